Background: an optimization exercise with open tools, aiming at small area. Do not read the settings as production practice.
At most, simulation tests tie the RTL to the original design; equivalence was not proved.
Runs are listed by start time; runs that overlapped did not see each other's results, and the first one shown may already differ from the original design.
The series may have gaps, and a smaller design here may also do less where the tests do not look.
No functional check of the RTL was part of runs 8 and 13.
The flow treats the clock pin as an ideal source, which a real chip does not have.
Power is estimated from default activity; no workload was simulated.

[flow/run.sh]
#!/bin/bash
# synth_recipe.tcl (not shown) runs the flow's synth.tcl, then flattens the netlist and writes it again
# the make line also repeats each setting of config.mk as NAME=value (left out here)
make -C /OpenROAD-flow-scripts/flow DESIGN_CONFIG=/design/flow/config.mk WORK_HOME=/design/flow/orfs CLKGATE_MAP_FILE= SYNTH_SCRIPT=/design/flow/synth_recipe.tcl finish
[flow/config.mk]
export PLATFORM = sky130hd
export DESIGN_NAME = Digital_Clock
export DESIGN_NICKNAME = Digital_Clock
export VERILOG_FILES = /design/flow/design.v
export SDC_FILE = /design/flow/constraint.sdc
export NUM_CORES = 4
export LEC_CHECK = 0
export CAP_MARGIN = 20
export CORE_MARGIN = 2
export CORE_UTILIZATION = 40
export SLEW_MARGIN = 20
[flow/constraint.sdc]
create_clock -name core_clock -period 10.0 [get_ports {clk}]
set_input_delay 2.0000 -clock core_clock [delete_from_list [all_inputs] [get_ports {clk}]]
set_output_delay 2.0000 -clock core_clock [all_outputs]
set_load 0.01 [all_outputs]
[flow/design.v]
`timescale 1ns / 1ps
module sevseg (
    input clk,
    input reset,
    input [3:0] digit,             
    output [1:0] digit_sel,        
    output [3:0] IO_SSEG_SEL,      
    output reg [6:0] IO_SSEG       
    );
    localparam [3:0] BLANK = 4'd12;    
    localparam [3:0] ALL_ON = 4'd15;   
    reg [2:0] phase;    
    reg [3:0] hold;     
    reg [3:0] st0, st2;
    reg [2:0] st1;
    reg [1:0] st3;
    reg [3:0] code;     
    wire [1:0] cur = phase[2:1];
    wire half = phase[0];
    assign digit_sel = cur + half;
    wire [1:0] prev = half ? cur : cur - 2'd1;
    wire blank = (code == BLANK);
    assign IO_SSEG_SEL = blank ? 4'b1111 : ~(4'b0001 << prev);
    reg [3:0] stored;
    always @(*) begin
        case (cur)
            2'd0: stored = st0;
            2'd1: stored = (st1 == 3'b111) ? ALL_ON : {1'b0, st1};
            2'd2: stored = st2;
            default: stored = (st3 == 2'b11) ? ALL_ON : {2'b00, st3};
        endcase
    end
    always @(posedge clk) begin
        if (reset) begin
            phase <= 0;
            hold <= 0;
            st0 <= 4'd8;
            st1 <= 3'b111;
            st2 <= 4'd8;
            st3 <= 2'b11;
            code <= BLANK;
        end else begin
            phase <= phase + 3'd1;
            if (half) begin
                code <= hold;
                hold <= digit;
            end else begin
                code <= stored;
                case (cur)
                    2'd0: st0 <= digit;
                    2'd1: st1 <= digit[2:0];
                    2'd2: st2 <= digit;
                    default: st3 <= digit[1:0];
                endcase
            end
        end
    end
    always @(*) begin
        case (code)
            4'd0 : IO_SSEG = 7'b1000000;
            4'd1 : IO_SSEG = 7'b1111001;
            4'd2 : IO_SSEG = 7'b0100100;
            4'd3 : IO_SSEG = 7'b0110000;
            4'd4 : IO_SSEG = 7'b0011001;
            4'd5 : IO_SSEG = 7'b0010010;
            4'd6 : IO_SSEG = 7'b0000010;
            4'd7 : IO_SSEG = 7'b1111000;
            4'd8 : IO_SSEG = 7'b0000000;
            4'd9 : IO_SSEG = 7'b0011000;
            4'd15: IO_SSEG = 7'b0000000;
            default: IO_SSEG = 7'b1111111;
        endcase
    end
endmodule
`timescale 1ns / 1ps
module Digital_Clock(
    input clk,
    input reset,
    input IO_BTN_C,IO_BTN_U, IO_BTN_L, IO_BTN_R, IO_BTN_D,
    input [0:0] IO_SWITCH,
    output [6:0] IO_SSEG, output [3:0] IO_SSEG_SEL,
    output [0:0] IO_LED,
    output change_time,
    output alarm,
    output reg speaker,
    output led_reset
    );
    assign led_reset = 1;
    reg [3:0] counter;           
    reg [5:0] Seconds;           
    reg [2:0] m_t;  reg [3:0] m_o;    
    reg [1:0] h_t;  reg [3:0] h_o;    
    reg [2:0] am_t; reg [3:0] am_o;   
    reg [1:0] ah_t; reg [3:0] ah_o;   
    reg current_bit;
    reg set_ct, set_al;          
    reg mode_ct, mode_al;
    reg AMPM, AM_PM;
    assign IO_LED[0] = AM_PM;
    assign change_time = mode_ct;
    assign alarm = mode_al;
    wire clock_mode = ~set_ct & ~set_al;
    wire sec60  = Seconds[5] & Seconds[4] & Seconds[3] & Seconds[2];
    wire cnt11  = counter[3] & counter[1] & counter[0];
    wire cnt_ge2 = counter[3] | counter[2] | counter[1];
    wire wrap   = clock_mode ? cnt11 : cnt_ge2;
    wire step   = ~clock_mode & cnt_ge2;
    function [12:0] hm_next;    
        input [2:0] mt; input [3:0] mo; input [1:0] ht; input [3:0] ho;
        input carry_in;     
        input st;           
        input bit_h;        
        input up, down;
        reg m60, h24, m0, h0, h1;
        reg [2:0] mt_inc, mt_dec; reg [3:0] mo_inc, mo_dec;
        reg [1:0] ht_inc, ht_dec; reg [3:0] ho_inc, ho_dec;
        reg [2:0] nmt; reg [3:0] nmo; reg [1:0] nht; reg [3:0] nho;
        begin
            m60 = mt[2] & mt[1];
            h24 = ht[1] & ho[2];
            m0  = (mt == 0) & (mo == 0);
            h0  = (ht == 0) & (ho == 0);
            h1  = (ht == 0) & (ho == 1);
            if (mo == 9) begin mo_inc = 0; mt_inc = mt + 1; end
            else begin mo_inc = mo + 1; mt_inc = mt; end
            if (mo == 0) begin mo_dec = 9; mt_dec = mt - 1; end
            else begin mo_dec = mo - 1; mt_dec = mt; end
            if (ho == 9) begin ho_inc = 0; ht_inc = ht + 1; end
            else begin ho_inc = ho + 1; ht_inc = ht; end
            if (h1) begin ho_dec = 2; ht_dec = 1; end
            else if (ho == 0) begin ho_dec = 9; ht_dec = ht - 1; end
            else begin ho_dec = ho - 1; ht_dec = ht; end
            nmt = mt; nmo = mo; nht = ht; nho = ho;
            if (st) begin
                if (!bit_h) begin
                    if (down & ~m0) begin nmt = mt_dec; nmo = mo_dec; end
                    else if (down & ~h0) begin
                        nmt = 5; nmo = 9; nht = ht_dec; nho = ho_dec;
                    end else if (up) begin nmt = mt_inc; nmo = mo_inc; end
                end else begin
                    if (down & ~h0) begin nht = ht_dec; nho = ho_dec; end
                    else if (up) begin nht = ht_inc; nho = ho_inc; end
                end
            end
            if (carry_in) begin nmt = mt_inc; nmo = mo_inc; end
            if (m60) begin nmt = 0; nmo = 0; nht = ht_inc; nho = ho_inc; end
            if (h24) begin nht = 0; nho = 0; end
            hm_next = {nmt, nmo, nht, nho};
        end
    endfunction
    wire [12:0] t_next = hm_next(m_t, m_o, h_t, h_o, sec60, step & set_ct,
                                 current_bit, IO_BTN_U, IO_BTN_D);
    wire [12:0] a_next = hm_next(am_t, am_o, ah_t, ah_o, 1'b0, step & set_al,
                                 current_bit, IO_BTN_U, IO_BTN_D);
    wire [1:0] digit_sel;
    wire [2:0] s_mt = set_al ? am_t : m_t;
    wire [3:0] s_mo = set_al ? am_o : m_o;
    wire [1:0] s_ht = set_al ? ah_t : h_t;
    wire [3:0] s_ho = set_al ? ah_o : h_o;
    reg [3:0] h12_o; reg h12_t; reg pm;
    always @(*) begin
        pm = s_ht[1] | (s_ht[0] & (s_ho >= 2));
        case (s_ht)
            2'd0: if (s_ho == 0) begin h12_t = 1; h12_o = 2; end
                  else begin h12_t = 0; h12_o = s_ho; end
            2'd1: if (s_ho <= 2) begin h12_t = 1; h12_o = s_ho; end
                  else begin h12_t = 0; h12_o = s_ho - 2; end
            default: if (s_ho <= 1) begin h12_t = 0; h12_o = s_ho + 8; end
                  else begin h12_t = 1; h12_o = s_ho - 2; end
        endcase
    end
    reg [3:0] digit;
    always @(*) begin
        case (digit_sel)
            2'd0: digit = s_mo;
            2'd1: digit = {1'b0, s_mt};
            2'd2: digit = AMPM ? s_ho : h12_o;
            default: digit = AMPM ? {2'b00, s_ht} : {3'b000, h12_t};
        endcase
    end
    sevseg display(.clk(clk), .reset(reset), .digit(digit),
        .digit_sel(digit_sel), .IO_SSEG_SEL(IO_SSEG_SEL), .IO_SSEG(IO_SSEG));
    always @(posedge clk) begin
        if (reset) begin
            counter <= 0;
            Seconds <= 0;
            {m_t, m_o, h_t, h_o} <= 0;
            {am_t, am_o, ah_t, ah_o} <= {3'd0, 4'd1, 2'd0, 4'd0};
            current_bit <= 0;
            set_ct <= 1;
            set_al <= 0;
            mode_ct <= 0;
            mode_al <= 0;
            AMPM <= 0;
            AM_PM <= 0;
            speaker <= 0;
        end else begin
            counter <= wrap ? 4'd0 : counter + 4'd1;
            if (sec60)
                Seconds <= 0;
            else if (clock_mode & cnt11)
                Seconds <= Seconds + 1;
            else if (clock_mode & IO_BTN_C)
                Seconds <= 0;
            {m_t, m_o, h_t, h_o} <= t_next;
            {am_t, am_o, ah_t, ah_o} <= a_next;
            if (clock_mode & IO_BTN_C)
                current_bit <= 0;
            else if (step & (IO_BTN_L | IO_BTN_R))
                current_bit <= ~current_bit;
            if (IO_BTN_C) begin
                set_ct <= clock_mode;
                set_al <= set_ct;
            end
            mode_ct <= set_ct;
            mode_al <= set_al;
            if (clock_mode)
                speaker <= ({m_t, m_o, h_t, h_o} == {am_t, am_o, ah_t, ah_o});
            AMPM <= IO_SWITCH[0];
            AM_PM <= ~AMPM & pm;
        end
    end
endmodule
==> impl_metrics.json, run 1 <==
{
  "syn_area_um2": 5120,
  "setup_tns_ns": 0,
  "post-route-cell-area_um2": 5700,
  "synth_edf_count": 0,
  "die_w_um": 117,
  "min_period_ns": 4.51,
  "syn_nets": 687,
  "postCtsResizedCells": 0,
  "synthArstFlopShare": 0,
  "grt_pass1_wl_mm": 21.0,
  "place_area_um2": 5390,
  "cts_buffers": 9,
  "min_from": "display.st2[1]",
  "reg2reg_depth": 8,
  "cts_tree": "yes",
  "core-area_um2": 12600,
  "r2r_end": "IO_SSEG[0]",
  "finalHoldViolCount": 0,
  "rrSetupSlack_ns": 7.36,
  "cp-start-kind": "flop",
  "seq_area_frac_synth": 0.293,
  "maxSlewViolCount": 0,
  "synth_top_cell_by_area": "dfxtp_1",
  "wl_mm": 12.7,
  "die_h_um": 117,
  "hold_buffers": 0,
  "viasPerCell": 5.85,
  "hold_class": "flop to flop",
  "irDropWorstVdd_mv": 0.0630,
  "grt_overflow": 0,
  "post_drt_wl_per_cell_um": 15.5,
  "crit_arrival_ns": 2.51,
  "fin_skew_ns": 0.00535,
  "leakage_nw": 2.03,
  "initial_core_util": 0.407,
  "fin_ws_ns": 5.49,
  "ant_nets": 0,
  "drv_cap": 0,
  "max_freq_ghz": 0.222,
  "htreeDepth": 3,
  "antenna_found_initial": 0,
  "synth_ff_type": "dfxtp_1",
  "yosys_warnings": 2,
  "setup-violations-final": 0,
  "dr.first_iter.drc_count": 255,
  "postSynthAreaPerCell_um2": 7.84,
  "clock-sinks": 75,
  "grt_usage": 0.193,
  "grt_pass1_vias": 4309,
  "path_class": "flop to output pin",
  "dp_slack_ns": 5.28,
  "crit_path_end_kind": "output pin",
  "cp_cell_sequence": "ha_1 > nor2b_1 > nand2_1 > clkdlybuf4s50_1",
  "nets": 680,
  "slowest_stage": "dfxtp_1",
  "diodes": 0,
  "num_vias": 4806,
  "drive_gt1_frac": 0.0738,
  "dieArea_um2": 13700,
  "cpPeakStageDelay_ns": 0.83,
  "drtPass1Iterations": 5,
  "remaining_drc_errors": 0,
  "syn_inst": 653,
  "grt_max_degree": 33,
  "clk_pin_slew_ns": 0.06,
  "io_buffers": 22,
  "ys_types": 77,
  "synth_top_cell_area_share": 0.293,
  "clk_latency_ns": 0.34,
  "r2r-start": "display.phase[2]",
  "max-clock-path-buffers": 2,
  "post_cts_buffers": 0,
  "status": "finished clean",
  "fin_total_pwr_uw": 926,
  "root_buffer": "clkbuf_16",
  "final_core_util": 0.453,
  "crit_fanout": 24,
  "place.gp.congestion": 0.910,
  "fin_crit_sh": 0.451,
  "slew-limit-headroom": 0.477,
  "rsz0062_at_grt": "no",
  "synth.area.top_cells": "dfxtp_1 29%, ha_1 6.4%, a21oi_1 5.0%",
  "rows": 41,
  "hold-path-endpoint": "display.st2[1]",
  "p_per_area_nw_per_um2": 162,
  "yosys_register_bits": 75,
  "hpwl_mm": 9.06,
  "worst_slew_pin_slew_ns": 0.783,
  "timing.critical_path.required_ns": 8.00,
  "fill_cells": 1274,
  "io_pins": 24,
  "holdPathStages": 2,
  "area_growth_pct": 11.3
}
cell type report:
type                    count  area, um^2  share of cell area
repair buffers             24         235              0.0413
multi-input cells         503        3320               0.583
flip-flops and latches     75        1500               0.263
inverters                  33         124              0.0217
well taps                 172         215              0.0378
clock inverters             3        46.3             0.00812
clock buffers              12         256              0.0450
power by group:
part	internal, mW	switching (mW)
logic	0.103	0.134
registers	0.324	0.0326
clock network	0.206	0.127
cells in the final DEF (no fill, tap or decap), types with 18 or more instances in the layout:
cell,count
nand2_1,52
a21oi_1,51
inv_1,33
nor2_1,51
nor2b_1,18
a211oi_1,20
nand3_1,25
ha_1,26
dfxtp_1,75
o21ai_0,43
clkdlybuf4s50_1,22
flip-flops by register name, indices dropped and copies added, names as in the netlist, 2 cells and up:
name and flops:
display.hold 4, display.st0 4, Seconds 6, counter 4
ah_t 2, display.st3 2, display.phase 3, am_o 4
h_t 2, am_t 3, display.st2 4, m_o 4
display.code 4, m_t 3, display.st1 3, IO_SSEG 7
ah_o 4, h_o 4
metal layers:
metal	share of wire	vias to the layer above	global-route usage	wire (um)
li1	-	2385	-	-
met1	0.47	2264	0.259	6010
met2	0.46	133	0.303	5890
met3	0.042	24	0.0350	532
met4	0.024	0	0.0871	303
met5	0	-	0	0
worst max-delay path by stage:
| stage | from | slack, ns | endpoint |
|---|---|---|---|
| CTS | display.phase[0] | 5.48 | IO_SSEG_SEL[0] |
| floorplan | IO_BTN_D | 6.55 | ah_o[2] |
| finish | display.phase[0] | 5.49 | IO_SSEG_SEL[2] |
| global route | display.phase[0] | 5.28 | IO_SSEG_SEL[2] |
| global placement | reset | 5.37 | IO_SSEG[0] |
| detailed placement | reset | 5.28 | IO_SSEG[1] |
worst max-delay path: cells and delay by family (launching register included):
family | cells | cell delay (ns)
simple gates | 2 | 0.30
flops | 1 | 0.83
buf+inv | 1 | 0.53
fa+ha+maj | 1 | 0.52
stage by stage:
stage,hold slack [ns],std cells
final,0.459,822
after global routing,0.486,822
after CTS,0.459,822
after detailed placement,0.453,807
after global placement,0.441,807
after floorplan,0.425,653
cells by family after synthesis:
kind of cell | after synthesis | share of synthesized area
simple gates | 233 | 0.243
compound gates | 203 | 0.263
mux | 19 | 0.0416
fa+ha+maj | 26 | 0.0636
xor+xnor | 21 | 0.0359
other cells | 1 | 0.000733
buf+inv | 75 | 0.0594
flops | 75 | 0.293
synth_stat cells, drive strengths merged, types with 13 or more instances:
library cell	count
a211oi	20
a21oi	51
a31oi	15
buf	16
clkbuf	26
dfxtp	75
ha	26
inv	33
nand2	52
nand2b	13
nand3	25
nand4	13
nor2	52
nor2b	18
nor3	15
o21ai	52
xnor2	14
==> run 2, diff against run 1 <==
--- a/flow/design.v
+++ b/flow/design.v
@@ -5,7 +5,7 @@
     input [3:0] digit,             
     output [1:0] digit_sel,        
     output [3:0] IO_SSEG_SEL,      
-    output reg [6:0] IO_SSEG       
+    output [6:0] IO_SSEG       
     );
     localparam [3:0] BLANK = 4'd12;    
     localparam [3:0] ALL_ON = 4'd15;   
@@ -55,22 +55,13 @@
             end
         end
     end
-    always @(*) begin
-        case (code)
-            4'd0 : IO_SSEG = 7'b1000000;
-            4'd1 : IO_SSEG = 7'b1111001;
-            4'd2 : IO_SSEG = 7'b0100100;
-            4'd3 : IO_SSEG = 7'b0110000;
-            4'd4 : IO_SSEG = 7'b0011001;
-            4'd5 : IO_SSEG = 7'b0010010;
-            4'd6 : IO_SSEG = 7'b0000010;
-            4'd7 : IO_SSEG = 7'b1111000;
-            4'd8 : IO_SSEG = 7'b0000000;
-            4'd9 : IO_SSEG = 7'b0011000;
-            4'd15: IO_SSEG = 7'b0000000;
-            default: IO_SSEG = 7'b1111111;
-        endcase
-    end
+    assign IO_SSEG[0] = (code == 4'd1) | (code == 4'd4) | (code == 4'd12);
+    assign IO_SSEG[1] = (code == 4'd5) | (code == 4'd6) | (code == 4'd12);
+    assign IO_SSEG[2] = (code == 4'd2) | (code == 4'd12);
+    assign IO_SSEG[3] = (code == 4'd1) | (code == 4'd4) | (code == 4'd7) | (code == 4'd9) | (code == 4'd12);
+    assign IO_SSEG[4] = (code == 4'd1) | (code == 4'd3) | (code == 4'd4) | (code == 4'd5) | (code == 4'd7) | (code == 4'd9) | (code == 4'd12);
+    assign IO_SSEG[5] = (code == 4'd1) | (code == 4'd2) | (code == 4'd3) | (code == 4'd7) | (code == 4'd12);
+    assign IO_SSEG[6] = (code == 4'd0) | (code == 4'd1) | (code == 4'd7) | (code == 4'd12);
 endmodule
 `timescale 1ns / 1ps
 module Digital_Clock(
@@ -105,53 +96,11 @@
     wire cnt_ge2 = counter[3] | counter[2] | counter[1];
     wire wrap   = clock_mode ? cnt11 : cnt_ge2;
     wire step   = ~clock_mode & cnt_ge2;
-    function [12:0] hm_next;    
-        input [2:0] mt; input [3:0] mo; input [1:0] ht; input [3:0] ho;
-        input carry_in;     
-        input st;           
-        input bit_h;        
-        input up, down;
-        reg m60, h24, m0, h0, h1;
-        reg [2:0] mt_inc, mt_dec; reg [3:0] mo_inc, mo_dec;
-        reg [1:0] ht_inc, ht_dec; reg [3:0] ho_inc, ho_dec;
-        reg [2:0] nmt; reg [3:0] nmo; reg [1:0] nht; reg [3:0] nho;
-        begin
-            m60 = mt[2] & mt[1];
-            h24 = ht[1] & ho[2];
-            m0  = (mt == 0) & (mo == 0);
-            h0  = (ht == 0) & (ho == 0);
-            h1  = (ht == 0) & (ho == 1);
-            if (mo == 9) begin mo_inc = 0; mt_inc = mt + 1; end
-            else begin mo_inc = mo + 1; mt_inc = mt; end
-            if (mo == 0) begin mo_dec = 9; mt_dec = mt - 1; end
-            else begin mo_dec = mo - 1; mt_dec = mt; end
-            if (ho == 9) begin ho_inc = 0; ht_inc = ht + 1; end
-            else begin ho_inc = ho + 1; ht_inc = ht; end
-            if (h1) begin ho_dec = 2; ht_dec = 1; end
-            else if (ho == 0) begin ho_dec = 9; ht_dec = ht - 1; end
-            else begin ho_dec = ho - 1; ht_dec = ht; end
-            nmt = mt; nmo = mo; nht = ht; nho = ho;
-            if (st) begin
-                if (!bit_h) begin
-                    if (down & ~m0) begin nmt = mt_dec; nmo = mo_dec; end
-                    else if (down & ~h0) begin
-                        nmt = 5; nmo = 9; nht = ht_dec; nho = ho_dec;
-                    end else if (up) begin nmt = mt_inc; nmo = mo_inc; end
-                end else begin
-                    if (down & ~h0) begin nht = ht_dec; nho = ho_dec; end
-                    else if (up) begin nht = ht_inc; nho = ho_inc; end
-                end
-            end
-            if (carry_in) begin nmt = mt_inc; nmo = mo_inc; end
-            if (m60) begin nmt = 0; nmo = 0; nht = ht_inc; nho = ho_inc; end
-            if (h24) begin nht = 0; nho = 0; end
-            hm_next = {nmt, nmo, nht, nho};
-        end
-    endfunction
-    wire [12:0] t_next = hm_next(m_t, m_o, h_t, h_o, sec60, step & set_ct,
-                                 current_bit, IO_BTN_U, IO_BTN_D);
-    wire [12:0] a_next = hm_next(am_t, am_o, ah_t, ah_o, 1'b0, step & set_al,
-                                 current_bit, IO_BTN_U, IO_BTN_D);
+    wire [12:0] t_next, a_next;
+    hm_unit time_u(.mt(m_t), .mo(m_o), .ht(h_t), .ho(h_o), .carry_in(sec60),
+        .st(step & set_ct), .bit_h(current_bit), .up(IO_BTN_U), .down(IO_BTN_D), .o(t_next));
+    hm_unit alarm_u(.mt(am_t), .mo(am_o), .ht(ah_t), .ho(ah_o), .carry_in(1'b0),
+        .st(step & set_al), .bit_h(current_bit), .up(IO_BTN_U), .down(IO_BTN_D), .o(a_next));
     wire [1:0] digit_sel;
     wire [2:0] s_mt = set_al ? am_t : m_t;
     wire [3:0] s_mo = set_al ? am_o : m_o;
@@ -221,3 +170,42 @@
         end
     end
 endmodule
+module hm_unit(input [2:0] mt, input [3:0] mo, input [1:0] ht, input [3:0] ho, input carry_in, st, bit_h, up, down, output [12:0] o);
+    wire m60 = mt[2] & mt[1];
+    wire h24 = ht[1] & ho[2];
+    wire m0  = ~(|mt | |mo);
+    wire h0  = ~(|ht | |ho);
+    wire h1  = ~(|ht | ho[3] | ho[2] | ho[1]) & ho[0];
+    wire stm = st & ~bit_h;
+    wire sth = st & bit_h;
+    wire dn_any = down & ~(m0 & h0);
+    wire dec_m = stm & dn_any;
+    wire inc_m = carry_in | (stm & up & ~dn_any);
+    wire dn_h = down & ~h0;
+    wire dec_h = dn_h & (sth | (stm & m0));
+    wire inc_h = m60 | (sth & up & ~dn_h);
+    wire [3:0] nmo;
+    wire mi = inc_m, mj = dec_m;
+    assign nmo[0] = mo[0] ^ (mi | mj);
+    assign nmo[1] = mi ? ((mo[1] ^ mo[0]) & ~mo[3]) : mj ? (~(mo[1] ^ mo[0]) & (mo[0] | mo[2] | mo[3])) : mo[1];
+    assign nmo[2] = mi ? (mo[2] ^ (mo[1] & mo[0])) : mj ? (mo[2] ^ (~mo[1] & ~mo[0] & (mo[2] | mo[3]))) : mo[2];
+    assign nmo[3] = mi ? (mo[3] ? ~mo[0] : (mo[2] & mo[1] & mo[0])) : mj ? (mo[3] ? mo[0] : ~(mo[2] | mo[1] | mo[0])) : mo[3];
+    wire ti = mi & mo[3] & mo[0];
+    wire tj = mj & ~(|mo);
+    wire [2:0] nmt;
+    assign nmt[0] = ~m60 & (mt[0] ^ (ti | tj));
+    assign nmt[1] = ~m60 & (ti ? (mt[1] ^ mt[0]) : tj ? ((mt[1] & mt[0]) | (mt[2] & ~mt[1] & ~mt[0])) : mt[1]);
+    assign nmt[2] = ~m60 & (ti ? (mt[2] ^ (mt[1] & mt[0])) : tj ? ((~mt[2] & ~mt[1] & ~mt[0]) | (mt[2] & mt[0])) : mt[2]);
+    wire hi = inc_h, hj = dec_h;
+    wire [3:0] nho;
+    assign nho[0] = ~h24 & (ho[0] ^ (hi | hj));
+    assign nho[1] = ~h24 & (hi ? ((ho[1] ^ ho[0]) & ~ho[3]) : hj ? ((~(ho[1] ^ ho[0]) & (ho[0] | ho[2] | ho[3])) | h1) : ho[1]);
+    assign nho[2] = ~h24 & (hi ? (ho[2] ^ (ho[1] & ho[0])) : hj ? (ho[2] ^ (~ho[1] & ~ho[0] & (ho[2] | ho[3]))) : ho[2]);
+    assign nho[3] = ~h24 & (hi ? (ho[3] ? ~ho[0] : (ho[2] & ho[1] & ho[0])) : hj ? (ho[3] ? ho[0] : ~(ho[2] | ho[1] | ho[0])) : ho[3]);
+    wire hti = hi & ho[3] & ho[0];
+    wire htj = hj & ~(|ho);
+    wire [1:0] nht;
+    assign nht[0] = ~h24 & (hti ? ~ht[0] : htj ? ht[1] : (hj & h1) ? 1'b1 : ht[0]);
+    assign nht[1] = ~h24 & (hti ? ht[0] : htj ? 1'b0 : ht[1]);
+    assign o = {nmt, nmo, nht, nho};
+endmodule
--- a/flow/config.mk
+++ b/flow/config.mk
@@ -5,6 +5,7 @@
 export SDC_FILE = /design/flow/constraint.sdc
 export NUM_CORES = 4
 export LEC_CHECK = 0
+export ABC_AREA = 1
 export CAP_MARGIN = 20
 export CORE_MARGIN = 2
 export CORE_UTILIZATION = 40
==> run 2 against run 1 <==
  * Count of clock-buffer cells in the layout shrank 1
  * Routed wire length is 9.6% lower
  * Critical path depth increased by 2
  * Sequential share of layout area shrank 0.50 points
  * Clock power increased by 3%
  * Still clean
  * Worst setup slack gained 0.36 ns
  * Die area down 9.2%
  * Critical endpoint is now IO_SSEG_SEL[1]
==> impl_metrics.json, run 2 <==
{
  "fin_crit_sh": 0.415,
  "max-clock-path-buffers": 2,
  "dp_slack_ns": 6.19,
  "p_per_area_nw_per_um2": 174,
  "num_vias": 4374,
  "most-common-layout-cells": "173 x nand2_1, 87 x inv_1, 77 x nor2_1",
  "clock-sinks": 68,
  "grt_usage": 0.193,
  "grt_overflow": 0,
  "r2r-start": "set_al",
  "critPathLaunch": "display.phase[2]",
  "path_class": "flop to output pin",
  "largest_reg_flops": 6,
  "status": "finished clean",
  "syn_inst": 699,
  "yosysMostFrequentCell": "nand2_1",
  "die_w_um": 112,
  "synth.area.top_cells": "dfxtp_1 29%, nand2_1 14%, inv_1 7.1%",
  "nets": 749,
  "hold-path-endpoint": "display.hold[0]",
  "yosys_register_bits": 68,
  "core-area_um2": 11400,
  "io_buffers": 22,
  "diodes": 0,
  "dieArea_um2": 12500,
  "min_period_ns": 4.15,
  "crit_fanout": 6,
  "synth_ff_type": "dfxtp_1",
  "place.gp.congestion": 0.908,
  "finalHoldViolCount": 0,
  "maxSlewViolCount": 0,
  "antenna_found_initial": 0,
  "reg2reg_depth": 10,
  "hpwl_mm": 8.86,
  "drive_gt1_frac": 0.119,
  "grt_pass1_vias": 4093,
  "drtPass1Iterations": 8,
  "dp.cells": 852,
  "final_core_util": 0.463,
  "crit_path_end_kind": "output pin",
  "ant_nets": 0,
  "seq_area_frac_synth": 0.294,
  "rrSetupSlack_ns": 7.85,
  "grt_max_degree": 28,
  "fin_skew_ns": 0.00881,
  "min_from": "display.hold[0]",
  "max_freq_ghz": 0.241,
  "die_h_um": 112,
  "grt_pass1_wl_mm": 19.5,
  "slew-limit-headroom": 0.550,
  "timing.critical_path.required_ns": 8.00,
  "postCtsResizedCells": 0,
  "irDropWorstVdd_mv": 0.0945,
  "root_buffer": "clkbuf_16",
  "rows": 39,
  "r2r_end": "display.hold[3]",
  "htreeDepth": 3,
  "cts_buffers": 9,
  "holdPathStages": 2,
  "cp-start-kind": "flop",
  "clk_pin_slew_ns": 0.05,
  "yosys_warnings": 2,
  "final_common_cell": "nand2_1",
  "synth_edf_count": 0,
  "fin_total_pwr_uw": 916,
  "place_area_um2": 4950,
  "finalNonFillerCells": 867,
  "synth_top_cell_area_share": 0.294,
  "ys_types": 41,
  "fin_ws_ns": 5.85,
  "io_pins": 24,
  "crit_arrival_ns": 2.15,
  "dr.first_iter.drc_count": 304,
  "worst_slew_pin_slew_ns": 0.675,
  "fill_cells": 1147,
  "clk_latency_ns": 0.34,
  "viasPerCell": 5.04,
  "syn_area_um2": 4630,
  "setup_tns_ns": 0,
  "setup-violations-final": 0,
  "synthArstFlopShare": 0,
  "wl_mm": 11.5,
  "leakage_nw": 2.46,
  "area_growth_pct": 13.7,
  "rsz0062_at_grt": "no",
  "cts_tree": "yes",
  "hold_class": "flop to flop",
  "hold_buffers": 0,
  "post_drt_wl_per_cell_um": 13.3,
  "post_cts_buffers": 0,
  "remaining_drc_errors": 0,
  "synth_top_cell_by_area": "dfxtp_1",
  "synth_common_cells": "173 x nand2_1, 87 x inv_1, 77 x nor2_1",
  "drv_cap": 0,
  "whs_ns": 0.454,
  "syn_nets": 728,
  "post-route-cell-area_um2": 5270,
  "initial_core_util": 0.407,
  "postSynthAreaPerCell_um2": 6.63
}
## run 2: how the worst max path moves through the flow
stage                     end  depth (start not counted)
2_1_floorplan  IO_SSEG_SEL[0]                          5
3_5_place_dp   IO_SSEG_SEL[1]                          6
6_report       IO_SSEG_SEL[1]                          6
3_3_place_gp   IO_SSEG_SEL[0]                          6
5_1_grt        IO_SSEG_SEL[1]                          6
4_1_cts        IO_SSEG_SEL[1]                          6
## run 2: routing by layer
layer  global-route usage  up-vias  wire length [um]
met1                0.248     1931              5490
met3               0.0397       23               595
li1                     -     2306                 -
met4               0.0930        0               278
met5                    0        -                 0
met2                0.309      114              5150
## run 2: worst max-delay path: stages (launching register included)
cell and delay [ns]:
dfxtp_1 0.46, inv_1 0.10, ha_1 0.27, o21ai_0 0.27, inv_1 0.10, nand3_1 0.08
clkdlybuf4s50_1 0.54
## run 2: logic make-up (layout without fill, tap and decap cells)
group           count (synthesis)  count (layout)  share of synthesized area
compound gates                126             126                      0.159
buf+inv                       109             134                     0.0978
fa+ha+maj                      21              21                     0.0567
flops                          68              68                      0.294
xor+xnor                       14              14                     0.0281
other cells                     1               1                   0.000810
simple gates                  360             360                      0.363
## run 2: where the power goes
group | leakage [nW] | switching [mW] | internal (mW)
registers | 0.554 | 0.0291 | 0.295
logic | 1.75 | 0.155 | 0.0950
clock network | 0.156 | 0.119 | 0.224
total | 2.46 | 0.303 | 0.613
## run 2: layout make-up
class                   instances  area, um^2  share of cell area
clock buffers                  11         243              0.0461
clock inverters                 4        73.8              0.0140
inverters                      96         365              0.0694
multi-input cells             522        2820               0.535
flip-flops and latches         68        1360               0.258
well taps                     143         179              0.0340
repair buffers                 23         228              0.0432
==> run 3, diff against run 2 <==
==> flow/flow/run.sh (new file) <==
#!/bin/bash
# Layout flow: the standard flow (standard.sh / ORFS) with
#  - synthesis: the standard flow's synthesis script with an area-oriented ABC mapping
#    script (flow/abc_map.script) and no adder-cell mapping;
#  - port buffers of the smallest buffer cell;
#  - clock tree of small clock buffers, without dummy loads.
# Each tool's output goes to its own log in this folder.
set -euo pipefail
HERE=$(pwd)
export FLOW_ABC_SCRIPT=$HERE/flow/abc_map.script
MK=(make -C "$FLOW_HOME" DESIGN_CONFIG="$FLOW_CONFIG" WORK_HOME="$HERE/orfs" CLKGATE_MAP_FILE=
    SYNTH_SCRIPT="$HERE/flow/synth.tcl" ADDER_MAP_FILE=
    "BUFFER_PORTS_ARGS=-buffer_cell sky130_fd_sc_hd__buf_1"
    "CTS_ARGS=-sink_clustering_enable -repair_clock_nets -dont_use_dummy_load -buf_list sky130_fd_sc_hd__clkbuf_8 -sink_clustering_size 20")
"${MK[@]}" synth > "$HERE/log_synth.log" 2>&1
"${MK[@]}" finish > "$HERE/log_finish.log" 2>&1
R=$HERE/orfs/results/$FLOW_PLATFORM/Digital_Clock/base
: # left out here: write the final layout as DEF
==> flow/flow/abc_map.script (new file) <==
strash; dc2; balance; rewrite; refactor; balance; rewrite; rewrite -z; balance; refactor -z; rewrite -z; balance; dch -f; amap; topo; dnsize
==> flow/flow/synth.tcl (new file) <==
# The standard synthesis (synth_recipe.tcl), with one change: the final
# technology mapping uses the ABC script in abc_map.script (area oriented).
proc synth {args} { yosys synth -nofsm -noshare {*}$args }
proc abc {args} {
  set i [lsearch -exact $args -script]
  if { $i >= 0 && ![string match *retime* [lindex $args [expr {$i + 1}]]] } {
    lset args [expr {$i + 1}] $::env(FLOW_ABC_SCRIPT)
  }
  yosys abc {*}$args
}
source $::env(SCRIPTS_DIR)/synth.tcl
# left out here: clear keep_hierarchy, flatten, clean up, hide names made inside functions, write 1_2_yosys.v
==> flow/standard.sh (new file) <==
#!/bin/bash
# synth_recipe.tcl (not shown) runs the flow's synth.tcl, then flattens the netlist and writes it again
# the make line also repeats each setting of config.mk as NAME=value (left out here)
make -C /OpenROAD-flow-scripts/flow DESIGN_CONFIG=/design/flow/config.mk WORK_HOME=/design/flow/orfs CLKGATE_MAP_FILE= SYNTH_SCRIPT=/design/flow/synth_recipe.tcl "${@:-finish}"
--- a/flow/config.mk
+++ b/flow/config.mk
@@ -8,5 +8,5 @@
 export ABC_AREA = 1
 export CAP_MARGIN = 20
 export CORE_MARGIN = 2
-export CORE_UTILIZATION = 40
+export CORE_UTILIZATION = 65
 export SLEW_MARGIN = 20
removed: flow/run.sh
==> run 3 against run 2 <==
  * Global-route usage up 12 points
  * Clock power fell by 51%
  * Non-clock buffer count is the same
  * Count of clock-buffer cells in the layout decreased by 2
  * Synthesized area fell by 22%
  * Worst setup slack better by 0.034 ns
  * Sequential share of layout area is 9.0 points higher
  * Routed wire length down 20%
  * Core utilization grew 25 points
  * Die area shrank 51%
  * Critical endpoint is now IO_SSEG_SEL[3]
  * Largest cell class unchanged
  * Largest power group is now registers
==> impl_metrics.json, run 3 <==
{
  "status": "finished clean",
  "grt.busiest_layer": "met2",
  "diodes": 0,
  "finalNonFillerCells": 623,
  "crit_fanout": 6,
  "reg2reg_depth": 10,
  "p_per_area_nw_per_um2": 148,
  "synth.area.top_cells": "dfxtp_1 38%, nor2_1 11%, clkinv_1 8.5%",
  "place_area_um2": 3780,
  "grt_use_met3": 0.0621,
  "htreeDepth": 3,
  "hpwl_mm": 6.97,
  "cp_cell_sequence": "clkinv_1 > nor2_1 > clkinv_1 > o21ai_0 > nand2_1 > buf_1",
  "grt_usage": 0.312,
  "dieArea_um2": 6160,
  "postCtsResizedCells": 0,
  "rows": 27,
  "clock-sinks": 68,
  "synth_top_cell_area_share": 0.378,
  "initial_core_util": 0.663,
  "timing.critical_path.required_ns": 8.00,
  "rsz0062_at_grt": "no",
  "root_buffer": "clkbuf_8",
  "dp_slack_ns": 6.18,
  "synth_ff_type": "dfxtp_1",
  "synthArstFlopShare": 0,
  "yosysMostFrequentCell": "nor2_1",
  "cts_tree": "yes",
  "switching_power_uw": 176,
  "die_w_um": 78.5,
  "wl_mm": 9.23,
  "postSynthAreaPerCell_um2": 6.93,
  "ant_nets": 0,
  "largest_reg_flops": 6,
  "leakage_nw": 1.34,
  "viasPerCell": 6.16,
  "drtPass1Iterations": 5,
  "num_vias": 3838,
  "netSwitchingFraction": 0.305,
  "crit_top_cell": "clkinv_1",
  "clock_power_share": 0.293,
  "critPathLaunch": "display.phase[0]",
  "hold-path-endpoint": "counter[0]",
  "io_buffers": 22,
  "core-area_um2": 5440,
  "dp.cells": 614,
  "fin_crit_sh": 0.411,
  "slew-limit-headroom": 0.465,
  "internal_power_uw": 402,
  "irDropWorstVdd_mv": 0.111,
  "syn_nets": 528,
  "max_freq_ghz": 0.243,
  "remaining_drc_errors": 0,
  "holdPathStages": 1,
  "synth_common_cells": "107 x nor2_1, 82 x clkinv_1, 68 x dfxtp_1",
  "crit_family": "compound AO/OA/AOI/OAI gates",
  "io_pins": 24,
  "post_cts_buffers": 0,
  "most-common-layout-cells": "107 x nor2_1, 82 x clkinv_1, 68 x dfxtp_1",
  "post_drt_wl_per_cell_um": 14.8,
  "grt_pass1_wl_mm": 15.3,
  "place.gp.congestion": 0.975,
  "drv_cap": 0,
  "drive_gt1_frac": 0.0181,
  "grt_max_degree": 22,
  "maxSlewViolCount": 0,
  "grt_pass1_vias": 3364,
  "crit_path_end_kind": "output pin",
  "antenna_found_initial": 0,
  "worst_slew_pin_slew_ns": 0.801,
  "fin_ws_ns": 5.89,
  "final_core_util": 0.718,
  "finalHoldViolCount": 0,
  "cp-start-kind": "flop",
  "post-route-cell-area_um2": 3900,
  "fin_skew_ns": 0.0350,
  "r2r_end": "display.st1[0]",
  "slowest_stage": "o21ai_0",
  "grtUsageMet2": 0.486,
  "grt_overflow": 0,
  "dr.first_iter.drc_count": 421,
  "setup_tns_ns": 0,
  "die_h_um": 78.5,
  "critPathBufInv": 3,
  "setup-violations-final": 0,
  "cpPeakStageDelay_ns": 0.59,
  "rrSetupSlack_ns": 6.80,
  "min_from": "counter[0]",
  "path_class": "flop to output pin",
  "hold_buffers": 0,
  "whs_ns": 0.446,
  "max-clock-path-buffers": 2,
  "yosys_register_bits": 68,
  "hold_class": "flop to flop",
  "power_frac_comb": 0.189,
  "syn_area_um2": 3610,
  "seq_area_frac_synth": 0.378,
  "nets": 561,
  "area_growth_pct": 8.22,
  "syn_inst": 520,
  "clk_latency_ns": 0.35,
  "clk_pin_slew_ns": 0.07,
  "fin_total_pwr_uw": 578,
  "p_seq_frac": 0.518,
  "min_period_ns": 4.11,
  "crit_arrival_ns": 2.11,
  "synth_edf_count": 0,
  "met1_usage": 0.432,
  "final_common_cell": "nor2_1",
  "yosys_warnings": 2,
  "cts_buffers": 9,
  "ys_types": 37,
  "r2r-start": "set_al",
  "synth_top_cell_by_area": "dfxtp_1"
}
## run 3: cell type report
| class | instances | area, um^2 |
|---|---|---|
| multi-input cells | 369 | 1930 |
| fillers | 472 | 1540 |
| flip-flops and latches | 68 | 1360 |
| inverters | 82 | 308 |
| clock buffers | 9 | 124 |
| repair buffers | 23 | 90.1 |
| well taps | 72 | 90.1 |
## run 3: worst max-delay path by stage
stage / end / slack [ns] / depth (start not counted)
floorplan: IO_SSEG_SEL[3] / 6.65 / 6
global placement: IO_SSEG_SEL[3] / 6.31 / 7
detailed placement: ah_o[2] / 6.18 / 8
CTS: IO_SSEG_SEL[3] / 5.91 / 6
global route: IO_SSEG_SEL[3] / 5.71 / 7
finish: IO_SSEG_SEL[3] / 5.89 / 6
## run 3: power by group through the flow
stage               Sequential (mW)  Combinational [mW]  Clock (mW)
global route                  0.301               0.122       0.181
finish                        0.299               0.109       0.169
CTS                           0.299               0.107       0.170
floorplan                     0.302              0.0788           0
global placement              0.305               0.104           0
detailed placement            0.305               0.107           0
## run 3: kinds of logic after synthesis
kind of cell,share of synthesized area
other,0.00104
AND/OR/NAND/NOR,0.253
AO/OA/AOI/OAI,0.281
flip-flops,0.378
buffers and inverters,0.0874
## run 3: metal layers
metal  up-vias  wire, um
met5         -         0
met4         0       189
li1       1916         -
met1      1722      4230
met2       175      3950
met3        25       848
## run 3: worst register-to-register path: cells and delay by family, from the launching register on
kind / cells / cell delay, ns
AND/OR/NAND/NOR: 2 / 0.16
AO/OA/AOI/OAI: 5 / 1.56
buffers and inverters: 3 / 0.71
flip-flops: 1 / 0.61
==> run 4, diff against run 3 <==
--- a/flow/flow/run.sh
+++ b/flow/flow/run.sh
@@ -11,7 +11,7 @@
 MK=(make -C "$FLOW_HOME" DESIGN_CONFIG="$FLOW_CONFIG" WORK_HOME="$HERE/orfs" CLKGATE_MAP_FILE=
     SYNTH_SCRIPT="$HERE/flow/synth.tcl" ADDER_MAP_FILE=
     "BUFFER_PORTS_ARGS=-buffer_cell sky130_fd_sc_hd__buf_1"
-    "CTS_ARGS=-sink_clustering_enable -repair_clock_nets -dont_use_dummy_load -buf_list sky130_fd_sc_hd__clkbuf_8 -sink_clustering_size 20")
+    "CTS_ARGS=-sink_clustering_enable -repair_clock_nets -dont_use_dummy_load -buf_list sky130_fd_sc_hd__clkbuf_4 -sink_clustering_size 8")
 "${MK[@]}" synth > "$HERE/log_synth.log" 2>&1
 "${MK[@]}" finish > "$HERE/log_finish.log" 2>&1
 R=$HERE/orfs/results/$FLOW_PLATFORM/Digital_Clock/base
==> run 4 against run 3 <==
  * Fmax down 1.9%
  * First-iteration DRC count down 9.3%
  * Synthesized cell count unchanged
  * Combinational power about the same
  * Sequential power about the same
  * Final area down 1.4%
  * Synthesized area unchanged
  * Non-clock buffer count unchanged
  * Power down 7.7%
  * Worst setup slack worse by 0.078 ns
  * Final cell count unchanged
==> impl_metrics.json, run 4 <==
{
  "status": "finished clean",
  "grt_pass1_wl_mm": 15.2,
  "dr.first_iter.drc_count": 382,
  "hold_buffers": 0,
  "viasPerCell": 6.18,
  "syn_inst": 520,
  "io_pins": 24,
  "initial_core_util": 0.663,
  "irDropWorstVdd_mv": 0.100,
  "reg2reg_depth": 10,
  "synth.area.top_cells": "dfxtp_1 38%, nor2_1 11%, clkinv_1 8.5%",
  "path_class": "flop to output pin",
  "synth_ff_type": "dfxtp_1",
  "r2r_end": "display.st1[0]",
  "maxSlewViolCount": 0,
  "grt_overflow": 0,
  "crit_fanout": 7,
  "place.gp.congestion": 0.975,
  "synth_top_cell_by_area": "dfxtp_1",
  "final_common_cell": "nor2_1",
  "worst_slew_pin_slew_ns": 0.807,
  "max_freq_ghz": 0.239,
  "fin_crit_sh": 0.419,
  "root_buffer": "clkbuf_4",
  "cts_buffers": 9,
  "grt_pass1_vias": 3379,
  "ant_nets": 0,
  "most-common-layout-cells": "107 x nor2_1, 82 x clkinv_1, 68 x dfxtp_1",
  "syn_area_um2": 3610,
  "num_vias": 3849,
  "area_growth_pct": 6.66,
  "min_from": "counter[0]",
  "rsz0062_at_grt": "no",
  "timing.critical_path.required_ns": 8.00,
  "diodes": 0,
  "leakage_nw": 1.31,
  "drtPass1Iterations": 5,
  "post_cts_buffers": 0,
  "rrSetupSlack_ns": 6.78,
  "yosys_register_bits": 68,
  "htreeDepth": 3,
  "finalHoldViolCount": 0,
  "antenna_found_initial": 0,
  "drv_cap": 0,
  "crit_path_end_kind": "output pin",
  "postCtsResizedCells": 0,
  "grt_max_degree": 22,
  "clk_latency_ns": 0.41,
  "synth_top_cell_area_share": 0.378,
  "remaining_drc_errors": 0,
  "yosysMostFrequentCell": "nor2_1",
  "r2r-start": "set_al",
  "hold_class": "flop to flop",
  "cts_tree": "yes",
  "fin_skew_ns": 0.0514,
  "hpwl_mm": 6.97,
  "drive_gt1_frac": 0.0181,
  "clk_pin_slew_ns": 0.11,
  "grt_usage": 0.310,
  "setup_tns_ns": 0,
  "io_buffers": 22,
  "ys_types": 37,
  "hold-path-endpoint": "counter[0]",
  "post_drt_wl_per_cell_um": 14.7,
  "slew-limit-headroom": 0.460,
  "setup-violations-final": 0,
  "die_w_um": 78.5,
  "clock-sinks": 68,
  "holdPathStages": 1,
  "largest_reg_flops": 6,
  "max-clock-path-buffers": 2,
  "synth_common_cells": "107 x nor2_1, 82 x clkinv_1, 68 x dfxtp_1",
  "cp-start-kind": "flop",
  "dp.cells": 614,
  "wl_mm": 9.17,
  "crit_arrival_ns": 2.19,
  "synthArstFlopShare": 0,
  "yosys_warnings": 2,
  "min_period_ns": 4.19,
  "syn_nets": 528,
  "core-area_um2": 5440,
  "synth_edf_count": 0,
  "p_per_area_nw_per_um2": 139,
  "rows": 27,
  "postSynthAreaPerCell_um2": 6.93,
  "dieArea_um2": 6160,
  "finalNonFillerCells": 623,
  "die_h_um": 78.5,
  "seq_area_frac_synth": 0.378,
  "nets": 561
}
==> run 4: cell counts after synthesis <==
No cell type changed its count.
==> run 4: kinds of logic after synthesis <==
group | count (synthesis) | synth area share
AND/OR/NAND/NOR | 215 | 0.253
buffers and inverters | 83 | 0.0874
AO/OA/AOI/OAI | 153 | 0.281
flip-flops | 68 | 0.378
other | 1 | 0.00104
==> run 4: final cells by class <==
class	count	area, um^2
well taps	72	90.1
clock buffers	9	67.6
inverters	82	308
repair buffers	23	90.1
flip-flops and latches	68	1360
fillers	480	1590
multi-input cells	369	1930
==> run 4: per-stage QoR <==
stage | instance area (um^2) | utilization | power (mW) | worst slack, ns | hold WS, ns
6_report | 3850 | 0.707 | 0.534 | 5.81 | 0.452
3_5_place_dp | 3780 | 0.695 | 0.412 | 6.18 | 0.439
4_1_cts | 3850 | 0.707 | 0.532 | 5.84 | 0.455
3_3_place_gp | 3780 | 0.695 | 0.409 | 6.31 | 0.430
2_1_floorplan | 3610 | - | 0.381 | 6.65 | 0.413
5_1_grt | 3850 | 0.707 | 0.560 | 5.64 | 0.461
==> run 4: metal layers <==
layer,routed length [um],GRT usage
met1,4200,0.433
met3,830,0.0460
met5,0,0
met2,3910,0.484
met4,219,0.121
==> run 4: report_power, final <==
group,internal (mW),switching [mW]
sequential,0.285,0.0137
clock,0.0418,0.0836
combinational,0.0362,0.0730
==> run 4: critical path, stage by stage (launching register included) <==
cell and delay, ns:
dfxtp_1 0.45, clkinv_1 0.13, nor2_1 0.24, clkinv_1 0.12, o21ai_0 0.61, nand2_1 0.10
buf_1 0.15
==> run 4: worst max path at each step <==
stage                endpoint              from
3_3_place_gp   IO_SSEG_SEL[3]  display.phase[0]
4_1_cts        IO_SSEG_SEL[3]  display.phase[0]
2_1_floorplan  IO_SSEG_SEL[3]  display.phase[0]
6_report       IO_SSEG_SEL[3]  display.phase[1]
3_5_place_dp          ah_o[2]          IO_BTN_D
5_1_grt        IO_SSEG_SEL[3]  display.phase[0]
==> run 5, diff against run 4 <==
==> flow/design.v (replaced) <==
`timescale 1ns / 1ps
module sevseg (
    input clk,
    input reset,
    input [3:0] digit,             
    output [1:0] digit_sel,        
    output [3:0] IO_SSEG_SEL,      
    output [6:0] IO_SSEG       
    );
    localparam [3:0] BLANK = 4'd12;    
    localparam [3:0] ALL_ON = 4'd15;   
    reg [2:0] phase;    
    reg [3:0] hold;     
    reg [3:0] st0, st2;
    reg [2:0] st1;
    reg [1:0] st3;
    reg [3:0] code;     
    wire [1:0] cur = phase[2:1];
    wire half = phase[0];
    assign digit_sel = cur + half;
    wire [1:0] prev = half ? cur : cur - 2'd1;
    wire blank = (code == BLANK);
    assign IO_SSEG_SEL = blank ? 4'b1111 : ~(4'b0001 << prev);
    reg [3:0] stored;
    always @(*) begin
        case (cur)
            2'd0: stored = st0;
            2'd1: stored = (st1 == 3'b111) ? ALL_ON : {1'b0, st1};
            2'd2: stored = st2;
            default: stored = (st3 == 2'b11) ? ALL_ON : {2'b00, st3};
        endcase
    end
    always @(posedge clk) begin
        if (reset) begin
            phase <= 0;
            hold <= 0;
            st0 <= 4'd8;
            st1 <= 3'b111;
            st2 <= 4'd8;
            st3 <= 2'b11;
            code <= BLANK;
        end else begin
            phase <= phase + 3'd1;
            if (half) begin
                code <= hold;
                hold <= digit;
            end else begin
                code <= stored;
                case (cur)
                    2'd0: st0 <= digit;
                    2'd1: st1 <= digit[2:0];
                    2'd2: st2 <= digit;
                    default: st3 <= digit[1:0];
                endcase
            end
        end
    end
    assign IO_SSEG[0] = (code == 4'd1) | (code == 4'd4) | (code == 4'd12);
    assign IO_SSEG[1] = (code == 4'd5) | (code == 4'd6) | (code == 4'd12);
    assign IO_SSEG[2] = (code == 4'd2) | (code == 4'd12);
    assign IO_SSEG[3] = (code == 4'd1) | (code == 4'd4) | (code == 4'd7) | (code == 4'd9) | (code == 4'd12);
    assign IO_SSEG[4] = (code == 4'd1) | (code == 4'd3) | (code == 4'd4) | (code == 4'd5) | (code == 4'd7) | (code == 4'd9) | (code == 4'd12);
    assign IO_SSEG[5] = (code == 4'd1) | (code == 4'd2) | (code == 4'd3) | (code == 4'd7) | (code == 4'd12);
    assign IO_SSEG[6] = (code == 4'd0) | (code == 4'd1) | (code == 4'd7) | (code == 4'd12);
endmodule
`timescale 1ns / 1ps
module Digital_Clock(
    input clk,  
    input reset,
    input IO_BTN_C,IO_BTN_U, IO_BTN_L, IO_BTN_R, IO_BTN_D,  
    input [0:0] IO_SWITCH, 
    output [6:0] IO_SSEG, output [3:0] IO_SSEG_SEL,  
    output [0:0] IO_LED,  
    output change_time,
    output alarm,
    output reg speaker,
    output led_reset
    );
    assign led_reset = 1;
    reg [3:0] counter;           
    reg [5:0] Seconds;           
    reg [5:0] Minutes;           
    reg [4:0] Hours;             
    reg [5:0] Minutes_alarm;
    reg [4:0] Hours_alarm;
    reg current_bit;
    reg set_ct, set_al;          
    reg c_prev;                  
    reg AMPM, AM_PM;
    assign IO_LED[0] = AM_PM;
    wire clock_mode = ~set_ct & ~set_al;
    assign change_time = c_prev ? set_al : set_ct;
    assign alarm = c_prev ? clock_mode : set_al;
    wire sec60   = Seconds[5] & Seconds[4] & Seconds[3] & Seconds[2];
    wire cnt11   = counter[3] & counter[1] & counter[0];
    wire cnt_ge2 = counter[3] | counter[2] | counter[1];
    wire wrap    = clock_mode ? cnt11 : cnt_ge2;
    wire step    = ~clock_mode & cnt_ge2;
    wire [10:0] t_next, a_next;
    hm_unit time_u(.m(Minutes), .h(Hours), .carry_in(sec60),
        .st(step & set_ct), .bit_h(current_bit), .up(IO_BTN_U), .down(IO_BTN_D), .o(t_next));
    hm_unit alarm_u(.m(Minutes_alarm), .h(Hours_alarm), .carry_in(1'b0),
        .st(step & set_al), .bit_h(current_bit), .up(IO_BTN_U), .down(IO_BTN_D), .o(a_next));
    wire [1:0] digit_sel;
    wire [5:0] s_m = set_al ? Minutes_alarm : Minutes;
    wire [4:0] s_h = set_al ? Hours_alarm : Hours;
    wire pm = (s_h >= 5'd12);
    reg [4:0] h_disp;
    always @(*) begin
        if (AMPM)                 h_disp = s_h;            
        else if (s_h == 5'd0)     h_disp = 5'd12;          
        else if (s_h > 5'd12)     h_disp = s_h - 5'd12;
        else                      h_disp = s_h;
    end
    wire [5:0] value = digit_sel[1] ? {1'b0, h_disp} : s_m;
    wire [2:0] tens = value / 10;
    wire [3:0] ones = value % 10;
    wire [3:0] digit = digit_sel[0] ? {1'b0, tens} : ones;
    sevseg display(.clk(clk), .reset(reset), .digit(digit),
        .digit_sel(digit_sel), .IO_SSEG_SEL(IO_SSEG_SEL), .IO_SSEG(IO_SSEG));
    always @(posedge clk) begin
        if (reset) begin
            counter <= 0;
            Seconds <= 0;
            Minutes <= 0;
            Hours <= 0;
            Minutes_alarm <= 1;
            Hours_alarm <= 0;
            current_bit <= 0;
            set_ct <= 1;
            set_al <= 0;
            c_prev <= 1;
            AMPM <= 0;
            AM_PM <= 0;
            speaker <= 0;
        end else begin
            counter <= wrap ? 4'd0 : counter + 4'd1;
            if (sec60)
                Seconds <= 0;
            else if (clock_mode & cnt11)
                Seconds <= Seconds + 1;
            else if (clock_mode & IO_BTN_C)
                Seconds <= 0;
            {Minutes, Hours} <= t_next;
            {Minutes_alarm, Hours_alarm} <= a_next;
            if (clock_mode & IO_BTN_C)
                current_bit <= 0;
            else if (step & (IO_BTN_L | IO_BTN_R))
                current_bit <= ~current_bit;
            if (IO_BTN_C) begin
                set_ct <= clock_mode;
                set_al <= set_ct;
            end
            c_prev <= IO_BTN_C;
            if (clock_mode)
                speaker <= ({Hours, Minutes} == {Hours_alarm, Minutes_alarm});
            AMPM <= IO_SWITCH[0];
            AM_PM <= ~AMPM & pm;
        end
    end
endmodule
module hm_unit(input [5:0] m, input [4:0] h, input carry_in, st, bit_h, up, down,
               output [10:0] o);
    wire m60 = m[5] & m[4] & m[3] & m[2];
    wire h24 = h[4] & h[3];
    wire m0  = ~|m;
    wire h0  = ~|h;
    wire h1  = (h == 5'd1);
    wire stm = st & ~bit_h;
    wire sth = st & bit_h;
    wire dn_any = down & ~(m0 & h0);
    wire dec_m = stm & dn_any;
    wire inc_m = carry_in | (stm & up & ~dn_any);
    wire dn_h  = down & ~h0;
    wire dec_h = dn_h & (sth | (stm & m0));
    wire inc_h = m60 | (sth & up & ~dn_h);
    reg [5:0] nm; reg [4:0] nh;
    always @(*) begin
        nm = m; nh = h;
        if (inc_m) nm = m + 6'd1;
        if (dec_m) nm = m0 ? 6'd59 : m - 6'd1;
        if (m60)   nm = 0;
        if (inc_h) nh = h + 5'd1;
        if (dec_h) nh = h1 ? 5'd12 : h - 5'd1;
        if (h24)   nh = 0;
    end
    assign o = {nm, nh};
endmodule
--- a/flow/flow/run.sh
+++ b/flow/flow/run.sh
@@ -11,7 +11,7 @@
 MK=(make -C "$FLOW_HOME" DESIGN_CONFIG="$FLOW_CONFIG" WORK_HOME="$HERE/orfs" CLKGATE_MAP_FILE=
     SYNTH_SCRIPT="$HERE/flow/synth.tcl" ADDER_MAP_FILE=
     "BUFFER_PORTS_ARGS=-buffer_cell sky130_fd_sc_hd__buf_1"
-    "CTS_ARGS=-sink_clustering_enable -repair_clock_nets -dont_use_dummy_load -buf_list sky130_fd_sc_hd__clkbuf_4 -sink_clustering_size 8")
+    "CTS_ARGS=-sink_clustering_enable -repair_clock_nets -dont_use_dummy_load -buf_list sky130_fd_sc_hd__clkbuf_16 -sink_clustering_size 70 -sink_clustering_max_diameter 500")
 "${MK[@]}" synth > "$HERE/log_synth.log" 2>&1
 "${MK[@]}" finish > "$HERE/log_finish.log" 2>&1
 R=$HERE/orfs/results/$FLOW_PLATFORM/Digital_Clock/base
==> flow/flow/abc_map.script (replaced) <==
strash; &get -n; &deepsyn -T 20; &put; dc2; dch -f; amap; topo; dnsize
==> run 5 against run 4 <==
  * Still clean on timing, DRC and antenna
  * Power increased by 26%
  * Global-route usage grew 1.1 points
  * Synthesized area fell by 10%
  * Fmax decreased by 12%
  * Clock skew decreased by 0.038 ns
  * Sequential share of layout area is 0.62 points lower
  * Combinational power up 28%
  * Flip-flop and latch count shrank 5
  * Count of clock-buffer cells in the layout unchanged
  * Sequential power shrank 5%
  * Via count fell by 9.7%
==> impl_metrics.json, run 5 <==
{
  "status": "finished clean",
  "initial_core_util": 0.681,
  "grt_overflow": 0,
  "min_period_ns": 4.78,
  "syn_inst": 459,
  "met1_usage": 0.437,
  "dr.first_iter.drc_count": 528,
  "clock_power_share": 0.373,
  "rrSetupSlack_ns": 5.22,
  "core-area_um2": 4750,
  "syn_nets": 467,
  "most-common-layout-cells": "94 x nor2_1, 67 x clkinv_1, 63 x dfxtp_1",
  "dp_slack_ns": 5.39,
  "post_cts_buffers": 0,
  "synth.area.top_cells": "dfxtp_1 39%, nor2_1 11%, clkinv_1 7.8%",
  "hold_class": "flop to flop",
  "die_w_um": 74.6,
  "rsz0062_at_grt": "no",
  "drive_gt1_frac": 0.0204,
  "root_buffer": "clkbuf_16",
  "p_per_area_nw_per_um2": 186,
  "path_class": "flop to flop",
  "grt_usage": 0.320,
  "post_drt_wl_per_cell_um": 15.2,
  "grt_max_degree": 15,
  "place_area_um2": 3400,
  "finalNonFillerCells": 557,
  "netSwitchingFraction": 0.302,
  "worst_slew_pin_slew_ns": 0.683,
  "fin_skew_ns": 0.0135,
  "post-route-cell-area_um2": 3630,
  "io_buffers": 22,
  "ant_nets": 0,
  "clk_pin_slew_ns": 0.05,
  "final_common_cell": "nor2_1",
  "maxSlewViolCount": 0,
  "max-clock-path-buffers": 2,
  "final_core_util": 0.763,
  "seq_area_frac_synth": 0.390,
  "clk_latency_ns": 0.33,
  "slew-limit-headroom": 0.540,
  "fin_crit_sh": 0.478,
  "die_h_um": 74.6,
  "diodes": 0,
  "ys_types": 39,
  "whs_ns": 0.438,
  "area_growth_pct": 12.1,
  "p_seq_frac": 0.420,
  "num_vias": 3477,
  "hpwl_mm": 6.23,
  "r2r-start": "set_al",
  "crit_arrival_ns": 4.96,
  "cts_tree": "yes",
  "leakage_nw": 1.23,
  "synth_ff_type": "dfxtp_1",
  "drtPass1Iterations": 7,
  "antenna_found_initial": 0,
  "syn_area_um2": 3240,
  "grt.busiest_layer": "met2",
  "internal_power_uw": 471,
  "yosysMostFrequentCell": "nor2_1",
  "viasPerCell": 6.24,
  "cts_buffers": 9,
  "synth_edf_count": 0,
  "remaining_drc_errors": 0,
  "reg2reg_depth": 18,
  "hold_buffers": 0,
  "synth_top_cell_area_share": 0.390,
  "dieArea_um2": 5560,
  "htreeDepth": 3,
  "synth_common_cells": "94 x nor2_1, 67 x clkinv_1, 63 x dfxtp_1",
  "fin_ws_ns": 5.22,
  "place.gp.congestion": 0.944,
  "r2r_end": "display.hold[2]",
  "crit_path_end_kind": "flop",
  "fin_total_pwr_uw": 674,
  "postCtsResizedCells": 0,
  "clock-sinks": 63,
  "yosys_register_bits": 63,
  "switching_power_uw": 204,
  "grt_pass1_vias": 3036,
  "synthArstFlopShare": 0,
  "drv_cap": 0,
  "crit_fanout": 14,
  "io_pins": 24,
  "grtUsageMet2": 0.494,
  "nets": 500,
  "critPathLaunch": "set_al",
  "endpoint": "display.hold[2]",
  "max_freq_ghz": 0.209,
  "yosys_warnings": 3,
  "min_from": "counter[0]",
  "finalHoldViolCount": 0,
  "dp.cells": 548,
  "postSynthAreaPerCell_um2": 7.05,
  "irDropWorstVdd_mv": 0.141,
  "synth_top_cell_by_area": "dfxtp_1",
  "setup-violations-final": 0,
  "timing.critical_path.required_ns": 10.18,
  "rows": 25,
  "wl_mm": 8.49,
  "cp-start-kind": "flop",
  "grt_pass1_wl_mm": 13.5,
  "setup_tns_ns": 0,
  "power_frac_comb": 0.207,
  "grt_use_met3": 0.0718
}
-- run 5: cell types whose count changed in the layout (fill, tap and decap cells not counted), sizes merged, moves of 5 or more --
cell    previous run  this run
nor3              28        20
nand3             13         8
nor2             107        94
a311oi             5         0
o221ai             8         2
nand2             46        34
nor4               3         8
clkinv            82        67
dfxtp             68        63
-- run 5: worst min path at each step --
stage,endpoint,slack [ns],cells after the start
global route,counter[0],0.47,1
finish,counter[0],0.44,1
floorplan,counter[0],0.41,1
global placement,counter[0],0.43,1
detailed placement,counter[0],0.43,1
CTS,counter[0],0.44,1
-- run 5: layer usage --
layer / vias up / share of wire
met5: - / 0
met4: 0 / 0.026
met3: 24 / 0.10
met2: 204 / 0.43
met1: 1544 / 0.45
li1: 1705 / -
-- run 5: power by group through the flow --
stage                     sequential [mW]  clock (mW)  combinational [mW]
after global routing                0.285       0.259               0.157
after detailed placement            0.287           0               0.135
after global placement              0.287           0               0.133
final                               0.283       0.252               0.140
after floorplan                     0.284           0               0.102
after CTS                           0.282       0.251               0.136
-- run 5: cells by family (layout without fill, tap and decap cells) --
| logic type | after synthesis | after routing | synth area share |
|---|---|---|---|
| AOI/OAI and AO/OA | 144 | 144 | 0.283 |
| and+or+nand+nor | 182 | 182 | 0.243 |
| xor gates and xnor gates | 1 | 1 | 0.00271 |
| other | 1 | 1 | 0.00116 |
| DFF | 63 | 63 | 0.390 |
| buffers and inverters | 68 | 99 | 0.0800 |
-- run 5: critical path, stage by stage, from the launching register on --
cell	delay, ns
dfxtp_1	0.59
clkinv_1	0.43
o22ai_1	0.40
nor2b_1	0.23
o21ai_0	0.10
o21ai_0	0.10
nand2_1	0.08
a21oi_1	0.13
a31oi_1	0.08
nand2_1	0.21
clkinv_1	0.16
nor4_1	0.42
nor3_1	0.13
or3_1	0.34
o21ai_0	0.52
o21ai_0	0.24
nor2_1	0.14
o32a_1	0.23
o21ai_0	0.12
-- run 5: layout make-up --
class,instances,area [um^2]
sequential,63,1260
clock buffer,9,225
multi-input combinational,328,1720
fill,373,1130
timing repair buffer,23,90.1
tap,67,83.8
inverter,67,251
==> run 6, diff against run 5 <==
--- a/flow/flow/run.sh
+++ b/flow/flow/run.sh
@@ -11,7 +11,7 @@
 MK=(make -C "$FLOW_HOME" DESIGN_CONFIG="$FLOW_CONFIG" WORK_HOME="$HERE/orfs" CLKGATE_MAP_FILE=
     SYNTH_SCRIPT="$HERE/flow/synth.tcl" ADDER_MAP_FILE=
     "BUFFER_PORTS_ARGS=-buffer_cell sky130_fd_sc_hd__buf_1"
-    "CTS_ARGS=-sink_clustering_enable -repair_clock_nets -dont_use_dummy_load -buf_list sky130_fd_sc_hd__clkbuf_16 -sink_clustering_size 70 -sink_clustering_max_diameter 500")
+    "CTS_ARGS=-sink_clustering_enable -repair_clock_nets -dont_use_dummy_load -buf_list sky130_fd_sc_hd__clkbuf_8 -sink_clustering_size 17")
 "${MK[@]}" synth > "$HERE/log_synth.log" 2>&1
 "${MK[@]}" finish > "$HERE/log_finish.log" 2>&1
 R=$HERE/orfs/results/$FLOW_PLATFORM/Digital_Clock/base
==> run 6 against run 5 <==
  * Still clean on timing, DRC and antenna
  * Count of clock-buffer cells in the layout unchanged
  * Register-to-register slack is essentially flat
  * Die area unchanged
  * First-iteration DRC count fell by 5.5%
  * Clock power decreased by 35%
  * Core utilization fell by 2.1 points
  * Routed wire length fell by 3.4%
  * Combinational power barely moved
  * Sequential share of layout area increased by 1.0 points
  * Final area decreased by 2.8%
  * Largest power group unchanged
  * Highest routed layer unchanged
==> impl_metrics.json, run 6 <==
{
  "setup-violations-final": 0,
  "ys_types": 39,
  "cp_cell_sequence": "nor2_1 > a21oi_1 > clkinv_1 > nand2_1 > clkinv_1 > nor2_1 > clkinv_1 > a31oi_1 > nand2_1 > o22ai_1 > nand2_1 > clkinv_1 > a21oi_1 > a21oi_1 > nor3_1 > or3_1 > o21ai_0 > o21ai_0 > nor3_1 > nor3_1 > o32ai_1",
  "clk_latency_ns": 0.34,
  "max_freq_ghz": 0.210,
  "setup_tns_ns": 0,
  "syn_inst": 459,
  "syn_area_um2": 3240,
  "final_core_util": 0.742,
  "synth_edf_count": 0,
  "leakage_nw": 1.18,
  "cts_tree": "yes",
  "cpPeakStageDelay_ns": 0.53,
  "num_vias": 3491,
  "slew-limit-headroom": 0.535,
  "hpwl_mm": 6.23,
  "cp-start-kind": "flop",
  "path_class": "flop to flop",
  "fin_crit_sh": 0.477,
  "grt_max_degree": 15,
  "post-route-cell-area_um2": 3530,
  "seq_area_frac_synth": 0.390,
  "diodes": 0,
  "grt_pass1_vias": 2979,
  "dieArea_um2": 5560,
  "clock_power_share": 0.279,
  "die_h_um": 74.6,
  "slowest_stage": "o21ai_0",
  "most-common-layout-cells": "94 x nor2_1, 67 x clkinv_1, 63 x dfxtp_1",
  "grt_pass1_wl_mm": 13.2,
  "worst_slew_pin_slew_ns": 0.693,
  "core-area_um2": 4750,
  "drtPass1Iterations": 5,
  "initial_core_util": 0.681,
  "rows": 25,
  "synth_ff_type": "dfxtp_1",
  "postCtsResizedCells": 0,
  "ant_nets": 0,
  "synth_top_cell_area_share": 0.390,
  "maxSlewViolCount": 0,
  "hold_class": "flop to flop",
  "synthArstFlopShare": 0,
  "internal_power_uw": 393,
  "power_frac_comb": 0.238,
  "io_buffers": 22,
  "switching_power_uw": 191,
  "post_drt_wl_per_cell_um": 14.7,
  "place.gp.congestion": 0.944,
  "critPathBufInv": 4,
  "crit_family": "compound AO/OA/AOI/OAI gates",
  "max-clock-path-buffers": 2,
  "synth.area.top_cells": "dfxtp_1 39%, nor2_1 11%, clkinv_1 7.8%",
  "htreeDepth": 3,
  "crit_arrival_ns": 5.01,
  "io_pins": 24,
  "crit_top_cell": "clkinv_1",
  "post_cts_buffers": 0,
  "yosys_warnings": 3,
  "hold_buffers": 0,
  "die_w_um": 74.6,
  "fin_skew_ns": 0.0165,
  "place_area_um2": 3400,
  "min_period_ns": 4.77,
  "p_per_area_nw_per_um2": 166,
  "antenna_found_initial": 0,
  "yosysMostFrequentCell": "nor2_1",
  "syn_nets": 467,
  "drive_gt1_frac": 0.0204,
  "synth_top_cell_by_area": "dfxtp_1",
  "crit_path_end_kind": "flop",
  "crit_fanout": 7,
  "grt_usage": 0.313,
  "viasPerCell": 6.27,
  "whs_ns": 0.442,
  "cts_buffers": 9,
  "p_seq_frac": 0.483,
  "clock-sinks": 63,
  "status": "finished clean",
  "dp_slack_ns": 5.39,
  "clk_pin_slew_ns": 0.07,
  "irDropWorstVdd_mv": 0.123,
  "rsz0062_at_grt": "no",
  "postSynthAreaPerCell_um2": 7.05,
  "yosys_register_bits": 63,
  "root_buffer": "clkbuf_8",
  "grt_overflow": 0,
  "final_common_cell": "nor2_1",
  "dr.first_iter.drc_count": 499,
  "netSwitchingFraction": 0.327,
  "synth_common_cells": "94 x nor2_1, 67 x clkinv_1, 63 x dfxtp_1",
  "timing.critical_path.required_ns": 10.24,
  "drv_cap": 0,
  "fin_ws_ns": 5.23,
  "area_growth_pct": 8.97,
  "nets": 500,
  "finalHoldViolCount": 0,
  "remaining_drc_errors": 0,
  "wl_mm": 8.19
}
-- run 6: through the flow --
step	instances	power [mW]
2_1_floorplan	459	0.386
3_3_place_gp	548	0.420
3_5_place_dp	548	0.422
4_1_cts	557	0.580
5_1_grt	557	0.612
6_report	557	0.585
-- run 6: worst paths after layout --
path	from	endpoint	slack, ns	cells past startpoint
max	display.phase[0]	display.hold[3]	5.23	21
min	counter[0]	counter[0]	0.44	1
max reg2reg	display.phase[0]	display.hold[3]	5.23	21
min reg2reg	counter[0]	counter[0]	0.44	1
-- run 6: power by group through the flow --
stage	Combinational [mW]	Sequential [mW]	Clock (mW)
global placement	0.133	0.287	0
floorplan	0.102	0.284	0
CTS	0.136	0.282	0.163
detailed placement	0.135	0.287	0
finish	0.139	0.282	0.163
global route	0.156	0.284	0.172
-- run 6: layout make-up --
cell class	count	area, um^2
clock buffers	9	124
fillers	382	1230
inverters	67	251
multi-input cells	328	1720
flip-flops and latches	63	1260
well taps	67	83.8
repair buffers	23	90.1
-- run 6: metal layers --
metal / track usage / routed length [um] / share of wire / vias up
li1: - / - / - / 1698
met1: 0.435 / 3700 / 0.45 / 1570
met2: 0.475 / 3500 / 0.43 / 204
met3: 0.0705 / 821 / 0.10 / 19
met4: 0.123 / 169 / 0.021 / 0
met5: 0 / 0 / 0 / -
-- run 6: logic make-up after synthesis --
group / share of synthesized area
buffers and inverters: 0.0800
XOR/XNOR: 0.00271
AO/OA/AOI/OAI: 0.283
AND/OR/NAND/NOR: 0.243
other: 0.00116
flip-flops: 0.390
-- run 6: worst register-to-register path: cells and delay by family (launching register included) --
kind,cells,cell delay (ns)
AOI/OAI and AO/OA,8,1.99
buffers and inverters,4,0.69
DFF,1,0.40
and+or+nand+nor,9,1.59
==> run 7, diff against run 6 <==
--- a/flow/flow/run.sh
+++ b/flow/flow/run.sh
@@ -11,7 +11,9 @@
 MK=(make -C "$FLOW_HOME" DESIGN_CONFIG="$FLOW_CONFIG" WORK_HOME="$HERE/orfs" CLKGATE_MAP_FILE=
     SYNTH_SCRIPT="$HERE/flow/synth.tcl" ADDER_MAP_FILE=
     "BUFFER_PORTS_ARGS=-buffer_cell sky130_fd_sc_hd__buf_1"
-    "CTS_ARGS=-sink_clustering_enable -repair_clock_nets -dont_use_dummy_load -buf_list sky130_fd_sc_hd__clkbuf_8 -sink_clustering_size 17")
+    "CTS_ARGS=-sink_clustering_enable -repair_clock_nets -dont_use_dummy_load -buf_list sky130_fd_sc_hd__clkbuf_8"
+    PRE_CTS_TCL="$HERE/flow/pre_cts.tcl")
+export FLOW_CLOCK_BUFFER=sky130_fd_sc_hd__clkbuf_16
 "${MK[@]}" synth > "$HERE/log_synth.log" 2>&1
 "${MK[@]}" finish > "$HERE/log_finish.log" 2>&1
 R=$HERE/orfs/results/$FLOW_PLATFORM/Digital_Clock/base
==> flow/flow/pre_cts.tcl (new file) <==
# Clock buffering for this small design: one clock buffer, placed at the
# centre of the flip-flops, drives every flip-flop's clock pin (the clock
# port drives only that buffer). TritonCTS then finds no flip-flop left on
# the port's net to build a tree for.
set block [ord::get_db_block]
set db [ord::get_db]
set master [$db findMaster $::env(FLOW_CLOCK_BUFFER)]
set clknet [$block findNet clk]
set newnet [odb::dbNet_create $block clknet_root]
$newnet setSigType CLOCK
set inst [odb::dbInst_create $block $master clkbuf_root]
set sx 0; set sy 0; set n 0
foreach iterm [$clknet getITerms] {
  set sink [$iterm getInst]
  set loc [$sink getLocation]
  set sx [expr {$sx + [lindex $loc 0]}]
  set sy [expr {$sy + [lindex $loc 1]}]
  incr n
  $iterm disconnect
  $iterm connect $newnet
}
puts "clock buffer $::env(FLOW_CLOCK_BUFFER) drives $n clock pins"
[$inst findITerm A] connect $clknet
[$inst findITerm X] connect $newnet
$inst setLocation [expr {$sx / $n}] [expr {$sy / $n}]
$inst setPlacementStatus PLACED
global_connect
detailed_placement
==> run 7 against run 6 <==
  * Still clean
  * Worst hold slack worse by 0.0015 ns
  * Worst setup slack lost 0.0099 ns
  * Synthesized area unchanged
  * Clock skew up 0.0057 ns
  * Final area grew 0.71%
  * Core utilization rose by 0.53 points
  * Sequential power about the same
  * Sequential share of layout area decreased by 0.25 points
  * Via count fell by 0.23%
  * Combinational power is essentially flat
  * Final cell count up 0.18%
  * Power up 2.9%
  * Largest power group unchanged
==> impl_metrics.json, run 7 <==
{
  "synth_top_cell_by_area": "dfxtp_1",
  "initial_core_util": 0.681,
  "die_h_um": 74.6,
  "grt_overflow": 0,
  "timing.critical_path.required_ns": 10.31,
  "grt.busiest_layer": "met2",
  "cts_buffers": 9,
  "fin_crit_sh": 0.478,
  "drtPass1Iterations": 6,
  "cp_cell_sequence": "nor2_1 > a21oi_1 > clkinv_1 > nand2_1 > clkinv_1 > nor2_1 > clkinv_1 > a31oi_1 > nand2_1 > o22ai_1 > nand2_1 > clkinv_1 > a21oi_1 > a21oi_1 > nor3_1 > or3_1 > o21ai_0 > o21ai_0 > nor2_1 > o32a_1 > o21ai_0",
  "hpwl_mm": 6.23,
  "yosysMostFrequentCell": "nor2_1",
  "final_core_util": 0.747,
  "synth_ff_type": "dfxtp_1",
  "synthArstFlopShare": 0,
  "ant_nets": 0,
  "p_per_area_nw_per_um2": 169,
  "crit_top_cell": "clkinv_1",
  "seq_area_frac_synth": 0.390,
  "fin_skew_ns": 0.0222,
  "max_freq_ghz": 0.209,
  "seq_area_um2": 1260,
  "postCtsResizedCells": 0,
  "grt_use_met3": 0.0745,
  "post_drt_wl_per_cell_um": 14.7,
  "final_common_cell": "nor2_1",
  "cp-start-kind": "flop",
  "grtUsageMet2": 0.481,
  "finalHoldViolCount": 0,
  "fill_cells": 381,
  "remaining_drc_errors": 0,
  "core-area_um2": 4750,
  "syn_area_um2": 3240,
  "io_buffers": 22,
  "path_class": "flop to flop",
  "die_w_um": 74.6,
  "grt_max_degree": 15,
  "netSwitchingFraction": 0.318,
  "yosys_register_bits": 63,
  "synth_common_cells": "94 x nor2_1, 67 x clkinv_1, 63 x dfxtp_1",
  "clock-sinks": 63,
  "ys_types": 39,
  "grt_pass1_vias": 3000,
  "syn_inst": 459,
  "hold_class": "flop to flop",
  "drive_gt1_frac": 0.0224,
  "status": "finished clean",
  "leakage_nw": 1.19,
  "min_period_ns": 4.78,
  "io_pins": 24,
  "cts_tree": "yes",
  "postSynthAreaPerCell_um2": 7.05,
  "antenna_found_initial": 0,
  "slew-limit-headroom": 0.544,
  "critPathBufInv": 4,
  "maxSlewViolCount": 0,
  "post_cts_buffers": 0,
  "clk_latency_ns": 0.45,
  "switching_power_uw": 191,
  "synth_edf_count": 0,
  "worst_slew_pin_slew_ns": 0.679,
  "synth.area.top_cells": "dfxtp_1 39%, nor2_1 11%, clkinv_1 7.8%",
  "wl_mm": 8.21,
  "met1_usage": 0.438,
  "crit_path_end_kind": "flop",
  "power_frac_comb": 0.230,
  "internal_power_uw": 410,
  "irDropWorstVdd_mv": 0.122,
  "hold_buffers": 0,
  "grt_usage": 0.312,
  "crit_arrival_ns": 5.08,
  "p_seq_frac": 0.470,
  "dp.cells": 548,
  "num_vias": 3483,
  "most-common-layout-cells": "94 x nor2_1, 67 x clkinv_1, 63 x dfxtp_1",
  "multiInputGateArea_um2": 1720,
  "syn_nets": 467,
  "synth_top_cell_area_share": 0.390,
  "grt_pass1_wl_mm": 13.3,
  "place.gp.congestion": 0.944,
  "slowest_stage": "o21ai_0",
  "rows": 25,
  "finalNonFillerCells": 558,
  "nets": 501,
  "viasPerCell": 6.24,
  "area_growth_pct": 9.74,
  "dr.first_iter.drc_count": 547,
  "clock_power_share": 0.300,
  "setup_tns_ns": 0,
  "drv_cap": 0,
  "crit_fanout": 7,
  "setup-violations-final": 0,
  "crit_family": "compound AO/OA/AOI/OAI gates",
  "dieArea_um2": 5560,
  "yosys_warnings": 3,
  "rsz0062_at_grt": "no",
  "diodes": 0,
  "cpPeakStageDelay_ns": 0.54,
  "clk_pin_slew_ns": 0.07
}
==> run 7: cell counts after synthesis <==
Identical to the previous run, type by type.
==> run 7: cells by family (layout without fill, tap and decap cells) <==
logic type,count (synthesis),after routing,share of synthesized area
flip-flops,63,63,0.390
AO/OA/AOI/OAI,144,144,0.283
AND/OR/NAND/NOR,182,182,0.243
XOR/XNOR,1,1,0.00271
other,1,1,0.00116
buffers and inverters,68,100,0.0800
==> run 7: through the flow <==
step | hold WS, ns | instance area, um^2 | worst slack (ns) | power, mW
floorplan | 0.413 | 3240 | 6.13 | 0.386
global placement | 0.428 | 3400 | 5.57 | 0.420
detailed placement | 0.434 | 3400 | 5.39 | 0.422
CTS | 0.443 | 3550 | 5.35 | 0.599
global route | 0.474 | 3550 | 4.65 | 0.632
finish | 0.441 | 3550 | 5.22 | 0.602
==> run 7: power groups by stage <==
| stage | logic [mW] | registers (mW) | clock network [mW] |
|---|---|---|---|
| floorplan | 0.102 | 0.284 | 0 |
| global placement | 0.133 | 0.287 | 0 |
| detailed placement | 0.135 | 0.287 | 0 |
| CTS | 0.136 | 0.282 | 0.182 |
| global route | 0.156 | 0.284 | 0.192 |
| finish | 0.139 | 0.282 | 0.180 |
==> run 7: layout make-up, clock buffers not listed <==
cell class | count | area share
multi-input combinational | 328 | 0.483
sequential | 63 | 0.355
inverter | 67 | 0.0708
timing repair buffer | 23 | 0.0254
tap | 67 | 0.0236
buffer | 1 | 0.00705
==> run 7: path summary, 6_finish.rpt <==
check	startpoint	end	slack [ns]	cells after the start
worst max register to register	display.phase[0]	display.hold[2]	5.22	21
worst min-delay path	counter[0]	counter[0]	0.44	1
worst max-delay path	display.phase[0]	display.hold[2]	5.22	21
worst min register to register	counter[0]	counter[0]	0.44	1
==> run 7: per-layer routing <==
metal  share of wire  wire length, um
met1            0.43             3540
met2            0.43             3510
met3            0.12              972
met4           0.021              176
met5               0                0
==> run 7: worst register-to-register path: stages, from the launching register on <==
cell and delay, ns:
dfxtp_1 0.39, nor2_1 0.07, a21oi_1 0.32, clkinv_1 0.25
nand2_1 0.15, clkinv_1 0.08, nor2_1 0.37, clkinv_1 0.23
a31oi_1 0.23, nand2_1 0.08, o22ai_1 0.24, nand2_1 0.22
clkinv_1 0.13, a21oi_1 0.07, a21oi_1 0.12, nor3_1 0.08
or3_1 0.34, o21ai_0 0.54, o21ai_0 0.25, nor2_1 0.14
o32a_1 0.23, o21ai_0 0.12
==> run 8, diff against run 7 <==
--- a/flow/design.v
+++ b/flow/design.v
@@ -81,8 +81,8 @@
     reg [5:0] Seconds;           
     reg [5:0] Minutes;           
     reg [4:0] Hours;             
-    reg [5:0] Minutes_alarm;
-    reg [4:0] Hours_alarm;
+    reg [5:0] Minutes_other;     
+    reg [4:0] Hours_other;
     reg current_bit;
     reg set_ct, set_al;          
     reg c_prev;                  
@@ -96,14 +96,17 @@
     wire cnt_ge2 = counter[3] | counter[2] | counter[1];
     wire wrap    = clock_mode ? cnt11 : cnt_ge2;
     wire step    = ~clock_mode & cnt_ge2;
-    wire [10:0] t_next, a_next;
-    hm_unit time_u(.m(Minutes), .h(Hours), .carry_in(sec60),
-        .st(step & set_ct), .bit_h(current_bit), .up(IO_BTN_U), .down(IO_BTN_D), .o(t_next));
-    hm_unit alarm_u(.m(Minutes_alarm), .h(Hours_alarm), .carry_in(1'b0),
-        .st(step & set_al), .bit_h(current_bit), .up(IO_BTN_U), .down(IO_BTN_D), .o(a_next));
+    wire [10:0] s_next;
+    hm_unit shown_u(.m(Minutes), .h(Hours), .carry_in(sec60),
+        .st(step), .bit_h(current_bit), .up(IO_BTN_U), .down(IO_BTN_D), .o(s_next));
+    wire o_m60 = Minutes_other[5] & Minutes_other[4] & Minutes_other[3] & Minutes_other[2];
+    wire o_h24 = Hours_other[4] & Hours_other[3];
+    wire [5:0] o_m_next = o_m60 ? 6'd0 : Minutes_other;
+    wire [4:0] o_h_next = o_h24 ? 5'd0 : o_m60 ? Hours_other + 5'd1 : Hours_other;
+    wire swap = IO_BTN_C & ~clock_mode;    
     wire [1:0] digit_sel;
-    wire [5:0] s_m = set_al ? Minutes_alarm : Minutes;
-    wire [4:0] s_h = set_al ? Hours_alarm : Hours;
+    wire [5:0] s_m = Minutes;
+    wire [4:0] s_h = Hours;
     wire pm = (s_h >= 5'd12);
     reg [4:0] h_disp;
     always @(*) begin
@@ -124,8 +127,8 @@
             Seconds <= 0;
             Minutes <= 0;
             Hours <= 0;
-            Minutes_alarm <= 1;
-            Hours_alarm <= 0;
+            Minutes_other <= 1;
+            Hours_other <= 0;
             current_bit <= 0;
             set_ct <= 1;
             set_al <= 0;
@@ -141,8 +144,13 @@
                 Seconds <= Seconds + 1;
             else if (clock_mode & IO_BTN_C)
                 Seconds <= 0;
-            {Minutes, Hours} <= t_next;
-            {Minutes_alarm, Hours_alarm} <= a_next;
+            if (swap) begin
+                {Minutes, Hours} <= {o_m_next, o_h_next};
+                {Minutes_other, Hours_other} <= s_next;
+            end else begin
+                {Minutes, Hours} <= s_next;
+                {Minutes_other, Hours_other} <= {o_m_next, o_h_next};
+            end
             if (clock_mode & IO_BTN_C)
                 current_bit <= 0;
             else if (step & (IO_BTN_L | IO_BTN_R))
@@ -153,7 +161,7 @@
             end
             c_prev <= IO_BTN_C;
             if (clock_mode)
-                speaker <= ({Hours, Minutes} == {Hours_alarm, Minutes_alarm});
+                speaker <= ({Hours, Minutes} == {Hours_other, Minutes_other});
             AMPM <= IO_SWITCH[0];
             AM_PM <= ~AMPM & pm;
         end
--- a/flow/flow/run.sh
+++ b/flow/flow/run.sh
@@ -11,9 +11,9 @@
 MK=(make -C "$FLOW_HOME" DESIGN_CONFIG="$FLOW_CONFIG" WORK_HOME="$HERE/orfs" CLKGATE_MAP_FILE=
     SYNTH_SCRIPT="$HERE/flow/synth.tcl" ADDER_MAP_FILE=
     "BUFFER_PORTS_ARGS=-buffer_cell sky130_fd_sc_hd__buf_1"
-    "CTS_ARGS=-sink_clustering_enable -repair_clock_nets -dont_use_dummy_load -buf_list sky130_fd_sc_hd__clkbuf_8"
+    "CTS_ARGS=-clk_nets clk -sink_clustering_enable -dont_use_dummy_load -buf_list sky130_fd_sc_hd__clkbuf_8"
     PRE_CTS_TCL="$HERE/flow/pre_cts.tcl")
-export FLOW_CLOCK_BUFFER=sky130_fd_sc_hd__clkbuf_16
+export FLOW_CLOCK_BUFFER=sky130_fd_sc_hd__clkbuf_8
 "${MK[@]}" synth > "$HERE/log_synth.log" 2>&1
 "${MK[@]}" finish > "$HERE/log_finish.log" 2>&1
 R=$HERE/orfs/results/$FLOW_PLATFORM/Digital_Clock/base
==> flow/flow/pre_cts.tcl (replaced) <==
# Clock buffering for this small design: the flip-flops are split into four
# groups by position (halves by x, then each half by y); one clock buffer,
# placed at the centre of its group, drives each group's clock pins. The
# clock port drives only these four buffers. TritonCTS is then run on the
# port's net only (CTS_ARGS -clk_nets clk), where it finds nothing to do.
set block [ord::get_db_block]
set db [ord::get_db]
set master [$db findMaster $::env(FLOW_CLOCK_BUFFER)]
set clknet [$block findNet clk]
set sinks {}
foreach iterm [$clknet getITerms] {
  set loc [[$iterm getInst] getLocation]
  lappend sinks [list $iterm [lindex $loc 0] [lindex $loc 1]]
}
proc halves { items idx } {
  set s [lsort -integer -index $idx $items]
  set h [expr {[llength $s] / 2}]
  return [list [lrange $s 0 [expr {$h - 1}]] [lrange $s $h end]]
}
set groups {}
foreach half [halves $sinks 1] {
  foreach q [halves $half 2] { lappend groups $q }
}
set g 0
foreach grp $groups {
  set net [odb::dbNet_create $block clknet_g$g]
  $net setSigType CLOCK
  set inst [odb::dbInst_create $block $master clkbuf_g$g]
  set sx 0; set sy 0
  foreach s $grp {
    set iterm [lindex $s 0]
    $iterm disconnect
    $iterm connect $net
    set sx [expr {$sx + [lindex $s 1]}]
    set sy [expr {$sy + [lindex $s 2]}]
  }
  set n [llength $grp]
  [$inst findITerm A] connect $clknet
  [$inst findITerm X] connect $net
  $inst setLocation [expr {$sx / $n}] [expr {$sy / $n}]
  $inst setPlacementStatus PLACED
  puts "clock buffer clkbuf_g$g ($::env(FLOW_CLOCK_BUFFER)) drives $n clock pins"
  incr g
}
global_connect
detailed_placement
==> run 8 against run 7 <==
  * Register-to-register slack improved by 0.85 ns
  * First-iteration DRC count decreased by 52%
  * Fmax increased by 1.6%
  * Combinational power decreased by 3%
  * Global-route usage decreased by 2.6 points
  * Power decreased by 7.0%
  * Clock power decreased by 21%
  * Critical endpoint is now IO_SSEG_SEL[3]
  * Largest power group unchanged
==> impl_metrics.json, run 8 <==
{
  "irDropWorstVdd_mv": 0.127,
  "drv_cap": 0,
  "clk_pin_slew_ns": 0.10,
  "setup_tns_ns": 0,
  "hold_class": "flop to flop",
  "status": "finished clean",
  "grt_pass1_vias": 2689,
  "grt_pass1_wl_mm": 12.1,
  "finalNonFillerCells": 510,
  "min_period_ns": 4.70,
  "nets": 466,
  "timing.critical_path.required_ns": 8.00,
  "drive_gt1_frac": 0.0154,
  "synth_ff_type": "dfxtp_1",
  "remaining_drc_errors": 0,
  "cts_buffers": 3,
  "grtUsageMet2": 0.459,
  "clk_latency_ns": 0.42,
  "syn_nets": 436,
  "rows": 25,
  "grt_max_degree": 17,
  "max_freq_ghz": 0.213,
  "reg2reg_depth": 16,
  "syn_inst": 428,
  "synth.area.top_cells": "dfxtp_1 41%, o22ai_1 9.7%, nor2_1 9.1%",
  "cp-start-kind": "flop",
  "dp.cells": 503,
  "diodes": 0,
  "holdPathStages": 1,
  "setup-violations-final": 0,
  "path_class": "flop to output pin",
  "maxSlewViolCount": 0,
  "crit_path_end_kind": "output pin",
  "fin_crit_sh": 0.470,
  "final_common_cell": "nor2_1",
  "ant_nets": 0,
  "p_per_area_nw_per_um2": 168,
  "met1_usage": 0.404,
  "postCtsResizedCells": 0,
  "cts_tree": "yes",
  "worst_slew_pin_slew_ns": 0.693,
  "synth_top_cell_area_share": 0.409,
  "hpwl_mm": 5.56,
  "most-common-layout-cells": "75 x nor2_1, 71 x clkinv_1, 63 x dfxtp_1",
  "synth_common_cells": "75 x nor2_1, 71 x clkinv_1, 63 x dfxtp_1",
  "r2r_end": "display.st0[2]",
  "crit_fanout": 8,
  "fin_skew_ns": 0.0160,
  "synth_edf_count": 0,
  "dr.first_iter.drc_count": 263,
  "grt_overflow": 0,
  "initial_core_util": 0.662,
  "grt_usage": 0.286,
  "seq_area_frac_synth": 0.409,
  "place.gp.congestion": 0.930,
  "hold-path-endpoint": "counter[0]",
  "synth_top_cell_by_area": "dfxtp_1",
  "postSynthAreaPerCell_um2": 7.21,
  "antenna_found_initial": 0,
  "drtPass1Iterations": 5,
  "yosys_warnings": 3,
  "syn_area_um2": 3090,
  "finalHoldViolCount": 0,
  "viasPerCell": 6.22,
  "fill_cells": 397,
  "post_drt_wl_per_cell_um": 14.5,
  "rrSetupSlack_ns": 6.07,
  "die_h_um": 72.9,
  "dieArea_um2": 5310,
  "min_from": "counter[0]",
  "wl_mm": 7.39,
  "crit_arrival_ns": 2.70,
  "core-area_um2": 4660,
  "die_w_um": 72.9,
  "yosysMostFrequentCell": "nor2_1",
  "grt.busiest_layer": "met2",
  "io_buffers": 22,
  "post_cts_buffers": 0,
  "rsz0062_at_grt": "no",
  "leakage_nw": 1.13,
  "io_pins": 24,
  "hold_buffers": 0,
  "yosys_register_bits": 63,
  "area_growth_pct": 7.75,
  "num_vias": 3174,
  "r2r-start": "display.phase[2]",
  "slew-limit-headroom": 0.533,
  "synthArstFlopShare": 0,
  "grt_use_met3": 0.0331,
  "ys_types": 36
}
-- run 8: cell count changes after synthesis, moves of 4 or more --
cell      change
o22ai_1      +21
nor2_1       -19
a211oi_1     -11
nor3_1       -10
a21oi_1       -9
o21ai_0       -7
a221oi_1      -4
clkinv_1      +4
-- run 8: critical path, cell delays in order (launching register included) --
cell,delay [ns]
dfxtp_1,0.48
clkinv_1,0.18
nor2_1,0.16
clkinv_1,0.17
o22ai_1,0.50
clkinv_1,0.30
or3_1,0.36
buf_1,0.13
-- run 8: logic make-up (layout without fill, tap and decap cells) --
logic type	after synthesis	after routing	synth area share
compound gates	138	138	0.287
flops	63	63	0.409
other cells	1	1	0.00122
simple gates	154	154	0.215
buf+inv	72	100	0.0888
-- run 8: layer usage --
| layer | vias up | part of all wire |
|---|---|---|
| li1 | 1579 | - |
| met1 | 1435 | 0.45 |
| met2 | 145 | 0.45 |
| met3 | 15 | 0.075 |
| met4 | 0 | 0.018 |
| met5 | - | 0 |
-- run 8: through the flow --
stage / cell area, um^2 / setup WS (ns) / power, mW / utilization / hold WS [ns]
detailed placement: 3230 / 5.44 / 0.419 / 0.693 / 0.436
floorplan: 3090 / 5.93 / 0.384 / - / 0.413
global route: 3320 / 4.93 / 0.591 / 0.713 / 0.482
global placement: 3230 / 5.60 / 0.417 / 0.693 / 0.432
finish: 3320 / 5.30 / 0.560 / 0.713 / 0.449
CTS: 3320 / 5.32 / 0.559 / 0.713 / 0.450
-- run 8: how the worst max path moves through the flow --
stage / startpoint / end / slack [ns] / cells after the start
2_1_floorplan: IO_BTN_D / Minutes_other[5] / 5.93 / 14
3_3_place_gp: IO_BTN_D / Minutes_other[5] / 5.60 / 15
3_5_place_dp: IO_BTN_D / Minutes_other[5] / 5.44 / 15
4_1_cts: display.phase[2] / IO_SSEG_SEL[3] / 5.32 / 7
5_1_grt: display.phase[2] / IO_SSEG_SEL[3] / 4.93 / 7
6_report: display.phase[2] / IO_SSEG_SEL[3] / 5.30 / 7
-- run 8: power by group --
part           switching (mW)  internal, mW  total (mW)
Combinational          0.0894        0.0453       0.135
Clock                  0.0792        0.0631       0.142
Sequential             0.0147         0.268       0.283
-- run 8: area by class of cell, clock buffers not listed --
class / count / area, um^2 / share of cell area
Buffer: 4 / 55.1 / 0.0166
Inverter: 71 / 267 / 0.0802
Multi-Input combinational cell: 293 / 1550 / 0.466
Sequential cell: 63 / 1260 / 0.379
Tap cell: 54 / 67.6 / 0.0203
Timing Repair Buffer: 22 / 82.6 / 0.0248
==> run 9, diff against run 8 <==
--- a/flow/design.v
+++ b/flow/design.v
@@ -91,7 +91,7 @@
     wire clock_mode = ~set_ct & ~set_al;
     assign change_time = c_prev ? set_al : set_ct;
     assign alarm = c_prev ? clock_mode : set_al;
-    wire sec60   = Seconds[5] & Seconds[4] & Seconds[3] & Seconds[2];
+    wire sec60   = Seconds[5] & ~Seconds[4] & ~Seconds[2] & ~Seconds[1] & ~Seconds[0];
     wire cnt11   = counter[3] & counter[1] & counter[0];
     wire cnt_ge2 = counter[3] | counter[2] | counter[1];
     wire wrap    = clock_mode ? cnt11 : cnt_ge2;
@@ -141,7 +141,7 @@
             if (sec60)
                 Seconds <= 0;
             else if (clock_mode & cnt11)
-                Seconds <= Seconds + 1;
+                Seconds <= {Seconds[4:0], ~(Seconds[5] ^ Seconds[4])};
             else if (clock_mode & IO_BTN_C)
                 Seconds <= 0;
             if (swap) begin
--- a/flow/flow/run.sh
+++ b/flow/flow/run.sh
@@ -3,7 +3,8 @@
 #  - synthesis: the standard flow's synthesis script with an area-oriented ABC mapping
 #    script (flow/abc_map.script) and no adder-cell mapping;
 #  - port buffers of the smallest buffer cell;
-#  - clock tree of small clock buffers, without dummy loads.
+#  - clock buffering by flow/pre_cts.tcl (four clock buffers, each driving a
+#    quarter of the flip-flops) instead of TritonCTS's tree.
 # Each tool's output goes to its own log in this folder.
 set -euo pipefail
 HERE=$(pwd)
==> run 9 against run 8 <==
  * Final area down 2.8%
  * Largest power group unchanged
  * Register-to-register slack worse by 0.46 ns
  * Critical path type is now flop to flop
  * Sequential share of layout area up 1.1 points
  * Worst hold slack worse by 0.0030 ns
  * First-iteration DRC count down 3.8%
  * Routed wire length up 0.81%
  * Synthesized cell count down 5.4%
  * Fmax up 7.2%
  * Die area down 2.8%
  * Global-route usage up 2.3 points
  * Critical path depth up 7
  * Highest routed layer unchanged
  * Critical endpoint is now display.hold[3]
==> impl_metrics.json, run 9 <==
{
  "worst_slew_pin_slew_ns": 0.792,
  "synth_ff_type": "dfxtp_1",
  "setup-violations-final": 0,
  "dieArea_um2": 5170,
  "min_period_ns": 4.39,
  "wl_mm": 7.45,
  "rsz0062_at_grt": "no",
  "post_cts_buffers": 0,
  "status": "finished clean",
  "setup_tns_ns": 0,
  "timing.critical_path.required_ns": 10.31,
  "max_freq_ghz": 0.228,
  "die_h_um": 71.9,
  "drv_cap": 0,
  "io_pins": 24,
  "syn_nets": 413,
  "grt_max_degree": 17,
  "drive_gt1_frac": 0.0162,
  "num_vias": 3086,
  "io_buffers": 22,
  "cpPeakStageDelay_ns": 0.63,
  "drtPass1Iterations": 5,
  "ys_types": 37,
  "path_class": "flop to flop",
  "seq_area_frac_synth": 0.421,
  "dp.cells": 478,
  "cts_buffers": 3,
  "postSynthAreaPerCell_um2": 7.40,
  "power_frac_comb": 0.189,
  "cts_tree": "yes",
  "most-common-layout-cells": "68 x nor2_1, 65 x clkinv_1, 63 x dfxtp_1",
  "hold_buffers": 0,
  "crit_family": "compound AO/OA/AOI/OAI gates",
  "syn_area_um2": 3000,
  "fin_crit_sh": 0.439,
  "synth_common_cells": "68 x nor2_1, 65 x clkinv_1, 63 x dfxtp_1",
  "post_drt_wl_per_cell_um": 15.4,
  "internal_power_uw": 358,
  "netSwitchingFraction": 0.297,
  "clock_power_share": 0.274,
  "die_w_um": 71.9,
  "synth.area.top_cells": "dfxtp_1 42%, o22ai_1 10%, nor2_1 8.5%",
  "final_core_util": 0.737,
  "crit_arrival_ns": 4.69,
  "yosys_register_bits": 63,
  "synth_edf_count": 0,
  "viasPerCell": 6.36,
  "switching_power_uw": 151,
  "finalHoldViolCount": 0,
  "crit_path_end_kind": "flop",
  "finalNonFillerCells": 485,
  "slowest_stage": "o21ai_0",
  "synth_top_cell_by_area": "dfxtp_1",
  "ant_nets": 0,
  "clk_pin_slew_ns": 0.09,
  "fill_cells": 357,
  "hpwl_mm": 5.68,
  "rows": 24,
  "fin_total_pwr_uw": 510,
  "cp-start-kind": "flop",
  "grt_overflow": 0,
  "p_per_area_nw_per_um2": 158,
  "diodes": 0,
  "leakage_nw": 1.07,
  "hold_class": "flop to flop",
  "cp_cell_sequence": "clkinv_1 > o22ai_1 > nor2_1 > nor2_1 > clkinv_1 > o32ai_1 > clkinv_1 > o21ai_0 > nor2_1 > a21oi_1 > a32oi_1 > a22oi_1 > clkinv_1 > a32o_1",
  "critPathBufInv": 4,
  "yosys_warnings": 3,
  "dp_slack_ns": 5.85,
  "antenna_found_initial": 0,
  "place.gp.congestion": 1.02,
  "irDropWorstVdd_mv": 0.162,
  "p_seq_frac": 0.537,
  "synth_top_cell_area_share": 0.421,
  "maxSlewViolCount": 0,
  "grt_pass1_vias": 2794,
  "critPathLaunch": "display.phase[1]",
  "core-area_um2": 4380,
  "postCtsResizedCells": 0,
  "crit_fanout": 7,
  "grt_pass1_wl_mm": 12.7,
  "initial_core_util": 0.683,
  "fin_ws_ns": 5.61,
  "remaining_drc_errors": 0,
  "final_common_cell": "nor2_1",
  "syn_inst": 405,
  "clk_latency_ns": 0.41,
  "nets": 443,
  "fin_skew_ns": 0.0152,
  "dr.first_iter.drc_count": 253,
  "min_from": "counter[0]",
  "crit_top_cell": "clkinv_1",
  "synthArstFlopShare": 0,
  "area_growth_pct": 7.89,
  "slew-limit-headroom": 0.470,
  "grt_usage": 0.309,
  "r2r-start": "display.phase[1]",
  "yosysMostFrequentCell": "nor2_1"
}
## run 9: final cells by class, clock buffers not listed
type | instances | area [um^2] | area share
Inverter | 65 | 244 | 0.0755
Multi-Input combinational cell | 276 | 1480 | 0.459
Buffer | 4 | 55.1 | 0.0170
Tap cell | 52 | 65.1 | 0.0201
Timing Repair Buffer | 22 | 82.6 | 0.0256
Sequential cell | 63 | 1260 | 0.390
## run 9: power by group through the flow
stage | Clock (mW) | Sequential (mW) | Combinational [mW]
after detailed placement | 0 | 0.279 | 0.0937
final | 0.140 | 0.274 | 0.0962
after CTS | 0.142 | 0.273 | 0.0941
after global routing | 0.150 | 0.275 | 0.108
after global placement | 0 | 0.279 | 0.0927
after floorplan | 0 | 0.277 | 0.0684
## run 9: stage by stage
step                      hold slack, ns  cell area, um^2
after floorplan                    0.413             3000
after global placement             0.430             3140
after detailed placement           0.433             3140
after CTS                          0.446             3230
after global routing               0.477             3230
final                              0.446             3230
## run 9: cell families after synthesis
group / share of synthesized area
simple gates: 0.200
compound gates: 0.294
buf+inv: 0.0840
flops: 0.421
other cells: 0.00125
## run 9: worst reg2reg max path, stage by stage, from the launching register on
cell and delay, ns:
dfxtp_1 0.48, clkinv_1 0.18, o22ai_1 0.41, nor2_1 0.14, nor2_1 0.36, clkinv_1 0.26
o32ai_1 0.49, clkinv_1 0.16, o21ai_0 0.63, nor2_1 0.15, a21oi_1 0.18, a32oi_1 0.16
a22oi_1 0.26, clkinv_1 0.15, a32o_1 0.28
## run 9: routing by layer
layer | part of all wire | GRT usage | vias to the layer above | routed length [um]
met3 | 0.11 | 0.0647 | 34 | 804
li1 | - | - | 1509 | -
met5 | 0 | 0 | - | 0
met1 | 0.44 | 0.444 | 1366 | 3280
met2 | 0.42 | 0.463 | 177 | 3150
met4 | 0.029 | 0.105 | 0 | 219
## run 9: path summary, 6_finish.rpt
check	to	slack (ns)	depth (start not counted)
min	counter[0]	0.45	1
max reg2reg	display.hold[3]	5.61	14
max	display.hold[3]	5.61	14
min reg2reg	counter[0]	0.45	1
==> run 10, diff against run 9 <==
--- a/flow/flow/run.sh
+++ b/flow/flow/run.sh
@@ -14,7 +14,7 @@
     "BUFFER_PORTS_ARGS=-buffer_cell sky130_fd_sc_hd__buf_1"
     "CTS_ARGS=-clk_nets clk -sink_clustering_enable -dont_use_dummy_load -buf_list sky130_fd_sc_hd__clkbuf_8"
     PRE_CTS_TCL="$HERE/flow/pre_cts.tcl")
-export FLOW_CLOCK_BUFFER=sky130_fd_sc_hd__clkbuf_8
+export FLOW_CLOCK_BUFFER=sky130_fd_sc_hd__clkbuf_4
 "${MK[@]}" synth > "$HERE/log_synth.log" 2>&1
 "${MK[@]}" finish > "$HERE/log_finish.log" 2>&1
 R=$HERE/orfs/results/$FLOW_PLATFORM/Digital_Clock/base
--- a/flow/config.mk
+++ b/flow/config.mk
@@ -8,5 +8,5 @@
 export ABC_AREA = 1
 export CAP_MARGIN = 20
 export CORE_MARGIN = 2
-export CORE_UTILIZATION = 65
+export CORE_UTILIZATION = 85
 export SLEW_MARGIN = 20
==> run 10 against run 9 <==
  * Synthesized cell count unchanged
  * The run now fails in global placement without I/O (3_1_place_gp_skip_io)
  * Synthesized area unchanged
==> impl_metrics.json, run 10 <==
{
  "status": "stopped before the end",
  "haltStage": "global placement without I/O (3_1_place_gp_skip_io)",
  "error": "[ERROR GPL-0301] Utilization 104.487 % exceeds 100%.",
  "die_w_um": 63.4,
  "syn_inst": 405,
  "synth_top_cell_area_share": 0.421,
  "yosys_register_bits": 63,
  "synth_ff_type": "dfxtp_1",
  "synth_edf_count": 0,
  "yosys_warnings": 3,
  "synthArstFlopShare": 0,
  "initial_core_util": 0.891,
  "synth.area.top_cells": "dfxtp_1 42%, o22ai_1 10%, nor2_1 8.5%",
  "die_h_um": 63.4,
  "synth_common_cells": "68 x nor2_1, 65 x clkinv_1, 63 x dfxtp_1",
  "syn_area_um2": 3000,
  "seq_area_frac_synth": 0.421,
  "yosysMostFrequentCell": "nor2_1",
  "postSynthAreaPerCell_um2": 7.40,
  "rows": 21,
  "synth_top_cell_by_area": "dfxtp_1",
  "syn_nets": 413,
  "ys_types": 37
}
-- run 10: cell counts after synthesis --
No cell type changed its count.
-- run 10: kinds of logic after synthesis --
group / count (synthesis) / synth area share
buffers and inverters: 66 / 0.0840
other: 1 / 0.00125
DFF: 63 / 0.421
AOI/OAI and AO/OA: 137 / 0.294
and+or+nand+nor: 138 / 0.200
==> run 11, diff against run 10 <==
--- a/flow/flow/run.sh
+++ b/flow/flow/run.sh
@@ -3,8 +3,9 @@
 #  - synthesis: the standard flow's synthesis script with an area-oriented ABC mapping
 #    script (flow/abc_map.script) and no adder-cell mapping;
 #  - port buffers of the smallest buffer cell;
-#  - clock buffering by flow/pre_cts.tcl (four clock buffers, each driving a
-#    quarter of the flip-flops) instead of TritonCTS's tree.
+#  - clock buffering by flow/pre_cts.tcl (a root clock buffer driving four
+#    clock buffers, each driving a quarter of the flip-flops) instead of
+#    TritonCTS's tree.
 # Each tool's output goes to its own log in this folder.
 set -euo pipefail
 HERE=$(pwd)
@@ -14,7 +15,8 @@
     "BUFFER_PORTS_ARGS=-buffer_cell sky130_fd_sc_hd__buf_1"
     "CTS_ARGS=-clk_nets clk -sink_clustering_enable -dont_use_dummy_load -buf_list sky130_fd_sc_hd__clkbuf_8"
     PRE_CTS_TCL="$HERE/flow/pre_cts.tcl")
-export FLOW_CLOCK_BUFFER=sky130_fd_sc_hd__clkbuf_4
+export FLOW_CLOCK_BUFFER=sky130_fd_sc_hd__clkbuf_8
+export FLOW_CLOCK_ROOT_BUFFER=sky130_fd_sc_hd__clkbuf_2
 "${MK[@]}" synth > "$HERE/log_synth.log" 2>&1
 "${MK[@]}" finish > "$HERE/log_finish.log" 2>&1
 R=$HERE/orfs/results/$FLOW_PLATFORM/Digital_Clock/base
==> flow/flow/abc_map.script (replaced) <==
strash; &get -n; &deepsyn -T 20; &put; dc2; dch -f; amap -F 20 -A 20 -C 5000; topo; dnsize
--- a/flow/flow/pre_cts.tcl
+++ b/flow/flow/pre_cts.tcl
@@ -1,8 +1,10 @@
 # Clock buffering for this small design: the flip-flops are split into four
 # groups by position (halves by x, then each half by y); one clock buffer,
-# placed at the centre of its group, drives each group's clock pins. The
-# clock port drives only these four buffers. TritonCTS is then run on the
-# port's net only (CTS_ARGS -clk_nets clk), where it finds nothing to do.
+# placed at the centre of its group, drives each group's clock pins. A root
+# clock buffer at the centre of all flip-flops drives the four, and the
+# clock port drives only the root buffer. TritonCTS is then run on the
+# port's net only (CTS_ARGS -clk_nets clk), which has a single sink, so it
+# adds nothing.
 set block [ord::get_db_block]
 set db [ord::get_db]
 set master [$db findMaster $::env(FLOW_CLOCK_BUFFER)]
@@ -17,6 +19,15 @@
   set h [expr {[llength $s] / 2}]
   return [list [lrange $s 0 [expr {$h - 1}]] [lrange $s $h end]]
 }
+set rootnet [odb::dbNet_create $block clknet_root]
+$rootnet setSigType CLOCK
+set root [odb::dbInst_create $block [$db findMaster $::env(FLOW_CLOCK_ROOT_BUFFER)] clkbuf_root]
+[$root findITerm A] connect $clknet
+[$root findITerm X] connect $rootnet
+set rx 0; set ry 0
+foreach s $sinks { set rx [expr {$rx + [lindex $s 1]}]; set ry [expr {$ry + [lindex $s 2]}] }
+$root setLocation [expr {$rx / [llength $sinks]}] [expr {$ry / [llength $sinks]}]
+$root setPlacementStatus PLACED
 set groups {}
 foreach half [halves $sinks 1] {
   foreach q [halves $half 2] { lappend groups $q }
@@ -35,7 +46,7 @@
     set sy [expr {$sy + [lindex $s 2]}]
   }
   set n [llength $grp]
-  [$inst findITerm A] connect $clknet
+  [$inst findITerm A] connect $rootnet
   [$inst findITerm X] connect $net
   $inst setLocation [expr {$sx / $n}] [expr {$sy / $n}]
   $inst setPlacementStatus PLACED
--- a/flow/config.mk
+++ b/flow/config.mk
@@ -8,5 +8,5 @@
 export ABC_AREA = 1
 export CAP_MARGIN = 20
 export CORE_MARGIN = 2
-export CORE_UTILIZATION = 85
+export CORE_UTILIZATION = 65
 export SLEW_MARGIN = 20
==> run 11 against run 10 <==
  * Now clean on timing, DRC and antenna
  * Synthesized cell count shrank 3.5%
  * Synthesized area grew 0.13%
==> impl_metrics.json, run 11 <==
{
  "status": "finished clean",
  "setup_tns_ns": 0,
  "postCtsResizedCells": 0,
  "power_frac_comb": 0.195,
  "irDropWorstVdd_mv": 0.115,
  "switching_power_uw": 146,
  "holdPathStages": 2,
  "path_class": "flop to flop",
  "grt_use_met3": 0.0222,
  "ant_nets": 0,
  "clk_latency_ns": 0.43,
  "grt_pass1_vias": 2619,
  "post_cts_buffers": 0,
  "fin_skew_ns": 0.0146,
  "r2r-start": "display.phase[1]",
  "crit_arrival_ns": 4.46,
  "initial_core_util": 0.679,
  "hold_class": "flop to flop",
  "crit_fanout": 7,
  "finalHoldViolCount": 0,
  "whs_ns": 0.457,
  "postSynthAreaPerCell_um2": 7.67,
  "crit_path_end_kind": "flop",
  "hold_buffers": 0,
  "grtUsageMet2": 0.442,
  "max_freq_ghz": 0.245,
  "synth_common_cells": "64 x clkinv_1, 63 x dfxtp_1, 54 x nor2_1",
  "min_from": "display.hold[2]",
  "post-route-cell-area_um2": 3200,
  "synth_ff_type": "dfxtp_1",
  "dr.first_iter.drc_count": 315,
  "place_area_um2": 3140,
  "wl_mm": 7.36,
  "clk_pin_slew_ns": 0.10,
  "drv_cap": 0,
  "syn_area_um2": 3000,
  "area_growth_pct": 6.68,
  "r2r_end": "display.st2[3]",
  "cp-start-kind": "flop",
  "rrSetupSlack_ns": 5.91,
  "die_w_um": 71.9,
  "grt_overflow": 0,
  "fin_crit_sh": 0.409,
  "ys_types": 38,
  "antenna_found_initial": 0,
  "worst_slew_pin_slew_ns": 0.768,
  "dieArea_um2": 5170,
  "place.gp.congestion": 0.982,
  "maxSlewViolCount": 0,
  "post_drt_wl_per_cell_um": 15.7,
  "timing.critical_path.required_ns": 10.37,
  "diodes": 0,
  "grt.busiest_layer": "met1",
  "remaining_drc_errors": 0,
  "netSwitchingFraction": 0.304,
  "dp_slack_ns": 5.95,
  "setup-violations-final": 0,
  "syn_nets": 399,
  "drive_gt1_frac": 0.0120,
  "core-area_um2": 4410,
  "viasPerCell": 6.42,
  "met1_usage": 0.466,
  "synth.area.top_cells": "dfxtp_1 42%, o22ai_1 11%, clkinv_1 8.0%",
  "most-common-layout-cells": "64 x clkinv_1, 63 x dfxtp_1, 54 x nor2_1",
  "hold-path-endpoint": "display.code[2]",
  "p_per_area_nw_per_um2": 150,
  "hpwl_mm": 5.56,
  "grt_pass1_wl_mm": 12.4,
  "num_vias": 3009,
  "slew-limit-headroom": 0.488,
  "final_core_util": 0.725,
  "io_pins": 24,
  "min_period_ns": 4.09,
  "yosys_warnings": 3,
  "fin_ws_ns": 5.91,
  "rsz0062_at_grt": "no",
  "leakage_nw": 1.02,
  "grt_max_degree": 17,
  "seq_area_frac_synth": 0.421,
  "synth_top_cell_by_area": "dfxtp_1",
  "nets": 427,
  "die_h_um": 71.9,
  "dp.cells": 464,
  "reg2reg_depth": 16,
  "drtPass1Iterations": 5,
  "finalNonFillerCells": 469,
  "final_common_cell": "clkinv_1",
  "rows": 24,
  "p_seq_frac": 0.572,
  "synthArstFlopShare": 0,
  "yosysMostFrequentCell": "clkinv_1",
  "synth_top_cell_area_share": 0.421,
  "synth_edf_count": 0,
  "grt_usage": 0.291,
  "io_buffers": 22,
  "clock_power_share": 0.233,
  "yosys_register_bits": 63,
  "fin_total_pwr_uw": 479,
  "syn_inst": 391,
  "internal_power_uw": 333
}
[run 11: cell count changes after synthesis, sizes merged, moves of 3 or more]
cell    delta
nand2     -16
o22ai      +4
nor2      -14
a31oi      +5
a221oi     +3
[run 11: layout make-up]
| cell class | count | area [um^2] |
|---|---|---|
| Buffer | 5 | 60.1 |
| Fill cell | 351 | 1210 |
| Inverter | 64 | 240 |
| Multi-Input combinational cell | 263 | 1490 |
| Sequential cell | 63 | 1260 |
| Tap cell | 52 | 65.1 |
| Timing Repair Buffer | 22 | 82.6 |
[run 11: power by group through the flow]
stage                     Sequential, mW  Combinational [mW]  Clock [mW]
after global routing               0.275               0.104       0.121
after CTS                          0.279              0.0919      0.0829
final                              0.274              0.0936       0.112
after floorplan                    0.277              0.0671           0
after detailed placement           0.279              0.0912           0
after global placement             0.279              0.0905           0
[run 11: kinds of logic after synthesis]
logic type / synth area share
AO/OA/AOI/OAI: 0.326
flip-flops: 0.421
buffers and inverters: 0.0826
other: 0.00125
AND/OR/NAND/NOR: 0.169
[run 11: routing by layer]
metal	share of wire	vias up
met1	0.48	1358
met4	0.010	0
met5	0	-
met2	0.43	139
li1	-	1504
met3	0.086	8
[run 11: how the worst max path moves through the flow]
stage                                start  cells past startpoint  slack [ns]                to
after global routing      display.phase[0]                     16        5.49    display.st2[3]
final                     display.phase[1]                     16        5.91    display.st2[3]
after CTS                            reset                      5        5.91        Minutes[4]
after floorplan                   IO_BTN_D                     11        6.36          Hours[4]
after global placement               reset                      5        5.97  Minutes_other[0]
after detailed placement             reset                      5        5.95  Minutes_other[0]
[run 11: critical path: stages, from the launching register on]
cell and delay [ns]:
dfxtp_1 0.42, clkinv_1 0.16, o22ai_1 0.32, nor2_1 0.14
nor2_1 0.31, clkinv_1 0.25, o32ai_1 0.43, nor2_1 0.12
nor2_1 0.13, nor3_1 0.09, o22ai_1 0.14, o21ai_0 0.26
or2_0 0.33, a21oi_1 0.15, o21ai_0 0.12, o31ai_1 0.45
o32a_1 0.24
==> run 12, diff against run 11 <==
==> flow/flow/abc_map.script (replaced) <==
strash; &get -n; &deepsyn -T 20; &put; dc2; dch -f; amap; topo; dnsize
==> run 12 against run 11 <==
  * Combinational power increased by 3.0%
  * Final area is 0.12% lower
  * Clock skew down 0.0044 ns
  * Clock power hardly changed
  * Final cell count grew 3.0%
  * Worst hold slack lost 0.011 ns
  * Synthesized area decreased by 0.13%
  * Flip-flop and latch count is the same
  * Synthesized cell count grew 3.6%
  * Die area down 0.11%
==> impl_metrics.json, run 12 <==
{
  "fin_skew_ns": 0.0102,
  "r2r-start": "display.phase[1]",
  "ant_nets": 0,
  "grtUsageMet2": 0.453,
  "place.gp.congestion": 1.02,
  "synth_common_cells": "68 x nor2_1, 65 x clkinv_1, 63 x dfxtp_1",
  "post_cts_buffers": 0,
  "most-common-layout-cells": "68 x nor2_1, 65 x clkinv_1, 63 x dfxtp_1",
  "path_class": "flop to flop",
  "yosys_register_bits": 63,
  "finalHoldViolCount": 0,
  "setup-violations-final": 0,
  "initial_core_util": 0.683,
  "status": "finished clean",
  "rsz0062_at_grt": "no",
  "die_w_um": 71.9,
  "reg2reg_depth": 14,
  "hpwl_mm": 5.68,
  "viasPerCell": 6.32,
  "grt_pass1_vias": 2734,
  "fin_crit_sh": 0.434,
  "timing.critical_path.required_ns": 10.34,
  "min_period_ns": 4.34,
  "rrSetupSlack_ns": 5.66,
  "num_vias": 3054,
  "grt_use_met3": 0.0394,
  "diodes": 0,
  "leakage_nw": 1.05,
  "yosysMostFrequentCell": "nor2_1",
  "grt_pass1_wl_mm": 12.6,
  "p_per_area_nw_per_um2": 151,
  "synth_edf_count": 0,
  "synth_top_cell_by_area": "dfxtp_1",
  "synth_ff_type": "dfxtp_1",
  "synthArstFlopShare": 0,
  "max_freq_ghz": 0.230,
  "synth.area.top_cells": "dfxtp_1 42%, o22ai_1 10%, nor2_1 8.5%",
  "final_common_cell": "nor2_1",
  "seq_area_frac_synth": 0.421,
  "hold-path-endpoint": "counter[0]",
  "area_growth_pct": 6.68,
  "grt_usage": 0.296,
  "hold_buffers": 0,
  "antenna_found_initial": 0,
  "rows": 24,
  "clk_pin_slew_ns": 0.10,
  "postCtsResizedCells": 0,
  "io_buffers": 22,
  "min_from": "counter[0]",
  "wl_mm": 7.37,
  "syn_inst": 405,
  "crit_fanout": 7,
  "hold_class": "flop to flop",
  "worst_slew_pin_slew_ns": 0.813,
  "final_core_util": 0.729,
  "grt_overflow": 0,
  "grt_max_degree": 17,
  "drv_cap": 0,
  "fill_cells": 369,
  "cp-start-kind": "flop",
  "setup_tns_ns": 0,
  "dieArea_um2": 5170,
  "irDropWorstVdd_mv": 0.157,
  "grt.busiest_layer": "met2",
  "slew-limit-headroom": 0.456,
  "crit_arrival_ns": 4.68,
  "syn_nets": 413,
  "core-area_um2": 4380,
  "dr.first_iter.drc_count": 262,
  "postSynthAreaPerCell_um2": 7.40,
  "clk_latency_ns": 0.44,
  "yosys_warnings": 3,
  "ys_types": 37,
  "r2r_end": "display.hold[3]",
  "io_pins": 24,
  "seq_area_um2": 1260,
  "drive_gt1_frac": 0.0116,
  "multiInputGateArea_um2": 1480,
  "holdPathStages": 1,
  "drtPass1Iterations": 6,
  "post_drt_wl_per_cell_um": 15.3,
  "synth_top_cell_area_share": 0.421,
  "crit_path_end_kind": "flop",
  "remaining_drc_errors": 0,
  "die_h_um": 71.9,
  "maxSlewViolCount": 0,
  "met1_usage": 0.450,
  "nets": 441,
  "syn_area_um2": 3000
}
-- run 12: cell count changes in the layout (fill, tap and decap cells not counted), moves of 3 or more --
| cell | previous run | this run |
|---|---|---|
| a221oi_1 | 5 | 2 |
| a31oi_1 | 6 | 1 |
| nand2_1 | 14 | 30 |
| nor2_1 | 54 | 68 |
| o22ai_1 | 53 | 49 |
-- run 12: worst max-delay path by stage --
stage | startpoint | endpoint | slack, ns | cells after the start
detailed placement | display.phase[1] | display.hold[3] | 5.85 | 14
finish | display.phase[1] | display.hold[3] | 5.66 | 14
global placement | display.phase[1] | display.hold[3] | 5.84 | 17
floorplan | IO_BTN_D | Hours[4] | 6.41 | 11
CTS | display.phase[1] | display.hold[3] | 5.82 | 14
global route | display.phase[1] | display.hold[3] | 5.20 | 14
-- run 12: worst max-delay path: stages (launching register included) --
cell      delay, ns
dfxtp_1        0.47
clkinv_1       0.18
o22ai_1        0.41
nor2_1         0.14
nor2_1         0.37
clkinv_1       0.26
o32ai_1        0.48
clkinv_1       0.15
o21ai_0        0.62
nor2_1         0.16
a21oi_1        0.19
a32oi_1        0.16
a22oi_1        0.26
clkinv_1       0.14
a32o_1         0.27
-- run 12: per-layer routing --
metal | up-vias | wire length (um)
met4 | 0 | 170
met5 | - | 0
met2 | 174 | 3120
met3 | 28 | 791
li1 | 1494 | -
met1 | 1358 | 3290
-- run 12: kinds of logic (layout without fill, tap and decap cells) --
logic type | Yosys count | after routing | share of synthesized area
other | 1 | 1 | 0.00125
AO/OA/AOI/OAI | 137 | 137 | 0.294
flip-flops | 63 | 63 | 0.421
buffers and inverters | 66 | 92 | 0.0840
AND/OR/NAND/NOR | 138 | 138 | 0.200
-- run 12: where the power goes --
group	switching [mW]	internal, mW
clock network	0.0740	0.0384
logic	0.0646	0.0317
registers	0.0100	0.264
total	0.149	0.334
-- run 12: cell type report --
cell class	count	share of cell area
inverters	65	0.0764
flip-flops and latches	63	0.395
plain buffers	5	0.0188
multi-input cells	276	0.464
well taps	52	0.0204
repair buffers	22	0.0258
-- run 12: stage by stage --
step                      hold slack [ns]  total power [mW]  cells  area, um^2  setup slack, ns
final                               0.446             0.482    483        3200             5.66
after global routing                0.477             0.504    483        3200             5.20
after CTS                           0.433             0.456    483        3200             5.82
after detailed placement            0.433             0.373    478        3140             5.85
after global placement              0.430             0.372    478        3140             5.84
after floorplan                     0.413             0.345    405        3000             6.41
==> run 13, diff against run 12 <==
--- a/flow/design.v
+++ b/flow/design.v
@@ -77,7 +77,8 @@
     output led_reset
     );
     assign led_reset = 1;
-    reg [3:0] counter;           
+    reg [1:0] cnt_hi;            
+    reg [1:0] cnt_lo;            
     reg [5:0] Seconds;           
     reg [5:0] Minutes;           
     reg [4:0] Hours;             
@@ -92,8 +93,9 @@
     assign change_time = c_prev ? set_al : set_ct;
     assign alarm = c_prev ? clock_mode : set_al;
     wire sec60   = Seconds[5] & ~Seconds[4] & ~Seconds[2] & ~Seconds[1] & ~Seconds[0];
-    wire cnt11   = counter[3] & counter[1] & counter[0];
-    wire cnt_ge2 = counter[3] | counter[2] | counter[1];
+    wire lo2     = cnt_lo[1];
+    wire cnt11   = cnt_hi[1] & cnt_hi[0] & lo2;
+    wire cnt_ge2 = cnt_hi[1] | cnt_hi[0] | lo2;
     wire wrap    = clock_mode ? cnt11 : cnt_ge2;
     wire step    = ~clock_mode & cnt_ge2;
     wire [10:0] s_next;
@@ -123,7 +125,8 @@
         .digit_sel(digit_sel), .IO_SSEG_SEL(IO_SSEG_SEL), .IO_SSEG(IO_SSEG));
     always @(posedge clk) begin
         if (reset) begin
-            counter <= 0;
+            cnt_hi <= 0;
+            cnt_lo <= 0;
             Seconds <= 0;
             Minutes <= 0;
             Hours <= 0;
@@ -137,7 +140,14 @@
             AM_PM <= 0;
             speaker <= 0;
         end else begin
-            counter <= wrap ? 4'd0 : counter + 4'd1;
+            if (wrap) begin
+                cnt_hi <= 0;
+                cnt_lo <= 0;
+            end else if (lo2) begin
+                cnt_hi <= cnt_hi + 2'd1;
+                cnt_lo <= 0;
+            end else
+                cnt_lo <= cnt_lo + 2'd1;
             if (sec60)
                 Seconds <= 0;
             else if (clock_mode & cnt11)
==> run 13 against run 12 <==
  * Still clean on timing, DRC and antenna
  * Clock power barely moved
  * Final area rose by 1.2%
  * Critical path depth fell by 8
  * Via count rose by 4.6%
  * Fmax fell by 3.5%
  * Routed wire length rose by 6.7%
  * Final cell count rose by 1.9%
  * Synthesized area rose by 1.3%
  * First-iteration DRC count rose by 11%
  * Critical path type is now flop to output pin
  * Critical endpoint is now IO_SSEG_SEL[3]
  * Highest routed layer unchanged
==> impl_metrics.json, run 13 <==
{
  "status": "finished clean",
  "yosys.area_share.adder": 0,
  "hold_buffers": 0,
  "p_seq_frac": 0.571,
  "most-common-layout-cells": "72 x clkinv_1, 71 x nor2_1, 63 x dfxtp_1",
  "synth.area.top_cells": "dfxtp_1 42%, clkinv_1 8.9%, nor2_1 8.8%",
  "dieArea_um2": 5230,
  "worst_slew_pin_slew_ns": 0.872,
  "synth_top_family_by_area": "compound AO/OA/AOI/OAI gates",
  "seq_area_frac_synth": 0.416,
  "synth_xor_area_frac": 0,
  "grt_pass1_wl_mm": 12.7,
  "synth-simple-area-share": 0.200,
  "yosysMostFrequentCell": "clkinv_1",
  "p_per_area_nw_per_um2": 147,
  "synth.area.mux_share": 0,
  "num_vias": 3195,
  "diodes": 0,
  "holdPathStages": 1,
  "drive_gt1_frac": 0.0114,
  "ant_nets": 0,
  "hpwl_mm": 5.94,
  "fill_cells": 362,
  "internal_power_uw": 330,
  "power_frac_comb": 0.189,
  "postSynthAreaPerCell_um2": 7.33,
  "finalHoldViolCount": 0,
  "drv_cap": 0,
  "final_common_cell": "clkinv_1",
  "grt_usage": 0.300,
  "fin_skew_ns": 0.0164,
  "ys_types": 37,
  "leakage_nw": 1.06,
  "crit_fanout": 9,
  "synth_edf_count": 0,
  "remaining_drc_errors": 0,
  "setup_tns_ns": 0,
  "min_from": "cnt_lo[0]",
  "yosys_register_bits": 63,
  "rsz0062_at_grt": "no",
  "crit_path_end_kind": "output pin",
  "clk_pin_slew_ns": 0.10,
  "antenna_found_initial": 0,
  "viasPerCell": 6.49,
  "switching_power_uw": 146,
  "grt_overflow": 0,
  "initial_core_util": 0.687,
  "postCtsResizedCells": 0,
  "cp-start-kind": "flop",
  "hold-path-endpoint": "cnt_lo[0]",
  "grt_max_degree": 17,
  "place.gp.congestion": 0.985,
  "timing.critical_path.required_ns": 8.00,
  "setup-violations-final": 0,
  "die_h_um": 72.3,
  "synth_compound_area_frac": 0.292,
  "nets": 450,
  "synth_common_cells": "72 x clkinv_1, 71 x nor2_1, 63 x dfxtp_1",
  "wl_mm": 7.87,
  "yosys_warnings": 3,
  "min_period_ns": 4.50,
  "hold_class": "flop to flop",
  "r2r_end": "display.st0[1]",
  "clock_power_share": 0.240,
  "core-area_um2": 4410,
  "slew-limit-headroom": 0.417,
  "crit_arrival_ns": 2.50,
  "reg2reg_depth": 9,
  "post_drt_wl_per_cell_um": 16.0,
  "critPathLaunch": "display.phase[1]",
  "dr.first_iter.drc_count": 292,
  "syn_area_um2": 3030,
  "io_pins": 24,
  "synth_top_cell_by_area": "dfxtp_1",
  "netSwitchingFraction": 0.306,
  "syn_inst": 414,
  "irDropWorstVdd_mv": 0.130,
  "post_cts_buffers": 0,
  "max_freq_ghz": 0.222,
  "drtPass1Iterations": 6,
  "rows": 24,
  "path_class": "flop to output pin",
  "area_growth_pct": 6.60,
  "rrSetupSlack_ns": 6.06,
  "r2r-start": "display.phase[1]",
  "die_w_um": 72.3,
  "fin_crit_sh": 0.450,
  "synthArstFlopShare": 0,
  "synth_top_cell_area_share": 0.416,
  "whs_ns": 0.416,
  "grt_pass1_vias": 2675,
  "synth_ff_type": "dfxtp_1",
  "maxSlewViolCount": 0,
  "syn_nets": 422,
  "io_buffers": 22,
  "clk_latency_ns": 0.46
}
## run 13: per-layer routing
metal | routed length (um) | global-route usage | part of all wire | vias to the layer above
met1 | 3580 | 0.470 | 0.45 | 1453
met3 | 777 | 0.0431 | 0.099 | 17
met5 | 0 | 0 | 0 | -
met2 | 3370 | 0.440 | 0.43 | 174
li1 | - | - | - | 1551
met4 | 139 | 0.0587 | 0.018 | 0
## run 13: how the worst max path moves through the flow
stage | endpoint | slack (ns) | depth (start not counted)
floorplan | IO_SSEG_SEL[3] | 6.49 | 5
global placement | IO_SSEG_SEL[3] | 6.11 | 6
detailed placement | Seconds[5] | 6.04 | 5
CTS | IO_SSEG_SEL[3] | 6.05 | 6
global route | IO_SSEG_SEL[3] | 5.29 | 6
finish | IO_SSEG_SEL[3] | 5.50 | 6
## run 13: critical path, cell delays in order, from the launching register on
cell	delay [ns]
dfxtp_1	0.42
clkinv_1	0.17
o22ai_1	0.49
nor2_1	0.15
nor2_1	0.51
nand3_1	0.13
buf_1	0.16
## run 13: final cells by class
type                    instances  area, um^2  share of cell area
repair buffers                 22        82.6              0.0255
well taps                      52        65.1              0.0201
flip-flops and latches         63        1260               0.390
multi-input cells             278        1500               0.462
inverters                      72         270              0.0836
plain buffers                   5        60.1              0.0186
## run 13: cells by family after synthesis
logic type / count (synthesis)
other: 1
buffers and inverters: 73
DFF: 63
and+or+nand+nor: 144
AOI/OAI and AO/OA: 133
## run 13: metrics by stage
stage / util / area (um^2) / cells / setup WS, ns / power (mW)
floorplan: - / 3030 / 414 / 6.49 / 0.339
global placement: 0.719 / 3170 / 487 / 6.11 / 0.364
detailed placement: 0.719 / 3170 / 487 / 6.04 / 0.366
CTS: 0.733 / 3230 / 492 / 6.05 / 0.449
global route: 0.733 / 3230 / 492 / 5.29 / 0.498
finish: 0.733 / 3230 / 492 / 5.50 / 0.476
## run 13: power groups by stage
stage / clock network [mW] / logic (mW) / registers, mW
final: 0.114 / 0.0901 / 0.272
after global routing: 0.125 / 0.100 / 0.273
after CTS: 0.0829 / 0.0886 / 0.277
after detailed placement: 0 / 0.0884 / 0.277
after global placement: 0 / 0.0869 / 0.277
after floorplan: 0 / 0.0639 / 0.275
==> run 14, diff against run 13 <==
--- a/flow/design.v
+++ b/flow/design.v
@@ -9,16 +9,16 @@
     );
     localparam [3:0] BLANK = 4'd12;    
     localparam [3:0] ALL_ON = 4'd15;   
-    reg [2:0] phase;    
+    reg [1:0] nd;       
+    reg half;           
     reg [3:0] hold;     
     reg [3:0] st0, st2;
     reg [2:0] st1;
     reg [1:0] st3;
     reg [3:0] code;     
-    wire [1:0] cur = phase[2:1];
-    wire half = phase[0];
-    assign digit_sel = cur + half;
-    wire [1:0] prev = half ? cur : cur - 2'd1;
+    assign digit_sel = nd;
+    wire [1:0] cur = nd;
+    wire [1:0] prev = nd - 2'd1;
     wire blank = (code == BLANK);
     assign IO_SSEG_SEL = blank ? 4'b1111 : ~(4'b0001 << prev);
     reg [3:0] stored;
@@ -32,7 +32,8 @@
     end
     always @(posedge clk) begin
         if (reset) begin
-            phase <= 0;
+            nd <= 0;
+            half <= 0;
             hold <= 0;
             st0 <= 4'd8;
             st1 <= 3'b111;
@@ -40,7 +41,8 @@
             st3 <= 2'b11;
             code <= BLANK;
         end else begin
-            phase <= phase + 3'd1;
+            half <= ~half;
+            if (!half) nd <= nd + 2'd1;
             if (half) begin
                 code <= hold;
                 hold <= digit;
@@ -77,8 +79,7 @@
     output led_reset
     );
     assign led_reset = 1;
-    reg [1:0] cnt_hi;            
-    reg [1:0] cnt_lo;            
+    reg [3:0] counter;           
     reg [5:0] Seconds;           
     reg [5:0] Minutes;           
     reg [4:0] Hours;             
@@ -93,9 +94,8 @@
     assign change_time = c_prev ? set_al : set_ct;
     assign alarm = c_prev ? clock_mode : set_al;
     wire sec60   = Seconds[5] & ~Seconds[4] & ~Seconds[2] & ~Seconds[1] & ~Seconds[0];
-    wire lo2     = cnt_lo[1];
-    wire cnt11   = cnt_hi[1] & cnt_hi[0] & lo2;
-    wire cnt_ge2 = cnt_hi[1] | cnt_hi[0] | lo2;
+    wire cnt11   = counter[3] & counter[1] & counter[0];
+    wire cnt_ge2 = counter[3] | counter[2] | counter[1];
     wire wrap    = clock_mode ? cnt11 : cnt_ge2;
     wire step    = ~clock_mode & cnt_ge2;
     wire [10:0] s_next;
@@ -125,8 +125,7 @@
         .digit_sel(digit_sel), .IO_SSEG_SEL(IO_SSEG_SEL), .IO_SSEG(IO_SSEG));
     always @(posedge clk) begin
         if (reset) begin
-            cnt_hi <= 0;
-            cnt_lo <= 0;
+            counter <= 0;
             Seconds <= 0;
             Minutes <= 0;
             Hours <= 0;
@@ -140,14 +139,7 @@
             AM_PM <= 0;
             speaker <= 0;
         end else begin
-            if (wrap) begin
-                cnt_hi <= 0;
-                cnt_lo <= 0;
-            end else if (lo2) begin
-                cnt_hi <= cnt_hi + 2'd1;
-                cnt_lo <= 0;
-            end else
-                cnt_lo <= cnt_lo + 2'd1;
+            counter <= wrap ? 4'd0 : counter + 4'd1;
             if (sec60)
                 Seconds <= 0;
             else if (clock_mode & cnt11)
==> run 14 against run 13 <==
  * Final area down 2.1%
  * Clock skew decreased by 0.0073 ns
  * First-iteration DRC count shrank 23%
  * Critical path type unchanged
  * Largest cell class unchanged
  * Highest routed layer unchanged
==> impl_metrics.json, run 14 <==
{
  "seq_area_frac_synth": 0.425,
  "postSynthAreaPerCell_um2": 7.43,
  "hold-path-endpoint": "counter[0]",
  "area_growth_pct": 6.75,
  "die_w_um": 71.5,
  "most-common-layout-cells": "68 x nor2_1, 63 x dfxtp_1, 59 x clkinv_1",
  "grt_max_degree": 17,
  "crit_family": "flip-flops",
  "clock_power_share": 0.230,
  "post_drt_wl_per_cell_um": 14.9,
  "clk_pin_slew_ns": 0.09,
  "rsz0062_at_grt": "no",
  "syn_nets": 407,
  "netSwitchingFraction": 0.316,
  "rrSetupSlack_ns": 6.96,
  "grtUsageMet2": 0.516,
  "grt.busiest_layer": "met2",
  "met1_usage": 0.365,
  "holdPathStages": 1,
  "irDropWorstVdd_mv": 0.138,
  "syn_inst": 399,
  "min_period_ns": 4.03,
  "leakage_nw": 1.07,
  "yosysMostFrequentCell": "nor2_1",
  "internal_power_uw": 338,
  "core-area_um2": 4380,
  "rows": 24,
  "fin_crit_sh": 0.403,
  "crit_path_end_kind": "output pin",
  "synth_ff_type": "dfxtp_1",
  "critPathBufInv": 2,
  "cp-start-kind": "flop",
  "worst_slew_pin_slew_ns": 0.749,
  "slew-limit-headroom": 0.496,
  "grt_usage": 0.286,
  "drive_gt1_frac": 0.0118,
  "yosys_register_bits": 63,
  "crit_cells": 4,
  "final_common_cell": "nor2_1",
  "grt_pass1_wl_mm": 12.1,
  "place.gp.congestion": 0.950,
  "maxSlewViolCount": 0,
  "grt_overflow": 0,
  "num_vias": 2940,
  "io_buffers": 22,
  "p_per_area_nw_per_um2": 156,
  "clk_latency_ns": 0.43,
  "crit_fanout": 15,
  "critPathLaunch": "display.nd[1]",
  "hold_buffers": 0,
  "io_pins": 24,
  "synth_top_cell_by_area": "dfxtp_1",
  "diodes": 0,
  "synth_common_cells": "68 x nor2_1, 63 x dfxtp_1, 59 x clkinv_1",
  "dieArea_um2": 5120,
  "status": "finished clean",
  "remaining_drc_errors": 0,
  "switching_power_uw": 156,
  "viasPerCell": 6.16,
  "synth.area.top_cells": "dfxtp_1 43%, o22ai_1 9.7%, nor2_1 8.6%",
  "drtPass1Iterations": 5,
  "grt_pass1_vias": 2685,
  "min_from": "counter[0]",
  "nets": 435,
  "wl_mm": 7.11,
  "yosys_warnings": 3,
  "r2r-start": "display.nd[1]",
  "hold_class": "flop to flop",
  "ys_types": 35,
  "fill_cells": 383,
  "slowest_stage": "dfxtp_1",
  "dr.first_iter.drc_count": 224,
  "timing.critical_path.required_ns": 8.00,
  "grt_use_met3": 0.0211,
  "ant_nets": 0,
  "antenna_found_initial": 0,
  "drv_cap": 0,
  "synth_top_cell_area_share": 0.425,
  "final_core_util": 0.722,
  "initial_core_util": 0.676,
  "fin_skew_ns": 0.00902,
  "postCtsResizedCells": 0,
  "syn_area_um2": 2970,
  "setup_tns_ns": 0,
  "hpwl_mm": 5.45,
  "cpPeakStageDelay_ns": 0.65,
  "cp_cell_sequence": "clkinv_1 > nor2_1 > nand2_1 > buf_1",
  "path_class": "flop to output pin",
  "synthArstFlopShare": 0,
  "reg2reg_depth": 12,
  "power_frac_comb": 0.203,
  "max_freq_ghz": 0.248,
  "synth_edf_count": 0,
  "finalHoldViolCount": 0,
  "setup-violations-final": 0,
  "post_cts_buffers": 0,
  "die_h_um": 71.5,
  "p_seq_frac": 0.567,
  "r2r_end": "display.hold[1]",
  "crit_arrival_ns": 2.03
}
-- run 14: cell count changes in the layout (fill, tap and decap cells not counted), sizes merged, moves of 4 or more --
cell,change
a21oi,+14
a221oi,-5
a22oi,+5
clkinv,-13
nor3,-6
o221ai,-5
nand2,-4
nand3,-5
o22ai,+4
-- run 14: cell type report --
cell class                 instances  area, um^2  share of cell area
buffer                             5        60.1              0.0190
inverter                          59         221              0.0700
multi-input combinational        276        1480               0.466
sequential                        63        1260               0.398
tap                               52        65.1              0.0206
timing repair buffer              22        82.6              0.0261
-- run 14: worst max path at each step --
stage,slack [ns],end
floorplan,6.44,Minutes_other[4]
global placement,6.22,Minutes_other[4]
detailed placement,6.11,Minutes_other[4]
CTS,6.09,Minutes_other[4]
global route,5.83,IO_SSEG_SEL[1]
finish,5.97,IO_SSEG_SEL[1]
-- run 14: cell families after synthesis --
| logic type | share of synthesized area |
|---|---|
| flops | 0.425 |
| other cells | 0.00126 |
| simple gates | 0.192 |
| compound gates | 0.304 |
| buf+inv | 0.0772 |
-- run 14: power by group through the flow --
stage	sequential, mW	clock (mW)	combinational, mW
3_5_place_dp	0.285	0	0.0986
4_1_cts	0.286	0.0829	0.0992
2_1_floorplan	0.281	0	0.0734
6_report	0.280	0.114	0.100
3_3_place_gp	0.285	0	0.0972
5_1_grt	0.282	0.123	0.113
-- run 14: routing by layer --
| layer | routed length (um) | up-vias |
|---|---|---|
| li1 | - | 1503 |
| met1 | 3070 | 1318 |
| met2 | 3480 | 100 |
| met3 | 371 | 19 |
| met4 | 200 | 0 |
| met5 | 0 | - |
-- run 14: worst register-to-register path, stage by stage (launching register included) --
cell and delay, ns:
dfxtp_1 0.65, clkinv_1 0.39, o32ai_1 0.40, a31oi_1 0.13
nor2_1 0.21, nor2_1 0.07, a21oi_1 0.16, nor2_1 0.07
o22ai_1 0.24, nor2_1 0.07, a21oi_1 0.26, o22ai_1 0.12
o21bai_1 0.18
-- run 14: metrics by stage --
step	total power [mW]	area, um^2	std cells	hold slack, ns	setup slack (ns)
after floorplan	0.355	2970	399	0.413	6.44
after global placement	0.382	3110	472	0.426	6.22
after detailed placement	0.384	3110	472	0.450	6.11
after CTS	0.468	3170	477	0.450	6.09
after global routing	0.519	3170	477	0.476	5.83
final	0.494	3170	477	0.458	5.97
==> run 15, diff against run 14 <==
--- a/flow/design.v
+++ b/flow/design.v
@@ -5,7 +5,7 @@
     input [3:0] digit,             
     output [1:0] digit_sel,        
     output [3:0] IO_SSEG_SEL,      
-    output [6:0] IO_SSEG       
+    output [6:0] IO_SSEG           
     );
     localparam [3:0] BLANK = 4'd12;    
     localparam [3:0] ALL_ON = 4'd15;   
@@ -17,13 +17,12 @@
     reg [1:0] st3;
     reg [3:0] code;     
     assign digit_sel = nd;
-    wire [1:0] cur = nd;
     wire [1:0] prev = nd - 2'd1;
     wire blank = (code == BLANK);
     assign IO_SSEG_SEL = blank ? 4'b1111 : ~(4'b0001 << prev);
     reg [3:0] stored;
     always @(*) begin
-        case (cur)
+        case (nd)
             2'd0: stored = st0;
             2'd1: stored = (st1 == 3'b111) ? ALL_ON : {1'b0, st1};
             2'd2: stored = st2;
@@ -34,27 +33,23 @@
         if (reset) begin
             nd <= 0;
             half <= 0;
-            hold <= 0;
-            st0 <= 4'd8;
+            hold <= ALL_ON;
+            st0 <= 4'd0;
             st1 <= 3'b111;
-            st2 <= 4'd8;
+            st2 <= ALL_ON;
             st3 <= 2'b11;
             code <= BLANK;
         end else begin
             half <= ~half;
             if (!half) nd <= nd + 2'd1;
-            if (half) begin
-                code <= hold;
-                hold <= digit;
-            end else begin
-                code <= stored;
-                case (cur)
-                    2'd0: st0 <= digit;
-                    2'd1: st1 <= digit[2:0];
-                    2'd2: st2 <= digit;
-                    default: st3 <= digit[1:0];
-                endcase
-            end
+            code <= hold;
+            hold <= stored;
+            case (nd)
+                2'd0: st0 <= digit;
+                2'd1: st1 <= digit[2:0];
+                2'd2: st2 <= digit;
+                default: st3 <= digit[1:0];
+            endcase
         end
     end
     assign IO_SSEG[0] = (code == 4'd1) | (code == 4'd4) | (code == 4'd12);
==> run 15 against run 14 <==
  * Register-to-register slack better by 0.13 ns
  * Final cell count is 0.63% lower
  * Sequential share of layout area is 0.22 points higher
  * Power is 3.5% higher
  * Worst setup slack better by 0.19 ns
  * Worst hold slack worse by 0.025 ns
  * Highest routed layer unchanged
  * Fmax is 4.9% higher
  * Clock skew is 0.0035 ns lower
  * Synthesized cell count is 0.75% lower
  * Critical endpoint unchanged
  * Largest power group unchanged
  * Flip-flop and latch count stayed put
==> impl_metrics.json, run 15 <==
{
  "status": "finished clean",
  "drtPass1Iterations": 5,
  "multiInputGateArea_um2": 1450,
  "grt_overflow": 0,
  "area_growth_pct": 6.79,
  "drv_cap": 0,
  "synthArstFlopShare": 0,
  "irDropWorstVdd_mv": 0.127,
  "crit_family": "flip-flops",
  "timing.critical_path.required_ns": 8.00,
  "slowest_stage": "dfxtp_1",
  "worst_slew_pin_slew_ns": 0.870,
  "hpwl_mm": 5.35,
  "postCtsResizedCells": 0,
  "post_cts_buffers": 0,
  "core-area_um2": 4350,
  "path_class": "flop to output pin",
  "setup-violations-final": 0,
  "slew-limit-headroom": 0.418,
  "grt_pass1_wl_mm": 12.0,
  "yosys_warnings": 3,
  "final_common_cell": "nor2_1",
  "synth.area.top_cells": "dfxtp_1 43%, o22ai_1 9.3%, nor2_1 8.4%",
  "cpPeakStageDelay_ns": 0.49,
  "yosysMostFrequentCell": "nor2_1",
  "dieArea_um2": 5090,
  "dp.cells": 469,
  "seq_area_frac_synth": 0.428,
  "clk_latency_ns": 0.43,
  "ys_types": 34,
  "io_buffers": 22,
  "die_w_um": 71.3,
  "grt_pass1_vias": 2662,
  "clk_pin_slew_ns": 0.09,
  "p_per_area_nw_per_um2": 162,
  "postSynthAreaPerCell_um2": 7.44,
  "cp-start-kind": "flop",
  "ant_nets": 0,
  "fin_crit_sh": 0.384,
  "fill_cells": 387,
  "hold_buffers": 0,
  "post_drt_wl_per_cell_um": 14.7,
  "synth_ff_type": "dfxtp_1",
  "dr.first_iter.drc_count": 223,
  "die_h_um": 71.3,
  "grt_max_degree": 17,
  "place.gp.congestion": 1.05,
  "yosys_register_bits": 63,
  "synth_top_cell_by_area": "dfxtp_1",
  "antenna_found_initial": 0,
  "syn_nets": 404,
  "max_freq_ghz": 0.261,
  "crit_fanout": 12,
  "syn_inst": 396,
  "critPathBufInv": 2,
  "diodes": 0,
  "most-common-layout-cells": "66 x nor2_1, 63 x dfxtp_1, 62 x clkinv_1",
  "num_vias": 2868,
  "initial_core_util": 0.677,
  "remaining_drc_errors": 0,
  "fin_skew_ns": 0.00552,
  "leakage_nw": 1.05,
  "syn_area_um2": 2950,
  "grt_usage": 0.281,
  "finalNonFillerCells": 474,
  "synth_common_cells": "66 x nor2_1, 63 x dfxtp_1, 62 x clkinv_1",
  "cp_cell_sequence": "clkinv_1 > or3_1 > buf_1",
  "wl_mm": 6.98,
  "drive_gt1_frac": 0.0118,
  "synth_edf_count": 0,
  "crit_arrival_ns": 1.84,
  "rsz0062_at_grt": "no",
  "seq_area_um2": 1260,
  "synth_top_cell_area_share": 0.428,
  "nets": 432,
  "min_period_ns": 3.84,
  "viasPerCell": 6.05,
  "finalHoldViolCount": 0,
  "io_pins": 24,
  "setup_tns_ns": 0,
  "crit_path_end_kind": "output pin",
  "rows": 24,
  "maxSlewViolCount": 0,
  "hold_class": "flop to flop"
}
==> run 15: cell families after synthesis <==
logic type	share of synthesized area
buffers and inverters	0.0815
other	0.00127
DFF	0.428
AOI/OAI and AO/OA	0.275
and+or+nand+nor	0.214
==> run 15: stage by stage <==
| stage | area, um^2 | worst slack [ns] | power [mW] | hold WS [ns] | util |
|---|---|---|---|---|---|
| 5_1_grt | 3150 | 5.93 | 0.536 | 0.462 | 0.723 |
| 6_report | 3150 | 6.16 | 0.511 | 0.432 | 0.723 |
| 2_1_floorplan | 2950 | 6.57 | 0.370 | 0.391 | - |
| 3_3_place_gp | 3090 | 5.88 | 0.398 | 0.414 | 0.709 |
| 4_1_cts | 3150 | 5.73 | 0.485 | 0.410 | 0.723 |
| 3_5_place_dp | 3090 | 5.73 | 0.401 | 0.410 | 0.709 |
==> run 15: power by group <==
group,switching (mW),internal [mW]
Clock,0.0750,0.0384
Sequential,0.0141,0.270
Combinational,0.0725,0.0411
==> run 15: worst paths after layout <==
kind	startpoint	end	slack [ns]	cells after the start
setup / recovery	display.nd[1]	IO_SSEG_SEL[1]	6.16	3
hold / removal	display.hold[2]	display.code[2]	0.43	1
setup reg to reg	Hours[3]	display.st0[1]	7.09	12
hold reg to reg	display.hold[2]	display.code[2]	0.43	1
==> run 15: area by class of cell <==
cell class,count,area share
repair buffers,22,0.0262
well taps,52,0.0207
plain buffers,5,0.0191
inverters,62,0.0739
flip-flops and latches,63,0.401
multi-input cells,270,0.459
==> run 15: metal layers <==
layer,GRT usage,up-vias,routed length [um]
met5,0,-,0
met4,0.0650,0,144
met3,0.0225,11,458
met2,0.460,116,3130
met1,0.408,1280,3240
li1,-,1461,-
==> run 16, diff against run 15 <==
--- a/flow/design.v
+++ b/flow/design.v
@@ -18,7 +18,7 @@
     reg [3:0] code;     
     assign digit_sel = nd;
     wire [1:0] prev = nd - 2'd1;
-    wire blank = (code == BLANK);
+    wire blank = code[3] & code[2] & ~code[1];    
     assign IO_SSEG_SEL = blank ? 4'b1111 : ~(4'b0001 << prev);
     reg [3:0] stored;
     always @(*) begin
@@ -52,13 +52,13 @@
             endcase
         end
     end
-    assign IO_SSEG[0] = (code == 4'd1) | (code == 4'd4) | (code == 4'd12);
-    assign IO_SSEG[1] = (code == 4'd5) | (code == 4'd6) | (code == 4'd12);
-    assign IO_SSEG[2] = (code == 4'd2) | (code == 4'd12);
-    assign IO_SSEG[3] = (code == 4'd1) | (code == 4'd4) | (code == 4'd7) | (code == 4'd9) | (code == 4'd12);
-    assign IO_SSEG[4] = (code == 4'd1) | (code == 4'd3) | (code == 4'd4) | (code == 4'd5) | (code == 4'd7) | (code == 4'd9) | (code == 4'd12);
-    assign IO_SSEG[5] = (code == 4'd1) | (code == 4'd2) | (code == 4'd3) | (code == 4'd7) | (code == 4'd12);
-    assign IO_SSEG[6] = (code == 4'd0) | (code == 4'd1) | (code == 4'd7) | (code == 4'd12);
+    assign IO_SSEG[0] = (~code[3] & ~code[2] & ~code[1] & code[0]) | (code[2] & ~code[1] & ~code[0]);
+    assign IO_SSEG[1] = (code[3] & code[2] & ~code[1]) | (code[2] & ~code[1] & code[0]) | (code[2] & code[1] & ~code[0]);
+    assign IO_SSEG[2] = (code[3] & code[2] & ~code[1]) | (~code[2] & code[1] & ~code[0]);
+    assign IO_SSEG[3] = (~code[3] & code[2] & code[1] & code[0]) | (~code[2] & ~code[1] & code[0]) | (code[2] & ~code[1] & ~code[0]);
+    assign IO_SSEG[4] = (~code[3] & code[0]) | (~code[2] & code[0]) | (code[2] & ~code[1]);
+    assign IO_SSEG[5] = (~code[3] & ~code[2] & code[0]) | (~code[3] & code[1] & code[0]) | (code[3] & code[2] & ~code[1]) | (~code[2] & code[1]);
+    assign IO_SSEG[6] = (~code[3] & ~code[2] & ~code[1]) | (~code[3] & code[2] & code[1] & code[0]) | (code[3] & code[2] & ~code[1]);
 endmodule
 `timescale 1ns / 1ps
 module Digital_Clock(
==> run 16 against run 15 <==
  * Still clean
  * Via count increased by 1.8%
  * Global-route usage grew 0.26 points
  * Routed wire length is essentially flat
  * Largest cell class unchanged
  * Largest power group unchanged
==> impl_metrics.json, run 16 <==
{
  "status": "finished clean",
  "synth.area.top_cells": "dfxtp_1 43%, o22ai_1 9.2%, nor2_1 8.1%",
  "synthArstFlopShare": 0,
  "synth_top_cell_area_share": 0.433,
  "maxSlewViolCount": 0,
  "cpPeakStageDelay_ns": 0.53,
  "yosys_warnings": 3,
  "critPathBufInv": 2,
  "syn_inst": 389,
  "clk_latency_ns": 0.42,
  "irDropWorstVdd_mv": 0.135,
  "most-common-layout-cells": "63 x dfxtp_1, 63 x nor2_1, 56 x clkinv_1",
  "viasPerCell": 6.24,
  "nets": 426,
  "io_buffers": 22,
  "max_freq_ghz": 0.251,
  "setup_tns_ns": 0,
  "clk_pin_slew_ns": 0.09,
  "rsz0062_at_grt": "no",
  "slew-limit-headroom": 0.523,
  "hold_class": "flop to flop",
  "grt_usage": 0.284,
  "min_period_ns": 3.99,
  "leakage_nw": 1.04,
  "reg2reg_depth": 17,
  "setup-violations-final": 0,
  "cp-start-kind": "flop",
  "worst_slew_pin_slew_ns": 0.714,
  "post_cts_buffers": 0,
  "die_h_um": 71.0,
  "area_growth_pct": 7.13,
  "grt_pass1_vias": 2599,
  "wl_mm": 6.98,
  "die_w_um": 71.0,
  "post-route-cell-area_um2": 3120,
  "ant_nets": 0,
  "fin_crit_sh": 0.399,
  "remaining_drc_errors": 0,
  "crit_cells": 4,
  "seq_area_frac_synth": 0.433,
  "dp.cells": 463,
  "postSynthAreaPerCell_um2": 7.49,
  "syn_nets": 397,
  "io_pins": 24,
  "crit_fanout": 9,
  "dieArea_um2": 5030,
  "seq_area_um2": 1260,
  "hold_buffers": 0,
  "antenna_found_initial": 0,
  "initial_core_util": 0.674,
  "synth_top_cell_by_area": "dfxtp_1",
  "synth_ff_type": "dfxtp_1",
  "core-area_um2": 4320,
  "dr.first_iter.drc_count": 323,
  "synth_edf_count": 0,
  "path_class": "flop to output pin",
  "drive_gt1_frac": 0.0144,
  "hpwl_mm": 5.21,
  "crit_family": "simple AND/OR/NAND/NOR gates",
  "timing.critical_path.required_ns": 8.00,
  "drv_cap": 0,
  "place_area_um2": 3060,
  "grt_pass1_wl_mm": 12.1,
  "p_per_area_nw_per_um2": 149,
  "grt_max_degree": 23,
  "multiInputGateArea_um2": 1440,
  "ys_types": 37,
  "place.gp.congestion": 0.918,
  "crit_arrival_ns": 1.99,
  "grt_overflow": 0,
  "postCtsResizedCells": 0,
  "post_drt_wl_per_cell_um": 14.9,
  "finalHoldViolCount": 0,
  "drtPass1Iterations": 5,
  "diodes": 0,
  "fin_skew_ns": 0.0163,
  "fill_cells": 345,
  "cp_cell_sequence": "clkinv_1 > nor2_1 > nand2_1 > buf_1",
  "synth_common_cells": "63 x dfxtp_1, 63 x nor2_1, 56 x clkinv_1",
  "syn_area_um2": 2910,
  "slowest_stage": "dfxtp_1",
  "num_vias": 2921,
  "finalNonFillerCells": 468,
  "rows": 24,
  "holdPathStages": 1,
  "yosys_register_bits": 63,
  "crit_path_end_kind": "output pin"
}
-- run 16: final timing paths --
check                                     start              end  slack, ns
worst max-delay path              display.nd[1]   IO_SSEG_SEL[1]       6.01
worst min-delay path            display.hold[2]  display.code[2]       0.42
worst max register to register           set_al   Hours_other[3]       7.11
worst min register to register  display.hold[2]  display.code[2]       0.42
-- run 16: layer usage --
layer	track usage	vias up	routed length [um]
li1	-	1459	-
met5	0	-	0
met2	0.434	110	3050
met3	0.0271	23	405
met1	0.438	1329	3360
met4	0.0629	0	173
-- run 16: through the flow --
step                utilization  setup WS (ns)  power, mW  hold WS (ns)
CTS                       0.722           5.98      0.443         0.403
global placement          0.708           6.21      0.358         0.393
detailed placement        0.708           6.00      0.360         0.403
floorplan                     -           6.49      0.336         0.391
global route              0.722           5.81      0.489         0.440
finish                    0.722           6.01      0.467         0.422
-- run 16: worst register-to-register path: stages (launching register included) --
cell and delay, ns:
dfxtp_1 0.32, nor2_1 0.36, clkinv_1 0.26, o21ai_0 0.18, clkinv_1 0.17, nand2_1 0.14, nor2_1 0.08, clkinv_1 0.09
nor2_1 0.07, nor2_1 0.12, o21ai_0 0.12, nor2b_1 0.18, nand3_1 0.11, nor2_1 0.08, nor2_1 0.17, nor2_1 0.06
a21oi_1 0.17, o22ai_1 0.10
-- run 16: layout make-up --
class	instances	area share
buffer	5	0.0192
tap	52	0.0208
sequential	63	0.404
multi-input combinational	269	0.460
inverter	56	0.0673
timing repair buffer	23	0.0289
-- run 16: cells by family (layout without fill, tap and decap cells) --
| kind of cell | count (synthesis) | in the layout | synth area share |
|---|---|---|---|
| other cells | 1 | 1 | 0.00129 |
| simple gates | 141 | 141 | 0.208 |
| compound gates | 127 | 127 | 0.283 |
| buf+inv | 57 | 84 | 0.0747 |
| flops | 63 | 63 | 0.433 |
-- run 16: power by group --
part | internal [mW] | switching [mW] | leakage (nW)
clock | 0.0384 | 0.0729 | 0.0329
combinational | 0.0276 | 0.0510 | 0.487
sequential | 0.266 | 0.0110 | 0.515
==> run 17, diff against run 16 <==
==> flow/flow/abc_map.script (replaced) <==
strash; &get -n; &deepsyn -T 20; &put; dch -f; amap; topo; dnsize
==> run 17 against run 16 <==
  * Via count increased by 0.45%
  * Clock power about the same
  * First-iteration DRC count decreased by 2.2%
  * Final cell count decreased by 0.85%
  * Worst setup slack got worse by 0.018 ns
  * Highest routed layer unchanged
  * Fmax decreased by 0.45%
  * Critical path depth unchanged
  * Power increased by 0.80%
  * Still clean
  * Combinational power increased by 2%
==> impl_metrics.json, run 17 <==
{
  "status": "finished clean",
  "postSynthAreaPerCell_um2": 7.50,
  "synth_common_cells": "63 x dfxtp_1, 59 x clkinv_1, 52 x nor2_1",
  "drv_cap": 0,
  "synth_edf_count": 0,
  "grt_usage": 0.280,
  "syn_nets": 394,
  "crit_fanout": 9,
  "grt_max_degree": 23,
  "critPathBufInv": 2,
  "most-common-layout-cells": "63 x dfxtp_1, 59 x clkinv_1, 52 x nor2_1",
  "irDropWorstVdd_mv": 0.119,
  "yosys.area_share.adder": 0,
  "place.gp.congestion": 0.932,
  "worst_slew_pin_slew_ns": 0.611,
  "cp_cell_sequence": "clkinv_1 > nor2_1 > nand2_1 > buf_1",
  "dr.first_iter.drc_count": 316,
  "synth.area.top_cells": "dfxtp_1 44%, o22ai_1 9.7%, clkinv_1 7.6%",
  "io_pins": 24,
  "timing.critical_path.required_ns": 8.00,
  "post_cts_buffers": 0,
  "yosys_warnings": 3,
  "min_period_ns": 4.01,
  "synth_ff_type": "dfxtp_1",
  "fill_cells": 377,
  "slowest_stage": "nor2_1",
  "leakage_nw": 1.03,
  "clk_latency_ns": 0.42,
  "die_h_um": 70.7,
  "path_class": "flop to output pin",
  "synth_compound_area_frac": 0.299,
  "seq_area_frac_synth": 0.436,
  "clk_pin_slew_ns": 0.10,
  "remaining_drc_errors": 0,
  "final_core_util": 0.716,
  "fin_crit_sh": 0.401,
  "initial_core_util": 0.670,
  "synth_top_family_by_area": "compound AO/OA/AOI/OAI gates",
  "synth-simple-area-share": 0.185,
  "final_common_cell": "dfxtp_1",
  "grt_pass1_vias": 2650,
  "drtPass1Iterations": 5,
  "yosys_register_bits": 63,
  "core-area_um2": 4320,
  "die_w_um": 70.7,
  "num_vias": 2934,
  "setup-violations-final": 0,
  "hold_class": "flop to flop",
  "nets": 422,
  "crit_path_end_kind": "output pin",
  "max_freq_ghz": 0.249,
  "postCtsResizedCells": 0,
  "crit_arrival_ns": 2.01,
  "hpwl_mm": 5.24,
  "cp-start-kind": "flop",
  "ant_nets": 0,
  "area_growth_pct": 6.91,
  "synth.area.mux_share": 0,
  "drive_gt1_frac": 0.0121,
  "synth_top_cell_area_share": 0.436,
  "viasPerCell": 6.32,
  "grt_pass1_wl_mm": 11.9,
  "antenna_found_initial": 0,
  "crit_family": "simple AND/OR/NAND/NOR gates",
  "synthArstFlopShare": 0,
  "wl_mm": 6.90,
  "slew-limit-headroom": 0.593,
  "post_drt_wl_per_cell_um": 14.9,
  "rows": 24,
  "synth_xor_area_frac": 0,
  "finalHoldViolCount": 0,
  "ys_types": 35,
  "diodes": 0,
  "rsz0062_at_grt": "no",
  "io_buffers": 22,
  "p_per_area_nw_per_um2": 152,
  "syn_inst": 386,
  "cpPeakStageDelay_ns": 0.52,
  "synth_top_cell_by_area": "dfxtp_1",
  "yosysMostFrequentCell": "dfxtp_1",
  "hold_buffers": 0,
  "dieArea_um2": 5000,
  "syn_area_um2": 2900,
  "maxSlewViolCount": 0,
  "grt_overflow": 0,
  "fin_skew_ns": 0.00632,
  "setup_tns_ns": 0
}
## run 17: changes by cell type in the layout (fill, tap and decap cells not counted), moves of 3 or more
cell	delta
a211oi_1	-3
clkinv_1	+3
nor2_1	-11
or2_0	-4
nor3_1	-3
a21oi_1	+7
o211ai_1	+3
a22oi_1	+3
nand2_1	+4
a31oi_1	+3
o21ai_0	-5
## run 17: area by class of cell
| type | instances | area, um^2 | area share |
|---|---|---|---|
| Inverter | 59 | 221 | 0.0715 |
| Sequential cell | 63 | 1260 | 0.407 |
| Timing Repair Buffer | 22 | 82.6 | 0.0267 |
| Tap cell | 52 | 65.1 | 0.0210 |
| Multi-Input combinational cell | 263 | 1410 | 0.454 |
| Buffer | 5 | 60.1 | 0.0194 |
## run 17: routing by layer
metal / routed length [um] / track usage / up-vias
met5: 0 / 0 / -
met1: 3170 / 0.397 / 1331
met4: 194 / 0.0839 / 0
li1: - / - / 1447
met3: 534 / 0.0427 / 17
met2: 3010 / 0.447 / 139
## run 17: where the power goes
group,switching (mW),internal (mW),leakage (nW),total (mW)
Combinational,0.0527,0.0277,0.487,0.0804
Sequential,0.0116,0.266,0.515,0.278
Clock,0.0739,0.0384,0.0329,0.112
Total,0.138,0.332,1.03,0.470
## run 17: final timing paths
path | startpoint | end | slack (ns) | cells after the start
setup / recovery | display.nd[1] | IO_SSEG_SEL[1] | 5.99 | 4
hold / removal | display.hold[0] | display.code[0] | 0.44 | 1
setup reg to reg | Minutes[3] | Hours[2] | 7.15 | 11
hold reg to reg | display.hold[0] | display.code[0] | 0.44 | 1
## run 17: worst reg2reg max path: cells and delay by family, from the launching register on
family / cells / cell delay [ns]
AND/OR/NAND/NOR: 6 / 1.38
flip-flops: 1 / 0.40
AO/OA/AOI/OAI: 5 / 0.95
## run 17: through the flow
step           cell area [um^2]  cells  power, mW  hold slack [ns]  setup slack [ns]
2_1_floorplan              2900    386      0.338            0.391              6.45
3_3_place_gp               3040    459      0.360            0.396              6.01
3_5_place_dp               3040    459      0.362            0.420              5.94
4_1_cts                    3100    464      0.445            0.420              5.91
5_1_grt                    3100    464      0.492            0.454              5.79
6_report                   3100    464      0.470            0.444              5.99
## run 17: cell families (layout without fill, tap and decap cells)
group / Yosys count / count (layout)
buffers and inverters: 60 / 86
DFF: 63 / 63
AOI/OAI and AO/OA: 136 / 136
and+or+nand+nor: 126 / 126
other: 1 / 1

[afterwards: timing with drivers on the ports]
No port has a modelled driver above. Below, the same layouts with a new extraction and two added sets of constraints.
Step 1 sets driving cells, clkbuf_16 on the clock port and buf_2 on the other inputs (assumed; they add their load-dependent delay and slew).
Step 2, shift: input delay + t, output delay - t, t = (earliest + latest rising clock arrival at the registers) / 2. This alone moves slack from input paths to output paths.
Three values: no drivers, after step 1, after step 2; two values: the first two.
run	shift t [ns]	setup slack, ns	worst hold slack (ns)	worst setup path after step 2	latest minus earliest clock arrival (ns)
run 1	0.377	5.487 / 5.449 / 5.263	0.459 / 0.459 / 0.459	input to register	0.006 / 0.005
run 2	0.371	5.852 / 5.815 / 6.186	0.454 / 0.454 / 0.454	register to output	0.009 / 0.009
run 3	0.358	5.885 / 5.856 / 6.113	0.446 / 0.446 / 0.446	input to register	0.036 / 0.036
run 4	0.415	5.807 / 5.780 / 6.115	0.452 / 0.452 / 0.452	input to register	0.052 / 0.052
run 5	0.352	5.224 / 5.224 / 5.224	0.438 / 0.438 / 0.438	register to register	0.014 / 0.014
run 6	0.362	5.233 / 5.233 / 5.233	0.442 / 0.442 / 0.442	register to register	0.017 / 0.016
run 7	0.469	5.223 / 5.223 / 5.223	0.441 / 0.441 / 0.441	register to register	0.022 / 0.022
run 8	0.432	5.299 / 5.276 / 5.229	0.449 / 0.449 / 0.449	input to register	0.017 / 0.016
run 9	0.436	5.615 / 5.615 / 5.615	0.446 / 0.446 / 0.446	register to register	0.015 / 0.015
run 11	0.444	5.913 / 5.913 / 5.796	0.457 / 0.457 / 0.457	input to register	0.015 / 0.015
run 12	0.457	5.656 / 5.656 / 5.656	0.446 / 0.446 / 0.446	register to register	0.010 / 0.010
run 13	0.482	5.501 / 5.475 / 5.957	0.416 / 0.416 / 0.416	register to output	0.016 / 0.016
run 14	0.449	5.972 / 5.949 / 6.026	0.458 / 0.458 / 0.458	input to register	0.009 / 0.009
run 15	0.454	6.162 / 6.135 / 5.724	0.432 / 0.432 / 0.432	input to register	0.007 / 0.006
run 16	0.437	6.010 / 5.985 / 5.926	0.422 / 0.422 / 0.422	input to register	0.016 / 0.016
run 17	0.444	5.992 / 5.968 / 5.897	0.444 / 0.444 / 0.444	input to register	0.007 / 0.007
After both steps every run listed still meets setup and hold. The setup slack of run 15, which loses most, moves by -0.027 ns with the drivers and by -0.438 ns with both steps.
